This is an optimization exercise on Yosys and OpenROAD, whose aim is small area, not a production implementation.
RTL that was checked went through simulation tests only; none was proved equivalent to the original.
The runs stand in the order in which they began. Some may have run side by side, so a run need not build on the results above it, and the first need not be the original design.
Some runs may be left out. An edit can pass the tests and still lose a function that they never use.
Only the layout flow was run in run 1; the RTL was not checked for function there.

===== design.v =====
module alu (clk, rst, opcode, input1, input2, carryout, result);
input [7:0] input1, input2;
input [3:0] opcode;
input clk, rst;
reg [8:0] temp;
output reg [7:0] result;
output reg carryout;
wire [8:0] temp_c = (opcode == 4'b0010 && temp[8]) ? temp + 9'd1 : temp;
always @(posedge clk) 
	begin
	if (rst) begin
		temp <= 0;
		result <= 0;
		carryout <= 0;
	end
	else begin
		case(opcode)
			4'b0000 : temp <= input1 + input2;  
			4'b0001 : temp <= input1 - input2;  
			4'b0010 : temp <= input1 + ~input2;  
			4'b0011 : temp [7:0] <= input1 | input2;  
			4'b0100 : temp [7:0] <= input1 & input2;  
			4'b0101 : temp [7:0] <= input1 ^ input2;  
			4'b0110 : temp [7:0] <= ~input1;  
			4'b0111 : temp [7:0] <= input1 << 1;  
			4'b1000 : temp [7:0] <= input1 >> 1;  
			4'b1001 : temp [7:0] <= {input1[6:0], input1[7]}; 
			4'b1010 : temp [7:0] <= {input1[0], input1[7:1]};  
			default : temp <= temp;
		endcase
		carryout <= temp_c[8];  
		result <= temp_c[7:0];
	end
	end
endmodule
module memory (clk, rst, ctrl, address, data_in, addr_out, instruction);
	input clk, rst, ctrl;
	input [7:0] address;  
	input [7:0] data_in; 
	output reg [7:0] addr_out;  
	output reg [7:0] instruction; 
	always @(posedge clk) begin
		if (rst) begin
			addr_out <= 0;
			instruction <= 0;
		end
		else if(!ctrl)
			addr_out <= address;
		else
			instruction <= data_in;
	end
endmodule
module regbank (clk, rst, clear, ctrl, reg1, reg2, write, datareg, read1, read2);
	input clk, rst, clear, ctrl;
	input [1:0] reg1, reg2, write;
	input [7:0] datareg;
	output reg [7:0] read1, read2;
	reg [7:0] registerfile [3:0];
	always @(negedge clk) 
	begin 
		if (rst) begin
			registerfile [0] <= 0;
			registerfile [1] <= 0;
			registerfile [2] <= 0;
			registerfile [3] <= 0;
			read1 <= 0;
			read2 <= 0;
		end
		else begin
		if(ctrl) registerfile[write] <= datareg; 
		if(clear) 
		   begin
				registerfile [0] <= 0;
				registerfile [1] <= 0;
				registerfile [2] <= 0;
				registerfile [3] <= 0;
			end
		read1 <= registerfile[reg1]; 
		read2 <= registerfile[reg2];
		end
	end
endmodule
module cu2 (clk, rst,
				ctrl0, address, instruction, data,
				opcode, input1, input2, carryout, result, 
				ctrl1, clear, reg1, reg2, write, datareg, read1, read2, 
				out);
input clk, rst, carryout;
input [7:0] result, read1, read2;
input [7:0] instruction, data;
output reg ctrl0, ctrl1, clear;
output reg [1:0] reg1, reg2, write;
output reg [3:0] opcode;
output reg [7:0] address, input1, input2, datareg, out;
reg jump;
wire nop, single;
reg [1:0] cycle;
reg [7:0] jumpaddress, inst, temp;
wire [7:0] instruction_c;
assign instruction_c = instruction;
assign single = (instruction_c[7:4] <= 4'b1010);
assign nop = (instruction_c == 8'b11111111);
always @ (posedge clk) begin
	if(rst) begin  
        jump <= 0;
	    temp <= 0;
		address <= 0;
		out <= 0;
		ctrl0 <= 0;
		ctrl1 <= 0;
		clear  <= 0;
		reg1 <= 0;
		reg2 <= 0;
		write  <= 0;
		opcode <= 0;
		input1 <= 0;
		input2 <= 0;
		datareg <= 0;
		jumpaddress <= 0;
		inst <= 0;
		cycle <= 2'b11;
	end
    else if(cycle == 2'b00) 
    begin  
		if (jump) temp <= jumpaddress; 
		else temp <= temp + 1;
		if (ctrl0) begin  
		    ctrl0 <= 0;
			cycle <= 2'b01;
		end
		address <= temp;
		cycle <= 2'b01;
	end
	else if (cycle == 2'b01) begin  
        jump <= 0;
		if(!ctrl0) begin  
			jump <= 0;
			ctrl0 <= 1;
			inst <= instruction;
			cycle <= 2'b01;
		end
		if (single) begin  
			if(instruction_c[7:4] == 4'b1010) clear <= 1;
			else begin
				clear <= 0;
				ctrl1 <= 1;
				reg1 <= instruction_c[3:2];
				reg2 <= instruction_c[1:0];
				input1 <= read1;
				input2 <= read2;
				opcode <= instruction_c[7:4];
				if(instruction_c[7:4] <= 4'b0101) write <= instruction_c[1:0];
				else write <= instruction_c[3:2];
				datareg <= result;
				out <= datareg;
			end
			cycle <= 2'b00;
		end
		else begin
			if (nop) cycle <= 2'b00;
			else cycle <= 2'b10;
		end
	end
	else if (cycle == 2'b10) begin  
		case (inst[7:4])
			4'b1011 : begin  
							ctrl1 <= 1;
							write <= inst[1:0];
							datareg <= data;
							out <= datareg;
							cycle <= 2'b00;
						end
			4'b1100 : begin  
							jump <= 1;
							jumpaddress <= data;
							cycle <= 2'b11;
						end
			4'b1101 : begin
			                if (carryout) jump <= 1;
			                jumpaddress <= data;
			                cycle <= 2'b11;
			            end
		endcase
	end
	else if (cycle == 2'b11) begin
		inst <= instruction;
		cycle <= 2'b00;
		end
end
endmodule
module cpufinal (clk, rst, data, data_in, addr_out, out);
input clk, rst;
input [7:0] data_in, data;
output [7:0] addr_out, out;
wire ctrl0, ctrl1, carryout, clear;
wire [1:0] reg1, reg2, write;
wire [3:0] opcode;
wire [7:0] address, input1, input2, result, datareg, read1, read2, instruction;
cu2 CU (.clk (clk), .rst (rst),
				.ctrl0 (ctrl0), .address (address), .instruction (instruction), .data (data),
				.opcode (opcode), .input1 (input1), .input2 (input2), .carryout (carryout), .result (result), 
				.ctrl1 (ctrl1), .clear (clear), .reg1 (reg1), .reg2 (reg2), .write (write), .datareg (datareg), .read1 (read1), .read2 (read2), 
				.out (out));
memory MEM (.clk (clk), .rst (rst), .ctrl (ctrl0), .address (address), .data_in (data_in), .addr_out (addr_out), .instruction (instruction));
alu ALU (.clk (clk), .rst (rst), .opcode (opcode), .input1 (input1), .input2 (input2), .carryout (carryout), .result (result));
regbank BANK (.clk (clk), .rst (rst), .clear (clear), .ctrl (ctrl1), .reg1 (reg1), .reg2 (reg2), .write (write), .datareg (datareg), .read1 (read1), .read2 (read2));
endmodule

===== run.sh =====
#!/bin/bash
# synth_recipe.tcl (not shown) runs the flow's synth.tcl, then flattens the netlist and writes it again
# the make line also repeats each setting of config.mk as NAME=value (left out here)
make -C /OpenROAD-flow-scripts/flow DESIGN_CONFIG=/design/flow/config.mk WORK_HOME=/design/flow/orfs CLKGATE_MAP_FILE= SYNTH_SCRIPT=/design/flow/synth_recipe.tcl finish

===== config.mk =====
export PLATFORM = sky130hd
export DESIGN_NAME = cpufinal
export DESIGN_NICKNAME = cpufinal
export VERILOG_FILES = /design/flow/design.v
export SDC_FILE = /design/flow/constraint.sdc
export NUM_CORES = 4
export LEC_CHECK = 0
export CAP_MARGIN = 20
export CORE_MARGIN = 2
export CORE_UTILIZATION = 40
export SLEW_MARGIN = 20

===== constraint.sdc =====
create_clock -name core_clock -period 5.0 [get_ports {clk}]
set_input_delay 1.0000 -clock core_clock [delete_from_list [all_inputs] [get_ports {clk}]]
set_output_delay 1.0000 -clock core_clock [all_outputs]
set_load 0.01 [all_outputs]

==> results of run 1 <==
[through the flow]
step                hold slack (ns)  worst slack, ns  instance area, um^2  cells
finish                       0.4850           0.6936                 9562   1225
global route                 0.5238           0.5495                 9562   1225
CTS                          0.4842           0.6792                 9562   1225
detailed placement           0.4742           0.2101                 8791   1146
global placement             0.4685           0.2314                 8791   1146
floorplan                    0.4497          0.09948                 8265    886
[routing by layer]
| layer | global-route usage (%) | wire length [um] | part of all wire [%] | vias up |
|---|---|---|---|---|
| met1 | 25.93 | 9429 | 46 | 3078 |
| met2 | 29.84 | 9347 | 46 | 168 |
| met5 | 0 | 0 | 0 | - |
| met3 | 4.753 | 1043 | 5.1 | 36 |
| li1 | - | - | - | 3252 |
| met4 | 7.981 | 476 | 2.3 | 0 |
[cell families after synthesis]
family	count (synthesis)	share of synthesized area [%]
flip-flops	160	42.63
XOR/XNOR	13	1.378
AND/OR/NAND/NOR	321	18.74
AO/OA/AOI/OAI	184	14.79
adder cells (fa/ha/maj)	36	5.722
multiplexers	80	12.13
buffers and inverters	92	4.617
[final timing paths]
kind	cells after the start	slack (ns)	startpoint	to
max	4	0.69	rst	BANK.read2[2]
min	2	0.49	CU.input2[3]	CU.input2[3]
max reg2reg	2	1.01	CU.reg1[0]	BANK.read1[0]
min reg2reg	2	0.49	CU.input2[3]	CU.input2[3]
[final cells by class]
class                   instances  share of cell area (%)
inverters                      34                   1.335
clock inverters                63                   3.651
repair buffers                 47                   4.528
clock buffers                  17                   4.449
well taps                     270                   3.533
flip-flops and latches        160                   36.85
multi-input cells             634                   45.66
[synthesized netlist by cell type (12+ instances only)]
cell type  number
a21oi_1        54
a211oi_1       16
buf_2          16
nand2b_1       14
nand2_1        76
nand3_1        18
mux2i_1        63
edfxtp_1       32
ha_1           33
o21ai_0        30
dfxtp_1       128
mux4_2         16
inv_1          35
a22oi_1        12
clkbuf_1       30
and2_1         50
nor2_1        116
[worst max-delay path, cell delays in order]
cell    delay [ns]
buf_4         0.09
buf_4         0.42
inv_1         0.37
and2_1        0.25
==> results.json, run 1 <==
{
  "hpwl_um": 14460,
  "grt_overflow": 0,
  "synth_cells": 886,
  "hold_viol_final": 0,
  "postSynth.topFlopCell": "dfxtp_1",
  "worst_slew_pin_slew_ns": 1.003,
  "outcome": "timing/DRC/antenna clean",
  "detail_route.vias_per_cell": 5.334,
  "finalSetupViolCount": 0,
  "layout_top_registers": "BANK.registerfile: 32 flops, ALU.temp: 9 flops",
  "synthToLayoutAreaGrowth_pct": 15.68,
  "netlist-cell-type-count": 70,
  "clock_tree_from_tritoncts": "built",
  "synth_top_area_share_pct": 31.00,
  "largest_register_ff_count": 32,
  "synth_seq_cells": 160,
  "layout.cells.most_common": "dfxtp_1",
  "maxCapViolCount": 0,
  "maxSlewHeadroom_pct": 33.08,
  "setup_repair_after_global_routing_missed_its_margin": "false",
  "postSynth.asyncResetShare_pct": 0,
  "yosys.area.top_type": "dfxtp_1",
  "post_synth.cell_area_avg_um2": 9.329,
  "worstHoldPathType": "register to register",
  "grt_antenna_before_repair": 0,
  "cts_resized": 0,
  "synth.yosys.seq_area_share_pct": 42.63,
  "grt_start_max_net_pins": 63,
  "firstDrtPassIters": 5,
  "drc_errors": 0,
  "layout-drive-gt1-share_pct": 7.853,
  "worst_setup_path_start_kind": "primary input",
  "dr.first_iter.drc_count": 508,
  "layout.area.seq_um2": 3523,
  "top_cells_by_area_synth": "dfxtp_1 (31%), edfxtp_1 (12%), mux2i_1 (7.6%)",
  "cts_max_level": 4,
  "multi_input_area_um2": 4365,
  "die_area_um2": 21830,
  "num_vias": 6534,
  "ios": 34,
  "required_ns": 2.83,
  "antennaDiodeCount": 0,
  "syn_area_um2": 8265,
  "number_of_global_route_vias_before_repair": 6457,
  "cts.clk_slew.worst_paths_ns": 0.07,
  "placeableCoreArea_um2": 20230,
  "track_usage_pct": 19.30,
  "fp-row-count": 52,
  "clockBufferDepth": 2,
  "totalWireLength_um": 20300,
  "fin_worst_skew_ns": 0.03889,
  "clock_tree.root_cell": "clkbuf_16",
  "start_util_pct": 40.85,
  "cts-hold-fix-buffers": 0,
  "global_route_wire_length_before_repair_um": 33290,
  "chipWidth_um": 147.8,
  "crit_path_end_kind": "register",
  "cts.repair_timing.setup_buffer_count": 0,
  "most-common-layout-cells": "dfxtp_1 (128), nor2_1 (116), inv_1 (82)",
  "globalplace.congestion": 0.8870,
  "tritoncts_num_sinks": 160,
  "finalNetCount": 996,
  "clkLatencyLatePin_ns": 0.46,
  "setup-tns-final_ns": 0,
  "fillers": 1922,
  "detail_route.wl_per_cell_um": 16.57,
  "finalMaxSlewViolations": 0,
  "synthesis.yosys.warnings": 4,
  "synth_nets": 940,
  "antenna_violating_nets_post_route": 0,
  "largest_register": "BANK.registerfile",
  "worstPathMaxFanout": 48,
  "port_buffer_count": 33,
  "fp.dieH_um": 147.8,
  "cts_made_buffers": 17,
  "crit_arrival_ns": 2.14,
  "finalCoreUtilization_pct": 47.25,
  "worstSetupPathType": "primary input to register",
  "number_of_synthesized_flops_with_an_enable_pin": 32
}
Power of run 1 is not shown: the default activity estimate is doubtful for this run.
==> run 2, diff against run 1 <==
==> design.v (replaced) <==
module cpufinal (clk, rst, data, data_in, addr_out, out);
input clk, rst;
input [7:0] data_in, data;
output reg [7:0] addr_out, out;
localparam RA   = 3'b000;  
localparam RB   = 3'b001;  
localparam P    = 3'b010;  
localparam PALU = 3'b011;  
localparam F    = 3'b100;  
localparam X    = 3'b101;  
localparam W1   = 3'b110;  
localparam W2   = 3'b111;  
reg [2:0] s;
reg [7:0] ir;             
reg [7:0] a;              
reg [7:0] pc;             
reg [1:0] reg1, reg2;     
reg [8:0] temp;           
reg [7:0] result;         
reg op2;                  
reg clear;                
reg [7:0] datareg;
reg [7:0] rf0, rf1, rf2, rf3;
wire [3:0] op = ir[7:4];
wire is_alu = op <= 4'b1001;
wire is_clr = op == 4'b1010;
wire is_nop = ir == 8'hFF;
wire [8:0] temp_c = (op2 && temp[8]) ? temp + 9'd1 : temp;
wire carry = temp_c[8];
reg [7:0] rd1, rd2;
always @* begin
	case (reg1)
		2'd0: rd1 = rf0;
		2'd1: rd1 = rf1;
		2'd2: rd1 = rf2;
		default: rd1 = rf3;
	endcase
	case (reg2)
		2'd0: rd2 = rf0;
		2'd1: rd2 = rf1;
		2'd2: rd2 = rf2;
		default: rd2 = rf3;
	endcase
end
reg [8:0] alu;
always @* begin
	alu = temp;
	case (op)
		4'b0000 : alu = rd1 + rd2;
		4'b0001 : alu = rd1 - rd2;
		4'b0010 : alu = rd1 + ~rd2;
		4'b0011 : alu[7:0] = rd1 | rd2;
		4'b0100 : alu[7:0] = rd1 & rd2;
		4'b0101 : alu[7:0] = rd1 ^ rd2;
		4'b0110 : alu[7:0] = ~rd1;
		4'b0111 : alu[7:0] = rd1 << 1;
		4'b1000 : alu[7:0] = rd1 >> 1;
		4'b1001 : alu[7:0] = {rd1[6:0], rd1[7]};
		default : alu = temp;
	endcase
end
wire [1:0] wsel = (op <= 4'b0101) ? ir[1:0] : ir[3:2];
wire st_f = s == F;
wire st_x = s == X;
wire st_palu = s == PALU;
wire st_step = s == P || s == PALU || s == RB;
wire ld_en = st_x && op == 4'b1011;
wire wr_alu = st_palu;
wire wr_ld = ld_en;
always @(posedge clk) begin
	result <= temp_c[7:0];
	if (rst) begin
		s <= RA;
		ir <= 0;
		pc <= 0;
		addr_out <= 0;
		out <= 0;
		datareg <= 0;
		temp <= 0;
	end else begin
		case (s)
			RA: s <= RB;
			RB, P, PALU, W2: s <= F;
			W1: s <= W2;
			F: begin
				if (is_alu) s <= PALU;
				else if (is_clr || is_nop) s <= P;
				else s <= X;
			end
			X: begin
				if (op == 4'b1011) s <= P;
				else if (op == 4'b1100 || op == 4'b1101) s <= W1;
			end
		endcase
		if (s == P || s == PALU || s == W1 || s == W2) ir <= data_in;
		if (st_step) begin
			a <= pc;
			pc <= pc + 8'd1;
		end
		if (st_x && (op == 4'b1100 || op == 4'b1101)) begin
			a <= pc;
			pc <= (op == 4'b1100 || carry) ? data : pc + 8'd1;
		end
		if (st_f) addr_out <= a;
		if (st_f && is_alu) begin
			datareg <= result;
			out <= datareg;
		end
		if (ld_en) begin
			datareg <= data;
			out <= datareg;
		end
		if (st_palu) temp <= alu;
	end
	if (st_f && is_alu) op2 <= op == 4'b0010;
	if (st_f && is_alu) clear <= 0;
	if (st_f && is_clr) clear <= 1;
	if (st_palu) begin
		reg1 <= ir[3:2];
		reg2 <= ir[1:0];
	end
	if (rst || clear) begin
		rf0 <= 0; rf1 <= 0; rf2 <= 0; rf3 <= 0;
	end else begin
		if ((wr_alu && wsel == 2'd0) || (wr_ld && ir[1:0] == 2'd0)) rf0 <= wr_alu ? datareg : data;
		if ((wr_alu && wsel == 2'd1) || (wr_ld && ir[1:0] == 2'd1)) rf1 <= wr_alu ? datareg : data;
		if ((wr_alu && wsel == 2'd2) || (wr_ld && ir[1:0] == 2'd2)) rf2 <= wr_alu ? datareg : data;
		if ((wr_alu && wsel == 2'd3) || (wr_ld && ir[1:0] == 2'd3)) rf3 <= wr_alu ? datareg : data;
	end
end
endmodule
==> results.json, run 2 <==
{
  "firstDrtPassIters": 5,
  "finalMaxSlewViolations": 0,
  "largest_register_ff_count": 9,
  "outcome": "timing/DRC/antenna clean",
  "crit_arrival_ns": 3.66,
  "globalplace.congestion": 0.9196,
  "cts_max_level": 3,
  "dr.first_iter.drc_count": 432,
  "detail_route.wl_per_cell_um": 19.34,
  "worst_setup_path_start_kind": "register",
  "list_of_most_frequent_post_synthesis_cells": "nor2_1 (115), dfxtp_1 (93), nand2_1 (83)",
  "antennaDiodeCount": 0,
  "clockBufferDepth": 2,
  "syn_area_um2": 6314,
  "num_vias": 5586,
  "maxSlewHeadroom_pct": 44.04,
  "grt_overflow": 0,
  "largest_register": "temp",
  "cts.clk_slew.worst_paths_ns": 0.07,
  "postSynth.topFlopCell": "dfxtp_1",
  "track_usage_pct": 22.92,
  "worstPathMaxFanout": 13,
  "clkLatencyLatePin_ns": 0.36,
  "cts.repair_timing.setup_buffer_count": 0,
  "die_area_um2": 16810,
  "netlist-cell-type-count": 80,
  "synth_nets": 789,
  "finalNetCount": 792,
  "antenna_violating_nets_post_route": 0,
  "synthToLayoutAreaGrowth_pct": 10.98,
  "finalCritPeriodShare_pct": 68.08,
  "number_of_synthesized_flops_with_an_enable_pin": 13,
  "postSynth.asyncResetShare_pct": 0,
  "clock_tree.root_cell": "clkbuf_16",
  "final_cells": 960,
  "maxCapViolCount": 0,
  "detailedPlace.worstSlack_ns": 1.632,
  "start_util_pct": 41.23,
  "yosys.area.top_type": "dfxtp_1",
  "worstSetupPathType": "register to register",
  "fmax_mhz": 293.8,
  "cts_made_buffers": 9,
  "final_critical_path_setup_slack_ns": 1.596,
  "number_of_global_route_vias_before_repair": 5148,
  "synthesis.yosys.warnings": 1,
  "fin_worst_skew_ns": 0.01058,
  "cts-hold-fix-buffers": 0,
  "synth_seq_cells": 106,
  "global_route_wire_length_before_repair_um": 29350,
  "drc_errors": 0,
  "layout-drive-gt1-share_pct": 8.011,
  "layout.cells.most_common": "nor2_1",
  "finalSetupViolCount": 0,
  "hold_viol_final": 0,
  "fp.dieH_um": 129.6,
  "placeableCoreArea_um2": 15310,
  "synth_top_area_share_pct": 29.49,
  "post_synth.cell_area_avg_um2": 8.520,
  "finalCoreUtilization_pct": 45.75,
  "synth.yosys.seq_area_share_pct": 35.67,
  "worstHoldPathType": "register to register",
  "worst_slew_pin_slew_ns": 0.8395,
  "totalWireLength_um": 18560,
  "fp-row-count": 45,
  "setup_repair_after_global_routing_missed_its_margin": "false",
  "setup-tns-final_ns": 0,
  "hpwl_um": 13720,
  "synthMostInstantiatedCell": "nor2_1",
  "clock_tree_from_tritoncts": "built",
  "crit_path_end_kind": "register",
  "placed_cells": 944,
  "grt_start_max_net_pins": 33,
  "chipWidth_um": 129.6,
  "ios": 34,
  "synth_cells": 741,
  "grt_antenna_before_repair": 0,
  "cts_resized": 0,
  "port_buffer_count": 33,
  "top_cells_by_area_synth": "dfxtp_1 (29%), nor2_1 (6.8%), edfxtp_1 (6.2%)",
  "finalCriticalPeriod_ns": 3.404,
  "most-common-layout-cells": "nor2_1 (115), dfxtp_1 (93), nand2_1 (83)",
  "tritoncts_num_sinks": 106,
  "detail_route.vias_per_cell": 5.819,
  "required_ns": 5.25
}
-- run 2: final timing paths --
path                             startpoint     endpoint  slack (ns)  depth (start not counted)
worst min-delay path            addr_out[2]  addr_out[2]        0.46                          2
worst max register to register      reg1[0]      temp[7]        1.60                          8
worst min register to register  addr_out[2]  addr_out[2]        0.46                          2
worst max-delay path                reg1[0]      temp[7]        1.60                          8
-- run 2: final cells by class --
class / count / area, um^2
fill: 1522 / 8308
multi-input combinational: 558 / 3722
sequential: 106 / 2252
timing repair buffer: 40 / 377.9
tap: 211 / 264.0
clock buffer: 12 / 246.5
inverter: 29 / 108.9
clock inverter: 4 / 35.03
-- run 2: cell families (layout without fill, tap and decap cells) --
group | count (synthesis) | count (layout) | synth area share [%]
adder cells (fa/ha/maj) | 30 | 30 | 6.302
flip-flops | 106 | 106 | 35.67
multiplexers | 40 | 40 | 9.612
AND/OR/NAND/NOR | 291 | 291 | 21.17
XOR/XNOR | 16 | 16 | 2.220
AO/OA/AOI/OAI | 181 | 181 | 19.66
buffers and inverters | 77 | 85 | 5.371
-- run 2: metrics by stage --
step,hold slack [ns],instance area (um^2)
2_1_floorplan,0.4376,6314
3_3_place_gp,0.4413,6725
3_5_place_dp,0.4494,6725
4_1_cts,0.4608,7007
5_1_grt,0.4835,7007
6_report,0.4567,7007
-- run 2: per-layer routing --
metal / part of all wire (%) / vias to the layer above / global-route usage (%)
met5: 0 / - / 0
met4: 2.3 / 0 / 8.476
met3: 5.2 / 30 / 3.633
met2: 45 / 174 / 33.42
met1: 48 / 2721 / 34.09
li1: - / 2661 / -
-- run 2: critical path: stages, from the launching register on --
cell and delay (ns):
edfxtp_1 0.62, mux4_2 0.69, ha_1 0.58, nor2_1 0.16, a221o_1 0.37, a221oi_2 0.31
xor2_1 0.18, a221oi_1 0.10, a311oi_1 0.30
Power of run 2 is not shown: the default activity estimate is doubtful for this run.
==> run 3, diff against run 2 <==
==> design.v (replaced) <==
module cpufinal (clk, rst, data, data_in, addr_out, out);
input clk, rst;
input [7:0] data_in, data;
output reg [7:0] addr_out, out;
localparam RA = 3'b100;  
localparam RB = 3'b101;  
localparam P  = 3'b111;  
localparam W1 = 3'b010;  
localparam W2 = 3'b011;  
localparam F  = 3'b000;  
localparam X  = 3'b001;  
reg [2:0] s;
reg [7:0] ir;             
reg [7:0] a;              
reg [7:0] pc;             
reg [1:0] reg1, reg2;     
reg [8:0] temp;           
reg [7:0] result;         
reg op2;                  
reg clear;                
reg [7:0] datareg;
reg [7:0] rf0, rf1, rf2, rf3;
wire st_step = s[2];
wire st_latch = s[1];
wire st_f = s == F;
wire st_x = s == X;
wire [3:0] op = ir[7:4];
wire is_alu = op <= 4'b1001;
wire is_clr = op == 4'b1010;
wire is_ld = op == 4'b1011;
wire is_jmp = op == 4'b1100;
wire is_jc = op == 4'b1101;
wire is_nop = ir == 8'hFF;
wire inc = op2 & temp[8];
genvar gi;
wire [9:0] tc_c;
wire [8:0] temp_c;
assign tc_c[0] = inc;
generate for (gi = 0; gi < 9; gi = gi + 1) begin : g_tc
	assign temp_c[gi] = temp[gi] ^ tc_c[gi];
	assign tc_c[gi+1] = temp[gi] & tc_c[gi];
end endgenerate
wire [8:0] pc_c;
wire [7:0] pc_inc;
assign pc_c[0] = 1'b1;
generate for (gi = 0; gi < 8; gi = gi + 1) begin : g_pc
	assign pc_inc[gi] = pc[gi] ^ pc_c[gi];
	assign pc_c[gi+1] = pc[gi] & pc_c[gi];
end endgenerate
wire carry = temp_c[8];
reg [7:0] rd1, rd2;
always @* begin
	case (reg1)
		2'd0: rd1 = rf0;
		2'd1: rd1 = rf1;
		2'd2: rd1 = rf2;
		default: rd1 = rf3;
	endcase
	case (reg2)
		2'd0: rd2 = rf0;
		2'd1: rd2 = rf1;
		2'd2: rd2 = rf2;
		default: rd2 = rf3;
	endcase
end
wire arith = op[3:2] == 2'b00 && op[1:0] != 2'b11;   
wire inv = op == 4'b0001 || op == 4'b0010 || op == 4'b0110;
wire bmask = op != 4'b0110;
wire and_op = op == 4'b0100;
wire or_op = op == 4'b0011;
wire shift = op == 4'b0111 || op[3];
wire [7:0] bb = (rd2 & {8{bmask}}) ^ {8{inv}};
wire [7:0] pp = rd1 ^ bb;
wire [7:0] gg = rd1 & bb;
wire [8:0] cc;
assign cc[0] = op == 4'b0001;
generate for (gi = 0; gi < 8; gi = gi + 1) begin : g_add
	assign cc[gi+1] = gg[gi] | (pp[gi] & cc[gi]);
end endgenerate
wire [7:0] lo = (pp ^ (cc[7:0] & {8{arith}})) | (gg & {8{or_op}});
wire [7:0] shl = {rd1[6:0], op[3] & rd1[7]};
wire [7:0] shr = {1'b0, rd1[7:1]};
wire [7:0] res8 = shift ? ((op[3] & ~op[0]) ? shr : shl) : and_op ? gg : lo;
wire [8:0] alu = {arith ? (inv ^ cc[8]) : temp[8], res8};
wire [1:0] wsel = (op <= 4'b0101 || is_ld) ? ir[1:0] : ir[3:2];
wire we = st_step && (is_alu || is_ld);
always @(posedge clk) begin
	result <= temp_c[7:0];
	if (rst) begin
		s <= RA;
		ir <= 0;
		pc <= 8'hFF;
		addr_out <= 0;
		out <= 0;
		datareg <= 0;
	end else begin
		if (st_step || st_latch) begin
			if (s[0]) s <= F;
			else s <= {s[2:1], 1'b1};
		end else if (st_f) begin
			if (is_alu || is_clr || is_nop) s <= P;
			else s <= X;
		end else begin
			if (is_ld) s <= P;
			else if (is_jmp || is_jc) s <= W1;
		end
		if (st_latch) ir <= data_in;
		if (st_step) begin
			a <= pc;
			pc <= pc_inc;
		end
		if (st_x && (is_jmp || is_jc)) begin
			a <= pc;
			pc <= (is_jmp || carry) ? data : pc_inc;
		end
		if (st_f) addr_out <= a;
		if ((st_f && is_alu) || (st_x && is_ld)) begin
			datareg <= st_f ? result : data;
			out <= datareg;
		end
	end
	if (st_step && is_alu) begin
		temp <= alu;
		reg1 <= ir[3:2];
		reg2 <= ir[1:0];
	end
	if (st_f && is_alu) op2 <= op == 4'b0010;
	if (st_f && is_alu) clear <= 0;
	if (st_f && is_clr) clear <= 1;
	if (rst || clear) begin
		rf0 <= 0; rf1 <= 0; rf2 <= 0; rf3 <= 0;
	end else if (we) begin
		case (wsel)
			2'd0: rf0 <= datareg;
			2'd1: rf1 <= datareg;
			2'd2: rf2 <= datareg;
			default: rf3 <= datareg;
		endcase
	end
end
endmodule
==> results.json, run 3 <==
{
  "crit_arrival_ns": 3.77,
  "synth_seq_cells": 106,
  "grt_start_max_net_pins": 47,
  "top_cells_by_area_synth": "dfxtp_1 (32%), edfxtp_1 (13%), mux2i_1 (9.7%)",
  "cts_resized": 0,
  "antennaDiodeCount": 0,
  "synth.yosys.seq_area_share_pct": 44.41,
  "worst_setup_path_start_kind": "register",
  "firstDrtPassIters": 4,
  "maxCapViolCount": 0,
  "rr_endpoint": "pc[0]",
  "finalCritPeriodShare_pct": 69.35,
  "cts.clk_slew.worst_paths_ns": 0.07,
  "cts.repair_timing.setup_buffer_count": 0,
  "largest_register": "temp",
  "ios": 34,
  "register_to_register_setup_slack_ns": 1.53,
  "postSynth.asyncResetShare_pct": 0,
  "synth_top_area_share_pct": 31.89,
  "final_cell_area_um2": 6012,
  "largest_register_ff_count": 9,
  "start_util_pct": 41.45,
  "yosys.area.top_type": "dfxtp_1",
  "global_route_wire_length_before_repair_um": 19760,
  "hold_viol_final": 0,
  "cts_max_level": 3,
  "finalCriticalPeriod_ns": 3.468,
  "grt_antenna_before_repair": 0,
  "hpwl_um": 8555,
  "syn_area_um2": 5274,
  "crit_path_end_kind": "register",
  "globalplace.congestion": 0.9081,
  "synthToLayoutAreaGrowth_pct": 14.00,
  "outcome": "timing/DRC/antenna clean",
  "maxSlewHeadroom_pct": 42.46,
  "critPathLaunch": "temp[8]",
  "cts-hold-fix-buffers": 0,
  "required_ns": 5.30,
  "fmax_mhz": 288.4,
  "worstPathMaxFanout": 10,
  "finalMaxSlewViolations": 0,
  "grt_overflow": 0,
  "postSynth.topFlopCell": "dfxtp_1",
  "drc_errors": 0,
  "synthMostInstantiatedCell": "nand2_1",
  "clkLatencyLatePin_ns": 0.35,
  "synthesis.yosys.warnings": 1,
  "layout.cells.most_common": "nand2_1",
  "layout-drive-gt1-share_pct": 9.225,
  "postPlaceCellArea_um2": 5688,
  "list_of_most_frequent_post_synthesis_cells": "nand2_1 (92), dfxtp_1 (84), mux2i_1 (51)",
  "finalSetupViolCount": 0,
  "number_of_global_route_vias_before_repair": 3839,
  "worst_hold_path.num_cells": 2,
  "tritoncts_num_sinks": 106,
  "fp-row-count": 41,
  "worstHoldPathType": "register to register",
  "finalNetCount": 577,
  "hold_path_endpoint": "datareg[6]",
  "placeableCoreArea_um2": 12720,
  "detail_route.wl_per_cell_um": 16.81,
  "fp.dieH_um": 118.8,
  "clock_tree.root_cell": "clkbuf_16",
  "r2r.worst_path.cells": 14,
  "antenna_violating_nets_post_route": 0,
  "port_buffer_count": 33,
  "min-delay-start": "result[6]",
  "num_vias": 3894,
  "dr.first_iter.drc_count": 426,
  "track_usage_pct": 17.77,
  "finalCoreUtilization_pct": 47.26,
  "fin_worst_skew_ns": 0.007174,
  "synth_nets": 562,
  "post_synth.cell_area_avg_um2": 10.10,
  "synth_cells": 522,
  "regToRegStartpoint": "temp[8]",
  "clock_tree_from_tritoncts": "built",
  "detail_route.vias_per_cell": 5.454,
  "chipWidth_um": 118.8,
  "setup_repair_after_global_routing_missed_its_margin": "false",
  "totalWireLength_um": 12000,
  "cts_made_buffers": 9,
  "number_of_synthesized_flops_with_an_enable_pin": 22,
  "most-common-layout-cells": "nand2_1 (92), dfxtp_1 (84), mux2i_1 (51)",
  "clockBufferDepth": 2,
  "netlist-cell-type-count": 64,
  "worst_slew_pin_slew_ns": 0.8622,
  "worstSetupPathType": "register to register",
  "fillers": 1223,
  "die_area_um2": 14120,
  "setup-tns-final_ns": 0
}
-- run 3: cell types whose count changed in the layout (fill, tap and decap cells not counted), moves of 11 or more --
| cell | before | now |
|---|---|---|
| mux2i_1 | 19 | 51 |
| nand3_1 | 20 | 5 |
| a21oi_1 | 64 | 22 |
| nor2_1 | 115 | 40 |
| a211oi_1 | 11 | 0 |
| inv_1 | 27 | 6 |
-- run 3: worst max-delay path by stage --
stage,end,slack (ns),depth (start not counted)
finish,pc[0],1.53,14
global route,pc[0],1.30,14
CTS,pc[0],1.51,14
detailed placement,pc[0],1.56,14
global placement,pc[0],1.64,14
floorplan,pc[0],1.89,14
-- run 3: kinds of logic after synthesis --
logic type | after synthesis | share of synthesized area [%]
AOI/OAI and AO/OA | 102 | 13.86
xor gates and xnor gates | 7 | 1.163
adders and majority gates | 22 | 5.219
buffers and inverters | 39 | 3.464
DFF | 106 | 44.41
muxes | 68 | 16.73
and+or+nand+nor | 178 | 15.16
-- run 3: stage by stage --
| stage | hold slack [ns] | setup slack, ns | cells |
|---|---|---|---|
| CTS | 0.4593 | 1.511 | 714 |
| floorplan | 0.4292 | 1.891 | 522 |
| global route | 0.4702 | 1.299 | 714 |
| detailed placement | 0.4423 | 1.564 | 698 |
| finish | 0.4555 | 1.532 | 714 |
| global placement | 0.4385 | 1.640 | 698 |
-- run 3: area by class of cell --
type	count	area, um^2	area share, %
clock inverter	7	93.84	1.561
timing repair buffer	36	352.8	5.869
clock buffer	9	225.2	3.746
multi-input combinational	377	2756	45.85
inverter	7	26.28	0.4370
sequential	106	2342	38.96
tap	172	215.2	3.580
-- run 3: per-layer routing --
layer	vias up	part of all wire, %	track usage, %	routed length (um)
li1	1927	-	-	-
met1	1876	46	23.05	5569
met2	74	48	28.48	5739
met3	17	3.6	4.215	437
met4	0	2.1	7.292	254
met5	-	0	0	0
-- run 3: worst max-delay path, stage by stage (launching register included) --
cell	delay, ns
edfxtp_1	0.40
and2_1	0.16
ha_1	0.17
ha_1	0.18
ha_1	0.17
ha_1	0.18
ha_1	0.18
ha_1	0.18
ha_1	0.18
ha_1	0.19
xnor2_1	0.17
a2111oi_4	0.68
nor2_1	0.25
mux2i_1	0.20
a21o_1	0.13
Power of run 3 is not shown: the default activity estimate is doubtful for this run.
==> run 4, diff against run 3 <==
--- a/config.mk
+++ b/config.mk
@@ -8,4 +8,5 @@
 export CAP_MARGIN = 20
 export CORE_MARGIN = 2
 export CORE_UTILIZATION = 40
+export CTS_BUF_LIST = sky130_fd_sc_hd__clkbuf_8
 export SLEW_MARGIN = 20
==> results.json, run 4 <==
{
  "dr.first_iter.drc_count": 360,
  "tritoncts_num_sinks": 106,
  "grt.met3_usage_pct": 4.406,
  "grt_overflow": 0,
  "start_util_pct": 41.45,
  "maxSlewHeadroom_pct": 41.86,
  "worst_path_cell_with_the_longest_stage_delay": "a2111oi_4",
  "placeableCoreArea_um2": 12720,
  "postPlaceCellArea_um2": 5688,
  "finalMaxSlewViolations": 0,
  "fp.dieH_um": 118.8,
  "synthToLayoutAreaGrowth_pct": 12.08,
  "slowest_delay_ns": 0.65,
  "finalSetupViolCount": 0,
  "antenna_violating_nets_post_route": 0,
  "worstSetupPathType": "register to register",
  "cts-hold-fix-buffers": 0,
  "detail_route.vias_per_cell": 5.471,
  "global_route_wire_length_before_repair_um": 19790,
  "totalWireLength_um": 11850,
  "synth-xor-area-share_pct": 1.163,
  "ios": 34,
  "outcome": "timing/DRC/antenna clean",
  "worstPathBufferInverterCount": 0,
  "largest_register_ff_count": 9,
  "hold_viol_final": 0,
  "num_vias": 3906,
  "most-common-layout-cells": "nand2_1 (92), dfxtp_1 (84), mux2i_1 (51)",
  "track_usage_pct": 17.79,
  "drc_errors": 0,
  "clock_tree.root_cell": "clkbuf_8",
  "layout-drive-gt1-share_pct": 9.225,
  "fillers": 1241,
  "antennaDiodeCount": 0,
  "worst_slew_pin_slew_ns": 0.8712,
  "layout.area.seq_um2": 2342,
  "worstPathMaxFanout": 10,
  "grt.busiest_layer": "met2",
  "finalCoreUtilization_pct": 46.46,
  "hpwl_um": 8555,
  "grt_antenna_before_repair": 0,
  "cts_made_buffers": 9,
  "synth.mux.area_fraction_pct": 16.73,
  "synth_seq_cells": 106,
  "grt_start_max_net_pins": 47,
  "finalNetCount": 577,
  "crit_path_end_kind": "register",
  "worst_setup_path_start_kind": "register",
  "synth_simple_gate_area_share_pct": 15.16,
  "cts.clk_slew.worst_paths_ns": 0.10,
  "netlist-cell-type-count": 64,
  "cts_max_level": 3,
  "synth_top_area_share_pct": 31.89,
  "clock_tree_from_tritoncts": "built",
  "list_of_most_frequent_post_synthesis_cells": "nand2_1 (92), dfxtp_1 (84), mux2i_1 (51)",
  "worstHoldPathType": "register to register",
  "maxCapViolCount": 0,
  "post_synth_fa_ha_maj_area_fraction_pct": 5.219,
  "crit_arrival_ns": 3.77,
  "cts_resized": 0,
  "detail_route.wl_per_cell_um": 16.60,
  "path_delay_family": "adder cells",
  "globalplace.congestion": 0.9081,
  "port_buffer_count": 33,
  "top_cells_by_area_synth": "dfxtp_1 (32%), edfxtp_1 (13%), mux2i_1 (9.7%)",
  "die_area_um2": 14120,
  "postSynth.topFlopCell": "dfxtp_1",
  "postSynth.asyncResetShare_pct": 0,
  "clockBufferDepth": 2,
  "number_of_global_route_vias_before_repair": 3823,
  "yosys.area.top_type": "dfxtp_1",
  "synth_top_family_by_area": "multiplexers",
  "largest_register": "temp",
  "layout.cells.most_common": "nand2_1",
  "chipWidth_um": 118.8,
  "synth_nets": 562,
  "critical-path-top-cell-by-count": "ha_1",
  "clkLatencyLatePin_ns": 0.39,
  "grt.met2_usage_pct": 28.63,
  "fp-row-count": 41,
  "timing.hold.ws_ns": 0.4595,
  "synthesis.yosys.warnings": 1,
  "required_ns": 5.35,
  "firstDrtPassIters": 5,
  "path_cells": "and2_1, ha_1, ha_1, ha_1, ha_1, ha_1, ha_1, ha_1, ha_1, xnor2_1, a2111oi_4, nor2_1, mux2i_1, a21o_1",
  "setup_repair_after_global_routing_missed_its_margin": "false",
  "multi_input_area_um2": 2756,
  "synth_cells": 522,
  "finalCriticalPeriod_ns": 3.422,
  "fin_worst_skew_ns": 0.01438,
  "setup-tns-final_ns": 0,
  "compound_gate_fraction_of_synth_area_pct": 13.86,
  "finalCritPeriodShare_pct": 68.43,
  "syn_area_um2": 5274,
  "post_synth.cell_area_avg_um2": 10.10,
  "use_met1_pct": 23.22,
  "fmax_mhz": 292.3,
  "synthMostInstantiatedCell": "nand2_1",
  "number_of_synthesized_flops_with_an_enable_pin": 22,
  "synth.yosys.seq_area_share_pct": 44.41,
  "final_cell_area_um2": 5911,
  "cts.repair_timing.setup_buffer_count": 0
}
## run 4: routing by layer
metal | share of wire, % | up-vias
met4 | 2.5 | 0
met5 | 0 | -
met3 | 3.7 | 20
met2 | 47 | 81
met1 | 47 | 1876
li1 | - | 1929
## run 4: path summary, 6_finish.rpt
| check | end | slack, ns | cells after the start | start |
|---|---|---|---|---|
| max | pc[0] | 1.58 | 14 | temp[8] |
| min | datareg[6] | 0.46 | 2 | result[6] |
| max reg2reg | pc[0] | 1.58 | 14 | temp[8] |
| min reg2reg | datareg[6] | 0.46 | 2 | result[6] |
## run 4: cell type report
cell class              instances  area share (%)
well taps                     172           3.641
inverters                       7          0.4445
repair buffers                 36           5.970
multi-input cells             377           46.63
flip-flops and latches        106           39.63
clock inverters                 7           1.588
clock buffers                   9           2.096
## run 4: per-stage QoR
stage                     setup slack, ns  instances
after floorplan                     1.891        522
after global placement              1.640        698
after detailed placement            1.564        698
after CTS                           1.535        714
after global routing                1.317        714
final                               1.578        714
## run 4: logic make-up (layout without fill, tap and decap cells)
group | Yosys count | in the layout
xor+xnor | 7 | 7
fa+ha+maj | 22 | 22
mux | 68 | 68
simple gates | 178 | 178
compound gates | 102 | 102
flops | 106 | 106
buf+inv | 39 | 59
## run 4: worst min-delay path: cells and delay by family, from the launching register on
kind | cells | cell delay (ns)
compound gates | 1 | 0.07
flops | 1 | 0.31
simple gates | 1 | 0.05
Power of run 4 is not shown: the default activity estimate is doubtful for this run.
==> run 5, diff against run 4 <==
==> flow/run.sh (new file) <==
#!/bin/bash
# The standard layout, with the port buffers made from the smallest buffer cell.
set -euo pipefail
bash standard.sh 'BUFFER_PORTS_ARGS=-buffer_cell sky130_fd_sc_hd__buf_1' finish > flow_make.log 2>&1
==> standard.sh (new file) <==
#!/bin/bash
# synth_recipe.tcl (not shown) runs the flow's synth.tcl, then flattens the netlist and writes it again
# the make line also repeats each setting of config.mk as NAME=value (left out here)
make -C /OpenROAD-flow-scripts/flow DESIGN_CONFIG=/design/flow/config.mk WORK_HOME=/design/flow/orfs CLKGATE_MAP_FILE= SYNTH_SCRIPT=/design/flow/synth_recipe.tcl "${@:-finish}"
removed: run.sh
==> results.json, run 5 <==
{
  "outcome": "timing/DRC/antenna clean",
  "cts.repair_timing.setup_buffer_count": 0,
  "synth_simple_gate_area_share_pct": 15.16,
  "synth_top_family_by_area": "multiplexers",
  "setup_repair_after_global_routing_missed_its_margin": "false",
  "yosys.area.top_type": "dfxtp_1",
  "setup-tns-final_ns": 0,
  "track_usage_pct": 18.01,
  "syn_area_um2": 5274,
  "cts_made_buffers": 9,
  "list_of_most_frequent_post_synthesis_cells": "nand2_1 (92), dfxtp_1 (84), mux2i_1 (51)",
  "final_cell_area_um2": 5665,
  "antenna_violating_nets_post_route": 0,
  "layout-drive-gt1-share_pct": 9.242,
  "ios": 34,
  "fmax_mhz": 285.4,
  "worst_setup_path_start_kind": "register",
  "clkLatencyLatePin_ns": 0.38,
  "placeableCoreArea_um2": 12720,
  "layout.cells.most_common": "nand2_1",
  "cts_max_level": 3,
  "synthesis.yosys.warnings": 1,
  "worstHoldPathType": "register to register",
  "worst_slew_pin_slew_ns": 0.9463,
  "cts-hold-fix-buffers": 0,
  "required_ns": 5.32,
  "synth_nets": 562,
  "most-common-layout-cells": "nand2_1 (92), dfxtp_1 (84), mux2i_1 (51)",
  "hold_viol_final": 0,
  "multi_input_area_um2": 2756,
  "met1Wirelength_um": 5681,
  "global_route_wire_length_before_repair_um": 20120,
  "synth-xor-area-share_pct": 1.163,
  "dr.first_iter.drc_count": 370,
  "crit_path_end_kind": "register",
  "clockBufferDepth": 2,
  "fp.dieH_um": 118.8,
  "netlist-cell-type-count": 64,
  "totalWireLength_um": 12320,
  "highest_signal_layer_in_the_routed_design": "met4",
  "number_of_global_route_vias_before_repair": 3891,
  "finalCriticalPeriod_ns": 3.504,
  "compound_gate_fraction_of_synth_area_pct": 13.86,
  "worst_hold_path.num_cells": 2,
  "finalNetCount": 576,
  "die_area_um2": 14120,
  "synth.mux.area_fraction_pct": 16.73,
  "firstDrtPassIters": 5,
  "clock_tree.root_cell": "clkbuf_8",
  "detail_route.wl_per_cell_um": 17.27,
  "worstSetupPathType": "register to register",
  "largest_register": "temp",
  "wl_met2_um": 5973,
  "synthMostInstantiatedCell": "nand2_1",
  "port_buffer_count": 33,
  "num_vias": 3940,
  "maxCapViolCount": 0,
  "postSynth.topFlopCell": "dfxtp_1",
  "synth_seq_cells": 106,
  "fp-row-count": 41,
  "synth.yosys.seq_area_share_pct": 44.41,
  "clock_tree_from_tritoncts": "built",
  "number_of_synthesized_flops_with_an_enable_pin": 22,
  "postPlaceCellArea_um2": 5475,
  "r2r.worst_path.cells": 14,
  "route.met3.wl_um": 456,
  "drc_errors": 0,
  "antennaDiodeCount": 0,
  "largest_register_ff_count": 9,
  "cts_resized": 0,
  "finalSetupViolCount": 0,
  "tritoncts_num_sinks": 106,
  "chipWidth_um": 118.8,
  "start_util_pct": 41.45,
  "worstPathMaxFanout": 10,
  "post_synth_fa_ha_maj_area_fraction_pct": 5.219,
  "grt_start_max_net_pins": 47,
  "maxSlewHeadroom_pct": 36.91,
  "cts.clk_slew.worst_paths_ns": 0.11,
  "globalplace.congestion": 0.8608,
  "synth_top_area_share_pct": 31.89,
  "top_cells_by_area_synth": "dfxtp_1 (32%), edfxtp_1 (13%), mux2i_1 (9.7%)",
  "postSynth.asyncResetShare_pct": 0,
  "detail_route.vias_per_cell": 5.526,
  "synthToLayoutAreaGrowth_pct": 7.426,
  "crit_arrival_ns": 3.82,
  "fin_worst_skew_ns": 0.01300,
  "fillers": 1243,
  "grt_antenna_before_repair": 0,
  "synth_cells": 522,
  "placed_cells": 697,
  "hpwl_um": 9007,
  "finalMaxSlewViolations": 0,
  "post_synth.cell_area_avg_um2": 10.10,
  "grt_overflow": 0,
  "final_cells": 713,
  "layout.area.seq_um2": 2342,
  "finalCritPeriodShare_pct": 70.09
}
run 5: kinds of logic after synthesis:
group	count (synthesis)
flops	106
fa+ha+maj	22
simple gates	178
xor+xnor	7
mux	68
compound gates	102
buf+inv	39
run 5: path summary, 6_finish.rpt:
check               from  slack, ns           to
max              temp[8]       1.50        pc[0]
min          addr_out[1]       0.46  addr_out[1]
max reg2reg      temp[8]       1.50        pc[0]
min reg2reg  addr_out[1]       0.46  addr_out[1]
run 5: layout make-up:
cell class / instances / area share, %
multi-input cells: 377 / 48.65
inverters: 7 / 0.4638
repair buffers: 35 / 2.473
clock buffers: 9 / 2.186
flip-flops and latches: 106 / 41.34
well taps: 172 / 3.799
clock inverters: 7 / 1.082
run 5: stage by stage:
step / worst slack [ns] / hold slack, ns / util, %
3_5_place_dp: 1.558 / 0.4473 / 43.04
4_1_cts: 1.465 / 0.4599 / 44.49
6_report: 1.496 / 0.4578 / 44.53
5_1_grt: 1.276 / 0.4869 / 44.53
3_3_place_gp: 1.621 / 0.4399 / 43.04
2_1_floorplan: 1.891 / 0.4292 / -
run 5: metal layers:
metal / vias up / track usage [%]
met2: 89 / 30.53
met4: 0 / 5.804
met3: 19 / 3.975
li1: 1924 / -
met1: 1908 / 22.81
met5: - / 0
run 5: critical path, stage by stage, from the launching register on:
cell,delay (ns)
edfxtp_1,0.43
and2_1,0.16
ha_1,0.17
ha_1,0.18
ha_1,0.18
ha_1,0.18
ha_1,0.18
ha_1,0.19
ha_1,0.18
ha_1,0.19
xnor2_1,0.17
a2111oi_4,0.66
nor2_1,0.25
mux2i_1,0.19
a21o_1,0.14
Power of run 5 is not shown: the default activity estimate is doubtful for this run.
==> run 6, diff against run 5 <==
==> flow/run.sh (replaced) <==
#!/bin/bash
# The standard layout with two changes:
#  - synthesis maps the logic with an area-oriented ABC script (flow/area.abc)
#    instead of ORFS's speed script; everything else in the synthesis,
#    including the flip-flop mapping, is the standard synthesis;
#  - the port buffers are made from the smallest buffer cell.
set -euo pipefail
here=$(pwd)
sed "s|^  log_cmd abc {\*}\$abc_args|  log_cmd abc {*}[lreplace \$abc_args 1 1 $here/flow/area.abc]|" \
  "$FLOW_HOME/scripts/synth.tcl" > "$here/my_synth.tcl"
grep -q "flow/area.abc" "$here/my_synth.tcl"
sed "s|^source \$::env(SCRIPTS_DIR)/synth.tcl|source $here/my_synth.tcl|" \
  "$here/synth_recipe.tcl" > "$here/my_synth_recipe.tcl"
grep -q "my_synth.tcl" "$here/my_synth_recipe.tcl"
bash standard.sh "SYNTH_SCRIPT=$here/my_synth_recipe.tcl" \
  'BUFFER_PORTS_ARGS=-buffer_cell sky130_fd_sc_hd__buf_1' finish > flow_make.log 2>&1
==> flow/area.abc (new file) <==
&get -n
&st
&deepsyn -J 200 -T 120
&dch -f
&nf -R 1000
&put
==> results.json, run 6 <==
{
  "r2r.worst_path.cells": 15,
  "crit_path_end_kind": "register",
  "highest_signal_layer_in_the_routed_design": "met4",
  "clkLatencyLatePin_ns": 0.39,
  "fp-row-count": 38,
  "maxSlewHeadroom_pct": 31.74,
  "synth_nets": 454,
  "grt_start_max_net_pins": 21,
  "synthToLayoutAreaGrowth_pct": 11.84,
  "worst_slew_pin_slew_ns": 1.015,
  "synth_top_area_share_pct": 37.19,
  "firstDrtPassIters": 5,
  "fin_worst_skew_ns": 0.01196,
  "setup_repair_after_global_routing_missed_its_margin": "false",
  "synth_seq_cells": 106,
  "global_route_wire_length_before_repair_um": 18290,
  "die_area_um2": 12170,
  "start_util_pct": 41.35,
  "grt_antenna_before_repair": 0,
  "met1Wirelength_um": 5469,
  "finalMaxSlewViolations": 0,
  "fp.dieH_um": 110.3,
  "postSynth.topFlopCell": "dfxtp_1",
  "netlist-cell-type-count": 36,
  "synthMostInstantiatedCell": "dfxtp_1",
  "synth.yosys.seq_area_share_pct": 51.80,
  "required_ns": 5.15,
  "worst_setup_path_start_kind": "register",
  "layout.cells.most_common": "dfxtp_1",
  "detail_route.wl_per_cell_um": 19.21,
  "fillers": 1029,
  "cts_made_buffers": 9,
  "finalCritPeriodShare_pct": 82.31,
  "antenna_violating_nets_post_route": 0,
  "outcome": "timing/DRC/antenna clean",
  "postSynth.asyncResetShare_pct": 0,
  "number_of_global_route_vias_before_repair": 3338,
  "yosys.area.top_type": "dfxtp_1",
  "chipWidth_um": 110.3,
  "port_buffer_count": 33,
  "synth_cells": 414,
  "clock_tree_from_tritoncts": "built",
  "num_vias": 3589,
  "synthesis.yosys.warnings": 1,
  "ios": 34,
  "clockBufferDepth": 2,
  "top_cells_by_area_synth": "dfxtp_1 (37%), edfxtp_1 (15%), a22o_1 (11%)",
  "timing.hold.ws_ns": 0.4597,
  "list_of_most_frequent_post_synthesis_cells": "dfxtp_1 (84), a22o_1 (57), nand2_1 (41)",
  "drc_errors": 0,
  "worst_hold_path.num_cells": 0,
  "fmax_mhz": 243.0,
  "cts_resized": 0,
  "post_synth.cell_area_avg_um2": 10.92,
  "crit_arrival_ns": 4.26,
  "worstSetupPathType": "register to register",
  "largest_register": "temp",
  "most-common-layout-cells": "dfxtp_1 (84), a22o_1 (57), nand2_1 (41)",
  "wl_met2_um": 5195,
  "setup-tns-final_ns": 0,
  "cts.clk_slew.worst_paths_ns": 0.10,
  "totalWireLength_um": 11680,
  "syn_area_um2": 4522,
  "layout-drive-gt1-share_pct": 5.769,
  "track_usage_pct": 20.70,
  "route.met3.wl_um": 830,
  "worstPathMaxFanout": 13,
  "finalCriticalPeriod_ns": 4.116,
  "clock_tree.root_cell": "clkbuf_8",
  "placeableCoreArea_um2": 10940,
  "antennaDiodeCount": 0,
  "largest_register_ff_count": 9,
  "hold_viol_final": 0,
  "worstHoldPathType": "register to register",
  "grt_overflow": 0,
  "cts-hold-fix-buffers": 0,
  "globalplace.congestion": 0.9415,
  "finalSetupViolCount": 0,
  "tritoncts_num_sinks": 106,
  "maxCapViolCount": 0,
  "number_of_synthesized_flops_with_an_enable_pin": 22,
  "hpwl_um": 8564,
  "detail_route.vias_per_cell": 5.903,
  "cts_max_level": 3,
  "cts.repair_timing.setup_buffer_count": 0,
  "dr.first_iter.drc_count": 240,
  "finalNetCount": 503
}
-- run 6: cell types whose count changed in the layout (fill, tap and decap cells not counted), moves of 7 or more --
cell	before	now
a222oi_1	1	16
a22o_1	6	57
a311oi_1	8	0
clkinv_1	0	15
mux2i_1	51	2
mux4_2	16	8
nand2_1	92	41
nor2_1	40	33
o21ai_0	31	11
-- run 6: area by class of cell --
| class | instances | area, um^2 | share of cell area, % |
|---|---|---|---|
| clock inverters | 6 | 58.81 | 1.163 |
| flip-flops and latches | 106 | 2342 | 46.31 |
| inverters | 14 | 52.55 | 1.039 |
| repair buffers | 38 | 161.4 | 3.191 |
| clock buffers | 10 | 137.6 | 2.721 |
| well taps | 140 | 175.2 | 3.464 |
| multi-input cells | 294 | 2130 | 42.11 |
-- run 6: metal layers --
layer	vias to the layer above	track usage, %
met2	134	30.76
met5	-	0
met4	0	6.339
met3	15	4.350
met1	1717	30.22
li1	1723	-
-- run 6: kinds of logic after synthesis --
| kind of cell | after synthesis | synth area share [%] |
|---|---|---|
| AOI/OAI and AO/OA | 138 | 23.60 |
| and+or+nand+nor | 120 | 12.15 |
| DFF | 106 | 51.80 |
| adders and majority gates | 22 | 6.087 |
| buffers and inverters | 14 | 1.162 |
| muxes | 10 | 4.427 |
| xor gates and xnor gates | 4 | 0.7749 |
-- run 6: metrics by stage --
stage,instances,setup slack [ns],util [%],area (um^2)
2_1_floorplan,414,1.447,-,4522
3_3_place_gp,592,1.115,44.43,4858
3_5_place_dp,592,0.9777,44.43,4858
4_1_cts,608,0.9612,46.22,5055
5_1_grt,608,0.6616,46.25,5057
6_report,608,0.8844,46.25,5057
-- run 6: path summary, 6_finish.rpt --
| kind | startpoint | slack [ns] | end |
|---|---|---|---|
| worst min-delay path | pc[7] | 0.46 | a[7] |
| worst max-delay path | ir[4] | 0.88 | temp[8] |
| worst min register to register | pc[7] | 0.46 | a[7] |
| worst max register to register | ir[4] | 0.88 | temp[8] |
-- run 6: worst max-delay path, stage by stage, from the launching register on --
cell and delay [ns]:
dfxtp_1 0.43, and2_0 0.27, nor3_1 0.76, a21oi_1 0.14
a21oi_1 0.18, ha_1 0.26, and3_1 0.18, or2_0 0.22
a21o_1 0.20, a21o_1 0.20, a21o_1 0.19, a21o_1 0.19
a21o_1 0.18, a21oi_1 0.23, o21bai_1 0.11, xnor2_1 0.12
Power of run 6 is not shown: the default activity estimate is doubtful for this run.
==> run 7, diff against run 6 <==
==> flow/run.sh (replaced) <==
#!/bin/bash
# The standard layout with three changes:
#  - synthesis maps the logic with an area-oriented ABC script (flow/area.abc)
#    instead of ORFS's speed script; everything else in the synthesis,
#    including the flip-flop mapping, is the standard synthesis;
#  - the port buffers are made from the smallest buffer cell;
#  - clock-tree synthesis uses clkbuf_8 and adds no dummy loads.
set -euo pipefail
here=$(pwd)
sed "s|^  log_cmd abc {\*}\$abc_args|  log_cmd abc {*}[lreplace \$abc_args 1 1 $here/flow/area.abc]|" \
  "$FLOW_HOME/scripts/synth.tcl" > "$here/my_synth.tcl"
grep -q "flow/area.abc" "$here/my_synth.tcl"
sed "s|^source \$::env(SCRIPTS_DIR)/synth.tcl|source $here/my_synth.tcl|" \
  "$here/synth_recipe.tcl" > "$here/my_synth_recipe.tcl"
grep -q "my_synth.tcl" "$here/my_synth_recipe.tcl"
bash standard.sh "SYNTH_SCRIPT=$here/my_synth_recipe.tcl" \
  'BUFFER_PORTS_ARGS=-buffer_cell sky130_fd_sc_hd__buf_1' \
  'CTS_ARGS=-sink_clustering_enable -repair_clock_nets -buf_list sky130_fd_sc_hd__clkbuf_8 -dont_use_dummy_load' \
  finish > flow_make.log 2>&1
--- a/config.mk
+++ b/config.mk
@@ -8,5 +8,5 @@
 export CAP_MARGIN = 20
 export CORE_MARGIN = 2
 export CORE_UTILIZATION = 40
-export CTS_BUF_LIST = sky130_fd_sc_hd__clkbuf_8
+export GPL_TIMING_DRIVEN = 0
 export SLEW_MARGIN = 20
==> results.json, run 7 <==
{
  "setup_repair_after_global_routing_missed_its_margin": "false",
  "layout-drive-gt1-share_pct": 5.640,
  "fmax_mhz": 240.4,
  "placeableCoreArea_um2": 10940,
  "synth_cells": 414,
  "final_cells": 601,
  "clock_tree_from_tritoncts": "built",
  "totalWireLength_um": 11290,
  "setup-tns-final_ns": 0,
  "clock_tree.root_cell": "clkbuf_8",
  "yosys.area.top_type": "dfxtp_1",
  "required_ns": 5.08,
  "cts.repair_timing.setup_buffer_count": 0,
  "fin_worst_skew_ns": 0.03457,
  "finalCritPeriodShare_pct": 83.20,
  "grt_start_max_net_pins": 21,
  "cts_max_level": 3,
  "cts_made_buffers": 9,
  "cts.clk_slew.worst_paths_ns": 0.10,
  "synth_nets": 454,
  "clockBufferDepth": 2,
  "placed_cells": 591,
  "maxCapViolCount": 0,
  "finalNetCount": 503,
  "syn_area_um2": 4522,
  "finalCriticalPeriod_ns": 4.160,
  "post_synth.cell_area_avg_um2": 10.92,
  "track_usage_pct": 19.96,
  "detail_route.wl_per_cell_um": 18.78,
  "largest_register_ff_count": 9,
  "hold_viol_final": 0,
  "grt_antenna_before_repair": 0,
  "global_route_wire_length_before_repair_um": 18110,
  "grt_overflow": 0,
  "crit_path_end_kind": "register",
  "synth_top_area_share_pct": 37.19,
  "maxSlewHeadroom_pct": 31.67,
  "crit_arrival_ns": 4.24,
  "worstSetupPathType": "register to register",
  "finalMaxSlewViolations": 0,
  "finalCoreUtilization_pct": 45.66,
  "outcome": "timing/DRC/antenna clean",
  "min-delay-start": "result[3]",
  "worst_setup_path_start_kind": "register",
  "hpwl_um": 8288,
  "ios": 34,
  "fp-row-count": 38,
  "synthesis.yosys.warnings": 1,
  "dr.first_iter.drc_count": 253,
  "largest_register": "temp",
  "number_of_global_route_vias_before_repair": 3313,
  "port_buffer_count": 33,
  "antennaDiodeCount": 0,
  "synthMostInstantiatedCell": "dfxtp_1",
  "firstDrtPassIters": 6,
  "finalSetupViolCount": 0,
  "postSynth.asyncResetShare_pct": 0,
  "worstHoldPathType": "register to register",
  "top_cells_by_area_synth": "dfxtp_1 (37%), edfxtp_1 (15%), a22o_1 (11%)",
  "critPathLaunch": "ir[4]",
  "clkLatencyLatePin_ns": 0.36,
  "globalplace.congestion": 0.8933,
  "worst_slew_pin_slew_ns": 1.017,
  "cts_resized": 0,
  "netlist-cell-type-count": 36,
  "synthToLayoutAreaGrowth_pct": 10.43,
  "num_vias": 3554,
  "cts-hold-fix-buffers": 0,
  "regToRegStartpoint": "ir[4]",
  "list_of_most_frequent_post_synthesis_cells": "dfxtp_1 (84), a22o_1 (57), nand2_1 (41)",
  "number_of_synthesized_flops_with_an_enable_pin": 22,
  "antenna_violating_nets_post_route": 0,
  "synth_seq_cells": 106,
  "tritoncts_num_sinks": 106,
  "synth.yosys.seq_area_share_pct": 51.80,
  "drc_errors": 0,
  "worstPathMaxFanout": 13,
  "start_util_pct": 41.35,
  "fp.dieH_um": 110.3,
  "chipWidth_um": 110.3,
  "detail_route.vias_per_cell": 5.913,
  "postSynth.topFlopCell": "dfxtp_1",
  "layout.cells.most_common": "dfxtp_1",
  "die_area_um2": 12170,
  "most-common-layout-cells": "dfxtp_1 (84), a22o_1 (57), nand2_1 (41)"
}
[run 7: path summary, 6_finish.rpt]
kind                                   end  slack, ns  cells after the start
worst max-delay path               temp[8]       0.84                     15
worst min register to register  datareg[3]       0.44                      2
worst max register to register     temp[8]       0.84                     15
worst min-delay path            datareg[3]       0.44                      2
[run 7: stage by stage]
stage | worst slack, ns | hold WS [ns] | cell area [um^2]
after floorplan | 1.447 | 0.4156 | 4522
after global placement | 0.7402 | 0.4321 | 4821
after detailed placement | 0.8031 | 0.4381 | 4862
after CTS | 0.7458 | 0.4333 | 4986
after global routing | 0.6127 | 0.4560 | 4994
final | 0.8398 | 0.4360 | 4994
[run 7: worst max-delay path: stages (launching register included)]
cell and delay, ns:
dfxtp_1 0.46, and2_0 0.29, or3_1 0.37, nor2_1 0.47
a21oi_1 0.13, ha_1 0.32, and3_1 0.18, or2_0 0.22
a21o_1 0.20, a21o_1 0.21, a21o_1 0.19, a21o_1 0.19
a21o_1 0.19, a21oi_1 0.21, o21bai_1 0.10, xnor2_1 0.14
[run 7: area by class of cell]
class / instances / area, um^2
fillers: 1039 / 5942
inverters: 14 / 52.55
flip-flops and latches: 106 / 2342
clock buffers: 9 / 123.9
multi-input cells: 294 / 2148
repair buffers: 38 / 151.4
well taps: 140 / 175.2
[run 7: logic make-up (layout without fill, tap and decap cells)]
group / after synthesis / count (layout) / synth area share [%]
adders and majority gates: 22 / 22 / 6.087
AOI/OAI and AO/OA: 138 / 138 / 23.60
buffers and inverters: 14 / 61 / 1.162
DFF: 106 / 106 / 51.80
and+or+nand+nor: 120 / 120 / 12.15
muxes: 10 / 10 / 4.427
xor gates and xnor gates: 4 / 4 / 0.7749
[run 7: routing by layer]
| layer | up-vias | global-route usage [%] | wire, um |
|---|---|---|---|
| li1 | 1718 | - | - |
| met1 | 1699 | 29.02 | 5306 |
| met2 | 121 | 29.23 | 5013 |
| met3 | 16 | 4.292 | 733 |
| met4 | 0 | 7.143 | 232 |
| met5 | - | 0 | 0 |
Power of run 7 is not shown: the default activity estimate is doubtful for this run.
==> run 8, diff against run 7 <==
--- a/flow/run.sh
+++ b/flow/run.sh
@@ -15,5 +15,5 @@
 grep -q "my_synth.tcl" "$here/my_synth_recipe.tcl"
 bash standard.sh "SYNTH_SCRIPT=$here/my_synth_recipe.tcl" \
   'BUFFER_PORTS_ARGS=-buffer_cell sky130_fd_sc_hd__buf_1' \
-  'CTS_ARGS=-sink_clustering_enable -repair_clock_nets -buf_list sky130_fd_sc_hd__clkbuf_8 -dont_use_dummy_load' \
+  'CTS_ARGS=-sink_clustering_enable -repair_clock_nets -buf_list {sky130_fd_sc_hd__clkbuf_8 sky130_fd_sc_hd__clkbuf_16} -dont_use_dummy_load -sink_clustering_size 40 -sink_clustering_max_diameter 200' \
   finish > flow_make.log 2>&1
==> results.json, run 8 <==
{
  "outcome": "timing/DRC/antenna clean",
  "worstPathMaxFanout": 13,
  "postPlaceCellArea_um2": 4862,
  "fmax_mhz": 241.4,
  "postSynth.asyncResetShare_pct": 0,
  "number_of_global_route_vias_before_repair": 3320,
  "drc_errors": 0,
  "register_to_register_setup_slack_ns": 0.86,
  "worst_slew_pin_slew_ns": 0.9964,
  "worstSetupPathType": "register to register",
  "hpwl_um": 8288,
  "tritoncts_num_sinks": 106,
  "cts.repair_timing.setup_buffer_count": 0,
  "start_util_pct": 41.35,
  "detail_route.vias_per_cell": 5.890,
  "setup-tns-final_ns": 0,
  "hold_viol_final": 0,
  "multi_input_area_um2": 2148,
  "grt_start_max_net_pins": 21,
  "detailedPlace.worstSlack_ns": 0.8031,
  "required_ns": 5.07,
  "synth.yosys.seq_area_share_pct": 51.80,
  "dr.first_iter.drc_count": 244,
  "met1Wirelength_um": 5338,
  "placeableCoreArea_um2": 10940,
  "yosys.area.top_type": "dfxtp_1",
  "detail_route.wl_per_cell_um": 18.84,
  "finalCriticalPeriod_ns": 4.142,
  "synth_cells": 414,
  "finalCoreUtilization_pct": 46.59,
  "synthToLayoutAreaGrowth_pct": 12.67,
  "globalplace.congestion": 0.8933,
  "highest_signal_layer_in_the_routed_design": "met4",
  "fin_worst_skew_ns": 0.02385,
  "wl_met2_um": 5069,
  "num_vias": 3540,
  "post_synth.cell_area_avg_um2": 10.92,
  "fillers": 1022,
  "list_of_most_frequent_post_synthesis_cells": "dfxtp_1 (84), a22o_1 (57), nand2_1 (41)",
  "firstDrtPassIters": 5,
  "final_cell_area_um2": 5095,
  "grt_antenna_before_repair": 0,
  "finalCritPeriodShare_pct": 82.85,
  "layout-drive-gt1-share_pct": 5.640,
  "cts.clk_slew.worst_paths_ns": 0.08,
  "synthMostInstantiatedCell": "dfxtp_1",
  "maxCapViolCount": 0,
  "crit_arrival_ns": 4.21,
  "layout.area.seq_um2": 2342,
  "worstHoldPathType": "register to register",
  "clock_tree.root_cell": "clkbuf_16",
  "most-common-layout-cells": "dfxtp_1 (84), a22o_1 (57), nand2_1 (41)",
  "worst_setup_path_start_kind": "register",
  "finalSetupViolCount": 0,
  "clock_tree_from_tritoncts": "built",
  "fp.dieH_um": 110.3,
  "totalWireLength_um": 11330,
  "maxSlewHeadroom_pct": 33.06,
  "cts_resized": 0,
  "number_of_synthesized_flops_with_an_enable_pin": 22,
  "clkLatencyLatePin_ns": 0.34,
  "syn_area_um2": 4522,
  "antennaDiodeCount": 0,
  "crit_path_end_kind": "register",
  "layout.cells.most_common": "dfxtp_1",
  "port_buffer_count": 33,
  "largest_register": "temp",
  "synth_nets": 454,
  "die_area_um2": 12170,
  "synth_seq_cells": 106,
  "netlist-cell-type-count": 36,
  "finalNetCount": 503,
  "largest_register_ff_count": 9,
  "final_critical_path_setup_slack_ns": 0.8576,
  "clockBufferDepth": 2,
  "cts_made_buffers": 9,
  "global_route_wire_length_before_repair_um": 18140,
  "antenna_violating_nets_post_route": 0,
  "chipWidth_um": 110.3,
  "grt_overflow": 0,
  "fp-row-count": 38,
  "postSynth.topFlopCell": "dfxtp_1",
  "cts_max_level": 3,
  "cts-hold-fix-buffers": 0,
  "finalMaxSlewViolations": 0,
  "route.met3.wl_um": 720,
  "synthesis.yosys.warnings": 1,
  "synth_top_area_share_pct": 37.19,
  "ios": 34,
  "top_cells_by_area_synth": "dfxtp_1 (37%), edfxtp_1 (15%), a22o_1 (11%)",
  "track_usage_pct": 19.99,
  "setup_repair_after_global_routing_missed_its_margin": "false"
}
-- run 8: layer usage --
metal / global-route usage [%] / vias up
met5: 0 / -
met4: 6.250 / 0
met3: 4.644 / 15
met2: 29.49 / 103
met1: 29.02 / 1707
li1: - / 1715
-- run 8: cell type report --
cell class / count / share of cell area [%]
inverter: 14 / 1.031
timing repair buffer: 38 / 2.972
multi-input combinational: 294 / 42.17
sequential: 106 / 45.97
clock buffer: 9 / 4.420
tap: 140 / 3.438
-- run 8: kinds of logic after synthesis --
kind of cell    Yosys count  share of synthesized area, %
fa+ha+maj                22                         6.087
buf+inv                  14                         1.162
simple gates            120                         12.15
xor+xnor                  4                        0.7749
flops                   106                         51.80
compound gates          138                         23.60
mux                      10                         4.427
-- run 8: through the flow --
step | std cells | hold slack [ns]
after floorplan | 414 | 0.4156
after global placement | 587 | 0.4321
after detailed placement | 591 | 0.4381
after CTS | 600 | 0.4498
after global routing | 601 | 0.4662
final | 601 | 0.4422
-- run 8: worst paths after layout --
check	startpoint	to	cells after the start
worst min register to register	result[3]	datareg[3]	2
worst max-delay path	ir[4]	temp[8]	15
worst min-delay path	result[3]	datareg[3]	2
worst max register to register	ir[4]	temp[8]	15
-- run 8: worst max-delay path, stage by stage (launching register included) --
cell,delay [ns]
dfxtp_1,0.44
and2_0,0.29
or3_1,0.37
nor2_1,0.47
a21oi_1,0.13
ha_1,0.32
and3_1,0.18
or2_0,0.22
a21o_1,0.20
a21o_1,0.21
a21o_1,0.20
a21o_1,0.19
a21o_1,0.19
a21oi_1,0.20
o21bai_1,0.10
xnor2_1,0.14
Power of run 8 is not shown: the default activity estimate is doubtful for this run.
==> run 9, diff against run 8 <==
--- a/flow/run.sh
+++ b/flow/run.sh
@@ -15,5 +15,5 @@
 grep -q "my_synth.tcl" "$here/my_synth_recipe.tcl"
 bash standard.sh "SYNTH_SCRIPT=$here/my_synth_recipe.tcl" \
   'BUFFER_PORTS_ARGS=-buffer_cell sky130_fd_sc_hd__buf_1' \
-  'CTS_ARGS=-sink_clustering_enable -repair_clock_nets -buf_list {sky130_fd_sc_hd__clkbuf_8 sky130_fd_sc_hd__clkbuf_16} -dont_use_dummy_load -sink_clustering_size 40 -sink_clustering_max_diameter 200' \
+  'CTS_ARGS=-sink_clustering_enable -repair_clock_nets -buf_list sky130_fd_sc_hd__clkbuf_8 -dont_use_dummy_load -sink_clustering_size 30 -sink_clustering_max_diameter 200' \
   finish > flow_make.log 2>&1
==> results.json, run 9 <==
{
  "outcome": "timing/DRC/antenna clean",
  "port_buffer_count": 33,
  "cts-hold-fix-buffers": 0,
  "finalMaxSlewViolations": 0,
  "crit_path_end_kind": "register",
  "global_route_wire_length_before_repair_um": 18110,
  "cts_max_level": 3,
  "fmax_mhz": 240.4,
  "synth_cells": 414,
  "chipWidth_um": 110.3,
  "post_synth.cell_area_avg_um2": 10.92,
  "most-common-layout-cells": "dfxtp_1 (84), a22o_1 (57), nand2_1 (41)",
  "finalCriticalPeriod_ns": 4.160,
  "firstDrtPassIters": 6,
  "finalCritPeriodShare_pct": 83.20,
  "drc_errors": 0,
  "layout.area.seq_um2": 2342,
  "slowest_delay_ns": 0.47,
  "antennaDiodeCount": 0,
  "layout.cells.most_common": "dfxtp_1",
  "final_cells": 601,
  "globalplace.congestion": 0.8933,
  "grt_antenna_before_repair": 0,
  "compound_gate_fraction_of_synth_area_pct": 23.60,
  "netlist-cell-type-count": 36,
  "worstHoldPathType": "register to register",
  "grt_overflow": 0,
  "finalSetupViolCount": 0,
  "syn_area_um2": 4522,
  "cts_made_buffers": 9,
  "grt_start_max_net_pins": 21,
  "synthesis.yosys.warnings": 1,
  "clockBufferDepth": 2,
  "worstPathMaxFanout": 13,
  "synthMostInstantiatedCell": "dfxtp_1",
  "critical-path-top-cell-by-count": "a21o_1",
  "hpwl_um": 8288,
  "num_vias": 3554,
  "layout-drive-gt1-share_pct": 5.640,
  "worst_path_cell_with_the_longest_stage_delay": "nor2_1",
  "setup_repair_after_global_routing_missed_its_margin": "false",
  "postSynth.asyncResetShare_pct": 0,
  "postSynth.topFlopCell": "dfxtp_1",
  "setup-tns-final_ns": 0,
  "detail_route.vias_per_cell": 5.913,
  "required_ns": 5.08,
  "ios": 34,
  "largest_register": "temp",
  "synth.mux.area_fraction_pct": 4.427,
  "worst_slew_pin_slew_ns": 1.017,
  "synth_top_area_share_pct": 37.19,
  "fp.dieH_um": 110.3,
  "synth_top_family_by_area": "compound AO/OA/AOI/OAI gates",
  "maxSlewHeadroom_pct": 31.67,
  "multi_input_area_um2": 2148,
  "synth-xor-area-share_pct": 0.7748,
  "synth.yosys.seq_area_share_pct": 51.80,
  "start_util_pct": 41.35,
  "crit_arrival_ns": 4.24,
  "synth_simple_gate_area_share_pct": 12.15,
  "placed_cells": 591,
  "timing.hold.ws_ns": 0.4360,
  "number_of_synthesized_flops_with_an_enable_pin": 22,
  "grt.busiest_layer": "met2",
  "clkLatencyLatePin_ns": 0.36,
  "hold_viol_final": 0,
  "totalWireLength_um": 11290,
  "worstSetupPathType": "register to register",
  "clock_tree.root_cell": "clkbuf_8",
  "synth_seq_cells": 106,
  "worstPathBufferInverterCount": 0,
  "antenna_violating_nets_post_route": 0,
  "list_of_most_frequent_post_synthesis_cells": "dfxtp_1 (84), a22o_1 (57), nand2_1 (41)",
  "path_cells": "and2_0, or3_1, nor2_1, a21oi_1, ha_1, and3_1, or2_0, a21o_1, a21o_1, a21o_1, a21o_1, a21o_1, a21oi_1, o21bai_1, xnor2_1",
  "finalNetCount": 503,
  "grt.met2_usage_pct": 29.23,
  "fin_worst_skew_ns": 0.03457,
  "worst_setup_path_start_kind": "register",
  "track_usage_pct": 19.96,
  "cts.clk_slew.worst_paths_ns": 0.10,
  "cts.repair_timing.setup_buffer_count": 0,
  "maxCapViolCount": 0,
  "detail_route.wl_per_cell_um": 18.78,
  "yosys.area.top_type": "dfxtp_1",
  "largest_register_ff_count": 9,
  "cts_resized": 0,
  "synth_nets": 454,
  "placeableCoreArea_um2": 10940,
  "path_delay_family": "simple AND/OR/NAND/NOR gates",
  "die_area_um2": 12170,
  "synthToLayoutAreaGrowth_pct": 10.43,
  "tritoncts_num_sinks": 106,
  "number_of_global_route_vias_before_repair": 3313,
  "clock_tree_from_tritoncts": "built",
  "fp-row-count": 38,
  "grt.met3_usage_pct": 4.292,
  "finalCoreUtilization_pct": 45.66,
  "post_synth_fa_ha_maj_area_fraction_pct": 6.087,
  "dr.first_iter.drc_count": 253,
  "top_cells_by_area_synth": "dfxtp_1 (37%), edfxtp_1 (15%), a22o_1 (11%)",
  "use_met1_pct": 29.02,
  "fillers": 1039
}
==> run 9: worst min-delay path, cell delays in order (launching register included) <==
cell and delay [ns]:
dfxtp_1 0.31, a222oi_1 0.08, clkinv_1 0.05
==> run 9: worst paths after layout <==
| kind | startpoint | to | slack (ns) | cells after the start |
|---|---|---|---|---|
| setup / recovery | ir[4] | temp[8] | 0.84 | 15 |
| hold / removal | result[3] | datareg[3] | 0.44 | 2 |
| setup reg to reg | ir[4] | temp[8] | 0.84 | 15 |
| hold reg to reg | result[3] | datareg[3] | 0.44 | 2 |
==> run 9: layer usage <==
layer	wire (um)	up-vias
met4	232	0
met3	733	16
met1	5306	1699
met2	5013	121
met5	0	-
li1	-	1718
==> run 9: metrics by stage <==
stage	worst slack (ns)	area (um^2)
global placement	0.7402	4821
detailed placement	0.8031	4862
CTS	0.7458	4986
global route	0.6127	4994
finish	0.8398	4994
floorplan	1.447	4522
==> run 9: logic make-up (layout without fill, tap and decap cells) <==
group           after synthesis  in the layout
fa+ha+maj                    22             22
xor+xnor                      4              4
flops                       106            106
mux                          10             10
simple gates                120            120
compound gates              138            138
buf+inv                      14             61
==> run 9: area by class of cell <==
cell class | count | share of cell area, %
inverters | 14 | 1.052
well taps | 140 | 3.508
multi-input cells | 294 | 43.02
clock buffers | 9 | 2.481
flip-flops and latches | 106 | 46.91
repair buffers | 38 | 3.032
Power of run 9 is not shown: the default activity estimate is doubtful for this run.
==> run 10, diff against run 9 <==
--- a/flow/run.sh
+++ b/flow/run.sh
@@ -15,5 +15,5 @@
 grep -q "my_synth.tcl" "$here/my_synth_recipe.tcl"
 bash standard.sh "SYNTH_SCRIPT=$here/my_synth_recipe.tcl" \
   'BUFFER_PORTS_ARGS=-buffer_cell sky130_fd_sc_hd__buf_1' \
-  'CTS_ARGS=-sink_clustering_enable -repair_clock_nets -buf_list sky130_fd_sc_hd__clkbuf_8 -dont_use_dummy_load -sink_clustering_size 30 -sink_clustering_max_diameter 200' \
+  'CTS_ARGS=-sink_clustering_enable -repair_clock_nets -buf_list sky130_fd_sc_hd__clkbuf_8 -dont_use_dummy_load' \
   finish > flow_make.log 2>&1
--- a/config.mk
+++ b/config.mk
@@ -7,6 +7,7 @@
 export LEC_CHECK = 0
 export CAP_MARGIN = 20
 export CORE_MARGIN = 2
-export CORE_UTILIZATION = 40
+export CORE_UTILIZATION = 65
 export GPL_TIMING_DRIVEN = 0
+export PLACE_DENSITY = 0.8
 export SLEW_MARGIN = 20
==> results.json, run 10 <==
{
  "hpwl_um": 7862,
  "fillers": 477,
  "syn_area_um2": 4522,
  "synth.yosys.seq_area_share_pct": 51.80,
  "cts_made_buffers": 9,
  "postSynth.topFlopCell": "dfxtp_1",
  "synth-xor-area-share_pct": 0.7748,
  "top_cells_by_area_synth": "dfxtp_1 (37%), edfxtp_1 (15%), a22o_1 (11%)",
  "largest_register": "temp",
  "finalNetCount": 500,
  "num_vias": 3634,
  "antenna_violating_nets_post_route": 0,
  "global_route_wire_length_before_repair_um": 17330,
  "synth_simple_gate_area_share_pct": 12.15,
  "drc_errors": 0,
  "finalCriticalPeriod_ns": 4.154,
  "synth_top_family_by_area": "compound AO/OA/AOI/OAI gates",
  "outcome": "timing/DRC/antenna clean",
  "die_area_um2": 7640,
  "synth_cells": 414,
  "tritoncts_num_sinks": 106,
  "fin_worst_skew_ns": 0.03571,
  "largest_register_ff_count": 9,
  "hold_viol_final": 0,
  "clock_tree_from_tritoncts": "built",
  "synthToLayoutAreaGrowth_pct": 8.661,
  "dr.first_iter.drc_count": 486,
  "clock_tree.root_cell": "clkbuf_8",
  "worstSetupPathType": "register to register",
  "yosys.area.top_type": "dfxtp_1",
  "setup-tns-final_ns": 0,
  "synthMostInstantiatedCell": "dfxtp_1",
  "detail_route.vias_per_cell": 6.755,
  "fp-row-count": 30,
  "worstHoldPathType": "register to register",
  "synthesis.yosys.warnings": 1,
  "synth_nets": 454,
  "finalCritPeriodShare_pct": 83.09,
  "totalWireLength_um": 10860,
  "layout.cells.most_common": "dfxtp_1",
  "port_buffer_count": 33,
  "finalSetupViolCount": 0,
  "chipWidth_um": 87.41,
  "synth_seq_cells": 106,
  "worst_setup_path_start_kind": "register",
  "grt_overflow": 0,
  "maxSlewHeadroom_pct": 35.17,
  "number_of_synthesized_flops_with_an_enable_pin": 22,
  "post_synth_fa_ha_maj_area_fraction_pct": 6.087,
  "list_of_most_frequent_post_synthesis_cells": "dfxtp_1 (84), a22o_1 (57), nand2_1 (41)",
  "clkLatencyLatePin_ns": 0.37,
  "compound_gate_fraction_of_synth_area_pct": 23.60,
  "required_ns": 5.07,
  "cts_max_level": 3,
  "start_util_pct": 66.93,
  "grt_antenna_before_repair": 0,
  "ios": 34,
  "regToRegStartpoint": "ir[4]",
  "grt_start_max_net_pins": 21,
  "setup_repair_after_global_routing_missed_its_margin": "false",
  "postSynth.asyncResetShare_pct": 0,
  "critPathLaunch": "ir[4]",
  "cts_resized": 0,
  "track_usage_pct": 29.87,
  "synth.mux.area_fraction_pct": 4.427,
  "cts.repair_timing.setup_buffer_count": 0,
  "min-delay-start": "a[1]",
  "cts.clk_slew.worst_paths_ns": 0.11,
  "globalplace.congestion": 0.9230,
  "fmax_mhz": 240.7,
  "maxCapViolCount": 0,
  "clockBufferDepth": 2,
  "cts-hold-fix-buffers": 0,
  "placeableCoreArea_um2": 6756,
  "antennaDiodeCount": 0,
  "crit_arrival_ns": 4.23,
  "crit_path_end_kind": "register",
  "worst_slew_pin_slew_ns": 0.9651,
  "netlist-cell-type-count": 36,
  "finalMaxSlewViolations": 0,
  "detail_route.wl_per_cell_um": 20.18,
  "firstDrtPassIters": 7,
  "post_synth.cell_area_avg_um2": 10.92,
  "most-common-layout-cells": "dfxtp_1 (84), a22o_1 (57), nand2_1 (41)",
  "number_of_global_route_vias_before_repair": 3335,
  "synth_top_area_share_pct": 37.19,
  "worstPathMaxFanout": 13,
  "layout-drive-gt1-share_pct": 5.459,
  "fp.dieH_um": 87.41
}
-- run 10: area by class of cell --
| class | instances | area [um^2] | area share, % |
|---|---|---|---|
| Timing Repair Buffer | 35 | 136.4 | 2.776 |
| Sequential cell | 106 | 2342 | 47.67 |
| Multi-Input combinational cell | 294 | 2158 | 43.93 |
| Tap cell | 80 | 100.1 | 2.037 |
| Clock buffer | 9 | 123.9 | 2.521 |
| Inverter | 14 | 52.55 | 1.070 |
-- run 10: path summary, 6_finish.rpt --
| path | to | slack [ns] | cells past startpoint |
|---|---|---|---|
| setup reg to reg | temp[7] | 0.85 | 15 |
| hold / removal | addr_out[1] | 0.44 | 1 |
| hold reg to reg | addr_out[1] | 0.44 | 1 |
| setup / recovery | temp[7] | 0.85 | 15 |
-- run 10: kinds of logic after synthesis --
kind of cell,count (synthesis)
compound gates,138
xor+xnor,4
fa+ha+maj,22
buf+inv,14
flops,106
mux,10
simple gates,120
-- run 10: critical path: stages, from the launching register on --
cell and delay, ns:
dfxtp_1 0.44, and2_0 0.30, or3_1 0.38, nor2_1 0.49, a21oi_1 0.14, ha_1 0.32, and3_1 0.18, or2_0 0.22
a21o_1 0.21, a21o_1 0.20, a21o_1 0.20, a21o_1 0.19, a21o_1 0.19, a21oi_1 0.20, nor2_1 0.08, xnor2_1 0.14
-- run 10: per-stage QoR --
step	setup WS [ns]	cells	util, %	instance area, um^2	hold slack (ns)
6_report	0.8456	538	72.72	4913	0.4407
5_1_grt	0.5447	538	72.72	4913	0.4527
4_1_cts	0.6940	538	72.54	4901	0.4450
3_5_place_dp	0.7772	529	70.70	4777	0.4384
3_3_place_gp	0.8833	527	70.24	4746	0.4332
2_1_floorplan	1.447	414	-	4522	0.4156
-- run 10: per-layer routing --
layer  up-vias  global-route usage (%)  routed length [um]
li1       1705                       -                   -
met1      1727                   42.52                4829
met2       172                   44.42                4899
met3        30                   6.919                 811
met4         0                   11.19                 318
met5         -                       0                   0
Power of run 10 is not shown: the default activity estimate is doubtful for this run.
==> run 11, diff against run 10 <==
--- a/config.mk
+++ b/config.mk
@@ -5,9 +5,9 @@
 export SDC_FILE = /design/flow/constraint.sdc
 export NUM_CORES = 4
 export LEC_CHECK = 0
-export CAP_MARGIN = 20
+export CAP_MARGIN = 0
 export CORE_MARGIN = 2
 export CORE_UTILIZATION = 65
 export GPL_TIMING_DRIVEN = 0
 export PLACE_DENSITY = 0.8
-export SLEW_MARGIN = 20
+export SLEW_MARGIN = 0
==> results.json, run 11 <==
{
  "synthesis.yosys.warnings": 1,
  "cts.repair_timing.setup_buffer_count": 0,
  "die_area_um2": 7640,
  "worst_hold_path.num_cells": 2,
  "hpwl_um": 7778,
  "tritoncts_num_sinks": 106,
  "worstPathBufferInverterCount": 0,
  "fp-row-count": 30,
  "outcome": "timing/DRC/antenna clean",
  "worst_setup_path_start_kind": "register",
  "regToRegStartpoint": "ir[4]",
  "finalNetCount": 498,
  "critical-path-top-cell-by-count": "a21o_1",
  "worst_path_cell_with_the_longest_stage_delay": "nor3_1",
  "track_usage_pct": 29.47,
  "post_synth_fa_ha_maj_area_fraction_pct": 6.087,
  "postSynth.asyncResetShare_pct": 0,
  "worst_slew_pin_slew_ns": 1.235,
  "highest_signal_layer_in_the_routed_design": "met4",
  "fp.dieH_um": 87.41,
  "post_synth.cell_area_avg_um2": 10.92,
  "postSynth.topFlopCell": "dfxtp_1",
  "cts_max_level": 3,
  "largest_register": "temp",
  "detail_route.wl_per_cell_um": 20.12,
  "clkLatencyLatePin_ns": 0.37,
  "final_cell_area_um2": 4888,
  "number_of_synthesized_flops_with_an_enable_pin": 22,
  "hold_viol_final": 0,
  "cts-hold-fix-buffers": 0,
  "synth_cells": 414,
  "r2r.worst_path.cells": 15,
  "ios": 34,
  "largest_register_ff_count": 9,
  "global_route_wire_length_before_repair_um": 17090,
  "rr_endpoint": "temp[7]",
  "cts_made_buffers": 9,
  "maxCapViolCount": 0,
  "clockBufferDepth": 2,
  "grt_overflow": 0,
  "placeableCoreArea_um2": 6756,
  "synth_simple_gate_area_share_pct": 12.15,
  "finalMaxSlewViolations": 0,
  "antenna_violating_nets_post_route": 0,
  "detail_route.vias_per_cell": 6.812,
  "num_vias": 3651,
  "cts_resized": 0,
  "setup-tns-final_ns": 0,
  "number_of_global_route_vias_before_repair": 3325,
  "syn_area_um2": 4522,
  "dr.first_iter.drc_count": 381,
  "register_to_register_setup_slack_ns": 0.64,
  "worstHoldPathType": "register to register",
  "worstSetupPathType": "register to register",
  "port_buffer_count": 33,
  "synth.yosys.seq_area_share_pct": 51.80,
  "synth-xor-area-share_pct": 0.7748,
  "totalWireLength_um": 10790,
  "compound_gate_fraction_of_synth_area_pct": 23.60,
  "grt_start_max_net_pins": 21,
  "list_of_most_frequent_post_synthesis_cells": "dfxtp_1 (84), a22o_1 (57), nand2_1 (41)",
  "fin_worst_skew_ns": 0.03536,
  "synth_top_family_by_area": "compound AO/OA/AOI/OAI gates",
  "layout.cells.most_common": "dfxtp_1",
  "yosys.area.top_type": "dfxtp_1",
  "finalCriticalPeriod_ns": 4.359,
  "finalCritPeriodShare_pct": 87.18,
  "wl_met2_um": 5035,
  "path_cells": "and2_0, nor3_1, a21oi_1, a21oi_1, ha_1, and3_1, or2_0, a21o_1, a21o_1, a21o_1, a21o_1, a21o_1, a21oi_1, nor2_1, xnor2_1",
  "hold_path_endpoint": "datareg[2]",
  "grt_antenna_before_repair": 0,
  "synthToLayoutAreaGrowth_pct": 8.107,
  "worstPathMaxFanout": 13,
  "firstDrtPassIters": 7,
  "synthMostInstantiatedCell": "dfxtp_1",
  "antennaDiodeCount": 0,
  "clock_tree_from_tritoncts": "built",
  "synth_top_area_share_pct": 37.19,
  "layout-drive-gt1-share_pct": 4.386,
  "path_delay_family": "simple AND/OR/NAND/NOR gates",
  "chipWidth_um": 87.41,
  "maxSlewHeadroom_pct": 17.06,
  "synth_seq_cells": 106,
  "setup_repair_after_global_routing_missed_its_margin": "false",
  "synth_nets": 454,
  "postPlaceCellArea_um2": 4758,
  "start_util_pct": 66.93,
  "top_cells_by_area_synth": "dfxtp_1 (37%), edfxtp_1 (15%), a22o_1 (11%)",
  "crit_arrival_ns": 4.43,
  "critPathLaunch": "ir[4]",
  "required_ns": 5.07,
  "route.met3.wl_um": 810,
  "drc_errors": 0,
  "fmax_mhz": 229.4,
  "finalSetupViolCount": 0,
  "cts.clk_slew.worst_paths_ns": 0.10,
  "most-common-layout-cells": "dfxtp_1 (84), a22o_1 (57), nand2_1 (41)",
  "clock_tree.root_cell": "clkbuf_8",
  "synth.mux.area_fraction_pct": 4.427,
  "crit_path_end_kind": "register",
  "netlist-cell-type-count": 36,
  "min-delay-start": "result[2]",
  "met1Wirelength_um": 4809,
  "globalplace.congestion": 0.9230,
  "slowest_delay_ns": 0.98
}
==> run 11: worst max-delay path by stage <==
| stage | endpoint | slack [ns] | cells after the start |
|---|---|---|---|
| after detailed placement | temp[7] | 0.81 | 15 |
| after floorplan | temp[8] | 1.45 | 15 |
| after CTS | temp[7] | 0.75 | 15 |
| after global placement | temp[8] | 0.88 | 15 |
| final | temp[7] | 0.64 | 15 |
| after global routing | temp[8] | 0.43 | 15 |
==> run 11: cell type report <==
cell class              instances  area [um^2]
clock buffers                   9        123.9
fillers                       507         1868
inverters                      14        52.55
multi-input cells             294         2146
flip-flops and latches        106         2342
well taps                      80        100.1
repair buffers                 33        123.9
==> run 11: kinds of logic (layout without fill, tap and decap cells) <==
| logic type | count (synthesis) | in the layout |
|---|---|---|
| buffers and inverters | 14 | 56 |
| multiplexers | 10 | 10 |
| XOR/XNOR | 4 | 4 |
| flip-flops | 106 | 106 |
| AND/OR/NAND/NOR | 120 | 120 |
| adder cells (fa/ha/maj) | 22 | 22 |
| AO/OA/AOI/OAI | 138 | 138 |
==> run 11: tightest hold or removal path, cell delays in order, from the launching register on <==
cell and delay [ns]:
dfxtp_1 0.32, a222oi_1 0.08, clkinv_1 0.04
==> run 11: layer usage <==
metal	vias to the layer above	global-route usage, %
li1	1711	-
met1	1772	41.06
met2	156	46.01
met3	12	6.066
met4	0	9.790
met5	-	0
==> run 11: per-stage QoR <==
stage                     util [%]  worst slack (ns)  hold slack (ns)  instances
after floorplan                  -             1.447           0.4156        414
after global placement       70.24            0.8833           0.4332        527
after detailed placement     70.43            0.8098           0.4382        527
after CTS                    72.26            0.7509           0.4547        536
after global routing         72.35            0.4271           0.4608        536
final                        72.35            0.6411           0.4537        536
Power of run 11 is not shown: the default activity estimate is doubtful for this run.
==> run 12, diff against run 11 <==
--- a/design.v
+++ b/design.v
@@ -48,21 +48,18 @@
 	assign pc_c[gi+1] = pc[gi] & pc_c[gi];
 end endgenerate
 wire carry = temp_c[8];
-reg [7:0] rd1, rd2;
+wire [1:0] rsel = st_f ? reg2 : reg1;
+reg [7:0] rd;
 always @* begin
-	case (reg1)
-		2'd0: rd1 = rf0;
-		2'd1: rd1 = rf1;
-		2'd2: rd1 = rf2;
-		default: rd1 = rf3;
-	endcase
-	case (reg2)
-		2'd0: rd2 = rf0;
-		2'd1: rd2 = rf1;
-		2'd2: rd2 = rf2;
-		default: rd2 = rf3;
+	case (rsel)
+		2'd0: rd = rf0;
+		2'd1: rd = rf1;
+		2'd2: rd = rf2;
+		default: rd = rf3;
 	endcase
 end
+wire [7:0] rd1 = rd;
+wire [7:0] rd2 = result;
 wire arith = op[3:2] == 2'b00 && op[1:0] != 2'b11;   
 wire inv = op == 4'b0001 || op == 4'b0010 || op == 4'b0110;
 wire bmask = op != 4'b0110;
@@ -85,7 +82,7 @@
 wire [1:0] wsel = (op <= 4'b0101 || is_ld) ? ir[1:0] : ir[3:2];
 wire we = st_step && (is_alu || is_ld);
 always @(posedge clk) begin
-	result <= temp_c[7:0];
+	result <= (st_f && is_alu) ? rd : temp_c[7:0];
 	if (rst) begin
 		s <= RA;
 		ir <= 0;
@@ -93,6 +90,7 @@
 		addr_out <= 0;
 		out <= 0;
 		datareg <= 0;
+		temp <= 0;
 	end else begin
 		if (st_step || st_latch) begin
 			if (s[0]) s <= F;
@@ -118,9 +116,9 @@
 			datareg <= st_f ? result : data;
 			out <= datareg;
 		end
+		if (s == P && is_alu) temp <= alu;
 	end
-	if (st_step && is_alu) begin
-		temp <= alu;
+	if (s == P && is_alu) begin
 		reg1 <= ir[3:2];
 		reg2 <= ir[1:0];
 	end
==> results.json, run 12 <==
{
  "postSynth.asyncResetShare_pct": 0,
  "multi_input_area_um2": 2220,
  "drc_errors": 0,
  "synthesis.yosys.warnings": 1,
  "outcome": "timing/DRC/antenna clean",
  "global_route_wire_length_before_repair_um": 17000,
  "r2r.worst_path.cells": 19,
  "cts.repair_timing.setup_buffer_count": 0,
  "synth.yosys.seq_area_share_pct": 50.27,
  "synthMostInstantiatedCell": "dfxtp_1",
  "chipWidth_um": 87.03,
  "cts_max_level": 3,
  "number_of_synthesized_flops_with_an_enable_pin": 13,
  "netlist-cell-type-count": 37,
  "number_of_global_route_vias_before_repair": 3389,
  "cts_made_buffers": 9,
  "track_usage_pct": 29.34,
  "required_ns": 5.18,
  "min-delay-start": "a[0]",
  "clock_tree.root_cell": "clkbuf_8",
  "synth_seq_cells": 106,
  "worstHoldPathType": "register to register",
  "worst_slew_pin_slew_ns": 1.239,
  "synth_simple_gate_area_share_pct": 16.22,
  "detail_route.vias_per_cell": 6.535,
  "postSynth.topFlopCell": "dfxtp_1",
  "fin_worst_skew_ns": 0.03288,
  "regToRegStartpoint": "s[0]",
  "largest_register": "temp",
  "post_synth.cell_area_avg_um2": 9.677,
  "start_util_pct": 66.69,
  "list_of_most_frequent_post_synthesis_cells": "dfxtp_1 (93), nand2_1 (72), a22o_1 (57)",
  "grt_overflow": 0,
  "grt_antenna_before_repair": 0,
  "cts_resized": 0,
  "firstDrtPassIters": 6,
  "clkLatencyLatePin_ns": 0.37,
  "rr_endpoint": "temp[8]",
  "fmax_mhz": 216.0,
  "placeableCoreArea_um2": 6719,
  "worst_setup_path_start_kind": "register",
  "cts-hold-fix-buffers": 0,
  "post_synth_fa_ha_maj_area_fraction_pct": 6.144,
  "worstSetupPathType": "register to register",
  "layout-drive-gt1-share_pct": 2.376,
  "finalCriticalPeriod_ns": 4.629,
  "clock_tree_from_tritoncts": "built",
  "hold_path_endpoint": "addr_out[0]",
  "syn_area_um2": 4481,
  "fillers": 523,
  "clockBufferDepth": 2,
  "setup-tns-final_ns": 0,
  "grt_start_max_net_pins": 27,
  "antennaDiodeCount": 0,
  "num_vias": 3823,
  "detail_route.wl_per_cell_um": 18.59,
  "globalplace.congestion": 0.9434,
  "die_area_um2": 7573,
  "synth_top_area_share_pct": 41.55,
  "cts.clk_slew.worst_paths_ns": 0.08,
  "largest_register_ff_count": 9,
  "hpwl_um": 8004,
  "setup_repair_after_global_routing_missed_its_margin": "false",
  "worst_hold_path.num_cells": 1,
  "fp.dieH_um": 87.03,
  "maxSlewHeadroom_pct": 17.42,
  "maxCapViolCount": 0,
  "synth-xor-area-share_pct": 0.3910,
  "synthToLayoutAreaGrowth_pct": 8.154,
  "port_buffer_count": 33,
  "top_cells_by_area_synth": "dfxtp_1 (42%), a22o_1 (11%), edfxtp_1 (8.7%)",
  "worstPathMaxFanout": 8,
  "tritoncts_num_sinks": 106,
  "crit_path_end_kind": "register",
  "synth_nets": 503,
  "finalNetCount": 547,
  "layout.area.seq_um2": 2252,
  "crit_arrival_ns": 4.81,
  "hold_viol_final": 0,
  "fp-row-count": 30,
  "compound_gate_fraction_of_synth_area_pct": 25.27,
  "yosys.area.top_type": "dfxtp_1",
  "finalCritPeriodShare_pct": 92.57,
  "finalSetupViolCount": 0,
  "antenna_violating_nets_post_route": 0,
  "most-common-layout-cells": "dfxtp_1 (93), nand2_1 (72), a22o_1 (57)",
  "layout.cells.most_common": "dfxtp_1",
  "synth.mux.area_fraction_pct": 1.117,
  "synth_top_family_by_area": "compound AO/OA/AOI/OAI gates",
  "totalWireLength_um": 10880,
  "synth_cells": 463,
  "dr.first_iter.drc_count": 379,
  "register_to_register_setup_slack_ns": 0.37,
  "ios": 34,
  "finalMaxSlewViolations": 0
}
-- run 12: cell types whose count changed after synthesis, sizes merged, moves of 6 or more --
cell | previous run | this run
o22ai | 4 | 10
nor2 | 33 | 44
edfxtp | 22 | 13
clkinv | 14 | 7
mux4 | 8 | 0
a222oi | 16 | 3
a22oi | 2 | 9
dfxtp | 84 | 93
o21ai | 11 | 27
nand2 | 41 | 72
-- run 12: cells by family after synthesis --
group,Yosys count
AO/OA/AOI/OAI,156
XOR/XNOR,2
flip-flops,106
buffers and inverters,7
AND/OR/NAND/NOR,165
adder cells (fa/ha/maj),22
multiplexers,5
-- run 12: layout make-up --
class | instances | share of cell area (%)
Sequential cell | 106 | 46.48
Timing Repair Buffer | 33 | 2.556
Tap cell | 80 | 2.066
Clock buffer | 9 | 2.556
Multi-Input combinational cell | 350 | 45.80
Inverter | 7 | 0.5422
-- run 12: through the flow --
step	instance area [um^2]	worst slack (ns)	std cells	hold slack (ns)	utilization [%]
finish	4846	0.3713	585	0.4583	72.12
detailed placement	4705	0.2148	576	0.4399	70.02
global route	4846	0.07005	585	0.4561	72.12
global placement	4705	0.2936	576	0.4401	70.02
floorplan	4481	1.181	463	0.4292	-
CTS	4828	0.1871	585	0.4533	71.86
-- run 12: worst max path at each step --
stage                     from  endpoint  slack, ns  cells past startpoint
after CTS                 s[0]   temp[8]       0.19                     19
final                     s[0]   temp[8]       0.37                     19
after global routing      s[0]   temp[8]       0.07                     19
after detailed placement  s[0]   temp[8]       0.21                     19
after global placement    s[0]   temp[8]       0.29                     19
after floorplan           s[0]   temp[8]       1.18                     19
-- run 12: per-layer routing --
layer	part of all wire [%]	global-route usage, %	vias to the layer above
met1	45	41.43	1795
met2	46	45.94	179
met5	0	0	-
met3	6.9	5.687	14
li1	-	-	1835
met4	2.0	8.523	0
-- run 12: critical path, cell delays in order, from the launching register on --
cell      delay, ns
dfxtp_1        0.38
nor3_2         0.51
mux2i_1        0.56
nor2b_1        0.17
a222oi_1       0.47
nand2_1        0.17
ha_1           0.36
a21oi_1        0.19
o21bai_1       0.12
a21oi_1        0.24
nor2b_1        0.10
o21a_1         0.21
o21a_1         0.20
o21a_1         0.18
nor2_1         0.13
nor2b_1        0.08
nor2_1         0.13
o21ai_0        0.09
a21oi_1        0.13
nor3_1         0.05
Power of run 12 is not shown: the default activity estimate is doubtful for this run.
==> run 13, diff against run 12 <==
==> flow/area.abc (replaced) <==
&get -n
&st
&deepsyn -J 1000 -T 1500
&dch -f
&nf -R 1000
&put
==> results.json, run 13 <==
{
  "yosys.area.top_type": "dfxtp_1",
  "ios": 34,
  "tritoncts_num_sinks": 106,
  "maxSlewHeadroom_pct": 24.78,
  "synth.yosys.seq_area_share_pct": 50.53,
  "detail_route.vias_per_cell": 6.358,
  "clock_tree_from_tritoncts": "built",
  "postSynth.topFlopCell": "dfxtp_1",
  "number_of_global_route_vias_before_repair": 3463,
  "finalCoreUtilization_pct": 71.97,
  "netlist-cell-type-count": 37,
  "fp.dieH_um": 86.81,
  "port_buffer_count": 33,
  "synthMostInstantiatedCell": "dfxtp_1",
  "chipWidth_um": 86.81,
  "cts.clk_slew.worst_paths_ns": 0.08,
  "drc_errors": 0,
  "post_synth.cell_area_avg_um2": 9.710,
  "clock_tree.root_cell": "clkbuf_8",
  "finalMaxSlewViolations": 0,
  "placeableCoreArea_um2": 6719,
  "required_ns": 5.25,
  "totalWireLength_um": 11020,
  "top_cells_by_area_synth": "dfxtp_1 (42%), a22o_1 (11%), edfxtp_1 (8.8%)",
  "worst_setup_path_start_kind": "register",
  "layout.cells.most_common": "dfxtp_1",
  "global_route_wire_length_before_repair_um": 17720,
  "cts_max_level": 3,
  "multi_input_area_um2": 2210,
  "layout.area.seq_um2": 2252,
  "worst_path_cell_with_the_longest_stage_delay": "nor2b_2",
  "grt_overflow": 0,
  "die_area_um2": 7535,
  "num_vias": 3694,
  "largest_register_ff_count": 9,
  "firstDrtPassIters": 5,
  "synth_seq_cells": 106,
  "path_cells": "nor3_2, mux2i_1, nor2b_2, a222oi_1, nand2_1, ha_1, a21o_1, a21oi_1, clkinv_1, a21oi_1, nor2b_1, o21a_1, o21a_1, o21ai_0, nand2b_1, a21oi_1, xor2_1, a211oi_1",
  "fillers": 533,
  "cts-hold-fix-buffers": 0,
  "setup_repair_after_global_routing_missed_its_margin": "false",
  "synth_cells": 459,
  "cts_made_buffers": 9,
  "slowest_delay_ns": 0.46,
  "list_of_most_frequent_post_synthesis_cells": "dfxtp_1 (93), nand2_1 (69), a22o_1 (58)",
  "globalplace.congestion": 0.9368,
  "start_util_pct": 66.33,
  "clkLatencyLatePin_ns": 0.37,
  "layout-drive-gt1-share_pct": 3.194,
  "detail_route.wl_per_cell_um": 18.96,
  "synth_nets": 499,
  "worstSetupPathType": "register to register",
  "clockBufferDepth": 2,
  "worstPathMaxFanout": 10,
  "setup-tns-final_ns": 0,
  "finalCritPeriodShare_pct": 92.93,
  "crit_path_end_kind": "register",
  "grt_start_max_net_pins": 20,
  "fin_worst_skew_ns": 0.02662,
  "hold_viol_final": 0,
  "fp-row-count": 30,
  "outcome": "timing/DRC/antenna clean",
  "synthesis.yosys.warnings": 1,
  "finalCriticalPeriod_ns": 4.647,
  "fmax_mhz": 215.2,
  "critical-path-top-cell-by-count": "a21oi_1",
  "worst_slew_pin_slew_ns": 1.124,
  "worstHoldPathType": "register to register",
  "grt_antenna_before_repair": 0,
  "syn_area_um2": 4457,
  "maxCapViolCount": 0,
  "hpwl_um": 8021,
  "antennaDiodeCount": 0,
  "dr.first_iter.drc_count": 324,
  "postSynth.asyncResetShare_pct": 0,
  "antenna_violating_nets_post_route": 0,
  "largest_register": "temp",
  "synth_top_area_share_pct": 41.77,
  "finalSetupViolCount": 0,
  "cts.repair_timing.setup_buffer_count": 0,
  "finalNetCount": 543,
  "track_usage_pct": 30.79,
  "synthToLayoutAreaGrowth_pct": 8.507,
  "crit_arrival_ns": 4.89,
  "most-common-layout-cells": "dfxtp_1 (93), nand2_1 (69), a22o_1 (58)",
  "number_of_synthesized_flops_with_an_enable_pin": 13
}
## run 13: cell count changes after synthesis, sizes merged, moves of 4 or more
| cell | delta |
|---|---|
| nor2 | +8 |
| a221oi | -6 |
| a21oi | -5 |
| a222oi | +5 |
| o31ai | -5 |
| and2 | +4 |
| nor3 | -4 |
## run 13: what timing repair did
| action | 4_1_cts | 5_1_grt |
|---|---|---|
| endpoints found under the hold margin | 0 | 0 |
| setup endpoints to repair | 0 | 2 |
| resized for setup | 0 | 6 |
## run 13: critical path: cells and delay by family (launching register included)
kind | cells | cell delay [ns]
fa+ha+maj | 1 | 0.28
xor+xnor | 1 | 0.09
flops | 1 | 0.43
buf+inv | 1 | 0.09
mux | 1 | 0.38
compound gates | 9 | 1.93
simple gates | 5 | 1.33
## run 13: worst paths after layout
check / endpoint / start / depth (start not counted) / slack [ns]
hold / removal: a[7] / pc[7] / 0 / 0.45
hold reg to reg: a[7] / pc[7] / 0 / 0.45
setup / recovery: temp[8] / s[0] / 18 / 0.35
setup reg to reg: temp[8] / s[0] / 18 / 0.35
## run 13: per-layer routing
metal / vias to the layer above / wire length, um / track usage, %
met5: - / 0 / 0
met4: 0 / 298 / 10.37
met3: 22 / 565 / 6.571
met2: 131 / 5076 / 46.70
met1: 1731 / 5075 / 43.77
li1: 1810 / - / -
## run 13: cells by family after synthesis
family	count (synthesis)	synth area share [%]
simple gates	166	16.23
mux	5	1.123
fa+ha+maj	22	6.176
xor+xnor	5	0.9825
buf+inv	7	0.5897
flops	106	50.53
compound gates	148	24.37
## run 13: stage by stage
stage	instance area, um^2	hold WS (ns)	cells	setup slack, ns
3_3_place_gp	4681	0.4414	572	0.2676
3_5_place_dp	4693	0.4425	572	0.1887
6_report	4836	0.4486	581	0.3535
5_1_grt	4836	0.4489	581	0.02031
2_1_floorplan	4457	0.4292	459	1.105
4_1_cts	4817	0.4464	581	0.1637
## run 13: layout make-up
type                    count  share of cell area, %
clock buffers               9                  2.561
flip-flops and latches    106                  46.57
repair buffers             33                  2.561
inverters                   7                 0.5433
multi-input cells         346                  45.69
well taps                  80                  2.070
Power of run 13 is not shown: the default activity estimate is doubtful for this run.
==> run 14, diff against run 13 <==
--- a/flow/run.sh
+++ b/flow/run.sh
@@ -15,5 +15,5 @@
 grep -q "my_synth.tcl" "$here/my_synth_recipe.tcl"
 bash standard.sh "SYNTH_SCRIPT=$here/my_synth_recipe.tcl" \
   'BUFFER_PORTS_ARGS=-buffer_cell sky130_fd_sc_hd__buf_1' \
-  'CTS_ARGS=-sink_clustering_enable -repair_clock_nets -buf_list sky130_fd_sc_hd__clkbuf_8 -dont_use_dummy_load' \
+  'CTS_ARGS=-sink_clustering_enable -repair_clock_nets -buf_list {sky130_fd_sc_hd__clkbuf_4 sky130_fd_sc_hd__clkbuf_8} -dont_use_dummy_load' \
   finish > flow_make.log 2>&1
==> results.json, run 14 <==
{
  "outcome": "timing/DRC/antenna clean",
  "finalSetupViolCount": 0,
  "maxSlewHeadroom_pct": 24.78,
  "worstSetupPathType": "register to register",
  "finalCritPeriodShare_pct": 92.93,
  "synthesis.yosys.warnings": 1,
  "largest_register": "temp",
  "number_of_global_route_vias_before_repair": 3463,
  "r2r.worst_path.cells": 18,
  "post_synth.cell_area_avg_um2": 9.710,
  "antennaDiodeCount": 0,
  "worstHoldPathType": "register to register",
  "tritoncts_num_sinks": 106,
  "finalNetCount": 543,
  "syn_area_um2": 4457,
  "setup_repair_after_global_routing_missed_its_margin": "false",
  "yosys.area.top_type": "dfxtp_1",
  "dr.first_iter.drc_count": 324,
  "cts.clk_slew.worst_paths_ns": 0.08,
  "globalplace.congestion": 0.9368,
  "most-common-layout-cells": "dfxtp_1 (93), nand2_1 (69), a22o_1 (58)",
  "synth_seq_cells": 106,
  "grt_overflow": 0,
  "crit_arrival_ns": 4.89,
  "register_to_register_setup_slack_ns": 0.35,
  "finalCriticalPeriod_ns": 4.647,
  "fillers": 533,
  "synth_cells": 459,
  "postSynth.topFlopCell": "dfxtp_1",
  "cts.repair_timing.setup_buffer_count": 0,
  "detail_route.wl_per_cell_um": 18.96,
  "netlist-cell-type-count": 37,
  "grt_start_max_net_pins": 20,
  "postSynth.asyncResetShare_pct": 0,
  "min-delay-start": "pc[7]",
  "top_cells_by_area_synth": "dfxtp_1 (42%), a22o_1 (11%), edfxtp_1 (8.8%)",
  "worst_hold_path.num_cells": 0,
  "finalMaxSlewViolations": 0,
  "fp-row-count": 30,
  "layout-drive-gt1-share_pct": 3.194,
  "grt_antenna_before_repair": 0,
  "ios": 34,
  "crit_path_end_kind": "register",
  "clock_tree.root_cell": "clkbuf_8",
  "fmax_mhz": 215.2,
  "worst_setup_path_start_kind": "register",
  "synth_top_area_share_pct": 41.77,
  "antenna_violating_nets_post_route": 0,
  "synthToLayoutAreaGrowth_pct": 8.507,
  "maxCapViolCount": 0,
  "fp.dieH_um": 86.81,
  "placeableCoreArea_um2": 6719,
  "hold_viol_final": 0,
  "totalWireLength_um": 11020,
  "synth.yosys.seq_area_share_pct": 50.53,
  "setup-tns-final_ns": 0,
  "rr_endpoint": "temp[8]",
  "track_usage_pct": 30.79,
  "num_vias": 3694,
  "largest_register_ff_count": 9,
  "critPathLaunch": "s[0]",
  "required_ns": 5.25,
  "detail_route.vias_per_cell": 6.358,
  "global_route_wire_length_before_repair_um": 17720,
  "drc_errors": 0,
  "synth_nets": 499,
  "die_area_um2": 7535,
  "clock_tree_from_tritoncts": "built",
  "hold_path_endpoint": "a[7]",
  "worstPathMaxFanout": 10,
  "layout.cells.most_common": "dfxtp_1",
  "port_buffer_count": 33,
  "chipWidth_um": 86.81,
  "worst_slew_pin_slew_ns": 1.124,
  "postPlaceCellArea_um2": 4693,
  "multi_input_area_um2": 2210,
  "cts_made_buffers": 9,
  "final_cell_area_um2": 4836,
  "hpwl_um": 8021,
  "synthMostInstantiatedCell": "dfxtp_1",
  "number_of_synthesized_flops_with_an_enable_pin": 13,
  "cts_max_level": 3,
  "clockBufferDepth": 2,
  "firstDrtPassIters": 5,
  "list_of_most_frequent_post_synthesis_cells": "dfxtp_1 (93), nand2_1 (69), a22o_1 (58)",
  "start_util_pct": 66.33,
  "clkLatencyLatePin_ns": 0.37,
  "layout.area.seq_um2": 2252,
  "regToRegStartpoint": "s[0]",
  "fin_worst_skew_ns": 0.02662
}
-- run 14: cell counts after synthesis --
Identical to the previous run, type by type.
-- run 14: area by class of cell --
cell class	instances	area share, %
multi-input combinational	346	45.69
timing repair buffer	33	2.561
tap	80	2.070
inverter	7	0.5433
clock buffer	9	2.561
sequential	106	46.57
-- run 14: worst max path at each step --
stage | to | slack, ns | cells after the start
CTS | temp[8] | 0.16 | 18
floorplan | temp[8] | 1.10 | 18
global placement | temp[8] | 0.27 | 18
finish | temp[8] | 0.35 | 18
detailed placement | temp[8] | 0.19 | 18
global route | temp[7] | 0.02 | 19
-- run 14: repair_timing --
action                     4_1_cts  5_1_grt
hold buffers                     0        0
hold endpoints to repair         0        0
setup endpoints to repair        0        2
gates resized for setup          0        6
-- run 14: critical path, cell delays in order (launching register included) --
cell,delay (ns)
dfxtp_1,0.43
nor3_2,0.45
mux2i_1,0.38
nor2b_2,0.46
a222oi_1,0.21
nand2_1,0.18
ha_1,0.28
a21o_1,0.20
a21oi_1,0.21
clkinv_1,0.09
a21oi_1,0.22
nor2b_1,0.11
o21a_1,0.21
o21a_1,0.20
o21ai_0,0.23
nand2b_1,0.13
a21oi_1,0.19
xor2_1,0.09
a211oi_1,0.26
-- run 14: logic make-up (layout without fill, tap and decap cells) --
family	count (synthesis)	in the layout	synth area share (%)
multiplexers	5	5	1.123
AND/OR/NAND/NOR	166	166	16.23
flip-flops	106	106	50.53
buffers and inverters	7	49	0.5897
adder cells (fa/ha/maj)	22	22	6.176
AO/OA/AOI/OAI	148	148	24.37
XOR/XNOR	5	5	0.9825
-- run 14: metrics by stage --
stage               setup WS (ns)  hold WS [ns]  std cells  util (%)
floorplan                   1.105        0.4292        459         -
global placement           0.2676        0.4414        572     69.66
detailed placement         0.1887        0.4425        572     69.85
CTS                        0.1637        0.4464        581     71.69
global route              0.02031        0.4489        581     71.97
finish                     0.3535        0.4486        581     71.97
-- run 14: routing by layer --
metal / vias up / global-route usage, % / wire (um)
met3: 22 / 6.571 / 565
met4: 0 / 10.37 / 298
met5: - / 0 / 0
met1: 1731 / 43.77 / 5075
met2: 131 / 46.70 / 5076
li1: 1810 / - / -
Power of run 14 is not shown: the default activity estimate is doubtful for this run.
==> run 15, diff against run 14 <==
==> flow/run.sh (replaced) <==
#!/bin/bash
# The standard layout with three changes:
#  - synthesis maps the logic with an area-oriented ABC script (flow/area.abc,
#    built around ABC's &deepsyn) instead of ORFS's speed script; everything
#    else in the synthesis, including the flip-flop mapping, is the standard flow's
#    standard synthesis;
#  - the port buffers are made from the smallest buffer cell;
#  - clock-tree synthesis uses clkbuf_8 and adds no dummy loads.
# All tool output goes to flow_make.log here and to ORFS's logs under orfs/.
set -euo pipefail
here=$(pwd)
sed "s|^  log_cmd abc {\*}\$abc_args|  log_cmd abc {*}[lreplace \$abc_args 1 1 $here/flow/area.abc]|" \
  "$FLOW_HOME/scripts/synth.tcl" > "$here/my_synth.tcl"
grep -q "flow/area.abc" "$here/my_synth.tcl"
sed "s|^source \$::env(SCRIPTS_DIR)/synth.tcl|source $here/my_synth.tcl|" \
  "$here/synth_recipe.tcl" > "$here/my_synth_recipe.tcl"
grep -q "my_synth.tcl" "$here/my_synth_recipe.tcl"
bash standard.sh "SYNTH_SCRIPT=$here/my_synth_recipe.tcl" \
  'BUFFER_PORTS_ARGS=-buffer_cell sky130_fd_sc_hd__buf_1' \
  'CTS_ARGS=-sink_clustering_enable -repair_clock_nets -buf_list sky130_fd_sc_hd__clkbuf_8 -dont_use_dummy_load' \
  finish > flow_make.log 2>&1
==> results.json, run 15 <==
{
  "cts.repair_timing.setup_buffer_count": 0,
  "cts.clk_slew.worst_paths_ns": 0.08,
  "largest_register_ff_count": 9,
  "list_of_most_frequent_post_synthesis_cells": "dfxtp_1 (93), nand2_1 (69), a22o_1 (58)",
  "cts_max_level": 3,
  "fp.dieH_um": 86.81,
  "synth.mux.area_fraction_pct": 1.123,
  "synth_top_family_by_area": "compound AO/OA/AOI/OAI gates",
  "fin_worst_skew_ns": 0.02662,
  "finalNetCount": 543,
  "synthesis.yosys.warnings": 1,
  "synth_simple_gate_area_share_pct": 16.23,
  "layout.cells.most_common": "dfxtp_1",
  "final_cell_area_um2": 4836,
  "synth_top_area_share_pct": 41.77,
  "wl_met2_um": 5076,
  "drc_errors": 0,
  "crit_arrival_ns": 4.89,
  "worst_slew_pin_slew_ns": 1.124,
  "number_of_global_route_vias_before_repair": 3463,
  "clock_tree_from_tritoncts": "built",
  "crit_path_end_kind": "register",
  "synthToLayoutAreaGrowth_pct": 8.507,
  "route.met3.wl_um": 565,
  "finalSetupViolCount": 0,
  "worstPathMaxFanout": 10,
  "largest_register": "temp",
  "most-common-layout-cells": "dfxtp_1 (93), nand2_1 (69), a22o_1 (58)",
  "synth_cells": 459,
  "die_area_um2": 7535,
  "top_cells_by_area_synth": "dfxtp_1 (42%), a22o_1 (11%), edfxtp_1 (8.8%)",
  "cts_made_buffers": 9,
  "post_synth_fa_ha_maj_area_fraction_pct": 6.176,
  "number_of_synthesized_flops_with_an_enable_pin": 13,
  "postSynth.topFlopCell": "dfxtp_1",
  "fmax_mhz": 215.2,
  "met1Wirelength_um": 5075,
  "firstDrtPassIters": 5,
  "ios": 34,
  "finalCriticalPeriod_ns": 4.647,
  "globalplace.congestion": 0.9368,
  "detail_route.wl_per_cell_um": 18.96,
  "num_vias": 3694,
  "grt_overflow": 0,
  "maxSlewHeadroom_pct": 24.78,
  "grt_start_max_net_pins": 20,
  "fp-row-count": 30,
  "detailedPlace.worstSlack_ns": 0.1887,
  "finalCoreUtilization_pct": 71.97,
  "chipWidth_um": 86.81,
  "worstHoldPathType": "register to register",
  "finalMaxSlewViolations": 0,
  "placeableCoreArea_um2": 6719,
  "synthMostInstantiatedCell": "dfxtp_1",
  "start_util_pct": 66.33,
  "global_route_wire_length_before_repair_um": 17720,
  "dr.first_iter.drc_count": 324,
  "clkLatencyLatePin_ns": 0.37,
  "clock_tree.root_cell": "clkbuf_8",
  "postSynth.asyncResetShare_pct": 0,
  "detail_route.vias_per_cell": 6.358,
  "synth-xor-area-share_pct": 0.9826,
  "final_critical_path_setup_slack_ns": 0.3535,
  "required_ns": 5.25,
  "port_buffer_count": 33,
  "antenna_violating_nets_post_route": 0,
  "post_synth.cell_area_avg_um2": 9.710,
  "fillers": 533,
  "cts-hold-fix-buffers": 0,
  "postPlaceCellArea_um2": 4693,
  "clockBufferDepth": 2,
  "track_usage_pct": 30.79,
  "compound_gate_fraction_of_synth_area_pct": 24.37,
  "setup_repair_after_global_routing_missed_its_margin": "false",
  "synth_seq_cells": 106,
  "syn_area_um2": 4457,
  "totalWireLength_um": 11020,
  "finalCritPeriodShare_pct": 92.93,
  "hpwl_um": 8021,
  "antennaDiodeCount": 0,
  "synth_nets": 499,
  "grt_antenna_before_repair": 0,
  "netlist-cell-type-count": 37,
  "layout-drive-gt1-share_pct": 3.194,
  "maxCapViolCount": 0,
  "setup-tns-final_ns": 0,
  "worstSetupPathType": "register to register",
  "highest_signal_layer_in_the_routed_design": "met4",
  "synth.yosys.seq_area_share_pct": 50.53,
  "tritoncts_num_sinks": 106,
  "worst_setup_path_start_kind": "register",
  "outcome": "timing/DRC/antenna clean",
  "hold_viol_final": 0,
  "yosys.area.top_type": "dfxtp_1"
}
-- run 15: cell counts after synthesis --
No cell type changed its count.
-- run 15: critical path, stage by stage (launching register included) --
cell	delay, ns
dfxtp_1	0.43
nor3_2	0.45
mux2i_1	0.38
nor2b_2	0.46
a222oi_1	0.21
nand2_1	0.18
ha_1	0.28
a21o_1	0.20
a21oi_1	0.21
clkinv_1	0.09
a21oi_1	0.22
nor2b_1	0.11
o21a_1	0.21
o21a_1	0.20
o21ai_0	0.23
nand2b_1	0.13
a21oi_1	0.19
xor2_1	0.09
a211oi_1	0.26
-- run 15: routing by layer --
layer | vias to the layer above | global-route usage [%]
met5 | - | 0
met4 | 0 | 10.37
met3 | 22 | 6.571
met2 | 131 | 46.70
met1 | 1731 | 43.77
li1 | 1810 | -
-- run 15: kinds of logic after synthesis --
group / count (synthesis)
buf+inv: 7
flops: 106
compound gates: 148
simple gates: 166
fa+ha+maj: 22
mux: 5
xor+xnor: 5
-- run 15: final timing paths --
| kind | from | depth (start not counted) | slack, ns | to |
|---|---|---|---|---|
| max | s[0] | 18 | 0.35 | temp[8] |
| min | pc[7] | 0 | 0.45 | a[7] |
| max reg2reg | s[0] | 18 | 0.35 | temp[8] |
| min reg2reg | pc[7] | 0 | 0.45 | a[7] |
-- run 15: timing repair --
action,4_1_cts,5_1_grt
hold endpoints to repair,0,0
setup endpoints to repair,0,2
resized for setup,0,6
-- run 15: cell type report --
type	count	area [um^2]	share of cell area, %
repair buffers	33	123.9	2.561
well taps	80	100.1	2.070
multi-input cells	346	2210	45.69
flip-flops and latches	106	2252	46.57
clock buffers	9	123.9	2.561
inverters	7	26.28	0.5433
-- run 15: through the flow --
stage,cells,hold slack (ns)
6_report,581,0.4486
5_1_grt,581,0.4489
4_1_cts,581,0.4464
3_5_place_dp,572,0.4425
3_3_place_gp,572,0.4414
2_1_floorplan,459,0.4292
Power of run 15 is not shown: the default activity estimate is doubtful for this run.
==> run 16, diff against run 15 <==
--- a/design.v
+++ b/design.v
@@ -86,7 +86,8 @@
 	if (rst) begin
 		s <= RA;
 		ir <= 0;
-		pc <= 8'hFF;
+		pc <= 8'h01;
+		a <= 0;
 		addr_out <= 0;
 		out <= 0;
 		datareg <= 0;
@@ -103,15 +104,12 @@
 			else if (is_jmp || is_jc) s <= W1;
 		end
 		if (st_latch) ir <= data_in;
-		if (st_step) begin
+		if (st_f) begin
+			addr_out <= a;
 			a <= pc;
 			pc <= pc_inc;
 		end
-		if (st_x && (is_jmp || is_jc)) begin
-			a <= pc;
-			pc <= (is_jmp || carry) ? data : pc_inc;
-		end
-		if (st_f) addr_out <= a;
+		if (st_x && (is_jmp || (is_jc && carry))) pc <= data;
 		if ((st_f && is_alu) || (st_x && is_ld)) begin
 			datareg <= st_f ? result : data;
 			out <= datareg;
==> results.json, run 16 <==
{
  "clock_tree_from_tritoncts": "built",
  "synthMostInstantiatedCell": "dfxtp_1",
  "fp.dieH_um": 86.21,
  "worst_slew_pin_slew_ns": 1.321,
  "synthesis.yosys.warnings": 1,
  "post_synth.cell_area_avg_um2": 10.05,
  "antennaDiodeCount": 0,
  "netlist-cell-type-count": 41,
  "postSynth.asyncResetShare_pct": 0,
  "path_cells": "nor3_4, mux2i_1, nand2_1, o22ai_1, nor2_1, ha_1, a21o_1, a21o_1, a21oi_1, clkinv_1, a21oi_1, nand2b_1, nand2b_1, a21oi_1, o21bai_1, a21o_1, a21oi_1, o21a_1, a211oi_1",
  "maxSlewHeadroom_pct": 11.75,
  "hpwl_um": 7963,
  "required_ns": 5.20,
  "worstPathMaxFanout": 9,
  "final_cells": 558,
  "ios": 34,
  "die_area_um2": 7432,
  "critPathLaunch": "s[2]",
  "postSynth.topFlopCell": "dfxtp_1",
  "most-common-layout-cells": "dfxtp_1 (101), a22o_1 (68), nand2_1 (39)",
  "clock_tree.root_cell": "clkbuf_8",
  "synth_cells": 437,
  "layout-drive-gt1-share_pct": 2.911,
  "worstHoldPathType": "register to register",
  "globalplace.congestion": 0.8893,
  "worst_path_cell_with_the_longest_stage_delay": "dfxtp_1",
  "crit_path_end_kind": "register",
  "synth_nets": 477,
  "min-delay-start": "addr_out[0]",
  "setup-tns-final_ns": 0,
  "largest_register": "temp",
  "top_cells_by_area_synth": "dfxtp_1 (46%), a22o_1 (14%), ha_1 (6.3%)",
  "worstSetupPathType": "register to register",
  "finalCoreUtilization_pct": 73.96,
  "global_route_wire_length_before_repair_um": 17810,
  "grt_antenna_before_repair": 0,
  "number_of_synthesized_flops_with_an_enable_pin": 5,
  "hold_viol_final": 0,
  "path_delay_family": "compound AO/OA/AOI/OAI gates",
  "port_buffer_count": 33,
  "clkLatencyLatePin_ns": 0.36,
  "placeableCoreArea_um2": 6459,
  "maxCapViolCount": 0,
  "slowest_delay_ns": 0.43,
  "fp-row-count": 29,
  "synth_top_area_share_pct": 46.03,
  "grt_start_max_net_pins": 23,
  "list_of_most_frequent_post_synthesis_cells": "dfxtp_1 (101), a22o_1 (68), nand2_1 (39)",
  "detail_route.vias_per_cell": 6.720,
  "placed_cells": 549,
  "number_of_global_route_vias_before_repair": 3570,
  "finalSetupViolCount": 0,
  "tritoncts_num_sinks": 106,
  "totalWireLength_um": 10960,
  "finalCriticalPeriod_ns": 4.653,
  "fin_worst_skew_ns": 0.02667,
  "drc_errors": 0,
  "clockBufferDepth": 2,
  "synthToLayoutAreaGrowth_pct": 8.744,
  "critical-path-top-cell-by-count": "a21oi_1",
  "finalMaxSlewViolations": 0,
  "finalCritPeriodShare_pct": 93.05,
  "grt_overflow": 0,
  "track_usage_pct": 30.74,
  "regToRegStartpoint": "s[2]",
  "cts_made_buffers": 9,
  "start_util_pct": 68.02,
  "fmax_mhz": 214.9,
  "chipWidth_um": 86.21,
  "synth.yosys.seq_area_share_pct": 49.44,
  "largest_register_ff_count": 9,
  "yosys.area.top_type": "dfxtp_1",
  "syn_area_um2": 4393,
  "crit_arrival_ns": 4.85,
  "synth_seq_cells": 106,
  "layout.cells.most_common": "dfxtp_1",
  "dr.first_iter.drc_count": 401,
  "firstDrtPassIters": 8,
  "detail_route.wl_per_cell_um": 19.64,
  "cts.clk_slew.worst_paths_ns": 0.09,
  "setup_repair_after_global_routing_missed_its_margin": "false",
  "outcome": "timing/DRC/antenna clean",
  "cts_max_level": 3,
  "worstPathBufferInverterCount": 1,
  "num_vias": 3750,
  "antenna_violating_nets_post_route": 0,
  "worst_setup_path_start_kind": "register",
  "finalNetCount": 523,
  "cts.repair_timing.setup_buffer_count": 0
}
==> run 16: cell families after synthesis <==
group	synth area share, %
xor+xnor	0.1994
mux	0.4557
flops	49.44
fa+ha+maj	6.266
compound gates	30.05
buf+inv	1.880
simple gates	11.71
==> run 16: worst register-to-register path, cell delays in order (launching register included) <==
cell	delay, ns
dfxtp_1	0.43
nor3_4	0.43
mux2i_1	0.43
nand2_1	0.31
o22ai_1	0.33
nor2_1	0.11
ha_1	0.34
a21o_1	0.21
a21o_1	0.19
a21oi_1	0.26
clkinv_1	0.11
a21oi_1	0.21
nand2b_1	0.15
nand2b_1	0.08
a21oi_1	0.27
o21bai_1	0.12
a21o_1	0.19
a21oi_1	0.13
o21a_1	0.13
a211oi_1	0.05
==> run 16: final timing paths <==
path | to | slack (ns) | cells past startpoint
worst max-delay path | temp[8] | 0.35 | 19
worst min-delay path | addr_out[0] | 0.48 | 1
worst max register to register | temp[8] | 0.35 | 19
worst min register to register | addr_out[0] | 0.48 | 1
==> run 16: area by class of cell <==
class | instances | area, um^2
clock buffers | 9 | 123.9
well taps | 77 | 96.34
repair buffers | 35 | 142.6
flip-flops and latches | 106 | 2172
fillers | 477 | 1682
multi-input cells | 309 | 2160
inverters | 22 | 82.58
==> run 16: per-layer routing <==
layer | track usage [%] | part of all wire, %
met4 | 12.22 | 2.7
met5 | 0 | 0
met2 | 48.48 | 47
met1 | 41.91 | 44
met3 | 6.000 | 6.8
==> run 16: what timing repair did <==
item | 4_1_cts | 5_1_grt
pin swaps | 0 | 1
setup endpoints to repair | 1 | 2
hold buffers | 0 | 0
gates resized for setup | 1 | 3
hold endpoints to repair | 0 | 0
==> run 16: metrics by stage <==
stage          setup slack, ns  hold slack (ns)  instance area, um^2
6_report                0.3474           0.4793                 4777
5_1_grt               0.006092           0.4964                 4777
2_1_floorplan           0.8979           0.4372                 4393
3_3_place_gp           0.06721           0.4558                 4613
4_1_cts                 0.2263           0.4804                 4767
3_5_place_dp          -0.01376           0.4549                 4638
Power of run 16 is not shown: the default activity estimate is doubtful for this run.
==> run 17, diff against run 16 <==
--- a/flow/run.sh
+++ b/flow/run.sh
@@ -17,5 +17,5 @@
 grep -q "my_synth.tcl" "$here/my_synth_recipe.tcl"
 bash standard.sh "SYNTH_SCRIPT=$here/my_synth_recipe.tcl" \
   'BUFFER_PORTS_ARGS=-buffer_cell sky130_fd_sc_hd__buf_1' \
-  'CTS_ARGS=-sink_clustering_enable -repair_clock_nets -buf_list sky130_fd_sc_hd__clkbuf_8 -dont_use_dummy_load' \
+  'CTS_ARGS=-repair_clock_nets -buf_list sky130_fd_sc_hd__clkbuf_8 -dont_use_dummy_load' \
   finish > flow_make.log 2>&1
==> results.json, run 17 <==
{
  "finalCriticalPeriod_ns": 4.653,
  "cts_max_level": 3,
  "totalWireLength_um": 10960,
  "cts.clk_slew.worst_paths_ns": 0.09,
  "cts-hold-fix-buffers": 0,
  "worstHoldPathType": "register to register",
  "multi_input_area_um2": 2160,
  "synth_top_area_share_pct": 46.03,
  "synth_simple_gate_area_share_pct": 11.71,
  "cts.repair_timing.setup_buffer_count": 0,
  "fp.dieH_um": 86.21,
  "post_synth.cell_area_avg_um2": 10.05,
  "clock_tree_from_tritoncts": "built",
  "grt_overflow": 0,
  "post_synth_fa_ha_maj_area_fraction_pct": 6.266,
  "yosys.area.top_type": "dfxtp_1",
  "number_of_global_route_vias_before_repair": 3570,
  "globalplace.congestion": 0.8893,
  "fillers": 477,
  "antennaDiodeCount": 0,
  "finalMaxSlewViolations": 0,
  "synth.mux.area_fraction_pct": 0.4557,
  "slowest_delay_ns": 0.43,
  "syn_area_um2": 4393,
  "worst_path_cell_with_the_longest_stage_delay": "dfxtp_1",
  "outcome": "timing/DRC/antenna clean",
  "ios": 34,
  "cts_made_buffers": 9,
  "finalSetupViolCount": 0,
  "synthMostInstantiatedCell": "dfxtp_1",
  "clkLatencyLatePin_ns": 0.36,
  "fmax_mhz": 214.9,
  "global_route_wire_length_before_repair_um": 17810,
  "synth.yosys.seq_area_share_pct": 49.44,
  "die_area_um2": 7432,
  "layout.area.seq_um2": 2172,
  "layout.cells.most_common": "dfxtp_1",
  "drc_errors": 0,
  "path_cells": "nor3_4, mux2i_1, nand2_1, o22ai_1, nor2_1, ha_1, a21o_1, a21o_1, a21oi_1, clkinv_1, a21oi_1, nand2b_1, nand2b_1, a21oi_1, o21bai_1, a21o_1, a21oi_1, o21a_1, a211oi_1",
  "grt_start_max_net_pins": 23,
  "compound_gate_fraction_of_synth_area_pct": 30.05,
  "number_of_synthesized_flops_with_an_enable_pin": 5,
  "finalNetCount": 523,
  "maxSlewHeadroom_pct": 11.75,
  "detail_route.wl_per_cell_um": 19.64,
  "synth_nets": 477,
  "maxCapViolCount": 0,
  "critical-path-top-cell-by-count": "a21oi_1",
  "postSynth.asyncResetShare_pct": 0,
  "track_usage_pct": 30.74,
  "postSynth.topFlopCell": "dfxtp_1",
  "placeableCoreArea_um2": 6459,
  "largest_register": "temp",
  "firstDrtPassIters": 8,
  "worst_setup_path_start_kind": "register",
  "synthesis.yosys.warnings": 1,
  "crit_path_end_kind": "register",
  "worst_slew_pin_slew_ns": 1.321,
  "grt_antenna_before_repair": 0,
  "worstPathMaxFanout": 9,
  "synth_seq_cells": 106,
  "finalCritPeriodShare_pct": 93.05,
  "synth_top_family_by_area": "compound AO/OA/AOI/OAI gates",
  "synth_cells": 437,
  "fp-row-count": 29,
  "port_buffer_count": 33,
  "most-common-layout-cells": "dfxtp_1 (101), a22o_1 (68), nand2_1 (39)",
  "worstSetupPathType": "register to register",
  "fin_worst_skew_ns": 0.02667,
  "setup_repair_after_global_routing_missed_its_margin": "false",
  "tritoncts_num_sinks": 106,
  "synthToLayoutAreaGrowth_pct": 8.744,
  "start_util_pct": 68.02,
  "postPlaceCellArea_um2": 4638,
  "num_vias": 3750,
  "required_ns": 5.20,
  "hpwl_um": 7963,
  "hold_viol_final": 0,
  "netlist-cell-type-count": 41,
  "dr.first_iter.drc_count": 401,
  "antenna_violating_nets_post_route": 0,
  "list_of_most_frequent_post_synthesis_cells": "dfxtp_1 (101), a22o_1 (68), nand2_1 (39)",
  "final_cell_area_um2": 4777,
  "crit_arrival_ns": 4.85,
  "chipWidth_um": 86.21,
  "detail_route.vias_per_cell": 6.720,
  "top_cells_by_area_synth": "dfxtp_1 (46%), a22o_1 (14%), ha_1 (6.3%)",
  "clockBufferDepth": 2,
  "largest_register_ff_count": 9,
  "synth-xor-area-share_pct": 0.1994,
  "clock_tree.root_cell": "clkbuf_8",
  "layout-drive-gt1-share_pct": 2.911
}
-- run 17: cell counts in the layout (fill, tap and decap cells not counted) --
No cell type changed its count.
-- run 17: logic make-up after synthesis --
logic type / after synthesis
buffers and inverters: 22
AOI/OAI and AO/OA: 171
xor gates and xnor gates: 1
muxes: 2
DFF: 106
adders and majority gates: 22
and+or+nand+nor: 113
-- run 17: path summary, 6_finish.rpt --
check / from / endpoint / slack [ns] / cells after the start
worst min register to register: addr_out[0] / addr_out[0] / 0.48 / 1
worst min-delay path: addr_out[0] / addr_out[0] / 0.48 / 1
worst max-delay path: s[2] / temp[8] / 0.35 / 19
worst max register to register: s[2] / temp[8] / 0.35 / 19
-- run 17: worst max-delay path: cells and delay by family, from the launching register on --
kind | cells | cell delay, ns
simple gates | 5 | 1.08
compound gates | 11 | 2.09
flops | 1 | 0.43
buf+inv | 1 | 0.11
mux | 1 | 0.43
fa+ha+maj | 1 | 0.34
-- run 17: area by class of cell --
class	count	share of cell area, %
Sequential cell	106	45.47
Timing Repair Buffer	35	2.986
Inverter	22	1.729
Clock buffer	9	2.593
Tap cell	77	2.017
Multi-Input combinational cell	309	45.21
-- run 17: routing by layer --
| metal | global-route usage, % | up-vias | wire length [um] |
|---|---|---|---|
| met2 | 48.48 | 168 | 5129 |
| met4 | 12.22 | 0 | 296 |
| li1 | - | 1792 | - |
| met3 | 6.000 | 26 | 743 |
| met1 | 41.91 | 1764 | 4790 |
| met5 | 0 | - | 0 |
-- run 17: repair_timing --
item / 4_1_cts / 5_1_grt
gates resized for setup: 1 / 3
setup endpoints to repair: 1 / 2
hold endpoints to repair: 0 / 0
pin swaps: 0 / 1
-- run 17: stage by stage --
stage / hold slack (ns) / worst slack (ns) / instances / utilization (%) / TNS, ns
after floorplan: 0.4372 / 0.8979 / 437 / - / 0
after global routing: 0.4964 / 0.006092 / 558 / 73.96 / 0
after global placement: 0.4558 / 0.06721 / 547 / 71.43 / 0
after detailed placement: 0.4549 / -0.01376 / 549 / 71.81 / -0.01376
final: 0.4793 / 0.3474 / 558 / 73.96 / 0
after CTS: 0.4804 / 0.2263 / 558 / 73.81 / 0
Power of run 17 is not shown: the default activity estimate is doubtful for this run.
==> run 18, diff against run 17 <==
--- a/flow/run.sh
+++ b/flow/run.sh
@@ -1,7 +1,8 @@
 #!/bin/bash
 # The standard layout with three changes:
 #  - synthesis maps the logic with an area-oriented ABC script (flow/area.abc,
-#    built around ABC's &deepsyn) instead of ORFS's speed script; everything
+#    built around ABC's &deepsyn, then a second choice-and-map pass)
+#    instead of ORFS's speed script; everything
 #    else in the synthesis, including the flip-flop mapping, is the standard flow's
 #    standard synthesis;
 #  - the port buffers are made from the smallest buffer cell;
@@ -17,5 +18,5 @@
 grep -q "my_synth.tcl" "$here/my_synth_recipe.tcl"
 bash standard.sh "SYNTH_SCRIPT=$here/my_synth_recipe.tcl" \
   'BUFFER_PORTS_ARGS=-buffer_cell sky130_fd_sc_hd__buf_1' \
-  'CTS_ARGS=-repair_clock_nets -buf_list sky130_fd_sc_hd__clkbuf_8 -dont_use_dummy_load' \
+  'CTS_ARGS=-sink_clustering_enable -repair_clock_nets -buf_list sky130_fd_sc_hd__clkbuf_8 -dont_use_dummy_load' \
   finish > flow_make.log 2>&1
==> flow/area.abc (replaced) <==
&get -n
&st
&deepsyn -J 1000 -T 900
&dch -f
&nf -R 1000
&put
strash
&get -n
&dch -f
&nf -R 1000
&put
==> results.json, run 18 <==
{
  "outcome": "timing/DRC/antenna clean",
  "worstHoldPathType": "register to register",
  "ios": 34,
  "slowest_delay_ns": 0.44,
  "post_synth.cell_area_avg_um2": 9.913,
  "antenna_violating_nets_post_route": 0,
  "synth_seq_cells": 106,
  "tritoncts_num_sinks": 106,
  "path_delay_family": "compound AO/OA/AOI/OAI gates",
  "synth.yosys.seq_area_share_pct": 49.57,
  "cts_made_buffers": 9,
  "num_vias": 3750,
  "maxSlewHeadroom_pct": 21.16,
  "cts_max_level": 3,
  "grt_overflow": 0,
  "synthesis.yosys.warnings": 1,
  "fin_worst_skew_ns": 0.02486,
  "largest_register_ff_count": 9,
  "list_of_most_frequent_post_synthesis_cells": "dfxtp_1 (101), a22o_1 (69), nand2_1 (57)",
  "cts-hold-fix-buffers": 0,
  "maxCapViolCount": 0,
  "most-common-layout-cells": "dfxtp_1 (101), a22o_1 (69), nand2_1 (57)",
  "synth_nets": 482,
  "chipWidth_um": 86.11,
  "fp-row-count": 29,
  "worst_path_cell_with_the_longest_stage_delay": "nor3_4",
  "die_area_um2": 7414,
  "synth_top_area_share_pct": 46.15,
  "grt_start_max_net_pins": 23,
  "setup-tns-final_ns": 0,
  "finalCritPeriodShare_pct": 94.15,
  "postSynth.topFlopCell": "dfxtp_1",
  "layout.cells.most_common": "dfxtp_1",
  "fp.dieH_um": 86.11,
  "port_buffer_count": 33,
  "cts_resized": 1,
  "clockBufferDepth": 2,
  "worstPathBufferInverterCount": 1,
  "antennaDiodeCount": 0,
  "hpwl_um": 7640,
  "synth_cells": 442,
  "synthToLayoutAreaGrowth_pct": 8.424,
  "critical-path-top-cell-by-count": "a21o_1",
  "syn_area_um2": 4382,
  "finalCriticalPeriod_ns": 4.708,
  "track_usage_pct": 29.25,
  "global_route_wire_length_before_repair_um": 17030,
  "detail_route.vias_per_cell": 6.673,
  "yosys.area.top_type": "dfxtp_1",
  "netlist-cell-type-count": 36,
  "hold_viol_final": 0,
  "clkLatencyLatePin_ns": 0.36,
  "required_ns": 5.26,
  "r2r.worst_path.cells": 19,
  "globalplace.congestion": 0.8700,
  "layout-drive-gt1-share_pct": 2.474,
  "placed_cells": 553,
  "top_cells_by_area_synth": "dfxtp_1 (46%), a22o_1 (14%), ha_1 (6.3%)",
  "start_util_pct": 68.23,
  "synthMostInstantiatedCell": "dfxtp_1",
  "placeableCoreArea_um2": 6422,
  "postSynth.asyncResetShare_pct": 0,
  "worstSetupPathType": "register to register",
  "worstSetupPathDepth": 19,
  "totalWireLength_um": 10540,
  "detail_route.wl_per_cell_um": 18.75,
  "fmax_mhz": 212.4,
  "finalNetCount": 527,
  "path_cells": "nor3_4, mux2i_1, nand2b_1, o22ai_1, nor2_1, o21ai_0, clkinv_1, ha_1, a21o_1, a21o_1, a21o_1, a21oi_1, nand2b_1, nand2b_1, a21o_1, a21o_1, a21oi_1, mux2_1, a211oi_1",
  "worst_slew_pin_slew_ns": 1.180,
  "firstDrtPassIters": 5,
  "final_cells": 562,
  "finalMaxSlewViolations": 0,
  "crit_arrival_ns": 4.97,
  "worst_setup_path_start_kind": "register",
  "cts.repair_timing.setup_buffer_count": 0,
  "worstPathMaxFanout": 9,
  "timing.hold.ws_ns": 0.4776,
  "number_of_global_route_vias_before_repair": 3467,
  "clock_tree.root_cell": "clkbuf_8",
  "clock_tree_from_tritoncts": "built",
  "worst_hold_path.num_cells": 1,
  "number_of_synthesized_flops_with_an_enable_pin": 5,
  "grt_antenna_before_repair": 0,
  "crit_path_end_kind": "register",
  "dr.first_iter.drc_count": 267,
  "largest_register": "temp",
  "finalSetupViolCount": 0,
  "cts.clk_slew.worst_paths_ns": 0.10,
  "drc_errors": 0
}
==> run 18: per-stage QoR <==
step	util [%]	instance area, um^2	setup slack (ns)
after floorplan	-	4382	0.7811
after global placement	71.65	4602	-0.01405
after detailed placement	71.87	4616	-0.07329
after CTS	73.87	4745	0.2193
after global routing	73.97	4751	-0.001851
final	73.97	4751	0.2923
==> run 18: path summary, 6_finish.rpt <==
| kind | from | endpoint | slack (ns) |
|---|---|---|---|
| worst max-delay path | s[1] | temp[8] | 0.29 |
| worst min-delay path | addr_out[3] | addr_out[3] | 0.48 |
| worst max register to register | s[1] | temp[8] | 0.29 |
| worst min register to register | addr_out[3] | addr_out[3] | 0.48 |
==> run 18: cell type report <==
cell class / instances / area [um^2]
fillers: 493 / 1672
well taps: 77 / 96.34
repair buffers: 34 / 131.4
flip-flops and latches: 106 / 2172
multi-input cells: 325 / 2186
clock buffers: 9 / 123.9
inverters: 11 / 41.29
==> run 18: layer usage <==
layer | GRT usage, % | up-vias | part of all wire, %
met5 | 0 | - | 0
met4 | 7.504 | 0 | 1.9
met3 | 5.967 | 19 | 6.1
met2 | 46.16 | 152 | 47
met1 | 41.19 | 1784 | 45
li1 | - | 1795 | -
==> run 18: kinds of logic after synthesis <==
group | synth area share, %
mux | 0.9709
buf+inv | 0.9423
flops | 49.57
xor+xnor | 0.1999
compound gates | 28.47
fa+ha+maj | 6.282
simple gates | 13.56
Power of run 18 is not shown: the default activity estimate is doubtful for this run.

[re-timing with driven ports]
The flow's constraints put no driver on any port. The routed layouts listed below were extracted and timed again, unchanged, in two steps.
Step 1: set_driving_cell puts a clkbuf_16 on clk and a buf_2 on each other input, an assumption about the parent block.
Step 2 moves the port delays by t, midway between the first and last clock arrival at a register: inputs arrive t later, outputs are due t later. That takes back most of the time a late clock gives input paths.
a / b / c = ideal / step 1 / step 2; a / b = the first two.
run	shift t [ns]	slack for setup (ns)	latest minus earliest clock arrival (ns)	slew at the worst register clock pin (ns)
run 2	0.392	1.596 / 1.596 / 1.596	0.011 / 0.011	0.08 / 0.08
run 3	0.390	1.532 / 1.532 / 1.532	0.008 / 0.008	0.07 / 0.07
run 4	0.421	1.578 / 1.578 / 1.578	0.015 / 0.015	0.10 / 0.10
run 5	0.406	1.496 / 1.496 / 1.496	0.013 / 0.013	0.11 / 0.11
run 6	0.414	0.884 / 0.884 / 0.884	0.012 / 0.012	0.10 / 0.10
run 7	0.378	0.840 / 0.840 / 0.840	0.034 / 0.035	0.10 / 0.10
run 8	0.367	0.858 / 0.858 / 0.858	0.024 / 0.024	0.08 / 0.08
run 9	0.378	0.840 / 0.840 / 0.840	0.034 / 0.035	0.10 / 0.10
run 10	0.381	0.846 / 0.846 / 0.846	0.037 / 0.036	0.11 / 0.11
run 11	0.381	0.641 / 0.641 / 0.641	0.035 / 0.036	0.10 / 0.10
run 12	0.386	0.371 / 0.371 / 0.371	0.033 / 0.033	0.11 / 0.11
run 13	0.387	0.353 / 0.354 / 0.354	0.027 / 0.028	0.10 / 0.10
run 14	0.387	0.353 / 0.354 / 0.354	0.027 / 0.028	0.10 / 0.10
run 15	0.387	0.353 / 0.354 / 0.354	0.027 / 0.028	0.10 / 0.10
run 16	0.385	0.347 / 0.347 / 0.347	0.026 / 0.027	0.10 / 0.10
run 17	0.385	0.347 / 0.347 / 0.347	0.026 / 0.027	0.10 / 0.10
run 18	0.380	0.292 / 0.292 / 0.292	0.025 / 0.025	0.10 / 0.10
After both steps setup and hold are still met in every run listed.
